This design comes from an exercise in tuning for small area on the open sky130 flow, not from production work. In this exercise RTL edits were held to simulation tests only and were not proved equivalent to the original. The runs stand in the order in which they began. Some may have run side by side, so a run need not build on the results above it, and the first need not be the original design. Some runs may be left out. An edit can pass the tests and still lose a function that they never use.

`run.sh`:
```
#!/bin/bash
# synth_recipe.tcl (not shown) runs the flow's synth.tcl, then flattens the netlist and writes it again
# the make line also repeats each setting of config.mk as NAME=value (left out here)
make -C /OpenROAD-flow-scripts/flow DESIGN_CONFIG=/design/flow/config.mk WORK_HOME=/design/flow/orfs CLKGATE_MAP_FILE= SYNTH_SCRIPT=/design/flow/synth_recipe.tcl finish
```
`constraint.sdc`:
```
create_clock -name core_clock -period 500.0 [get_ports {clk_1k}]
set_input_delay 100.0000 -clock core_clock [delete_from_list [all_inputs] [get_ports {clk_1k}]]
set_output_delay 100.0000 -clock core_clock [all_outputs]
set_load 0.01 [all_outputs]
```
`config.mk`:
```
export PLATFORM = sky130hd
export DESIGN_NAME = DigitalClock
export DESIGN_NICKNAME = DigitalClock
export VERILOG_FILES = /design/flow/design.v
export SDC_FILE = /design/flow/constraint.sdc
export NUM_CORES = 4
export LEC_CHECK = 0
export ABC_AREA = 1
export CAP_MARGIN = 20
export CORE_MARGIN = 2
export CORE_UTILIZATION = 40
export SLEW_MARGIN = 20
```
`design.v`:
```
module oneshot_universal
#(
    parameter WIDTH = 1
)(
    input                   clk,
    input                   rst,
    input  [WIDTH-1:0]      btn,
    output reg [WIDTH-1:0]  btn_trig
);
    reg [WIDTH-1:0] btn_reg;
    always @(posedge clk) begin
        if (rst) begin
            btn_reg  <= {WIDTH{1'b0}};
            btn_trig <= {WIDTH{1'b0}};
        end
        else begin
            btn_reg  <= btn;
            btn_trig <= btn & ~btn_reg;
        end
    end
endmodule
module clock_divider_1k_to_1hz(
    input  clk,
    input  rst,
    output reg tick_1hz
);
    reg [9:0] cnt; 
    always @(posedge clk) begin
        if (rst) begin
            cnt      <= 10'd0;
            tick_1hz <= 1'b0;
        end
        else if (cnt == 10'd999) begin
            cnt      <= 10'd0;
            tick_1hz <= 1'b1;
        end
        else begin
            cnt      <= cnt + 10'd1;
            tick_1hz <= 1'b0;
        end
    end
endmodule
module time_counter_hms_bcd(
    input        clk,
    input        rst,
    input        clr_time,
    input        tick_1hz,
    input        inc_hour,
    input        inc_min,
    input        inc_sec,
    output reg [3:0] sec_ones,
    output reg [3:0] sec_tens,
    output reg [3:0] min_ones,
    output reg [3:0] min_tens,
    output reg [3:0] hour_ones,
    output reg [1:0] hour_tens
);
    wire sec_pulse  = tick_1hz | inc_sec;
    wire min_pulse  = inc_min;
    wire hour_pulse = inc_hour;
    always @(posedge clk) begin
        if (rst || clr_time) begin
            sec_ones  <= 4'd0;
            sec_tens  <= 4'd0;
            min_ones  <= 4'd0;
            min_tens  <= 4'd0;
            hour_ones <= 4'd0;
            hour_tens <= 2'd0;
        end
        else begin
            if (sec_pulse) begin
                if (sec_ones == 4'd9) begin
                    sec_ones <= 4'd0;
                    if (sec_tens == 4'd5) begin
                        sec_tens <= 4'd0;
                        if (min_ones == 4'd9) begin
                            min_ones <= 4'd0;
                            if (min_tens == 4'd5) begin
                                min_tens <= 4'd0;
                                if (hour_tens == 2'd2 && hour_ones == 4'd3) begin
                                    hour_tens <= 2'd0;
                                    hour_ones <= 4'd0;
                                end
                                else if (hour_ones == 4'd9) begin
                                    hour_ones <= 4'd0;
                                    hour_tens <= hour_tens + 2'd1;
                                end
                                else begin
                                    hour_ones <= hour_ones + 4'd1;
                                end
                            end
                            else begin
                                min_tens <= min_tens + 4'd1;
                            end
                        end
                        else begin
                            min_ones <= min_ones + 4'd1;
                        end
                    end
                    else begin
                        sec_tens <= sec_tens + 4'd1;
                    end
                end
                else begin
                    sec_ones <= sec_ones + 4'd1;
                end
            end
            if (min_pulse) begin
                if (min_ones == 4'd9) begin
                    min_ones <= 4'd0;
                    if (min_tens == 4'd5) begin
                        min_tens <= 4'd0;
                        if (hour_tens == 2'd2 && hour_ones == 4'd3) begin
                            hour_tens <= 2'd0;
                            hour_ones <= 4'd0;
                        end
                        else if (hour_ones == 4'd9) begin
                            hour_ones <= 4'd0;
                            hour_tens <= hour_tens + 2'd1;
                        end
                        else begin
                            hour_ones <= hour_ones + 4'd1;
                        end
                    end
                    else begin
                        min_tens <= min_tens + 4'd1;
                    end
                end
                else begin
                    min_ones <= min_ones + 4'd1;
                end
            end
            if (hour_pulse) begin
                if (hour_tens == 2'd2 && hour_ones == 4'd3) begin
                    hour_tens <= 2'd0;
                    hour_ones <= 4'd0;
                end
                else if (hour_ones == 4'd9) begin
                    hour_ones <= 4'd0;
                    hour_tens <= hour_tens + 2'd1;
                end
                else begin
                    hour_ones <= hour_ones + 4'd1;
                end
            end
        end
    end
endmodule
module AlarmController(
    input wire clk_1k,
    input wire rst,
    input wire tick_1hz,
    input wire alarm_sw,
    input wire btn_confirm,
    input wire btn_cancel,
    input wire btn_stop,
    input wire [2:0] alarm_btn_t,
    input wire [5:0] local_hour_val,
    input wire [5:0] cur_min_val,
    input wire [5:0] cur_sec_val,
    output reg alarm_enabled,
    output reg alarm_ringing,
    output reg [1:0] alarm_lcd_mode,
    output reg [5:0] alarm_hour_val,
    output reg [5:0] alarm_min_val,
    output reg [5:0] alarm_sec_val,
    output reg [3:0] alarm_h_tens,
    output reg [3:0] alarm_h_ones,
    output reg [3:0] alarm_m_tens,
    output reg [3:0] alarm_m_ones,
    output reg [3:0] alarm_s_tens,
    output reg [3:0] alarm_s_ones,
    output reg [7:0] alarm_leds
);
    reg [5:0] set_hour;
    reg [5:0] set_min;
    reg [5:0] set_sec;
    reg [5:0] mem_hour [0:7];
    reg [5:0] mem_min  [0:7];
    reg [5:0] mem_sec  [0:7];
    reg [3:0] alarm_count;
    reg [2:0] trigger_idx;
    reg [10:0] msg_timer;
    integer i;
    reg [2:0] next_alarm_idx;
    reg [16:0] min_diff;
    reg [16:0] diff;
    reg [16:0] cur_time_sec;
    reg [16:0] alarm_time_sec;
    always @(*) begin
        cur_time_sec = (local_hour_val * 3600) + (cur_min_val * 60) + cur_sec_val;
        min_diff = 17'd86401;
        next_alarm_idx = 3'd0;
        for (i = 0; i < 8; i = i + 1) begin
            if (i < alarm_count) begin
                alarm_time_sec = (mem_hour[i] * 3600) + (mem_min[i] * 60) + mem_sec[i];
                if (alarm_time_sec >= cur_time_sec) begin
                    diff = alarm_time_sec - cur_time_sec;
                end else begin
                    diff = (alarm_time_sec + 17'd86400) - cur_time_sec;
                end
                if (diff < min_diff) begin
                    min_diff = diff;
                    next_alarm_idx = i[2:0];
                end
            end
        end
    end
    always @(posedge clk_1k) begin
        if (rst) begin
            alarm_enabled <= 1'b0;
            alarm_ringing <= 1'b0;
            alarm_lcd_mode <= 2'b00;
            set_hour <= 0; set_min <= 0; set_sec <= 0;
            alarm_count <= 4'd0;
            trigger_idx <= 3'd0;
            msg_timer <= 11'd0;
        end else begin
        if (msg_timer > 0) msg_timer <= msg_timer - 1;
        if (alarm_ringing && btn_stop) begin
            alarm_ringing <= 1'b0;
            if (alarm_count > 0) begin
                if (trigger_idx != (alarm_count - 1)) begin
                    mem_hour[trigger_idx] <= mem_hour[alarm_count - 1];
                    mem_min[trigger_idx]  <= mem_min[alarm_count - 1];
                    mem_sec[trigger_idx]  <= mem_sec[alarm_count - 1];
                end
                alarm_count <= alarm_count - 1;
                if (alarm_count == 1) alarm_enabled <= 1'b0;
            end
            if (alarm_sw) alarm_lcd_mode <= 2'b01;
            else alarm_lcd_mode <= 2'b00;
            msg_timer <= 0;
        end
        else if (alarm_sw) begin
            if (alarm_btn_t[0]) begin
                if (set_hour >= 23) set_hour <= 0; else set_hour <= set_hour + 1;
            end
            if (alarm_btn_t[1]) begin
                if (set_min >= 59) set_min <= 0; else set_min <= set_min + 1;
            end
            if (alarm_btn_t[2]) begin
                if (set_sec >= 59) set_sec <= 0; else set_sec <= set_sec + 1;
            end
            if (btn_confirm) begin
                if (alarm_count < 4'd8) begin
                    mem_hour[alarm_count] <= set_hour;
                    mem_min[alarm_count]  <= set_min;
                    mem_sec[alarm_count]  <= set_sec;
                    alarm_count <= alarm_count + 1;
                    alarm_enabled <= 1'b1;
                end
                alarm_lcd_mode <= 2'b10;
                msg_timer <= 11'd2000;
            end
            else if (btn_cancel) begin
                alarm_count <= 4'd0;
                alarm_enabled <= 1'b0;
                alarm_ringing <= 1'b0;
                set_hour <= 0; set_min <= 0; set_sec <= 0;
                alarm_lcd_mode <= 2'b10;
                msg_timer <= 11'd2000;
            end
            else begin
                if (msg_timer == 0) begin
                    if (alarm_ringing) alarm_lcd_mode <= 2'b11;
                    else alarm_lcd_mode <= 2'b01;
                end
            end
        end
        else begin
            if (alarm_ringing) begin
                alarm_lcd_mode <= 2'b11;
            end
            else if (msg_timer == 0) begin
                alarm_lcd_mode <= 2'b00;
            end
        end
        if (alarm_enabled && !alarm_ringing) begin
            if (tick_1hz) begin
                for (i = 0; i < 8; i = i + 1) begin
                    if (i < alarm_count) begin
                        if ((local_hour_val == mem_hour[i]) && 
                            (cur_min_val == mem_min[i]) && 
                            (cur_sec_val == mem_sec[i])) begin
                            alarm_ringing <= 1'b1;
                            trigger_idx <= i[2:0];
                            alarm_lcd_mode <= 2'b11;
                        end
                    end
                end
            end
        end
        end
    end
    always @(*) begin
        case (alarm_count)
            4'd0: alarm_leds = 8'b0000_0000;
            4'd1: alarm_leds = 8'b0000_0001;
            4'd2: alarm_leds = 8'b0000_0011;
            4'd3: alarm_leds = 8'b0000_0111;
            4'd4: alarm_leds = 8'b0000_1111;
            4'd5: alarm_leds = 8'b0001_1111;
            4'd6: alarm_leds = 8'b0011_1111;
            4'd7: alarm_leds = 8'b0111_1111;
            4'd8: alarm_leds = 8'b1111_1111;
            default: alarm_leds = 8'b0000_0000;
        endcase
    end
    always @(*) begin
        if (alarm_sw) begin
            alarm_hour_val = set_hour;
            alarm_min_val  = set_min;
            alarm_sec_val  = set_sec;
        end 
        else if (alarm_count > 0) begin
            alarm_hour_val = mem_hour[next_alarm_idx];
            alarm_min_val  = mem_min[next_alarm_idx];
            alarm_sec_val  = mem_sec[next_alarm_idx];
        end 
        else begin
            alarm_hour_val = 6'd0;
            alarm_min_val  = 6'd0;
            alarm_sec_val  = 6'd0;
        end
        alarm_h_tens = alarm_hour_val / 10;
        alarm_h_ones = alarm_hour_val % 10;
        alarm_m_tens = alarm_min_val / 10;
        alarm_m_ones = alarm_min_val % 10;
        alarm_s_tens = alarm_sec_val / 10;
        alarm_s_ones = alarm_sec_val % 10;
    end
endmodule
module StopwatchController(
    input        clk_1k,
    input        rst,
    input        stopwatch_sw,
    input        btn_start,
    input        btn_lap,
    input        btn_clear,
    input        btn_view,
    output reg [3:0] cur_m_tens, cur_m_ones,
    output reg [3:0] cur_s_tens, cur_s_ones,
    output reg [3:0] cur_cs_tens, cur_cs_ones,
    output reg [3:0] lap_m_tens, lap_m_ones,
    output reg [3:0] lap_s_tens, lap_s_ones,
    output reg [3:0] lap_cs_tens, lap_cs_ones,
    output reg [3:0] int_m_tens, int_m_ones,
    output reg [3:0] int_s_tens, int_s_ones,
    output reg [3:0] int_cs_tens, int_cs_ones,
    output reg [3:0] best_m_tens, best_m_ones,
    output reg [3:0] best_s_tens, best_s_ones,
    output reg [3:0] best_cs_tens, best_cs_ones,
    output reg [3:0] avg_m_tens, avg_m_ones,
    output reg [3:0] avg_s_tens, avg_s_ones,
    output reg [3:0] avg_cs_tens, avg_cs_ones,
    output reg        lap_valid,
    output reg [1:0]  sw_lcd_mode,
    output reg        sw_update_toggle
);
    reg stopwatch_sw_d;
    wire sw_rise =  stopwatch_sw & ~stopwatch_sw_d;
    reg running;
    reg [3:0] cs_ones, cs_tens;
    reg [3:0] s_ones, s_tens;
    reg [3:0] m_ones, m_tens;
    reg [3:0] sub_10ms;
    reg [31:0] sw_ticks;
    reg [31:0] prev_lap_ticks;
    reg [31:0] interval_ticks;
    reg [31:0] lap_count;
    reg [31:0] sum_lap_ticks;
    reg [31:0] best_lap_ticks;
    reg [11:0] banner_cnt;
    task calc_bcd;
        input [31:0] ticks;
        output [3:0] mt, mo, st, so, cst, cso;
        reg [31:0] q;
        reg [12:0] t;
        reg [6:0] m, s, c;
        begin
            q = ticks / 6000;
            m = (q > 99) ? 7'd99 : q[6:0];
            t = ticks % 6000;
            s = t / 100;
            c = t % 100;
            mt = m / 10; mo = m % 10;
            st = s / 10; so = s % 10;
            cst = c / 10; cso = c % 10;
        end
    endtask
    always @(posedge clk_1k) begin
        if (rst) begin
            stopwatch_sw_d <= 0; running <= 0;
            cs_ones <= 0; cs_tens <= 0; s_ones <= 0; s_tens <= 0; m_ones <= 0; m_tens <= 0; sub_10ms <= 0;
            sw_ticks <= 0; prev_lap_ticks <= 0;
            lap_count <= 0; sum_lap_ticks <= 0;
            best_lap_ticks <= 32'hFFFF_FFFF;
            lap_valid <= 0; sw_lcd_mode <= 0; sw_update_toggle <= 0;
            banner_cnt <= 0;
            cur_m_tens<=0; cur_m_ones<=0; cur_s_tens<=0; cur_s_ones<=0; cur_cs_tens<=0; cur_cs_ones<=0;
            lap_m_tens<=0; lap_m_ones<=0; lap_s_tens<=0; lap_s_ones<=0; lap_cs_tens<=0; lap_cs_ones<=0;
            int_m_tens<=0; int_m_ones<=0; int_s_tens<=0; int_s_ones<=0; int_cs_tens<=0; int_cs_ones<=0;
            best_m_tens<=0; best_m_ones<=0; best_s_tens<=0; best_s_ones<=0; best_cs_tens<=0; best_cs_ones<=0;
            avg_m_tens<=0; avg_m_ones<=0; avg_s_tens<=0; avg_s_ones<=0; avg_cs_tens<=0; avg_cs_ones<=0;
        end
        else begin
        stopwatch_sw_d <= stopwatch_sw;
        if (sw_rise || (stopwatch_sw && btn_clear)) begin
            running <= 0;
            cs_ones <= 0; cs_tens <= 0; s_ones <= 0; s_tens <= 0; m_ones <= 0; m_tens <= 0; sub_10ms <= 0;
            sw_ticks <= 0;
            prev_lap_ticks <= 0;
            lap_count <= 0;
            sum_lap_ticks <= 0;
            best_lap_ticks <= 32'hFFFF_FFFF;
            lap_valid <= 0;
            cur_m_tens<=0; cur_m_ones<=0; cur_s_tens<=0; cur_s_ones<=0; cur_cs_tens<=0; cur_cs_ones<=0;
            lap_m_tens<=0; lap_m_ones<=0; lap_s_tens<=0; lap_s_ones<=0; lap_cs_tens<=0; lap_cs_ones<=0;
            int_m_tens<=0; int_m_ones<=0; int_s_tens<=0; int_s_ones<=0; int_cs_tens<=0; int_cs_ones<=0;
            best_m_tens<=0; best_m_ones<=0; best_s_tens<=0; best_s_ones<=0; best_cs_tens<=0; best_cs_ones<=0;
            avg_m_tens<=0; avg_m_ones<=0; avg_s_tens<=0; avg_s_ones<=0; avg_cs_tens<=0; avg_cs_ones<=0;
            if (sw_rise) begin
                sw_lcd_mode <= 2'b01;
                banner_cnt <= 0;
            end
            sw_update_toggle <= ~sw_update_toggle;
        end
        else if (!stopwatch_sw) begin
            running <= 0;
            sw_lcd_mode <= 2'b00;
        end
        else begin
            if (sw_lcd_mode == 2'b01) begin
                if (banner_cnt >= 3000) begin
                    sw_lcd_mode <= 2'b10;
                    sw_update_toggle <= ~sw_update_toggle;
                end else banner_cnt <= banner_cnt + 1;
            end
            if ((sw_lcd_mode != 2'b01) && btn_start) running <= ~running;
            if ((sw_lcd_mode != 2'b01) && btn_view) begin
                if (sw_lcd_mode == 2'b10) sw_lcd_mode <= 2'b11;
                else if (sw_lcd_mode == 2'b11) sw_lcd_mode <= 2'b10;
                sw_update_toggle <= ~sw_update_toggle;
            end
            if (running) begin
                if (sub_10ms == 9) begin
                    sub_10ms <= 0;
                    sw_ticks <= sw_ticks + 1;
                    if (cs_ones==9) begin cs_ones<=0;
                        if (cs_tens==9) begin cs_tens<=0;
                            if (s_ones==9) begin s_ones<=0;
                                if (s_tens==5) begin s_tens<=0;
                                    if (m_ones==9) begin m_ones<=0;
                                        if (m_tens==5) m_tens<=0; else m_tens<=m_tens+1;
                                    end else m_ones<=m_ones+1;
                                end else s_tens<=s_tens+1;
                            end else s_ones<=s_ones+1;
                        end else cs_tens<=cs_tens+1;
                    end else cs_ones<=cs_ones+1;
                end else sub_10ms <= sub_10ms + 1;
            end
            cur_m_tens <= m_tens; cur_m_ones <= m_ones;
            cur_s_tens <= s_tens; cur_s_ones <= s_ones;
            cur_cs_tens <= cs_tens; cur_cs_ones <= cs_ones;
            if ((sw_lcd_mode != 2'b01) && btn_lap) begin
                lap_m_tens <= m_tens; lap_m_ones <= m_ones;
                lap_s_tens <= s_tens; lap_s_ones <= s_ones;
                lap_cs_tens <= cs_tens; lap_cs_ones <= cs_ones;
                interval_ticks = sw_ticks - prev_lap_ticks;
                prev_lap_ticks <= sw_ticks;
                calc_bcd(interval_ticks, 
                         int_m_tens, int_m_ones, int_s_tens, int_s_ones, int_cs_tens, int_cs_ones);
                lap_valid <= 1;
                if (lap_count == 0 || sw_ticks < best_lap_ticks) begin
                    best_lap_ticks <= sw_ticks;
                    calc_bcd(sw_ticks, 
                             best_m_tens, best_m_ones, best_s_tens, best_s_ones, best_cs_tens, best_cs_ones);
                end
                sum_lap_ticks <= sum_lap_ticks + sw_ticks;
                lap_count <= lap_count + 1;
                calc_bcd((sum_lap_ticks + sw_ticks) / (lap_count + 1),
                         avg_m_tens, avg_m_ones, avg_s_tens, avg_s_ones, avg_cs_tens, avg_cs_ones);
                sw_update_toggle <= ~sw_update_toggle;
            end
        end
        end
    end
endmodule
module TimerController(
    input wire clk_1k,
    input wire rst,          
    input wire tick_1hz,        
    input wire timer_sw,        
    input wire btn_h_inc,       
    input wire btn_m_inc,       
    input wire btn_s_inc,       
    input wire btn_confirm,     
    input wire btn_start, 
    input wire btn_clear,
    input wire btn_add5,
    input wire btn_add10,
    input wire btn_add15,
    output reg [3:0] tm_h_tens,
    output reg [3:0] tm_h_ones,
    output reg [3:0] tm_m_tens,
    output reg [3:0] tm_m_ones,
    output reg [3:0] tm_s_tens,
    output reg [3:0] tm_s_ones,
    output reg [1:0] timer_state, 
    output wire led_1_blink,      
    output wire [2:0] rgb_pwm,    
    output wire piezo_out,
    output reg [3:0] sand_count
);
    reg [5:0] cnt_hour;
    reg [5:0] cnt_min;
    reg [5:0] cnt_sec;
    localparam S_IDLE_SET = 2'd0;
    localparam S_RUNNING  = 2'd1;
    localparam S_RINGING  = 2'd2;
    localparam S_CONFIRM  = 2'd3;
    reg [1:0] ring_cnt;
    reg [10:0] confirm_msg_cnt;
    reg [16:0] total_start_time;
    reg [16:0] current_remain;
    always @(posedge clk_1k) begin
        if (rst || btn_clear) begin
            timer_state <= S_IDLE_SET;
            cnt_hour <= 0; cnt_min <= 0; cnt_sec <= 0;
            ring_cnt <= 0; confirm_msg_cnt <= 0; total_start_time <= 0;
        end
        else begin
            case (timer_state)
                S_IDLE_SET: begin
                    ring_cnt <= 0;
                    if (timer_sw) begin
                        if (btn_h_inc) begin if (cnt_hour >= 23) cnt_hour <= 0; else cnt_hour <= cnt_hour + 1; end
                        if (btn_m_inc) begin if (cnt_min >= 59) cnt_min <= 0; else cnt_min <= cnt_min + 1; end
                        if (btn_s_inc) begin if (cnt_sec >= 59) cnt_sec <= 0; else cnt_sec <= cnt_sec + 1; end
                        if (btn_add5) begin
                            if (cnt_min + 5 >= 60) begin
                                cnt_min <= (cnt_min + 5) - 60;
                                if (cnt_hour < 23) cnt_hour <= cnt_hour + 1;
                            end else begin
                                cnt_min <= cnt_min + 5;
                            end
                        end
                        if (btn_add10) begin
                            if (cnt_min + 10 >= 60) begin
                                cnt_min <= (cnt_min + 10) - 60;
                                if (cnt_hour < 23) cnt_hour <= cnt_hour + 1;
                            end else begin
                                cnt_min <= cnt_min + 10;
                            end
                        end
                        if (btn_add15) begin
                            if (cnt_min + 15 >= 60) begin
                                cnt_min <= (cnt_min + 15) - 60;
                                if (cnt_hour < 23) cnt_hour <= cnt_hour + 1;
                            end else begin
                                cnt_min <= cnt_min + 15;
                            end
                        end
                        if (btn_confirm) begin
                            timer_state <= S_CONFIRM; confirm_msg_cnt <= 0;
                        end
                        if (btn_start) begin
                            if (cnt_hour != 0 || cnt_min != 0 || cnt_sec != 0) begin
                                timer_state <= S_RUNNING;
                                total_start_time <= (cnt_hour * 3600) + (cnt_min * 60) + cnt_sec;
                            end
                        end
                    end
                end
                S_CONFIRM: begin
                    if (confirm_msg_cnt >= 2000) timer_state <= S_IDLE_SET;
                    else confirm_msg_cnt <= confirm_msg_cnt + 1;
                end
                S_RUNNING: begin
                    if (tick_1hz) begin
                        if (cnt_sec > 0) cnt_sec <= cnt_sec - 1;
                        else begin 
                            if (cnt_min > 0) begin cnt_min <= cnt_min - 1; cnt_sec <= 59; end
                            else begin 
                                if (cnt_hour > 0) begin cnt_hour <= cnt_hour - 1; cnt_min <= 59; cnt_sec <= 59; end
                                else begin timer_state <= S_RINGING; ring_cnt <= 3; end
                            end
                        end
                    end
                end
                S_RINGING: begin
                    if (tick_1hz) begin
                        if (ring_cnt > 0) ring_cnt <= ring_cnt - 1;
                        else begin timer_state <= S_IDLE_SET; cnt_hour <= 0; cnt_min <= 0; cnt_sec <= 0; end
                    end
                end
            endcase
        end
    end
    always @(*) begin
        current_remain = (cnt_hour * 3600) + (cnt_min * 60) + cnt_sec;
        if (timer_state == S_RUNNING && total_start_time > 0) begin
            sand_count = (current_remain * 9 + (total_start_time/2)) / total_start_time;
            if (sand_count > 9) sand_count = 9;
            if (sand_count == 0 && current_remain > 0) sand_count = 1;
        end else if (timer_state == S_IDLE_SET || timer_state == S_CONFIRM) begin
            sand_count = 9;
        end else begin
            sand_count = 0;
        end
    end
    always @(*) begin
        tm_h_tens = cnt_hour / 10; tm_h_ones = cnt_hour % 10;
        tm_m_tens = cnt_min / 10; tm_m_ones = cnt_min % 10;
        tm_s_tens = cnt_sec / 10; tm_s_ones = cnt_sec % 10;
    end
    reg [9:0] blink_cnt;
    always @(posedge clk_1k) begin
        if (rst) blink_cnt <= 0;
        else if (timer_state == S_RUNNING) begin
            if (blink_cnt >= 999) blink_cnt <= 0; else blink_cnt <= blink_cnt + 1;
        end else blink_cnt <= 0;
    end
    assign led_1_blink = ((timer_state == S_RUNNING) && !timer_sw) ? (blink_cnt < 500) : 1'b0;
    reg piezo_reg;
    always @(posedge clk_1k) begin
        if (rst) piezo_reg <= 0; else if (timer_state == S_RINGING) piezo_reg <= ~piezo_reg; else piezo_reg <= 0;
    end
    assign piezo_out = (timer_state == S_RINGING) ? piezo_reg : 0;
    wire [11:0] total_sec = (cnt_hour * 3600) + (cnt_min * 60) + cnt_sec;
    reg r_on, g_on, b_on;
    always @(*) begin
        r_on = 0; g_on = 0; b_on = 0;
        if (timer_state == S_RUNNING && cnt_hour == 0) begin
            if (total_sec <= 15 && total_sec > 5) g_on = 1;
            else if (total_sec <= 5 && total_sec > 3) begin r_on = 1; g_on = 1; end
            else if (total_sec <= 3) r_on = 1;
        end
        else if (timer_state == S_RINGING) r_on = 1;
    end
    assign rgb_pwm[2] = r_on; assign rgb_pwm[1] = g_on; assign rgb_pwm[0] = b_on; 
endmodule
module seven_seg_driver_6digit(
    input        clk,
    input        rst,
    input  [3:0] d0,
    input  [3:0] d1,
    input  [3:0] d2,
    input  [3:0] d3,
    input  [3:0] d4,
    input  [3:0] d5,
    output [7:0] seg_data,
    output reg [7:0] seg_sel
);
    reg [2:0] scan_cnt;
    always @(posedge clk) begin
        if (rst)
            scan_cnt <= 3'd0;
        else if (scan_cnt == 3'd5)
            scan_cnt <= 3'd0;
        else
            scan_cnt <= scan_cnt + 3'd1;
    end
    reg [3:0] cur_digit;
    always @(*) begin
        case (scan_cnt)
            3'd0: cur_digit = d0;
            3'd1: cur_digit = d1;
            3'd2: cur_digit = d2;
            3'd3: cur_digit = d3;
            3'd4: cur_digit = d4;
            3'd5: cur_digit = d5;
            default: cur_digit = 4'd0;
        endcase
    end
    always @(*) begin
        seg_sel = 8'b1111_1111;
        case (scan_cnt)
            3'd0: seg_sel[0] = 1'b0;
            3'd1: seg_sel[1] = 1'b0;
            3'd2: seg_sel[2] = 1'b0;
            3'd3: seg_sel[3] = 1'b0;
            3'd4: seg_sel[4] = 1'b0;
            3'd5: seg_sel[5] = 1'b0;
            default: ;
        endcase
    end
    reg [7:0] seg_data_n;
    always @(*) begin
        case (cur_digit)
            4'd0: seg_data_n = 8'b1100_0000;
            4'd1: seg_data_n = 8'b1111_1001;
            4'd2: seg_data_n = 8'b1010_0100;
            4'd3: seg_data_n = 8'b1011_0000;
            4'd4: seg_data_n = 8'b1001_1001;
            4'd5: seg_data_n = 8'b1001_0010;
            4'd6: seg_data_n = 8'b1000_0010;
            4'd7: seg_data_n = 8'b1111_1000;
            4'd8: seg_data_n = 8'b1000_0000;
            4'd9: seg_data_n = 8'b1001_0000;
            default: seg_data_n = 8'b1111_1111;
        endcase
        case (scan_cnt)
            3'd0, 3'd2, 3'd4: seg_data_n[7] = 1'b0;
            default:           seg_data_n[7] = 1'b1;
        endcase
    end
    assign seg_data = ~seg_data_n;
endmodule
module LCD_WorldTime_Controller(
    input        clk,
    input        rst,
    input        is_pm,
    input  [2:0] world_mode,
    input        mode_12,
    input        alarm_enabled,
    input  [1:0] alarm_lcd_mode,
    input  [3:0] alarm_h_tens, alarm_h_ones,
    input  [3:0] alarm_m_tens, alarm_m_ones,
    input  [3:0] alarm_s_tens, alarm_s_ones,
    input  [1:0] sw_lcd_mode,
    input        sw_update_toggle,
    input        sw_lap_valid,
    input  [3:0] sw_lap_m_tens, sw_lap_m_ones, sw_lap_s_tens, sw_lap_s_ones, sw_lap_cs_tens, sw_lap_cs_ones,
    input  [3:0] sw_int_m_tens, sw_int_m_ones, sw_int_s_tens, sw_int_s_ones, sw_int_cs_tens, sw_int_cs_ones,
    input  [3:0] sw_best_m_tens, sw_best_m_ones, sw_best_s_tens, sw_best_s_ones, sw_best_cs_tens, sw_best_cs_ones,
    input  [3:0] sw_avg_m_tens, sw_avg_m_ones, sw_avg_s_tens, sw_avg_s_ones, sw_avg_cs_tens, sw_avg_cs_ones,
    input        timer_sw,
    input  [1:0] timer_state,
    input  [3:0] tm_h_tens, tm_h_ones,
    input  [3:0] tm_m_tens, tm_m_ones,
    input  [3:0] tm_s_tens, tm_s_ones,
    input  [3:0] timer_sand_count,
    output reg       lcd_rs,
    output reg       lcd_rw,
    output reg       lcd_e,
    output reg [7:0] lcd_data
);
    reg [7:0] city_rom [0:7];
    reg [3:0] city_len;
    integer j;
    always @(*) begin
        for (j=0; j<8; j=j+1) city_rom[j] = " ";
        case (world_mode)
            3'd0: begin city_rom[0]="S"; city_rom[1]="E"; city_rom[2]="O"; city_rom[3]="U"; city_rom[4]="L"; city_len=5; end
            3'd1: begin city_rom[0]="N"; city_rom[1]="Y"; city_rom[2]="C"; city_len=3; end
            3'd2: begin city_rom[0]="L"; city_rom[1]="O"; city_rom[2]="N"; city_rom[3]="D"; city_rom[4]="O"; city_rom[5]="N"; city_len=6; end
            3'd3: begin city_rom[0]="P"; city_rom[1]="A"; city_rom[2]="R"; city_rom[3]="I"; city_rom[4]="S"; city_len=5; end
            3'd4: begin city_rom[0]="R"; city_rom[1]="O"; city_rom[2]="M"; city_rom[3]="E"; city_len=4; end
            3'd5: begin city_rom[0]="T"; city_rom[1]="O"; city_rom[2]="K"; city_rom[3]="Y"; city_rom[4]="O"; city_len=5; end
            default: begin city_rom[0]="?"; city_len=1; end
        endcase
    end
    reg [7:0] row1_buf [0:15];
    reg [7:0] row2_buf [0:15];
    integer i, start;
    integer k; 
    reg        mode_banner;
    reg [11:0] mode_cnt;
    reg [2:0] prev_mode;
    reg       prev_pm;
    reg       prev_mode12;
    reg       prev_banner;
    reg       prev_alarm_enabled;
    reg [1:0] prev_alarm_lcd_mode;
    reg [3:0] prev_alarm_h_ones;
    reg [3:0] prev_alarm_m_ones;
    reg [3:0] prev_alarm_s_ones;
    reg [1:0] prev_sw_lcd_mode;
    reg       prev_sw_update_toggle;
    reg       prev_timer_sw;
    reg [1:0] prev_timer_state;
    reg [3:0] prev_tm_h_ones;
    reg [3:0] prev_tm_m_ones;
    reg [3:0] prev_tm_m_tens;
    reg [3:0] prev_tm_s_ones; 
    reg [3:0] prev_sand_count;
    always @(*) begin
        for (k=0; k<16; k=k+1) begin 
            row1_buf[k] = " "; 
            row2_buf[k] = " "; 
        end
        if (timer_state == 2'd2) begin
            row1_buf[3]="T"; row1_buf[4]="I"; row1_buf[5]="M"; row1_buf[6]="E"; row1_buf[7]="R";
            row1_buf[9]="E"; row1_buf[10]="N"; row1_buf[11]="D"; row1_buf[12]="!";
            row2_buf[4]="0"+tm_h_tens; row2_buf[5]="0"+tm_h_ones; row2_buf[6]=":";
            row2_buf[7]="0"+tm_m_tens; row2_buf[8]="0"+tm_m_ones; row2_buf[9]=":";
            row2_buf[10]="0"+tm_s_tens; row2_buf[11]="0"+tm_s_ones;
        end
        else if (timer_state == 2'd3) begin
            row1_buf[3]="T"; row1_buf[4]="I"; row1_buf[5]="M"; row1_buf[6]="E"; row1_buf[7]="R";
            row1_buf[9]="S"; row1_buf[10]="E"; row1_buf[11]="T"; row1_buf[12]="!";
            row2_buf[4]="0"+tm_h_tens; row2_buf[5]="0"+tm_h_ones; row2_buf[6]=":";
            row2_buf[7]="0"+tm_m_tens; row2_buf[8]="0"+tm_m_ones; row2_buf[9]=":";
            row2_buf[10]="0"+tm_s_tens; row2_buf[11]="0"+tm_s_ones;
        end
        else if (timer_sw) begin
            row1_buf[3]="T"; row1_buf[4]="I"; row1_buf[5]="M"; row1_buf[6]="E"; row1_buf[7]="R";
            row1_buf[9]="M"; row1_buf[10]="O"; row1_buf[11]="D"; row1_buf[12]="E";
            row2_buf[4]="0"+tm_h_tens; row2_buf[5]="0"+tm_h_ones; row2_buf[6]=":";
            row2_buf[7]="0"+tm_m_tens; row2_buf[8]="0"+tm_m_ones; row2_buf[9]=":";
            row2_buf[10]="0"+tm_s_tens; row2_buf[11]="0"+tm_s_ones;
        end
        else if (alarm_lcd_mode != 2'b00) begin
            row1_buf[5]="*"; row1_buf[6]="A"; row1_buf[7]="L"; row1_buf[8]="A"; row1_buf[9]="R"; row1_buf[10]="M";
            case (alarm_lcd_mode)
                2'b01: begin row2_buf[6]="M"; row2_buf[7]="O"; row2_buf[8]="D"; row2_buf[9]="E"; end
                2'b10: begin if (alarm_enabled) begin row2_buf[6]="S"; row2_buf[7]="E"; row2_buf[8]="T"; row2_buf[9]="!"; end
                             else begin row2_buf[5]="C"; row2_buf[6]="A"; row2_buf[7]="N"; row2_buf[8]="C"; row2_buf[9]="E"; row2_buf[10]="L"; end end
                2'b11: begin row2_buf[6]="E"; row2_buf[7]="N"; row2_buf[8]="D"; row2_buf[9]="!"; end
            endcase
        end
        else if (sw_lcd_mode != 2'b00) begin
            case (sw_lcd_mode)
                2'b01: begin
                    row1_buf[3]="S"; row1_buf[4]="T"; row1_buf[5]="O"; row1_buf[6]="P"; row1_buf[7]="W"; row1_buf[8]="A"; row1_buf[9]="T"; row1_buf[10]="C"; row1_buf[11]="H";
                    row2_buf[6]="M"; row2_buf[7]="O"; row2_buf[8]="D"; row2_buf[9]="E";
                end
                2'b10: begin
                    row1_buf[0]="L"; row1_buf[1]="A"; row1_buf[2]="P"; row1_buf[3]=":";
                    if (sw_lap_valid) begin
                        row1_buf[5]="0"+sw_lap_m_tens; row1_buf[6]="0"+sw_lap_m_ones; row1_buf[7]=".";
                        row1_buf[8]="0"+sw_lap_s_tens; row1_buf[9]="0"+sw_lap_s_ones; row1_buf[10]=".";
                        row1_buf[11]="0"+sw_lap_cs_tens; row1_buf[12]="0"+sw_lap_cs_ones;
                    end
                    row2_buf[0]="I"; row2_buf[1]="N"; row2_buf[2]="T"; row2_buf[3]=":";
                    if (sw_lap_valid) begin
                        row2_buf[5]="0"+sw_int_m_tens; row2_buf[6]="0"+sw_int_m_ones; row2_buf[7]=".";
                        row2_buf[8]="0"+sw_int_s_tens; row2_buf[9]="0"+sw_int_s_ones; row2_buf[10]=".";
                        row2_buf[11]="0"+sw_int_cs_tens; row2_buf[12]="0"+sw_int_cs_ones;
                    end
                end
                2'b11: begin
                    row1_buf[0]="B"; row1_buf[1]="E"; row1_buf[2]="S"; row1_buf[3]="T"; row1_buf[4]=":";
                    if (sw_lap_valid) begin
                        row1_buf[6]="0"+sw_best_m_tens; row1_buf[7]="0"+sw_best_m_ones; row1_buf[8]=".";
                        row1_buf[9]="0"+sw_best_s_tens; row1_buf[10]="0"+sw_best_s_ones; row1_buf[11]=".";
                        row1_buf[12]="0"+sw_best_cs_tens; row1_buf[13]="0"+sw_best_cs_ones;
                    end
                    row2_buf[0]="A"; row2_buf[1]="V"; row2_buf[2]="G"; row2_buf[3]=":";
                    if (sw_lap_valid) begin
                        row2_buf[5]="0"+sw_avg_m_tens; row2_buf[6]="0"+sw_avg_m_ones; row2_buf[7]=".";
                        row2_buf[8]="0"+sw_avg_s_tens; row2_buf[9]="0"+sw_avg_s_ones; row2_buf[10]=".";
                        row2_buf[11]="0"+sw_avg_cs_tens; row2_buf[12]="0"+sw_avg_cs_ones;
                    end
                end
            endcase
        end
        else begin
            if (mode_12) begin row1_buf[0]="1"; row1_buf[1]="2"; end else begin row1_buf[0]="2"; row1_buf[1]="4"; end
            if (alarm_enabled) begin
                row1_buf[8]="0"+alarm_h_tens; row1_buf[9]="0"+alarm_h_ones; row1_buf[10]=":";
                row1_buf[11]="0"+alarm_m_tens; row1_buf[12]="0"+alarm_m_ones; row1_buf[13]=":";
                row1_buf[14]="0"+alarm_s_tens; row1_buf[15]="0"+alarm_s_ones;
            end 
            else if (timer_state == 2'd1) begin 
                for (k = 0; k < 9; k = k + 1) begin
                    if (k < timer_sand_count) row1_buf[7 + k] = 8'h00;
                    else row1_buf[7 + k] = " ";
                end
            end 
            else if (mode_banner) begin
                row1_buf[3]="H"; row1_buf[4]="O"; row1_buf[5]="U"; row1_buf[6]="R";
                row1_buf[8]="M"; row1_buf[9]="O"; row1_buf[10]="D"; row1_buf[11]="E";
            end
            if (mode_12) begin row2_buf[0] = (is_pm ? "P" : "A"); row2_buf[1] = "M"; end
            for (k=0; k<8; k=k+1) if (k<city_len) row2_buf[16 - city_len + k] = city_rom[k];
        end
    end
    localparam S_POWERON_DELAY = 4'd0,
               S_FUNC_SET      = 4'd1,
               S_DISP_ON       = 4'd2,
               S_CLEAR         = 4'd3,
               S_ENTRY_MODE    = 4'd4,
               S_CGRAM_ADDR    = 4'd5,
               S_CGRAM_WRITE   = 4'd6,
               S_IDLE          = 4'd7,
               S_SETADDR_ROW1  = 4'd8,
               S_WRITE_ROW1    = 4'd9,
               S_SETADDR_ROW2  = 4'd10,
               S_WRITE_ROW2    = 4'd11;
    reg [3:0] state;
    reg [15:0] delay_cnt;
    reg [4:0]  idx;
    reg [7:0] bell_pattern;
    always @(*) begin
        case (idx[2:0])
            3'd0: bell_pattern = 8'b00100;
            3'd1: bell_pattern = 8'b01110;
            3'd2: bell_pattern = 8'b01110;
            3'd3: bell_pattern = 8'b01110;
            3'd4: bell_pattern = 8'b01110;
            3'd5: bell_pattern = 8'b11111;
            3'd6: bell_pattern = 8'b00100;
            default: bell_pattern = 8'b00000;
        endcase
    end
    wire [7:0] row1_char = idx[4] ? 8'h20 : row1_buf[idx[3:0]];
    wire [7:0] row2_char = idx[4] ? 8'h20 : row2_buf[idx[3:0]];
    always @(posedge clk) begin
        if (rst) begin
            state <= S_POWERON_DELAY;
            lcd_rs <= 0; lcd_rw <= 0; lcd_e <= 0; lcd_data <= 0;
            delay_cnt <= 0; idx <= 0;
            mode_banner <= 0; mode_cnt <= 0;
            prev_mode <= 3'd7; prev_pm <= 1; prev_mode12 <= 1; prev_banner <= 1;
            prev_alarm_enabled <= 1; prev_alarm_lcd_mode <= 3;
            prev_alarm_h_ones <= 15; prev_alarm_m_ones <= 15; prev_alarm_s_ones <= 15;
            prev_sw_lcd_mode <= 3; prev_sw_update_toggle <= 1;
            prev_timer_sw <= 1; prev_timer_state <= 3;
            prev_tm_h_ones <= 15; prev_tm_m_ones <= 15; prev_tm_m_tens <= 15;
            prev_tm_s_ones <= 15;
            prev_sand_count <= 15;
        end
        else case (state)
            S_POWERON_DELAY: begin
                if (delay_cnt >= 16'd500) begin delay_cnt <= 0; state <= S_FUNC_SET; end
                else delay_cnt <= delay_cnt + 1;
                lcd_e <= 0;
            end
            S_FUNC_SET: begin
                lcd_rs<=0; lcd_rw<=0; lcd_data<=8'h38; lcd_e<=1;
                if (delay_cnt == 5) begin lcd_e<=0; delay_cnt<=0; state<=S_DISP_ON; end
                else delay_cnt<=delay_cnt+1;
            end
            S_DISP_ON: begin
                lcd_rs<=0; lcd_rw<=0; lcd_data<=8'h0C; lcd_e<=1;
                if (delay_cnt == 5) begin lcd_e<=0; delay_cnt<=0; state<=S_CLEAR; end
                else delay_cnt<=delay_cnt+1;
            end
            S_CLEAR: begin
                lcd_rs<=0; lcd_rw<=0; lcd_data<=8'h01; lcd_e<=1;
                if (delay_cnt == 20) begin lcd_e<=0; delay_cnt<=0; state<=S_ENTRY_MODE; end
                else delay_cnt<=delay_cnt+1;
            end
            S_ENTRY_MODE: begin
                lcd_rs<=0; lcd_rw<=0; lcd_data<=8'h06; lcd_e<=1;
                if (delay_cnt == 5) begin lcd_e<=0; delay_cnt<=0; state<=S_CGRAM_ADDR; end 
                else delay_cnt<=delay_cnt+1;
            end
            S_CGRAM_ADDR: begin
                lcd_rs<=0; lcd_rw<=0; lcd_data<=8'h40; lcd_e<=1;
                if (delay_cnt == 5) begin 
                    lcd_e<=0; delay_cnt<=0; idx<=0; state<=S_CGRAM_WRITE; 
                end else delay_cnt<=delay_cnt+1;
            end
            S_CGRAM_WRITE: begin
                lcd_rs<=1; lcd_rw<=0; lcd_data<=bell_pattern; lcd_e<=1;
                if (delay_cnt == 5) begin
                    lcd_e<=0; delay_cnt<=0; idx<=idx+1;
                    if (idx == 7) state <= S_SETADDR_ROW1; 
                end else delay_cnt<=delay_cnt+1;
            end
            S_IDLE: begin
                lcd_e <= 0;
                if (mode_banner) begin
                    if (mode_cnt >= 12'd3000) mode_banner <= 0; else mode_cnt <= mode_cnt + 1;
                end
                if (prev_mode12 != mode_12) begin mode_banner <= 1; mode_cnt <= 0; end
                if ( (prev_mode != world_mode) || (prev_pm != is_pm) || (prev_mode12 != mode_12) ||
                     (prev_banner != mode_banner) || (prev_alarm_enabled != alarm_enabled) ||
                     (prev_alarm_lcd_mode != alarm_lcd_mode) || (prev_alarm_h_ones != alarm_h_ones) ||
                     (prev_alarm_m_ones != alarm_m_ones) || (prev_alarm_s_ones != alarm_s_ones) ||
                     (prev_sw_lcd_mode != sw_lcd_mode) || (prev_sw_update_toggle != sw_update_toggle) ||
                     (prev_timer_sw != timer_sw) || (prev_timer_state != timer_state) ||
                     (prev_tm_h_ones != tm_h_ones) || (prev_tm_m_tens != tm_m_tens) || (prev_tm_m_ones != tm_m_ones) ||
                     (prev_tm_s_ones != tm_s_ones) || (prev_sand_count != timer_sand_count) ) begin
                    state <= S_SETADDR_ROW1;
                end
            end
            S_SETADDR_ROW1: begin
                lcd_rs<=0; lcd_rw<=0; lcd_data<=8'h80; lcd_e<=1;
                if (delay_cnt == 3) begin lcd_e<=0; delay_cnt<=0; idx<=0; state<=S_WRITE_ROW1; end
                else delay_cnt<=delay_cnt+1;
            end
            S_WRITE_ROW1: begin
                lcd_rs<=1; lcd_rw<=0; lcd_data<=row1_char; lcd_e<=1;
                if (delay_cnt == 3) begin
                    lcd_e<=0; delay_cnt<=0; idx<=idx+1;
                    if (idx == 16) state <= S_SETADDR_ROW2;
                end else delay_cnt<=delay_cnt+1;
            end
            S_SETADDR_ROW2: begin
                lcd_rs<=0; lcd_rw<=0; lcd_data<=8'hC0; lcd_e<=1;
                if (delay_cnt == 3) begin lcd_e<=0; delay_cnt<=0; idx<=0; state<=S_WRITE_ROW2; end
                else delay_cnt<=delay_cnt+1;
            end
            S_WRITE_ROW2: begin
                lcd_rs<=1; lcd_rw<=0; lcd_data<=row2_char; lcd_e<=1;
                if (delay_cnt == 3) begin
                    lcd_e<=0; delay_cnt<=0; idx<=idx+1;
                    if (idx == 16) begin
                        prev_mode <= world_mode; prev_pm <= is_pm; prev_mode12 <= mode_12;
                        prev_banner <= mode_banner; prev_alarm_enabled <= alarm_enabled;
                        prev_alarm_lcd_mode <= alarm_lcd_mode; prev_alarm_h_ones <= alarm_h_ones;
                        prev_alarm_m_ones <= alarm_m_ones; prev_alarm_s_ones <= alarm_s_ones;
                        prev_sw_lcd_mode <= sw_lcd_mode; prev_sw_update_toggle <= sw_update_toggle;
                        prev_timer_sw <= timer_sw; prev_timer_state <= timer_state;
                        prev_tm_h_ones <= tm_h_ones; prev_tm_m_tens <= tm_m_tens; prev_tm_m_ones <= tm_m_ones;
                        prev_tm_s_ones <= tm_s_ones; prev_sand_count <= timer_sand_count;
                        state <= S_IDLE;
                    end
                end else delay_cnt<=delay_cnt+1;
            end
            default: state <= S_POWERON_DELAY;
        endcase
    end
endmodule
module DigitalClock(
    input        clk_1k,
    input        rst,
    input        clr_sw_n,
    input        alarm_sw,
    input        stopwatch_sw,
    input        timer_sw,
    input  [8:0] btn,          
    output [7:0] seg_data,
    output [7:0] seg_sel,
    output       lcd_rs,
    output       lcd_rw,
    output       lcd_e,
    output [7:0] lcd_data,
    output       piezo,
    output [7:0] led_1,        
    output [3:0] led_r,        
    output [3:0] led_g,        
    output [3:0] led_b         
);
    wire [8:0] btn_t;
    oneshot_universal #(.WIDTH(9)) u_btn_oneshot (
        .clk      (clk_1k),
        .rst      (rst),
        .btn      (btn),
        .btn_trig (btn_t)
    );
    wire clr_sw = ~clr_sw_n;
    wire clr_time;
    oneshot_universal #(.WIDTH(1)) u_clr_oneshot (
        .clk      (clk_1k),
        .rst      (rst),
        .btn      (clr_sw),
        .btn_trig (clr_time)
    );
    wire tick_1hz;
    clock_divider_1k_to_1hz u_div (
        .clk      (clk_1k),
        .rst      (rst),
        .tick_1hz (tick_1hz)
    );
    wire clock_adjust_enable = ~alarm_sw & ~stopwatch_sw & ~timer_sw;
    wire inc_hour_main = btn_t[0] & clock_adjust_enable;
    wire inc_min_main  = btn_t[1] & clock_adjust_enable;
    wire inc_sec_main  = btn_t[2] & clock_adjust_enable;
    wire [3:0] sec_ones, sec_tens;
    wire [3:0] min_ones, min_tens;
    wire [3:0] hour_ones;
    wire [1:0] hour_tens;
    time_counter_hms_bcd u_time (
        .clk       (clk_1k),
        .rst       (rst),
        .clr_time  (clr_time),
        .tick_1hz  (tick_1hz),
        .inc_hour  (inc_hour_main),
        .inc_min   (inc_min_main),
        .inc_sec   (inc_sec_main),
        .sec_ones  (sec_ones), .sec_tens  (sec_tens),
        .min_ones  (min_ones), .min_tens  (min_tens),
        .hour_ones (hour_ones), .hour_tens (hour_tens)
    );
    reg mode_12;
    always @(posedge clk_1k) begin
        if (rst) begin
            mode_12 <= 1'b0;
        end
        else if (btn_t[3] && clock_adjust_enable) begin
            mode_12 <= ~mode_12;
        end
    end
    reg [2:0] world_mode;
    always @(posedge clk_1k) begin
        if (rst) begin
            world_mode <= 3'd0;
        end
        else if (btn_t[4] && clock_adjust_enable) begin
            if (world_mode == 3'd5) world_mode <= 3'd0;
            else world_mode <= world_mode + 3'd1;
        end
    end
    reg [5:0] local_hour_val;
    reg [5:0] cur_min_val, cur_sec_val;
    always @(*) begin
        case (hour_tens)
            2'd0: local_hour_val = {2'b00, hour_ones};
            2'd1: local_hour_val = 6'd10 + hour_ones;
            2'd2: local_hour_val = 6'd20 + hour_ones;
            default: local_hour_val = 6'd0;
        endcase
        cur_min_val = {2'b00, min_tens} * 6'd10 + {2'b00, min_ones};
        cur_sec_val = {2'b00, sec_tens} * 6'd10 + {2'b00, sec_ones};
    end
    reg [5:0] world_hour_val, disp_hour_val;
    reg [1:0] disp_hour_tens;
    reg [3:0] disp_hour_ones;
    reg [5:0] temp_hour;
    reg       is_pm;
    always @(*) begin
        case (world_mode)
            3'd0: temp_hour = local_hour_val;
            3'd1: temp_hour = local_hour_val + 6'd10; 
            3'd2: temp_hour = local_hour_val + 6'd15; 
            3'd3: temp_hour = local_hour_val + 6'd16; 
            3'd4: temp_hour = local_hour_val + 6'd16; 
            3'd5: temp_hour = local_hour_val;
            default: temp_hour = local_hour_val;
        endcase
        if (temp_hour >= 6'd24) world_hour_val = temp_hour - 6'd24;
        else world_hour_val = temp_hour;
        is_pm = (world_hour_val >= 6'd12);
        if (!mode_12) disp_hour_val = world_hour_val;
        else begin
            if (world_hour_val == 6'd0) disp_hour_val = 6'd12;
            else if (world_hour_val <= 6'd12) disp_hour_val = world_hour_val;
            else disp_hour_val = world_hour_val - 6'd12;
        end
        if (disp_hour_val >= 6'd20) begin
            disp_hour_tens = 2'd2; disp_hour_ones = disp_hour_val - 6'd20;
        end else if (disp_hour_val >= 6'd10) begin
            disp_hour_tens = 2'd1; disp_hour_ones = disp_hour_val - 6'd10;
        end else begin
            disp_hour_tens = 2'd0; disp_hour_ones = disp_hour_val[3:0];
        end
    end
    wire alarm_ringing, alarm_enabled;
    wire [1:0] alarm_lcd_mode;
    wire [3:0] alarm_h_tens, alarm_h_ones, alarm_m_tens, alarm_m_ones, alarm_s_tens, alarm_s_ones;
    wire [5:0] ah_val, am_val, as_val; 
    wire [7:0] alarm_leds; 
    AlarmController u_alarm (
        .clk_1k         (clk_1k),
        .rst            (rst),
        .tick_1hz       (tick_1hz),
        .alarm_sw       (alarm_sw),
        .btn_confirm    (btn_t[3]),
        .btn_cancel     (btn_t[4]),
        .btn_stop       (btn_t[5]),
        .alarm_btn_t    (btn_t[2:0]),
        .local_hour_val (local_hour_val),
        .cur_min_val    (cur_min_val),
        .cur_sec_val    (cur_sec_val),
        .alarm_enabled  (alarm_enabled),
        .alarm_ringing  (alarm_ringing),
        .alarm_lcd_mode (alarm_lcd_mode),
        .alarm_hour_val (ah_val), .alarm_min_val (am_val), .alarm_sec_val (as_val),
        .alarm_h_tens   (alarm_h_tens), .alarm_h_ones   (alarm_h_ones),
        .alarm_m_tens   (alarm_m_tens), .alarm_m_ones   (alarm_m_ones),
        .alarm_s_tens   (alarm_s_tens), .alarm_s_ones   (alarm_s_ones),
        .alarm_leds     (alarm_leds) 
    );
    wire [3:0] sw_m_t, sw_m_o, sw_s_t, sw_s_o, sw_cs_t, sw_cs_o;
    wire [3:0] sw_lap_m_tens, sw_lap_m_ones, sw_lap_s_tens, sw_lap_s_ones, sw_lap_cs_tens, sw_lap_cs_ones;
    wire [3:0] sw_best_m_tens, sw_best_m_ones, sw_best_s_tens, sw_best_s_ones, sw_best_cs_tens, sw_best_cs_ones;
    wire [3:0] sw_avg_m_tens, sw_avg_m_ones, sw_avg_s_tens, sw_avg_s_ones, sw_avg_cs_tens, sw_avg_cs_ones;
    wire [3:0] sw_int_m_tens, sw_int_m_ones, sw_int_s_tens, sw_int_s_ones, sw_int_cs_tens, sw_int_cs_ones;
    wire sw_lap_valid, sw_update_toggle;
    wire [1:0] sw_lcd_mode;
    StopwatchController u_stopwatch (
        .clk_1k           (clk_1k),
        .rst              (rst),
        .stopwatch_sw     (stopwatch_sw),
        .btn_start        (btn_t[0]),
        .btn_lap          (btn_t[1]),
        .btn_clear        (btn_t[2]),
        .btn_view         (btn_t[3]),
        .cur_m_tens       (sw_m_t), .cur_m_ones (sw_m_o),
        .cur_s_tens       (sw_s_t), .cur_s_ones (sw_s_o),
        .cur_cs_tens      (sw_cs_t), .cur_cs_ones (sw_cs_o),
        .lap_m_tens       (sw_lap_m_tens), .lap_m_ones(sw_lap_m_ones),
        .lap_s_tens       (sw_lap_s_tens), .lap_s_ones(sw_lap_s_ones),
        .lap_cs_tens      (sw_lap_cs_tens), .lap_cs_ones(sw_lap_cs_ones),
        .int_m_tens(sw_int_m_tens), .int_m_ones(sw_int_m_ones),
        .int_s_tens(sw_int_s_tens), .int_s_ones(sw_int_s_ones),
        .int_cs_tens(sw_int_cs_tens), .int_cs_ones(sw_int_cs_ones),
        .best_m_tens      (sw_best_m_tens), .best_m_ones(sw_best_m_ones),
        .best_s_tens      (sw_best_s_tens), .best_s_ones(sw_best_s_ones),
        .best_cs_tens     (sw_best_cs_tens), .best_cs_ones(sw_best_cs_ones),
        .avg_m_tens       (sw_avg_m_tens), .avg_m_ones(sw_avg_m_ones),
        .avg_s_tens       (sw_avg_s_tens), .avg_s_ones(sw_avg_s_ones),
        .avg_cs_tens      (sw_avg_cs_tens), .avg_cs_ones(sw_avg_cs_ones),
        .lap_valid        (sw_lap_valid),
        .sw_lcd_mode      (sw_lcd_mode),
        .sw_update_toggle (sw_update_toggle)
    );
    wire [3:0] tm_h_tens, tm_h_ones;
    wire [3:0] tm_m_tens, tm_m_ones;
    wire [3:0] tm_s_tens, tm_s_ones;
    wire [1:0] timer_state;
    wire       timer_piezo;
    wire [2:0] timer_rgb_sig; 
    wire       timer_led_blink; 
    wire [3:0] timer_sand_count; 
    TimerController u_timer (
        .clk_1k      (clk_1k),
        .rst         (rst),
        .tick_1hz    (tick_1hz),
        .timer_sw    (timer_sw),
        .btn_h_inc   (btn_t[0]), 
        .btn_m_inc   (btn_t[1]), 
        .btn_s_inc   (btn_t[2]), 
        .btn_confirm (btn_t[3]), 
        .btn_start   (btn_t[4]), 
        .btn_clear   (btn_t[5]), 
        .btn_add5    (btn_t[6]), 
        .btn_add10   (btn_t[7]), 
        .btn_add15   (btn_t[8]), 
        .tm_h_tens   (tm_h_tens), .tm_h_ones(tm_h_ones),
        .tm_m_tens   (tm_m_tens), .tm_m_ones(tm_m_ones),
        .tm_s_tens   (tm_s_tens), .tm_s_ones(tm_s_ones),
        .timer_state (timer_state),
        .led_1_blink (timer_led_blink), 
        .rgb_pwm     (timer_rgb_sig),
        .piezo_out   (timer_piezo),
        .sand_count  (timer_sand_count) 
    );
    assign led_r = {4{timer_rgb_sig[2]}};
    assign led_g = {4{timer_rgb_sig[1]}};
    assign led_b = {4{timer_rgb_sig[0]}};
    wire timer_run_bg = (timer_state == 2'd1) && (!timer_sw);
    assign led_1[0]   = timer_run_bg ? timer_led_blink : alarm_leds[0];
    assign led_1[7:1] = alarm_leds[7:1];
    wire disp_timer = timer_sw;
    wire disp_sw    = stopwatch_sw && !disp_timer;
    wire disp_alarm = alarm_sw && !disp_sw && !disp_timer;
    wire [3:0] seg_d0, seg_d1, seg_d2, seg_d3, seg_d4, seg_d5;
    assign seg_d0 = disp_timer ? tm_s_ones :
                    disp_sw    ? sw_cs_o :
                    disp_alarm ? alarm_s_ones : sec_ones;
    assign seg_d1 = disp_timer ? tm_s_tens :
                    disp_sw    ? sw_cs_t :
                    disp_alarm ? alarm_s_tens : sec_tens;
    assign seg_d2 = disp_timer ? tm_m_ones :
                    disp_sw    ? sw_s_o :
                    disp_alarm ? alarm_m_ones : min_ones;
    assign seg_d3 = disp_timer ? tm_m_tens :
                    disp_sw    ? sw_s_t :
                    disp_alarm ? alarm_m_tens : min_tens;
    assign seg_d4 = disp_timer ? tm_h_ones :
                    disp_sw    ? sw_m_o :
                    disp_alarm ? alarm_h_ones : disp_hour_ones;
    assign seg_d5 = disp_timer ? tm_h_tens :
                    disp_sw    ? sw_m_t :
                    disp_alarm ? {2'b00, alarm_h_tens[1:0]} : {2'b00, disp_hour_tens};
    seven_seg_driver_6digit u_7seg (
        .clk      (clk_1k),
        .rst      (rst),
        .d0(seg_d0), .d1(seg_d1), .d2(seg_d2),
        .d3(seg_d3), .d4(seg_d4), .d5(seg_d5),
        .seg_data (seg_data),
        .seg_sel  (seg_sel)
    );
    LCD_WorldTime_Controller u_lcd (
        .clk             (clk_1k),
        .rst             (rst),
        .is_pm           (is_pm),
        .world_mode      (world_mode),
        .mode_12         (mode_12),
        .alarm_enabled   (alarm_enabled),
        .alarm_lcd_mode  (alarm_lcd_mode),
        .alarm_h_tens(alarm_h_tens), .alarm_h_ones(alarm_h_ones),
        .alarm_m_tens(alarm_m_tens), .alarm_m_ones(alarm_m_ones),
        .alarm_s_tens(alarm_s_tens), .alarm_s_ones(alarm_s_ones),
        .sw_lcd_mode       (sw_lcd_mode),
        .sw_update_toggle  (sw_update_toggle),
        .sw_lap_valid      (sw_lap_valid),
        .sw_lap_m_tens(sw_lap_m_tens), .sw_lap_m_ones(sw_lap_m_ones),
        .sw_lap_s_tens(sw_lap_s_tens), .sw_lap_s_ones(sw_lap_s_ones),
        .sw_lap_cs_tens(sw_lap_cs_tens), .sw_lap_cs_ones(sw_lap_cs_ones),
        .sw_int_m_tens(sw_int_m_tens), .sw_int_m_ones(sw_int_m_ones),
        .sw_int_s_tens(sw_int_s_tens), .sw_int_s_ones(sw_int_s_ones),
        .sw_int_cs_tens(sw_int_cs_tens), .sw_int_cs_ones(sw_int_cs_ones),
        .sw_best_m_tens(sw_best_m_tens), .sw_best_m_ones(sw_best_m_ones),
        .sw_best_s_tens(sw_best_s_tens), .sw_best_s_ones(sw_best_s_ones),
        .sw_best_cs_tens(sw_best_cs_tens), .sw_best_cs_ones(sw_best_cs_ones),
        .sw_avg_m_tens(sw_avg_m_tens), .sw_avg_m_ones(sw_avg_m_ones),
        .sw_avg_s_tens(sw_avg_s_tens), .sw_avg_s_ones(sw_avg_s_ones),
        .sw_avg_cs_tens(sw_avg_cs_tens), .sw_avg_cs_ones(sw_avg_cs_ones),
        .timer_sw        (timer_sw),
        .timer_state     (timer_state),
        .tm_h_tens(tm_h_tens), .tm_h_ones(tm_h_ones),
        .tm_m_tens(tm_m_tens), .tm_m_ones(tm_m_ones),
        .tm_s_tens(tm_s_tens), .tm_s_ones(tm_s_ones),
        .timer_sand_count(timer_sand_count), 
        .lcd_rs          (lcd_rs),
        .lcd_rw          (lcd_rw),
        .lcd_e           (lcd_e),
        .lcd_data        (lcd_data)
    );
    localparam MELODY_LEN = 5'd25;
    localparam HALF_SEC_CNT = 10'd500;
    localparam NOTE_REST = 2'd0;
    localparam NOTE_DO   = 2'd1;
    localparam NOTE_RE   = 2'd2;
    localparam NOTE_MI   = 2'd3;
    reg [1:0] cur_note;
    reg [4:0] note_idx;
    reg       play_phase;
    reg [9:0] half_cnt;
    reg [9:0] tone_cnt_melody;
    reg       piezo_melody;
    wire [9:0] tone_limit = (cur_note == NOTE_MI) ? 10'd1 :
                            (cur_note == NOTE_RE) ? 10'd2 :
                            (cur_note == NOTE_DO) ? 10'd3 : 10'd0;
    always @(posedge clk_1k) begin
        if (rst || !alarm_ringing) begin
            note_idx <= 0; play_phase <= 1; half_cnt <= 0; tone_cnt_melody <= 0;
            cur_note <= 0; piezo_melody <= 0;
        end else begin
            if (half_cnt >= HALF_SEC_CNT-1) begin
                half_cnt <= 0; play_phase <= ~play_phase;
                if (!play_phase) begin
                    if (note_idx == MELODY_LEN-1) note_idx <= 0;
                    else note_idx <= note_idx + 1;
                end
            end else half_cnt <= half_cnt + 1;
            if (play_phase) begin
                case (note_idx) 
                    5'd0,5'd4,5'd5,5'd6,5'd10,5'd11,5'd12,5'd13,5'd17,5'd18,5'd19,5'd22: cur_note <= NOTE_MI;
                    5'd1,5'd3,5'd7,5'd8,5'd9,5'd14,5'd16,5'd20,5'd21,5'd23: cur_note <= NOTE_RE;
                    5'd2,5'd15,5'd24: cur_note <= NOTE_DO;
                    default: cur_note <= NOTE_REST;
                endcase
            end else cur_note <= NOTE_REST;
            if (tone_limit == 0) begin
                piezo_melody <= 0; tone_cnt_melody <= 0;
            end else begin
                if (tone_cnt_melody >= tone_limit) begin
                    tone_cnt_melody <= 0; piezo_melody <= ~piezo_melody;
                end else tone_cnt_melody <= tone_cnt_melody + 1;
            end
        end
    end
    assign piezo = piezo_melody | timer_piezo;
endmodule
```
==> summary.md, run 1 <==
| Metric | Value |
|---|---|
| Status | complete, no violations |
| # setup viols final | 0 |
| Worst Hold Launch | u_btn_oneshot.btn_reg[2] |
| Final core occ | 42.8% |
| CP delay by family, top | compound AO/OA/AOI/OAI gates |
| Routed wire per std cell | 17.9 um |
| Total GRT Usage | 26.2% |
| Critical path's largest stage delay | 0.66 ns |
| Cell row count | 228 |
| CP Data Required Time | 400.00 ns |
| Count of buffer and inverter cells on the critical path | 6 |
| Nets | 27000 |
| Synth Cell Area | 155000 um^2 |
| ANT nets after route | 0 |
| Syn_area_per_cell | 6.29 um^2 |
| Vias in the first global route | between 100k and 150k |
| Max clock buf depth | 3 |
| Max_slew headroom | roughly 16% |
| Tmin final | 206.80 ns |
| Critical path class | in -> out |
| Die height | around 630 um |
| Layout cells sized above 1 | roughly 6.1% |
| Final HPWL from detailed placement | 433 mm |
| # hold bufs at CTS | 0 |
| Critical path launch point | alarm_sw |
| Vias/cell | 5.33 |
| Least-Margin Pin Slew | around 1.3 ns |
| Crit path capture type | primary output |
| Final slew viol count | 0 |
| Clock Tree Root | clkbuf_16 |
| Port Buffers | 55 |
| CP max FO | 23 |
| Synth async-reset ratio | 0% |
| Pin count of the biggest net entering global routing | 176 |
| 1st-pass router iterations | 7 |
| GP Congestion | 1.01 |
| First-pass GRT wire length | 822 mm |
| R2R Path Start | u_timer.cnt_min[0] |
| Initial Utilization | 40.2% |
| RSZ-0062 raised after global routing | no |
| Htree depth | 3 |
| CP dominant cell by count | o21ai_0 |
| FF+latch count, synth | about 760 |
| Arrival time worst endpoint | 106.80 ns |
| Yosys Warn Count | 13 |
| Final hold violations | 0 |
| GRT overflow | 0 |
| Max-cap viol count | 0 |
| Largest registers | u_alarm.mem_hour: 48 flops, u_alarm.mem_min: 48 flops, u_alarm.mem_sec: 48 flops |
| Worst Hold Class | reg -> reg |
| TNS Setup | 0 ns |
| Clk slew on worst S/H paths | 0.05 ns |
| CTS tree | built |
| Post-CTS Setup Bufs | 0 |
| Worst path slowest cell | nand4_1 |
| Clock skew | about 0.077 ns |
| Post-synthesis cell type count | 102 |
| Fraction of the cycle the final worst path needs | 41.4% |
| Synth-to-Final Area Change | 6.59% |
| Die area | 393000 um^2 |
| Post-synthesis cell count | roughly 25000 |
| Number of synthesized flops with an enable pin | 144 |
| Worst-Skew Late Latency | ~0.77 ns |
| Final wirelength | 534 mm |
| DR DRC count | 0 |
| Via count | 159000 |
| Max Fclk | 4.84 MHz |
| CTS sink cnt | 763 |
| Crit start category | input port |
| Die W | about 630 um |
| Core Footprint | slightly below 400000 um^2 |
| CTS buffer count | just over 90 |
| CP cell instances | clkdlybuf4s50_1, inv_1, o21ai_0, inv_1, ha_1, inv_1, ha_1, o21ai_0, nand2_1, nor3_1, or2_2, xor2_1, inv_1, o21ai_0, o2111ai_1, xor2_1, o21ai_0, o21bai_1, nand4_1, ha_1, nand2_1, nand2_1, o21ai_0, clkdlybuf4s50_1 |
| Most used DFF post-synth | dfxtp_1 |
| IO Pins | 63 |
| Initial antenna violation count | 12 |
| Seq/Total Area, Yosys | a little over a tenth |
| Resize count post-CTS | 0 |
| Iteration-0 DRC Markers | 11700 |
## placed cells by master, fill, tap and decap left out, types with 94 or more instances in the layout
master	instances
nand2_1	5109
inv_1	3748
ha_1	2172
a21oi_1	2084
nor2_1	2061
o21ai_0	1875
nand3_1	1175
xor2_1	904
dfxtp_1	617
xnor2_1	553
nand2_2	383
nor3_1	339
nand4_1	294
fa_1	280
o211ai_1	249
buf_4	237
or2_2	207
o21bai_1	161
edfxtp_1	144
a21o_1	140
a211oi_1	116
nor4_1	104
a31oi_1	101
inv_2	98
clkbuf_16	95
nor2_2	94
## path summary, 6_finish.rpt
kind              cells past startpoint                   endpoint  slack [ns]
hold / removal                        1  u_btn_oneshot.btn_trig[2]        0.38
setup reg to reg                    646             u_lcd.state[1]      389.48
setup / recovery                     24                seg_data[5]      293.20
hold reg to reg                       1  u_btn_oneshot.btn_trig[2]        0.38
## metrics by stage
stage               instances  cell area (um^2)  hold WS, ns  setup slack [ns]
global route            29800            165000        0.396            292.73
floorplan               24700            155000        0.367            295.99
global placement        29600            162000        0.370            293.21
CTS                     29800            165000        0.386            293.19
finish                  29800            165000        0.385            293.20
detailed placement      29600            162000        0.377            293.20
## synth_stat cells (361+ instances only)
cell type / n / area, um^2
xor2_1: 914 / 8010
nor2_1: 2073 / 7780
nand2_2: 382 / 2390
xnor2_1: 554 / 4850
ha_1: 2172 / 27200
inv_1: 3751 / 14100
nand2_1: 5111 / 19200
clkbuf_1: 361 / 1360
a21oi_1: 2085 / 10400
dfxtp_1: 619 / 12400
o21ai_0: 1889 / 9450
nand3_1: 1175 / 5880
## routing by layer
metal	routed length, um	GRT usage [%]
met3	28900	2.69
met5	50	0
met1	235000	33.6
met2	245000	44.5
met4	25400	10.7
## logic make-up after synthesis
logic type / after synthesis / synth area share, %
AND/OR/NAND/NOR: 10100 / 28.6
AO/OA/AOI/OAI: 5395 / 19.8
buffers and inverters: 4417 / 11.0
adder cells (fa/ha/maj): 2452 / 21.1
XOR/XNOR: 1473 / 8.34
flip-flops: 763 / 10.8
multiplexers: 46 / 0.298
other: 2 / 0.00484
## area by class of cell
| cell class | count | area [um^2] |
|---|---|---|
| Antenna cell | 6 | 15.0 |
| Clock buffer | 119 | 2600 |
| Clock inverter | 53 | 816 |
| Fill cell | 41200 | 221000 |
| Inverter | 3914 | 14700 |
| Multi-Input combinational cell | 19500 | 122000 |
| Sequential cell | 763 | 16700 |
| Tap cell | 5175 | 6470 |
| Timing Repair Buffer | 293 | 2350 |
## worst register-to-register path: cells and delay by family (launching register included)
| family | cells | cell delay, ns |
|---|---|---|
| simple gates | 211 | 27.42 |
| mux | 1 | 0.38 |
| buf+inv | 119 | 16.43 |
| xor+xnor | 3 | 0.71 |
| flops | 1 | 0.82 |
| compound gates | 274 | 52.17 |
| fa+ha+maj | 38 | 12.47 |
Power of run 1 is left out: the tool's default activity adds up to more than one toggle a clock period on the data nets, which glitch-free logic cannot reach.
==> run 2, diff against run 1 <==
--- a/design.v
+++ b/design.v
@@ -49,98 +49,51 @@
     input        inc_min,
     input        inc_sec,
-    output reg [3:0] sec_ones,
-    output reg [3:0] sec_tens,
-    output reg [3:0] min_ones,
-    output reg [3:0] min_tens,
+    output [3:0] sec_ones,
+    output [3:0] sec_tens,
+    output [3:0] min_ones,
+    output [3:0] min_tens,
     output reg [3:0] hour_ones,
     output reg [1:0] hour_tens
 );
-    wire sec_pulse  = tick_1hz | inc_sec;
-    wire min_pulse  = inc_min;
-    wire hour_pulse = inc_hour;
+    reg [3:0] s_o, m_o;
+    reg [2:0] s_t, m_t;
+    assign sec_ones = s_o;
+    assign sec_tens = {1'b0, s_t};
+    assign min_ones = m_o;
+    assign min_tens = {1'b0, m_t};
+    wire sec_pulse = tick_1hz | inc_sec;
+    wire sec_wrap  = sec_pulse & (s_o == 4'd9) & (s_t == 3'd5);
+    wire min_step  = sec_wrap | inc_min;
+    wire min_wrap  = min_step & (m_o == 4'd9) & (m_t == 3'd5);
+    wire hour_step = min_wrap | inc_hour;
     always @(posedge clk) begin
         if (rst || clr_time) begin
-            sec_ones  <= 4'd0;
-            sec_tens  <= 4'd0;
-            min_ones  <= 4'd0;
-            min_tens  <= 4'd0;
-            hour_ones <= 4'd0;
-            hour_tens <= 2'd0;
+            s_o <= 4'd0; s_t <= 3'd0;
+            m_o <= 4'd0; m_t <= 3'd0;
+            hour_ones <= 4'd0; hour_tens <= 2'd0;
         end
         else begin
             if (sec_pulse) begin
-                if (sec_ones == 4'd9) begin
-                    sec_ones <= 4'd0;
-                    if (sec_tens == 4'd5) begin
-                        sec_tens <= 4'd0;
-                        if (min_ones == 4'd9) begin
-                            min_ones <= 4'd0;
-                            if (min_tens == 4'd5) begin
-                                min_tens <= 4'd0;
-                                if (hour_tens == 2'd2 && hour_ones == 4'd3) begin
-                                    hour_tens <= 2'd0;
-                                    hour_ones <= 4'd0;
-                                end
-                                else if (hour_ones == 4'd9) begin
-                                    hour_ones <= 4'd0;
-                                    hour_tens <= hour_tens + 2'd1;
-                                end
-                                else begin
-                                    hour_ones <= hour_ones + 4'd1;
-                                end
-                            end
-                            else begin
-                                min_tens <= min_tens + 4'd1;
-                            end
-                        end
-                        else begin
-                            min_ones <= min_ones + 4'd1;
-                        end
-                    end
-                    else begin
-                        sec_tens <= sec_tens + 4'd1;
-                    end
-                end
-                else begin
-                    sec_ones <= sec_ones + 4'd1;
+                if (s_o == 4'd9) begin
+                    s_o <= 4'd0;
+                    s_t <= (s_t == 3'd5) ? 3'd0 : s_t + 3'd1;
                 end
+                else s_o <= s_o + 4'd1;
             end
-            if (min_pulse) begin
-                if (min_ones == 4'd9) begin
-                    min_ones <= 4'd0;
-                    if (min_tens == 4'd5) begin
-                        min_tens <= 4'd0;
-                        if (hour_tens == 2'd2 && hour_ones == 4'd3) begin
-                            hour_tens <= 2'd0;
-                            hour_ones <= 4'd0;
-                        end
-                        else if (hour_ones == 4'd9) begin
-                            hour_ones <= 4'd0;
-                            hour_tens <= hour_tens + 2'd1;
-                        end
-                        else begin
-                            hour_ones <= hour_ones + 4'd1;
-                        end
-                    end
-                    else begin
-                        min_tens <= min_tens + 4'd1;
-                    end
-                end
-                else begin
-                    min_ones <= min_ones + 4'd1;
+            if (min_step) begin
+                if (m_o == 4'd9) begin
+                    m_o <= 4'd0;
+                    m_t <= (m_t == 3'd5) ? 3'd0 : m_t + 3'd1;
                 end
+                else m_o <= m_o + 4'd1;
             end
-            if (hour_pulse) begin
+            if (hour_step) begin
                 if (hour_tens == 2'd2 && hour_ones == 4'd3) begin
-                    hour_tens <= 2'd0;
-                    hour_ones <= 4'd0;
+                    hour_tens <= 2'd0; hour_ones <= 4'd0;
                 end
                 else if (hour_ones == 4'd9) begin
-                    hour_ones <= 4'd0;
-                    hour_tens <= hour_tens + 2'd1;
-                end
-                else begin
-                    hour_ones <= hour_ones + 4'd1;
+                    hour_ones <= 4'd0; hour_tens <= hour_tens + 2'd1;
                 end
+                else hour_ones <= hour_ones + 4'd1;
             end
         end
@@ -156,58 +109,79 @@
     input wire btn_stop,
     input wire [2:0] alarm_btn_t,
-    input wire [5:0] local_hour_val,
-    input wire [5:0] cur_min_val,
-    input wire [5:0] cur_sec_val,
-    output reg alarm_enabled,
-    output reg alarm_ringing,
-    output reg [1:0] alarm_lcd_mode,
-    output reg [5:0] alarm_hour_val,
-    output reg [5:0] alarm_min_val,
-    output reg [5:0] alarm_sec_val,
-    output reg [3:0] alarm_h_tens,
-    output reg [3:0] alarm_h_ones,
-    output reg [3:0] alarm_m_tens,
-    output reg [3:0] alarm_m_ones,
-    output reg [3:0] alarm_s_tens,
-    output reg [3:0] alarm_s_ones,
+    input wire [4:0] cur_hour,
+    input wire [5:0] cur_min,
+    input wire [5:0] cur_sec,
+    output wire alarm_enabled,
+    output reg  alarm_ringing,
+    output reg  [1:0] alarm_lcd_mode,
+    output wire [3:0] alarm_h_tens,
+    output wire [3:0] alarm_h_ones,
+    output wire [3:0] alarm_m_tens,
+    output wire [3:0] alarm_m_ones,
+    output wire [3:0] alarm_s_tens,
+    output wire [3:0] alarm_s_ones,
     output reg [7:0] alarm_leds
 );
-    reg [5:0] set_hour;
+    reg [4:0] set_hour;
     reg [5:0] set_min;
     reg [5:0] set_sec;
-    reg [5:0] mem_hour [0:7];
-    reg [5:0] mem_min  [0:7];
-    reg [5:0] mem_sec  [0:7];
+    reg [16:0] mem [0:7];
     reg [3:0] alarm_count;
     reg [2:0] trigger_idx;
     reg [10:0] msg_timer;
+    assign alarm_enabled = (alarm_count != 4'd0);
+    wire [16:0] cur = {cur_hour, cur_min, cur_sec};
+    wire [7:0] valid;
+    wire [17:0] key [0:7];
+    genvar g;
+    generate
+        for (g = 0; g < 8; g = g + 1) begin : g_key
+            assign valid[g] = (alarm_count > g);
+            assign key[g] = {(mem[g] < cur), mem[g]};
+        end
+    endgenerate
+    wire [17:0] k1 [0:3];
+    wire [2:0]  i1 [0:3];
+    wire [3:0]  v1;
+    generate
+        for (g = 0; g < 4; g = g + 1) begin : g_l1
+            wire pick_b = valid[2*g+1] & (~valid[2*g] | (key[2*g+1] <= key[2*g]));
+            assign k1[g] = pick_b ? key[2*g+1] : key[2*g];
+            assign i1[g] = pick_b ? (2*g+1) : (2*g);
+            assign v1[g] = valid[2*g] | valid[2*g+1];
+        end
+    endgenerate
+    wire [17:0] k2 [0:1];
+    wire [2:0]  i2 [0:1];
+    wire [1:0]  v2;
+    generate
+        for (g = 0; g < 2; g = g + 1) begin : g_l2
+            wire pick_b = v1[2*g+1] & (~v1[2*g] | (k1[2*g+1] <= k1[2*g]));
+            assign k2[g] = pick_b ? k1[2*g+1] : k1[2*g];
+            assign i2[g] = pick_b ? i1[2*g+1] : i1[2*g];
+            assign v2[g] = v1[2*g] | v1[2*g+1];
+        end
+    endgenerate
+    wire pick3 = v2[1] & (~v2[0] | (k2[1] <= k2[0]));
+    wire [17:0] kmin = pick3 ? k2[1] : k2[0];
+    wire [2:0]  imin = pick3 ? i2[1] : i2[0];
+    wire match = (kmin == {1'b0, cur});
+    wire [3:0]  cnt_m1   = alarm_count - 4'd1;
+    wire [16:0] mem_last = mem[cnt_m1[2:0]];
+    wire do_stop    = alarm_ringing & btn_stop;
+    wire do_confirm = ~do_stop & alarm_sw & btn_confirm;
+    wire do_add     = do_confirm & (alarm_count < 4'd8);
+    wire do_cancel  = ~do_stop & alarm_sw & ~btn_confirm & btn_cancel;
+    wire do_remove  = do_stop & (alarm_count != 4'd0);
+    wire do_trig    = alarm_enabled & ~alarm_ringing & tick_1hz & match;
+    wire [2:0]  waddr = do_stop ? trigger_idx : alarm_count[2:0];
+    wire [16:0] wdata = do_stop ? mem_last : {set_hour, set_min, set_sec};
     integer i;
-    reg [2:0] next_alarm_idx;
-    reg [16:0] min_diff;
-    reg [16:0] diff;
-    reg [16:0] cur_time_sec;
-    reg [16:0] alarm_time_sec;
-    always @(*) begin
-        cur_time_sec = (local_hour_val * 3600) + (cur_min_val * 60) + cur_sec_val;
-        min_diff = 17'd86401;
-        next_alarm_idx = 3'd0;
-        for (i = 0; i < 8; i = i + 1) begin
-            if (i < alarm_count) begin
-                alarm_time_sec = (mem_hour[i] * 3600) + (mem_min[i] * 60) + mem_sec[i];
-                if (alarm_time_sec >= cur_time_sec) begin
-                    diff = alarm_time_sec - cur_time_sec;
-                end else begin
-                    diff = (alarm_time_sec + 17'd86400) - cur_time_sec;
-                end
-                if (diff < min_diff) begin
-                    min_diff = diff;
-                    next_alarm_idx = i[2:0];
-                end
-            end
-        end
+    always @(posedge clk_1k) begin
+        for (i = 0; i < 8; i = i + 1)
+            if ((do_remove | do_add) && waddr == i) mem[i] <= wdata;
     end
     always @(posedge clk_1k) begin
         if (rst) begin
-            alarm_enabled <= 1'b0;
             alarm_ringing <= 1'b0;
             alarm_lcd_mode <= 2'b00;
@@ -217,79 +191,40 @@
             msg_timer <= 11'd0;
         end else begin
-        if (msg_timer > 0) msg_timer <= msg_timer - 1;
-        if (alarm_ringing && btn_stop) begin
-            alarm_ringing <= 1'b0;
-            if (alarm_count > 0) begin
-                if (trigger_idx != (alarm_count - 1)) begin
-                    mem_hour[trigger_idx] <= mem_hour[alarm_count - 1];
-                    mem_min[trigger_idx]  <= mem_min[alarm_count - 1];
-                    mem_sec[trigger_idx]  <= mem_sec[alarm_count - 1];
-                end
-                alarm_count <= alarm_count - 1;
-                if (alarm_count == 1) alarm_enabled <= 1'b0;
-            end
-            if (alarm_sw) alarm_lcd_mode <= 2'b01;
-            else alarm_lcd_mode <= 2'b00;
-            msg_timer <= 0;
-        end
-        else if (alarm_sw) begin
-            if (alarm_btn_t[0]) begin
-                if (set_hour >= 23) set_hour <= 0; else set_hour <= set_hour + 1;
-            end
-            if (alarm_btn_t[1]) begin
-                if (set_min >= 59) set_min <= 0; else set_min <= set_min + 1;
-            end
-            if (alarm_btn_t[2]) begin
-                if (set_sec >= 59) set_sec <= 0; else set_sec <= set_sec + 1;
-            end
-            if (btn_confirm) begin
-                if (alarm_count < 4'd8) begin
-                    mem_hour[alarm_count] <= set_hour;
-                    mem_min[alarm_count]  <= set_min;
-                    mem_sec[alarm_count]  <= set_sec;
-                    alarm_count <= alarm_count + 1;
-                    alarm_enabled <= 1'b1;
-                end
-                alarm_lcd_mode <= 2'b10;
-                msg_timer <= 11'd2000;
-            end
-            else if (btn_cancel) begin
-                alarm_count <= 4'd0;
-                alarm_enabled <= 1'b0;
+            if (msg_timer != 0) msg_timer <= msg_timer - 11'd1;
+            if (do_stop) begin
                 alarm_ringing <= 1'b0;
-                set_hour <= 0; set_min <= 0; set_sec <= 0;
-                alarm_lcd_mode <= 2'b10;
-                msg_timer <= 11'd2000;
+                if (alarm_count != 0) alarm_count <= cnt_m1;
+                alarm_lcd_mode <= alarm_sw ? 2'b01 : 2'b00;
+                msg_timer <= 0;
+            end
+            else if (alarm_sw) begin
+                if (alarm_btn_t[0]) set_hour <= (set_hour >= 5'd23) ? 5'd0 : set_hour + 5'd1;
+                if (alarm_btn_t[1]) set_min  <= (set_min  >= 6'd59) ? 6'd0 : set_min + 6'd1;
+                if (alarm_btn_t[2]) set_sec  <= (set_sec  >= 6'd59) ? 6'd0 : set_sec + 6'd1;
+                if (btn_confirm) begin
+                    if (do_add) alarm_count <= alarm_count + 4'd1;
+                    alarm_lcd_mode <= 2'b10;
+                    msg_timer <= 11'd2000;
+                end
+                else if (btn_cancel) begin
+                    alarm_count <= 4'd0;
+                    alarm_ringing <= 1'b0;
+                    set_hour <= 0; set_min <= 0; set_sec <= 0;
+                    alarm_lcd_mode <= 2'b10;
+                    msg_timer <= 11'd2000;
+                end
+                else if (msg_timer == 0) begin
+                    alarm_lcd_mode <= alarm_ringing ? 2'b11 : 2'b01;
+                end
             end
             else begin
-                if (msg_timer == 0) begin
-                    if (alarm_ringing) alarm_lcd_mode <= 2'b11;
-                    else alarm_lcd_mode <= 2'b01;
-                end
+                if (alarm_ringing) alarm_lcd_mode <= 2'b11;
+                else if (msg_timer == 0) alarm_lcd_mode <= 2'b00;
             end
-        end
-        else begin
-            if (alarm_ringing) begin
+            if (do_trig) begin
+                alarm_ringing <= 1'b1;
+                trigger_idx <= imin;
                 alarm_lcd_mode <= 2'b11;
             end
-            else if (msg_timer == 0) begin
-                alarm_lcd_mode <= 2'b00;
-            end
-        end
-        if (alarm_enabled && !alarm_ringing) begin
-            if (tick_1hz) begin
-                for (i = 0; i < 8; i = i + 1) begin
-                    if (i < alarm_count) begin
-                        if ((local_hour_val == mem_hour[i]) && 
-                            (cur_min_val == mem_min[i]) && 
-                            (cur_sec_val == mem_sec[i])) begin
-                            alarm_ringing <= 1'b1;
-                            trigger_idx <= i[2:0];
-                            alarm_lcd_mode <= 2'b11;
-                        end
-                    end
-                end
-            end
-        end
         end
     end
@@ -308,27 +243,17 @@
         endcase
     end
-    always @(*) begin
-        if (alarm_sw) begin
-            alarm_hour_val = set_hour;
-            alarm_min_val  = set_min;
-            alarm_sec_val  = set_sec;
-        end 
-        else if (alarm_count > 0) begin
-            alarm_hour_val = mem_hour[next_alarm_idx];
-            alarm_min_val  = mem_min[next_alarm_idx];
-            alarm_sec_val  = mem_sec[next_alarm_idx];
-        end 
-        else begin
-            alarm_hour_val = 6'd0;
-            alarm_min_val  = 6'd0;
-            alarm_sec_val  = 6'd0;
-        end
-        alarm_h_tens = alarm_hour_val / 10;
-        alarm_h_ones = alarm_hour_val % 10;
-        alarm_m_tens = alarm_min_val / 10;
-        alarm_m_ones = alarm_min_val % 10;
-        alarm_s_tens = alarm_sec_val / 10;
-        alarm_s_ones = alarm_sec_val % 10;
-    end
+    wire [16:0] shown = alarm_sw ? {set_hour, set_min, set_sec} :
+                        alarm_enabled ? kmin[16:0] : 17'd0;
+    bin6_to_bcd u_h (.v({1'b0, shown[16:12]}), .tens(alarm_h_tens), .ones(alarm_h_ones));
+    bin6_to_bcd u_m (.v(shown[11:6]), .tens(alarm_m_tens), .ones(alarm_m_ones));
+    bin6_to_bcd u_s (.v(shown[5:0]),  .tens(alarm_s_tens), .ones(alarm_s_ones));
+endmodule
+module bin6_to_bcd(
+    input  [5:0] v,
+    output [3:0] tens,
+    output [3:0] ones
+);
+    assign tens = v / 10;
+    assign ones = v % 10;
 endmodule
 module StopwatchController(
@@ -340,19 +265,19 @@
     input        btn_clear,
     input        btn_view,
-    output reg [3:0] cur_m_tens, cur_m_ones,
-    output reg [3:0] cur_s_tens, cur_s_ones,
-    output reg [3:0] cur_cs_tens, cur_cs_ones,
-    output reg [3:0] lap_m_tens, lap_m_ones,
-    output reg [3:0] lap_s_tens, lap_s_ones,
-    output reg [3:0] lap_cs_tens, lap_cs_ones,
-    output reg [3:0] int_m_tens, int_m_ones,
-    output reg [3:0] int_s_tens, int_s_ones,
-    output reg [3:0] int_cs_tens, int_cs_ones,
-    output reg [3:0] best_m_tens, best_m_ones,
-    output reg [3:0] best_s_tens, best_s_ones,
-    output reg [3:0] best_cs_tens, best_cs_ones,
-    output reg [3:0] avg_m_tens, avg_m_ones,
-    output reg [3:0] avg_s_tens, avg_s_ones,
-    output reg [3:0] avg_cs_tens, avg_cs_ones,
+    output [3:0] cur_m_tens, cur_m_ones,
+    output [3:0] cur_s_tens, cur_s_ones,
+    output [3:0] cur_cs_tens, cur_cs_ones,
+    output [3:0] lap_m_tens, lap_m_ones,
+    output [3:0] lap_s_tens, lap_s_ones,
+    output [3:0] lap_cs_tens, lap_cs_ones,
+    output [3:0] int_m_tens, int_m_ones,
+    output [3:0] int_s_tens, int_s_ones,
+    output [3:0] int_cs_tens, int_cs_ones,
+    output [3:0] best_m_tens, best_m_ones,
+    output [3:0] best_s_tens, best_s_ones,
+    output [3:0] best_cs_tens, best_cs_ones,
+    output [3:0] avg_m_tens, avg_m_ones,
+    output [3:0] avg_s_tens, avg_s_ones,
+    output [3:0] avg_cs_tens, avg_cs_ones,
     output reg        lap_valid,
     output reg [1:0]  sw_lcd_mode,
@@ -360,159 +285,212 @@
 );
     reg stopwatch_sw_d;
-    wire sw_rise =  stopwatch_sw & ~stopwatch_sw_d;
+    wire sw_rise = stopwatch_sw & ~stopwatch_sw_d;
+    wire clear   = sw_rise | (stopwatch_sw & btn_clear);
+    wire active  = ~clear & stopwatch_sw;
     reg running;
-    reg [3:0] cs_ones, cs_tens;
-    reg [3:0] s_ones, s_tens;
-    reg [3:0] m_ones, m_tens;
     reg [3:0] sub_10ms;
-    reg [31:0] sw_ticks;
-    reg [31:0] prev_lap_ticks;
-    reg [31:0] interval_ticks;
-    reg [31:0] lap_count;
+    reg [11:0] banner_cnt;
+    wire not_banner = (sw_lcd_mode != 2'b01);
+    wire tick = active & running & (sub_10ms == 4'd9);
+    wire lap  = active & not_banner & btn_lap;
+    reg [21:0] cur;
+    reg pend;
+    wire [21:0] cur_inc;
+    bcd_mmsscc_inc u_inc (.v(cur), .o(cur_inc));
+    wire [21:0] cnt = pend ? cur_inc : cur;
+    assign {cur_m_tens, cur_m_ones, cur_s_tens, cur_s_ones, cur_cs_tens, cur_cs_ones} =
+        {1'b0, cur[21:19], cur[18:15], 1'b0, cur[14:12], cur[11:8], cur[7:4], cur[3:0]};
+    reg [21:0] lapr;
+    assign {lap_m_tens, lap_m_ones, lap_s_tens, lap_s_ones, lap_cs_tens, lap_cs_ones} =
+        {1'b0, lapr[21:19], lapr[18:15], 1'b0, lapr[14:12], lapr[11:8], lapr[7:4], lapr[3:0]};
+    reg [31:0] sw_ticks;      
+    reg [31:0] int_ticks;     
+    reg [31:0] lap_n;         
     reg [31:0] sum_lap_ticks;
     reg [31:0] best_lap_ticks;
-    reg [11:0] banner_cnt;
-    task calc_bcd;
-        input [31:0] ticks;
-        output [3:0] mt, mo, st, so, cst, cso;
-        reg [31:0] q;
-        reg [12:0] t;
-        reg [6:0] m, s, c;
-        begin
-            q = ticks / 6000;
-            m = (q > 99) ? 7'd99 : q[6:0];
-            t = ticks % 6000;
-            s = t / 100;
-            c = t % 100;
-            mt = m / 10; mo = m % 10;
-            st = s / 10; so = s % 10;
-            cst = c / 10; cso = c % 10;
-        end
-    endtask
+    wire sw_wrap  = &sw_ticks;
+    wire int_wrap = &int_ticks;
+    wire [23:0] best_live, int_live;
+    calc_bcd_track u_tb (.clk(clk_1k), .clr(rst | clear | (tick & sw_wrap)), .inc(tick), .set1(1'b0), .v(best_live));
+    calc_bcd_track u_ti (.clk(clk_1k), .clr(rst | clear | lap | (tick & int_wrap)), .inc(tick), .set1(lap & tick), .v(int_live));
+    reg [23:0] intr, bestr, avgr;
+    assign {int_m_tens, int_m_ones, int_s_tens, int_s_ones, int_cs_tens, int_cs_ones} = intr;
+    assign {best_m_tens, best_m_ones, best_s_tens, best_s_ones, best_cs_tens, best_cs_ones} = bestr;
+    assign {avg_m_tens, avg_m_ones, avg_s_tens, avg_s_ones, avg_cs_tens, avg_cs_ones} = avgr;
+    wire [31:0] sum_new = sum_lap_ticks + sw_ticks;
+    wire [31:0] avg_q = sum_new / lap_n;
+    wire [23:0] avg_bcd;
+    calc_bcd32 u_avg (.ticks(avg_q), .o(avg_bcd));
+    wire best_upd = (lap_n == 32'd1) || (sw_ticks < best_lap_ticks);
     always @(posedge clk_1k) begin
         if (rst) begin
             stopwatch_sw_d <= 0; running <= 0;
-            cs_ones <= 0; cs_tens <= 0; s_ones <= 0; s_tens <= 0; m_ones <= 0; m_tens <= 0; sub_10ms <= 0;
-            sw_ticks <= 0; prev_lap_ticks <= 0;
-            lap_count <= 0; sum_lap_ticks <= 0;
+            sub_10ms <= 0; cur <= 0; pend <= 0;
+            sw_ticks <= 0; int_ticks <= 0;
+            lap_n <= 32'd1; sum_lap_ticks <= 0;
             best_lap_ticks <= 32'hFFFF_FFFF;
             lap_valid <= 0; sw_lcd_mode <= 0; sw_update_toggle <= 0;
             banner_cnt <= 0;
-            cur_m_tens<=0; cur_m_ones<=0; cur_s_tens<=0; cur_s_ones<=0; cur_cs_tens<=0; cur_cs_ones<=0;
-            lap_m_tens<=0; lap_m_ones<=0; lap_s_tens<=0; lap_s_ones<=0; lap_cs_tens<=0; lap_cs_ones<=0;
-            int_m_tens<=0; int_m_ones<=0; int_s_tens<=0; int_s_ones<=0; int_cs_tens<=0; int_cs_ones<=0;
-            best_m_tens<=0; best_m_ones<=0; best_s_tens<=0; best_s_ones<=0; best_cs_tens<=0; best_cs_ones<=0;
-            avg_m_tens<=0; avg_m_ones<=0; avg_s_tens<=0; avg_s_ones<=0; avg_cs_tens<=0; avg_cs_ones<=0;
+            lapr <= 0; intr <= 0; bestr <= 0; avgr <= 0;
         end
         else begin
-        stopwatch_sw_d <= stopwatch_sw;
-        if (sw_rise || (stopwatch_sw && btn_clear)) begin
-            running <= 0;
-            cs_ones <= 0; cs_tens <= 0; s_ones <= 0; s_tens <= 0; m_ones <= 0; m_tens <= 0; sub_10ms <= 0;
-            sw_ticks <= 0;
-            prev_lap_ticks <= 0;
-            lap_count <= 0;
-            sum_lap_ticks <= 0;
-            best_lap_ticks <= 32'hFFFF_FFFF;
-            lap_valid <= 0;
-            cur_m_tens<=0; cur_m_ones<=0; cur_s_tens<=0; cur_s_ones<=0; cur_cs_tens<=0; cur_cs_ones<=0;
-            lap_m_tens<=0; lap_m_ones<=0; lap_s_tens<=0; lap_s_ones<=0; lap_cs_tens<=0; lap_cs_ones<=0;
-            int_m_tens<=0; int_m_ones<=0; int_s_tens<=0; int_s_ones<=0; int_cs_tens<=0; int_cs_ones<=0;
-            best_m_tens<=0; best_m_ones<=0; best_s_tens<=0; best_s_ones<=0; best_cs_tens<=0; best_cs_ones<=0;
-            avg_m_tens<=0; avg_m_ones<=0; avg_s_tens<=0; avg_s_ones<=0; avg_cs_tens<=0; avg_cs_ones<=0;
-            if (sw_rise) begin
-                sw_lcd_mode <= 2'b01;
-                banner_cnt <= 0;
-            end
-            sw_update_toggle <= ~sw_update_toggle;
-        end
-        else if (!stopwatch_sw) begin
-            running <= 0;
-            sw_lcd_mode <= 2'b00;
-        end
-        else begin
-            if (sw_lcd_mode == 2'b01) begin
-                if (banner_cnt >= 3000) begin
-                    sw_lcd_mode <= 2'b10;
-                    sw_update_toggle <= ~sw_update_toggle;
-                end else banner_cnt <= banner_cnt + 1;
-            end
-            if ((sw_lcd_mode != 2'b01) && btn_start) running <= ~running;
-            if ((sw_lcd_mode != 2'b01) && btn_view) begin
-                if (sw_lcd_mode == 2'b10) sw_lcd_mode <= 2'b11;
-                else if (sw_lcd_mode == 2'b11) sw_lcd_mode <= 2'b10;
+            stopwatch_sw_d <= stopwatch_sw;
+            if (clear) begin
+                running <= 0;
+                sub_10ms <= 0; cur <= 0; pend <= 0;
+                sw_ticks <= 0; int_ticks <= 0;
+                lap_n <= 32'd1; sum_lap_ticks <= 0;
+                best_lap_ticks <= 32'hFFFF_FFFF;
+                lap_valid <= 0;
+                lapr <= 0; intr <= 0; bestr <= 0; avgr <= 0;
+                if (sw_rise) begin
+                    sw_lcd_mode <= 2'b01;
+                    banner_cnt <= 0;
+                end
                 sw_update_toggle <= ~sw_update_toggle;
             end
-            if (running) begin
-                if (sub_10ms == 9) begin
-                    sub_10ms <= 0;
-                    sw_ticks <= sw_ticks + 1;
-                    if (cs_ones==9) begin cs_ones<=0;
-                        if (cs_tens==9) begin cs_tens<=0;
-                            if (s_ones==9) begin s_ones<=0;
-                                if (s_tens==5) begin s_tens<=0;
-                                    if (m_ones==9) begin m_ones<=0;
-                                        if (m_tens==5) m_tens<=0; else m_tens<=m_tens+1;
-                                    end else m_ones<=m_ones+1;
-                                end else s_tens<=s_tens+1;
-                            end else s_ones<=s_ones+1;
-                        end else cs_tens<=cs_tens+1;
-                    end else cs_ones<=cs_ones+1;
-                end else sub_10ms <= sub_10ms + 1;
-            end
-            cur_m_tens <= m_tens; cur_m_ones <= m_ones;
-            cur_s_tens <= s_tens; cur_s_ones <= s_ones;
-            cur_cs_tens <= cs_tens; cur_cs_ones <= cs_ones;
-            if ((sw_lcd_mode != 2'b01) && btn_lap) begin
-                lap_m_tens <= m_tens; lap_m_ones <= m_ones;
-                lap_s_tens <= s_tens; lap_s_ones <= s_ones;
-                lap_cs_tens <= cs_tens; lap_cs_ones <= cs_ones;
-                interval_ticks = sw_ticks - prev_lap_ticks;
-                prev_lap_ticks <= sw_ticks;
-                calc_bcd(interval_ticks, 
-                         int_m_tens, int_m_ones, int_s_tens, int_s_ones, int_cs_tens, int_cs_ones);
-                lap_valid <= 1;
-                if (lap_count == 0 || sw_ticks < best_lap_ticks) begin
-                    best_lap_ticks <= sw_ticks;
-                    calc_bcd(sw_ticks, 
-                             best_m_tens, best_m_ones, best_s_tens, best_s_ones, best_cs_tens, best_cs_ones);
-                end
-                sum_lap_ticks <= sum_lap_ticks + sw_ticks;
-                lap_count <= lap_count + 1;
-                calc_bcd((sum_lap_ticks + sw_ticks) / (lap_count + 1),
-                         avg_m_tens, avg_m_ones, avg_s_tens, avg_s_ones, avg_cs_tens, avg_cs_ones);
-                sw_update_toggle <= ~sw_update_toggle;
+            else if (!stopwatch_sw) begin
+                running <= 0;
+                sw_lcd_mode <= 2'b00;
+            end
+            else begin
+                if (sw_lcd_mode == 2'b01) begin
+                    if (banner_cnt >= 12'd3000) begin
+                        sw_lcd_mode <= 2'b10;
+                        sw_update_toggle <= ~sw_update_toggle;
+                    end else banner_cnt <= banner_cnt + 12'd1;
+                end
+                if (not_banner && btn_start) running <= ~running;
+                if (not_banner && btn_view) begin
+                    if (sw_lcd_mode == 2'b10) sw_lcd_mode <= 2'b11;
+                    else if (sw_lcd_mode == 2'b11) sw_lcd_mode <= 2'b10;
+                    sw_update_toggle <= ~sw_update_toggle;
+                end
+                if (running) begin
+                    if (sub_10ms == 4'd9) begin
+                        sub_10ms <= 0;
+                        sw_ticks <= sw_ticks + 32'd1;
+                        int_ticks <= int_ticks + 32'd1;
+                    end else sub_10ms <= sub_10ms + 4'd1;
+                end
+                cur <= cnt;
+                pend <= tick;
+                if (lap) begin
+                    lapr <= cnt;
+                    int_ticks <= {31'd0, tick};
+                    intr <= int_live;
+                    lap_valid <= 1;
+                    if (best_upd) begin
+                        best_lap_ticks <= sw_ticks;
+                        bestr <= best_live;
+                    end
+                    sum_lap_ticks <= sum_new;
+                    lap_n <= lap_n + 32'd1;
+                    avgr <= avg_bcd;
+                    sw_update_toggle <= ~sw_update_toggle;
+                end
             end
         end
+    end
+endmodule
+module bcd_mmsscc_inc(
+    input  [21:0] v,
+    output [21:0] o
+);
+    wire [2:0] mt = v[21:19];
+    wire [3:0] mo = v[18:15];
+    wire [2:0] st = v[14:12];
+    wire [3:0] so = v[11:8];
+    wire [3:0] ct = v[7:4];
+    wire [3:0] co = v[3:0];
+    wire c0 = (co == 4'd9);
+    wire c1 = c0 & (ct == 4'd9);
+    wire c2 = c1 & (so == 4'd9);
+    wire c3 = c2 & (st == 3'd5);
+    wire c4 = c3 & (mo == 4'd9);
+    assign o[3:0]   = c0 ? 4'd0 : co + 4'd1;
+    assign o[7:4]   = c0 ? (c1 ? 4'd0 : ct + 4'd1) : ct;
+    assign o[11:8]  = c1 ? (c2 ? 4'd0 : so + 4'd1) : so;
+    assign o[14:12] = c2 ? (c3 ? 3'd0 : st + 3'd1) : st;
+    assign o[18:15] = c3 ? (c4 ? 4'd0 : mo + 4'd1) : mo;
+    assign o[21:19] = c4 ? ((mt == 3'd5) ? 3'd0 : mt + 3'd1) : mt;
+endmodule
+module calc_bcd_track(
+    input clk,
+    input clr,
+    input inc,
+    input set1,
+    output [23:0] v
+);
+    reg [3:0] mt, mo, so, ct, co;
+    reg [2:0] st;
+    assign v = {mt, mo, 1'b0, st, so, ct, co};
+    wire c0 = (co == 4'd9);
+    wire c1 = c0 & (ct == 4'd9);
+    wire c2 = c1 & (so == 4'd9);
+    wire c3 = c2 & (st == 3'd5);
+    wire sat = (mt == 4'd9) & (mo == 4'd9);
+    always @(posedge clk) begin
+        if (clr) begin
+            mt <= 0; mo <= 0; st <= 0; so <= 0; ct <= 0; co <= {3'd0, set1};
+        end else if (inc) begin
+            co <= c0 ? 4'd0 : co + 4'd1;
+            if (c0) ct <= c1 ? 4'd0 : ct + 4'd1;
+            if (c1) so <= c2 ? 4'd0 : so + 4'd1;
+            if (c2) st <= c3 ? 3'd0 : st + 3'd1;
+            if (c3 & ~sat) begin
+                if (mo == 4'd9) begin mo <= 0; mt <= mt + 4'd1; end
+                else mo <= mo + 4'd1;
+            end
         end
     end
 endmodule
+module calc_bcd32(
+    input  [31:0] ticks,
+    output [23:0] o
+);
+    reg [31:0] q;
+    reg [12:0] t;
+    reg [6:0] m, s, c;
+    reg [3:0] mt, mo, st, so, cst, cso;
+    always @(*) begin
+        q = ticks / 6000;
+        m = (q > 99) ? 7'd99 : q[6:0];
+        t = ticks % 6000;
+        s = t / 100;
+        c = t % 100;
+        mt = m / 10; mo = m % 10;
+        st = s / 10; so = s % 10;
+        cst = c / 10; cso = c % 10;
+    end
+    assign o = {mt, mo, st, so, cst, cso};
+endmodule
 module TimerController(
     input wire clk_1k,
-    input wire rst,          
-    input wire tick_1hz,        
-    input wire timer_sw,        
-    input wire btn_h_inc,       
-    input wire btn_m_inc,       
-    input wire btn_s_inc,       
-    input wire btn_confirm,     
-    input wire btn_start, 
+    input wire rst,
+    input wire tick_1hz,
+    input wire timer_sw,
+    input wire btn_h_inc,
+    input wire btn_m_inc,
+    input wire btn_s_inc,
+    input wire btn_confirm,
+    input wire btn_start,
     input wire btn_clear,
     input wire btn_add5,
     input wire btn_add10,
     input wire btn_add15,
-    output reg [3:0] tm_h_tens,
-    output reg [3:0] tm_h_ones,
-    output reg [3:0] tm_m_tens,
-    output reg [3:0] tm_m_ones,
-    output reg [3:0] tm_s_tens,
-    output reg [3:0] tm_s_ones,
-    output reg [1:0] timer_state, 
-    output wire led_1_blink,      
-    output wire [2:0] rgb_pwm,    
+    output wire [3:0] tm_h_tens,
+    output wire [3:0] tm_h_ones,
+    output wire [3:0] tm_m_tens,
+    output wire [3:0] tm_m_ones,
+    output wire [3:0] tm_s_tens,
+    output wire [3:0] tm_s_ones,
+    output reg [1:0] timer_state,
+    output wire led_1_blink,
+    output wire [2:0] rgb_pwm,
     output wire piezo_out,
     output reg [3:0] sand_count
 );
-    reg [5:0] cnt_hour;
+    reg [4:0] cnt_hour;
     reg [5:0] cnt_min;
     reg [5:0] cnt_sec;
@@ -524,5 +502,9 @@
     reg [10:0] confirm_msg_cnt;
     reg [16:0] total_start_time;
-    reg [16:0] current_remain;
+    wire [16:0] current_remain = (cnt_hour * 17'd3600) + (cnt_min * 17'd60) + cnt_sec;
+    wire any_set = (cnt_hour != 0) | (cnt_min != 0) | (cnt_sec != 0);
+    wire [6:0] m5  = cnt_min + 7'd5;
+    wire [6:0] m10 = cnt_min + 7'd10;
+    wire [6:0] m15 = cnt_min + 7'd15;
     always @(posedge clk_1k) begin
         if (rst || btn_clear) begin
@@ -536,61 +518,43 @@
                     ring_cnt <= 0;
                     if (timer_sw) begin
-                        if (btn_h_inc) begin if (cnt_hour >= 23) cnt_hour <= 0; else cnt_hour <= cnt_hour + 1; end
-                        if (btn_m_inc) begin if (cnt_min >= 59) cnt_min <= 0; else cnt_min <= cnt_min + 1; end
-                        if (btn_s_inc) begin if (cnt_sec >= 59) cnt_sec <= 0; else cnt_sec <= cnt_sec + 1; end
+                        if (btn_h_inc) cnt_hour <= (cnt_hour >= 5'd23) ? 5'd0 : cnt_hour + 5'd1;
+                        if (btn_m_inc) cnt_min <= (cnt_min >= 6'd59) ? 6'd0 : cnt_min + 6'd1;
+                        if (btn_s_inc) cnt_sec <= (cnt_sec >= 6'd59) ? 6'd0 : cnt_sec + 6'd1;
                         if (btn_add5) begin
-                            if (cnt_min + 5 >= 60) begin
-                                cnt_min <= (cnt_min + 5) - 60;
-                                if (cnt_hour < 23) cnt_hour <= cnt_hour + 1;
-                            end else begin
-                                cnt_min <= cnt_min + 5;
-                            end
+                            if (m5 >= 7'd60) begin cnt_min <= m5 - 7'd60; if (cnt_hour < 5'd23) cnt_hour <= cnt_hour + 5'd1; end
+                            else cnt_min <= m5[5:0];
                         end
                         if (btn_add10) begin
-                            if (cnt_min + 10 >= 60) begin
-                                cnt_min <= (cnt_min + 10) - 60;
-                                if (cnt_hour < 23) cnt_hour <= cnt_hour + 1;
-                            end else begin
-                                cnt_min <= cnt_min + 10;
-                            end
+                            if (m10 >= 7'd60) begin cnt_min <= m10 - 7'd60; if (cnt_hour < 5'd23) cnt_hour <= cnt_hour + 5'd1; end
+                            else cnt_min <= m10[5:0];
                         end
                         if (btn_add15) begin
-                            if (cnt_min + 15 >= 60) begin
-                                cnt_min <= (cnt_min + 15) - 60;
-                                if (cnt_hour < 23) cnt_hour <= cnt_hour + 1;
-                            end else begin
-                                cnt_min <= cnt_min + 15;
-                            end
+                            if (m15 >= 7'd60) begin cnt_min <= m15 - 7'd60; if (cnt_hour < 5'd23) cnt_hour <= cnt_hour + 5'd1; end
+                            else cnt_min <= m15[5:0];
                         end
                         if (btn_confirm) begin
                             timer_state <= S_CONFIRM; confirm_msg_cnt <= 0;
                         end
-                        if (btn_start) begin
-                            if (cnt_hour != 0 || cnt_min != 0 || cnt_sec != 0) begin
-                                timer_state <= S_RUNNING;
-                                total_start_time <= (cnt_hour * 3600) + (cnt_min * 60) + cnt_sec;
-                            end
+                        if (btn_start && any_set) begin
+                            timer_state <= S_RUNNING;
+                            total_start_time <= current_remain;
                         end
                     end
                 end
                 S_CONFIRM: begin
-                    if (confirm_msg_cnt >= 2000) timer_state <= S_IDLE_SET;
-                    else confirm_msg_cnt <= confirm_msg_cnt + 1;
+                    if (confirm_msg_cnt >= 11'd2000) timer_state <= S_IDLE_SET;
+                    else confirm_msg_cnt <= confirm_msg_cnt + 11'd1;
                 end
                 S_RUNNING: begin
                     if (tick_1hz) begin
-                        if (cnt_sec > 0) cnt_sec <= cnt_sec - 1;
-                        else begin 
-                            if (cnt_min > 0) begin cnt_min <= cnt_min - 1; cnt_sec <= 59; end
-                            else begin 
-                                if (cnt_hour > 0) begin cnt_hour <= cnt_hour - 1; cnt_min <= 59; cnt_sec <= 59; end
-                                else begin timer_state <= S_RINGING; ring_cnt <= 3; end
-                            end
-                        end
+                        if (cnt_sec != 0) cnt_sec <= cnt_sec - 6'd1;
+                        else if (cnt_min != 0) begin cnt_min <= cnt_min - 6'd1; cnt_sec <= 6'd59; end
+                        else if (cnt_hour != 0) begin cnt_hour <= cnt_hour - 5'd1; cnt_min <= 6'd59; cnt_sec <= 6'd59; end
+                        else begin timer_state <= S_RINGING; ring_cnt <= 2'd3; end
                     end
                 end
                 S_RINGING: begin
                     if (tick_1hz) begin
-                        if (ring_cnt > 0) ring_cnt <= ring_cnt - 1;
+                        if (ring_cnt != 0) ring_cnt <= ring_cnt - 2'd1;
                         else begin timer_state <= S_IDLE_SET; cnt_hour <= 0; cnt_min <= 0; cnt_sec <= 0; end
                     end
@@ -599,10 +563,11 @@
         end
     end
+    wire [19:0] sand_num = current_remain * 20'd9 + {4'd0, total_start_time[16:1]};
+    wire [19:0] sand_q = sand_num / {3'd0, total_start_time};
     always @(*) begin
-        current_remain = (cnt_hour * 3600) + (cnt_min * 60) + cnt_sec;
-        if (timer_state == S_RUNNING && total_start_time > 0) begin
-            sand_count = (current_remain * 9 + (total_start_time/2)) / total_start_time;
+        if (timer_state == S_RUNNING && total_start_time != 0) begin
+            sand_count = sand_q[3:0];
             if (sand_count > 9) sand_count = 9;
-            if (sand_count == 0 && current_remain > 0) sand_count = 1;
+            if (sand_count == 0 && current_remain != 0) sand_count = 1;
         end else if (timer_state == S_IDLE_SET || timer_state == S_CONFIRM) begin
             sand_count = 9;
@@ -611,34 +576,35 @@
         end
     end
-    always @(*) begin
-        tm_h_tens = cnt_hour / 10; tm_h_ones = cnt_hour % 10;
-        tm_m_tens = cnt_min / 10; tm_m_ones = cnt_min % 10;
-        tm_s_tens = cnt_sec / 10; tm_s_ones = cnt_sec % 10;
-    end
+    bin6_to_bcd u_th (.v({1'b0, cnt_hour}), .tens(tm_h_tens), .ones(tm_h_ones));
+    bin6_to_bcd u_tm (.v(cnt_min), .tens(tm_m_tens), .ones(tm_m_ones));
+    bin6_to_bcd u_ts (.v(cnt_sec), .tens(tm_s_tens), .ones(tm_s_ones));
     reg [9:0] blink_cnt;
     always @(posedge clk_1k) begin
         if (rst) blink_cnt <= 0;
         else if (timer_state == S_RUNNING) begin
-            if (blink_cnt >= 999) blink_cnt <= 0; else blink_cnt <= blink_cnt + 1;
+            if (blink_cnt >= 10'd999) blink_cnt <= 0; else blink_cnt <= blink_cnt + 10'd1;
         end else blink_cnt <= 0;
     end
-    assign led_1_blink = ((timer_state == S_RUNNING) && !timer_sw) ? (blink_cnt < 500) : 1'b0;
+    assign led_1_blink = ((timer_state == S_RUNNING) && !timer_sw) ? (blink_cnt < 10'd500) : 1'b0;
     reg piezo_reg;
     always @(posedge clk_1k) begin
-        if (rst) piezo_reg <= 0; else if (timer_state == S_RINGING) piezo_reg <= ~piezo_reg; else piezo_reg <= 0;
-    end
-    assign piezo_out = (timer_state == S_RINGING) ? piezo_reg : 0;
-    wire [11:0] total_sec = (cnt_hour * 3600) + (cnt_min * 60) + cnt_sec;
-    reg r_on, g_on, b_on;
+        if (rst) piezo_reg <= 0;
+        else if (timer_state == S_RINGING) piezo_reg <= ~piezo_reg;
+        else piezo_reg <= 0;
+    end
+    assign piezo_out = (timer_state == S_RINGING) ? piezo_reg : 1'b0;
+    wire hour0 = (cnt_hour == 0);
+    wire [11:0] total_sec = current_remain[11:0];
+    reg r_on, g_on;
     always @(*) begin
-        r_on = 0; g_on = 0; b_on = 0;
-        if (timer_state == S_RUNNING && cnt_hour == 0) begin
-            if (total_sec <= 15 && total_sec > 5) g_on = 1;
-            else if (total_sec <= 5 && total_sec > 3) begin r_on = 1; g_on = 1; end
-            else if (total_sec <= 3) r_on = 1;
+        r_on = 0; g_on = 0;
+        if (timer_state == S_RUNNING && hour0) begin
+            if (total_sec <= 12'd15 && total_sec > 12'd5) g_on = 1;
+            else if (total_sec <= 12'd5 && total_sec > 12'd3) begin r_on = 1; g_on = 1; end
+            else if (total_sec <= 12'd3) r_on = 1;
         end
         else if (timer_state == S_RINGING) r_on = 1;
     end
-    assign rgb_pwm[2] = r_on; assign rgb_pwm[1] = g_on; assign rgb_pwm[0] = b_on; 
+    assign rgb_pwm = {r_on, g_on, 1'b0};
 endmodule
 module seven_seg_driver_6digit(
@@ -882,5 +848,5 @@
                S_WRITE_ROW2    = 4'd11;
     reg [3:0] state;
-    reg [15:0] delay_cnt;
+    reg [8:0] delay_cnt;
     reg [4:0]  idx;
     reg [7:0] bell_pattern;
@@ -916,5 +882,5 @@
         else case (state)
             S_POWERON_DELAY: begin
-                if (delay_cnt >= 16'd500) begin delay_cnt <= 0; state <= S_FUNC_SET; end
+                if (delay_cnt >= 9'd500) begin delay_cnt <= 0; state <= S_FUNC_SET; end
                 else delay_cnt <= delay_cnt + 1;
                 lcd_e <= 0;
@@ -1088,16 +1054,9 @@
         end
     end
-    reg [5:0] local_hour_val;
-    reg [5:0] cur_min_val, cur_sec_val;
-    always @(*) begin
-        case (hour_tens)
-            2'd0: local_hour_val = {2'b00, hour_ones};
-            2'd1: local_hour_val = 6'd10 + hour_ones;
-            2'd2: local_hour_val = 6'd20 + hour_ones;
-            default: local_hour_val = 6'd0;
-        endcase
-        cur_min_val = {2'b00, min_tens} * 6'd10 + {2'b00, min_ones};
-        cur_sec_val = {2'b00, sec_tens} * 6'd10 + {2'b00, sec_ones};
-    end
+    wire [4:0] local_hour_val = (hour_tens == 2'd0) ? {1'b0, hour_ones} :
+                                (hour_tens == 2'd1) ? 5'd10 + hour_ones :
+                                (hour_tens == 2'd2) ? 5'd20 + hour_ones : 5'd0;
+    wire [5:0] cur_min_val = min_tens[2:0] * 6'd10 + min_ones;
+    wire [5:0] cur_sec_val = sec_tens[2:0] * 6'd10 + sec_ones;
     reg [5:0] world_hour_val, disp_hour_val;
     reg [1:0] disp_hour_tens;
@@ -1107,11 +1066,9 @@
     always @(*) begin
         case (world_mode)
-            3'd0: temp_hour = local_hour_val;
-            3'd1: temp_hour = local_hour_val + 6'd10; 
-            3'd2: temp_hour = local_hour_val + 6'd15; 
-            3'd3: temp_hour = local_hour_val + 6'd16; 
-            3'd4: temp_hour = local_hour_val + 6'd16; 
-            3'd5: temp_hour = local_hour_val;
-            default: temp_hour = local_hour_val;
+            3'd1: temp_hour = local_hour_val + 6'd10;
+            3'd2: temp_hour = local_hour_val + 6'd15;
+            3'd3: temp_hour = local_hour_val + 6'd16;
+            3'd4: temp_hour = local_hour_val + 6'd16;
+            default: temp_hour = {1'b0, local_hour_val};
         endcase
         if (temp_hour >= 6'd24) world_hour_val = temp_hour - 6'd24;
@@ -1135,5 +1092,4 @@
     wire [1:0] alarm_lcd_mode;
     wire [3:0] alarm_h_tens, alarm_h_ones, alarm_m_tens, alarm_m_ones, alarm_s_tens, alarm_s_ones;
-    wire [5:0] ah_val, am_val, as_val; 
     wire [7:0] alarm_leds; 
     AlarmController u_alarm (
@@ -1146,11 +1102,10 @@
         .btn_stop       (btn_t[5]),
         .alarm_btn_t    (btn_t[2:0]),
-        .local_hour_val (local_hour_val),
-        .cur_min_val    (cur_min_val),
-        .cur_sec_val    (cur_sec_val),
+        .cur_hour       (local_hour_val),
+        .cur_min        (cur_min_val),
+        .cur_sec        (cur_sec_val),
         .alarm_enabled  (alarm_enabled),
         .alarm_ringing  (alarm_ringing),
         .alarm_lcd_mode (alarm_lcd_mode),
-        .alarm_hour_val (ah_val), .alarm_min_val (am_val), .alarm_sec_val (as_val),
         .alarm_h_tens   (alarm_h_tens), .alarm_h_ones   (alarm_h_ones),
         .alarm_m_tens   (alarm_m_tens), .alarm_m_ones   (alarm_m_ones),
@@ -1297,5 +1252,5 @@
     );
     localparam MELODY_LEN = 5'd25;
-    localparam HALF_SEC_CNT = 10'd500;
+    localparam HALF_SEC_CNT = 9'd500;
     localparam NOTE_REST = 2'd0;
     localparam NOTE_DO   = 2'd1;
@@ -1305,10 +1260,10 @@
     reg [4:0] note_idx;
     reg       play_phase;
-    reg [9:0] half_cnt;
-    reg [9:0] tone_cnt_melody;
+    reg [8:0] half_cnt;
+    reg [1:0] tone_cnt_melody;
     reg       piezo_melody;
-    wire [9:0] tone_limit = (cur_note == NOTE_MI) ? 10'd1 :
-                            (cur_note == NOTE_RE) ? 10'd2 :
-                            (cur_note == NOTE_DO) ? 10'd3 : 10'd0;
+    wire [1:0] tone_limit = (cur_note == NOTE_MI) ? 2'd1 :
+                            (cur_note == NOTE_RE) ? 2'd2 :
+                            (cur_note == NOTE_DO) ? 2'd3 : 2'd0;
     always @(posedge clk_1k) begin
         if (rst || !alarm_ringing) begin
==> run 2 against run 1 <==
Critical path depth fell by 1. Core utilization rose by 0.32 points. Highest routed layer unchanged. Global-route usage rose by 0.26 points. Synthesized cell count fell by 35%. Area after synthesis fell by 34%. Still clean. Fmax rose by 0.32%.
==> summary.md, run 2 <==
| Metric | Value |
|---|---|
| Status | complete, no violations (unchanged) |
| Synth async-reset ratio | 0% (unchanged) |
| ANT nets after route | 0 (unchanged) |
| Worst path slowest cell | nor4_2 (was nand4_1) |
| Max FFs per register | around 140 |
| # setup viols final | 0 (unchanged) |
| R2R Path Start | u_stopwatch.sw_ticks[16] (was u_timer.cnt_min[0]) |
| Synth top area share | 16.3% (was 17.5%) |
| Pre-CTS WS | 293.84 ns (was 293.20 ns) |
| Hold Crit Depth | 1 (unchanged) |
| Worst R2R End | u_stopwatch.avgr[1] (was u_lcd.state[1]) |
| R2R setup slack | 401.03 ns (was 389.48 ns) |
| Crit start category | input port (unchanged) |
| Arrival time worst endpoint | 106.15 ns (was 106.80 ns) |
| GRT overflow | 0 (unchanged) |
| Worst-Skew Late Latency | 0.78 ns (was 0.77 ns) |
| Via count | 105000 (was 159000) |
| CTS tree | built (unchanged) |
| Crit path capture type | primary output (unchanged) |
| Layout cells sized above 1 | 6.12% (was 6.13%) |
| TNS Setup | 0 ns (unchanged) |
| GP Congestion | 1.05 (was 1.01) |
| Total GRT Usage | 26.4% (was 26.2%) |
| Max Fclk | 4.85 MHz (was 4.84 MHz) |
| Critical path's largest stage delay | 0.78 ns (was 0.66 ns) |
| CTS buffer count | 93 (was 92) |
| Register with the most flip-flops | u_alarm.mem |
| Hold EP | u_clr_oneshot.btn_trig (was u_btn_oneshot.btn_trig[2]) |
| Cell row count | 185 (was 228) |
| Clock Tree Root | clkbuf_16 (unchanged) |
| Worst Hold Class | reg -> reg (unchanged) |
| Htree depth | 3 (unchanged) |
| Clk slew on worst S/H paths | 0.05 ns (about the same) |
| Initial antenna violation count | 4 (was 12) |
| Clock skew | 0.0863 ns (was 0.0765 ns) |
| Yosys Warn Count | 16 (was 13) |
| Final worst slack | 293.85 ns (was 293.20 ns) |
| Port Buffers | 55 (unchanged) |
| Post-synthesis cell type count | 110 (was 102) |
| Least-Margin Pin Slew | 1.17 ns (was 1.26 ns) |
| Ranking of synthesized cells by area | ha_1, dfxtp_1, nand2_1 (was ha_1, nand2_1, inv_1) |
| Vias in the first global route | 97900 (was 146000) |
| Fillers | 27000 (was 41200) |
| Core Footprint | 254000 um^2 (was 386000 um^2) |
| 1st-pass router iterations | 10 (was 7) |
| Routed wire per std cell | 18.3 um (was 17.9 um) |
| CP Data Required Time | 400.00 ns (about the same) |
| Initial Utilization | 40.2% (about the same) |
| Critical path class | in -> out (unchanged) |
| DR DRC count | 0 (unchanged) |
| Resize count post-CTS | 0 (unchanged) |
| Commonest cells after routing, fill and taps aside | nand2_1, inv_1, nor2_1, a21oi_1, o21ai_0 (was nand2_1, inv_1, ha_1, a21oi_1, nor2_1) |
| Max clock buf depth | 3 (unchanged) |
| IO Pins | 63 (unchanged) |
| Post-synthesis cell count | 15900 (was 24700) |
| Die area | 259000 um^2 (was 393000 um^2) |
| Number of synthesized flops with an enable pin | 137 (was 144) |
| Nets | 17300 (was 27000) |
| Syn_area_per_cell | 6.40 um^2 (was 6.29 um^2) |
| Final hold violations | 0 (unchanged) |
| Die W | 509 um (was 627 um) |
| Most used DFF post-synth | dfxtp_1 (unchanged) |
| CP max FO | 22 (was 23) |
| Final slew viol count | 0 (unchanged) |
| Fraction of the cycle the final worst path needs | 41.2% (was 41.4%) |
| FF-to-FF path depth | 604 (was 646) |
| Max-cap viol count | 0 (unchanged) |
| Tmin final | 206.15 ns (was 206.80 ns) |
| Most frequent cell after synthesis | nand2_1 (unchanged) |
| RSZ-0062 raised after global routing | no (unchanged) |
| Synth Cell Area | 102000 um^2 (was 155000 um^2) |
| Iteration-0 DRC Markers | 8310 (was 11700) |
| Cell count after placement | 19200 (was 29600) |
| Worst Hold Launch | u_clr_oneshot.btn_reg (was u_btn_oneshot.btn_reg[2]) |
| Post-CTS Setup Bufs | 0 (unchanged) |
| Seq/Total Area, Yosys | 16.1% (was 10.8%) |
| First-pass GRT wire length | 550 mm (was 822 mm) |
| Synth cell count leaders | nand2_1, inv_1, nor2_1 (was nand2_1, inv_1, ha_1) |
| Most common cell after layout, fill and taps aside | nand2_1 (unchanged) |
| Final HPWL from detailed placement | 282 mm (was 433 mm) |
| Synth-to-Final Area Change | 7.43% (was 6.59%) |
| Pin count of the biggest net entering global routing | 87 (was 176) |
| Die height | 509 um (was 627 um) |
| Largest area contributor in the netlist | ha_1 (unchanged) |
| CP cell instances | clkdlybuf4s50_1, buf_4, inv_1, o21ai_0, inv_1, ha_1, inv_1, ha_1, o21ai_0, nand3_1, nand2_1, xor2_1, inv_1, o21ai_0, nand4_1, inv_1, nor2_1, xor2_1, a221oi_1, nor4_2, o21ai_0, o21ai_0, clkdlybuf4s50_1 (was clkdlybuf4s50_1, inv_1, o21ai_0, inv_1, ha_1, inv_1, ha_1, o21ai_0, nand2_1, nor3_1, or2_2, xor2_1, inv_1, o21ai_0, o2111ai_1, xor2_1, o21ai_0, o21bai_1, nand4_1, ha_1, nand2_1, nand2_1, o21ai_0, clkdlybuf4s50_1) |
| Max_slew headroom | 22.0% (was 15.8%) |
| Final wirelength | 353 mm (was 534 mm) |
| FF+latch count, synth | 751 (was 763) |
| CTS sink cnt | 751 (was 763) |
| Vias/cell | 5.46 (was 5.33) |
| # hold bufs at CTS | 0 (unchanged) |
| Fin cells | 19300 (was 29800) |
## run 2: changes by cell type after synthesis, sizes merged, moves of 275 or more
| cell | previous run | this run |
|---|---|---|
| a21oi | 2112 | 1486 |
| ha | 2172 | 1330 |
| inv | 3855 | 2377 |
| nand2 | 5568 | 3236 |
| nand3 | 1246 | 662 |
| nor2 | 2189 | 1582 |
| o21ai | 1981 | 1427 |
| xnor2 | 554 | 279 |
| xor2 | 919 | 438 |
## run 2: cell type report
type / count / area [um^2] / area share (%)
flip-flops and latches: 751 / 16400 / 15.0
diodes: 1 / 2.50 / 0.00228
clock inverters: 43 / 569 / 0.519
clock buffers: 127 / 2620 / 2.39
repair buffers: 221 / 1790 / 1.64
inverters: 2425 / 9170 / 8.36
multi-input cells: 12400 / 74800 / 68.3
well taps: 3366 / 4210 / 3.84
## run 2: kinds of logic (layout without fill, tap and decap cells)
group / after synthesis / in the layout / share of synthesized area [%]
simple gates: 6321 / 6321 / 27.5
buf+inv: 2790 / 2816 / 10.7
mux: 22 / 22 / 0.216
fa+ha+maj: 1361 / 1361 / 16.9
compound gates: 3967 / 3967 / 22.3
flops: 751 / 751 / 16.1
xor+xnor: 717 / 717 / 6.20
other cells: 2 / 8 / 0.00736
## run 2: per-stage QoR
stage	util [%]	hold WS (ns)	instance area [um^2]
floorplan	-	0.367	102000
global placement	41.9	0.380	106000
detailed placement	41.9	0.371	106000
CTS	43.2	0.378	110000
global route	43.2	0.394	110000
finish	43.2	0.377	110000
## run 2: worst max-delay path by stage
stage	from	endpoint	slack [ns]	depth (start not counted)
floorplan	alarm_sw	seg_data[4]	296.22	22
global placement	alarm_sw	seg_data[4]	293.92	23
detailed placement	alarm_sw	seg_data[4]	293.84	23
CTS	alarm_sw	seg_data[4]	293.81	23
global route	alarm_sw	seg_data[4]	293.19	23
finish	alarm_sw	seg_data[4]	293.85	23
## run 2: critical path, delay by kind of cell
family	cells	cell delay (ns)
AOI/OAI and AO/OA	6	1.63
xor gates and xnor gates	2	0.62
adders and majority gates	2	0.41
buffers and inverters	8	2.02
and+or+nand+nor	5	1.44
## run 2: metal layers
layer	global-route usage, %	wire length, um	up-vias
met3	2.85	19300	666
met4	10.5	15300	4
li1	-	-	53800
met1	33.8	157000	48200
met5	0	27	-
met2	45.0	162000	2788
Power of run 2 is left out for the same reason.
==> run 3, diff against run 2 <==
--- a/design.v
+++ b/design.v
@@ -229,17 +229,8 @@
         end
     end
+    integer li;
     always @(*) begin
-        case (alarm_count)
-            4'd0: alarm_leds = 8'b0000_0000;
-            4'd1: alarm_leds = 8'b0000_0001;
-            4'd2: alarm_leds = 8'b0000_0011;
-            4'd3: alarm_leds = 8'b0000_0111;
-            4'd4: alarm_leds = 8'b0000_1111;
-            4'd5: alarm_leds = 8'b0001_1111;
-            4'd6: alarm_leds = 8'b0011_1111;
-            4'd7: alarm_leds = 8'b0111_1111;
-            4'd8: alarm_leds = 8'b1111_1111;
-            default: alarm_leds = 8'b0000_0000;
-        endcase
+        for (li = 0; li < 8; li = li + 1)
+            alarm_leds[li] = (alarm_count > li) && (alarm_count <= 4'd8);
     end
     wire [16:0] shown = alarm_sw ? {set_hour, set_min, set_sec} :
@@ -280,4 +271,9 @@
     output [3:0] avg_s_tens, avg_s_ones,
     output [3:0] avg_cs_tens, avg_cs_ones,
+    input        tmr_job,
+    input [19:0] tmr_a,
+    input [16:0] tmr_b,
+    output [3:0] tmr_q,
+    output [16:0] tmr_r,
     output reg        lap_valid,
     output reg [1:0]  sw_lcd_mode,
@@ -318,8 +314,23 @@
     assign {best_m_tens, best_m_ones, best_s_tens, best_s_ones, best_cs_tens, best_cs_ones} = bestr;
     assign {avg_m_tens, avg_m_ones, avg_s_tens, avg_s_ones, avg_cs_tens, avg_cs_ones} = avgr;
-    wire [31:0] sum_new = sum_lap_ticks + sw_ticks;
-    wire [31:0] avg_q = sum_new / lap_n;
+    reg        stage_ok;
+    reg [23:0] avg_stage;
+    wire lap_now  = lap & ~stage_ok;
+    wire mode_tmr = tmr_job;
+    wire mode_la  = ~tmr_job & ~lap_now;
+    wire zero_nxt = rst | clear;
+    wire [31:0] sum_new = sum_lap_ticks + sw_ticks + {31'd0, mode_la & tick & ~lap};
+    wire [31:0] div_a = mode_tmr ? {12'd0, tmr_a} : (mode_la & zero_nxt) ? 32'd0 : sum_new;
+    wire [31:0] div_b = mode_tmr ? {15'd0, tmr_b} : (mode_la & zero_nxt) ? 32'd1 : lap_n;
+    wire [31:0] div_q, div_r;
+    udiv #(.W(32), .DW(32)) u_div (.a(div_a), .d(div_b), .q(div_q), .r(div_r));
+    assign tmr_q = div_q[3:0];
+    assign tmr_r = div_r[16:0];
     wire [23:0] avg_bcd;
-    calc_bcd32 u_avg (.ticks(avg_q), .o(avg_bcd));
+    calc_bcd32 u_avg (.ticks(div_q), .o(avg_bcd));
+    always @(posedge clk_1k) begin
+        stage_ok <= mode_la;
+        if (mode_la) avg_stage <= avg_bcd;
+    end
     wire best_upd = (lap_n == 32'd1) || (sw_ticks < best_lap_ticks);
     always @(posedge clk_1k) begin
@@ -387,5 +398,5 @@
                     sum_lap_ticks <= sum_new;
                     lap_n <= lap_n + 32'd1;
-                    avgr <= avg_bcd;
+                    avgr <= stage_ok ? avg_stage : avg_bcd;
                     sw_update_toggle <= ~sw_update_toggle;
                 end
@@ -466,4 +477,47 @@
     assign o = {mt, mo, st, so, cst, cso};
 endmodule
+module udiv #(parameter W = 32, parameter DW = 32) (
+    input  [W-1:0]  a,
+    input  [DW-1:0] d,
+    output [W-1:0]  q,
+    output [DW-1:0] r
+);
+    wire [DW:0] rem [0:W];
+    assign rem[W] = {(DW+1){1'b0}};
+    genvar k;
+    generate
+        for (k = W - 1; k >= 0; k = k - 1) begin : row
+            localparam integer N  = (W - k < DW + 1) ? (W - k) : (DW + 1);
+            wire [N-1:0] p;
+            if (N > 1) begin : g_p
+                assign p = {rem[k+1][N-2:0], a[k]};
+            end else begin : g_p1
+                assign p = a[k];
+            end
+            wire hi_zero;
+            if (W - k >= DW) begin : g_hz
+                assign hi_zero = 1'b1;
+            end else begin : g_hz2
+                assign hi_zero = ~|d[DW-1:W-k];
+            end
+            wire [N-1:0] dd;
+            if (N <= DW) begin : g_dd
+                assign dd = d[N-1:0];
+            end else begin : g_dd2
+                assign dd = {1'b0, d};
+            end
+            wire [N:0] diff = {1'b0, p} - {1'b0, dd};
+            wire ge = hi_zero & ~diff[N];
+            assign q[k] = ge;
+            wire [N-1:0] nr = ge ? diff[N-1:0] : p;
+            if (N < DW + 1) begin : g_r
+                assign rem[k] = {{(DW+1-N){1'b0}}, nr};
+            end else begin : g_r2
+                assign rem[k] = nr;
+            end
+        end
+    endgenerate
+    assign r = rem[0][DW-1:0];
+endmodule
 module TimerController(
     input wire clk_1k,
@@ -480,4 +534,9 @@
     input wire btn_add10,
     input wire btn_add15,
+    output wire        div_job,
+    output wire [19:0] div_a,
+    output wire [16:0] div_b,
+    input  wire [3:0]  div_q,
+    input  wire [16:0] div_r,
     output wire [3:0] tm_h_tens,
     output wire [3:0] tm_h_ones,
@@ -500,16 +559,61 @@
     localparam S_CONFIRM  = 2'd3;
     reg [1:0] ring_cnt;
-    reg [10:0] confirm_msg_cnt;
+    reg [10:0] cnt2;               
     reg [16:0] total_start_time;
-    wire [16:0] current_remain = (cnt_hour * 17'd3600) + (cnt_min * 17'd60) + cnt_sec;
+    reg [16:0] sand_x;             
+    reg [3:0]  sand_q;             
     wire any_set = (cnt_hour != 0) | (cnt_min != 0) | (cnt_sec != 0);
+    wire [16:0] remain = (cnt_hour * 17'd3600) + (cnt_min * 17'd60) + cnt_sec;
     wire [6:0] m5  = cnt_min + 7'd5;
     wire [6:0] m10 = cnt_min + 7'd10;
     wire [6:0] m15 = cnt_min + 7'd15;
+    reg [4:0] set_h;
+    reg [5:0] set_m, set_s;
+    always @(*) begin
+        set_h = cnt_hour; set_m = cnt_min; set_s = cnt_sec;
+        if (btn_h_inc) set_h = (cnt_hour >= 5'd23) ? 5'd0 : cnt_hour + 5'd1;
+        if (btn_m_inc) set_m = (cnt_min >= 6'd59) ? 6'd0 : cnt_min + 6'd1;
+        if (btn_s_inc) set_s = (cnt_sec >= 6'd59) ? 6'd0 : cnt_sec + 6'd1;
+        if (btn_add5) begin
+            if (m5 >= 7'd60) begin set_m = m5 - 7'd60; if (cnt_hour < 5'd23) set_h = cnt_hour + 5'd1; end
+            else set_m = m5[5:0];
+        end
+        if (btn_add10) begin
+            if (m10 >= 7'd60) begin set_m = m10 - 7'd60; if (cnt_hour < 5'd23) set_h = cnt_hour + 5'd1; end
+            else set_m = m10[5:0];
+        end
+        if (btn_add15) begin
+            if (m15 >= 7'd60) begin set_m = m15 - 7'd60; if (cnt_hour < 5'd23) set_h = cnt_hour + 5'd1; end
+            else set_m = m15[5:0];
+        end
+    end
+    wire [16:0] remain_set = (set_h * 17'd3600) + (set_m * 17'd60) + set_s;
+    wire in_idle = (timer_state == S_IDLE_SET);
+    wire start = in_idle & timer_sw & btn_start & any_set;
+    assign div_job = ~rst & ~btn_clear & start;
+    assign div_a = remain_set * 20'd9 + {4'd0, remain[16:1]};
+    assign div_b = remain;
+    wire running = (timer_state == S_RUNNING);
+    wire count_down = running & tick_1hz & any_set;
+    reg [16:0] nx;
+    reg [3:0]  nj;
+    integer jj;
+    always @(*) begin
+        if (sand_x >= 17'd9) begin
+            nx = sand_x - 17'd9; nj = 4'd0;
+        end else if (total_start_time >= 17'd9) begin
+            nx = sand_x + total_start_time - 17'd9; nj = 4'd1;
+        end else begin
+            nj = 4'd9;
+            for (jj = 9; jj >= 1; jj = jj - 1)
+                if ({4'd0, sand_x[3:0]} + jj * total_start_time[3:0] >= 9) nj = jj;
+            nx = {13'd0, sand_x[3:0]} + nj * total_start_time[3:0] - 17'd9;
+        end
+    end
     always @(posedge clk_1k) begin
         if (rst || btn_clear) begin
             timer_state <= S_IDLE_SET;
             cnt_hour <= 0; cnt_min <= 0; cnt_sec <= 0;
-            ring_cnt <= 0; confirm_msg_cnt <= 0; total_start_time <= 0;
+            ring_cnt <= 0; cnt2 <= 0; total_start_time <= 0;
         end
         else begin
@@ -517,34 +621,22 @@
                 S_IDLE_SET: begin
                     ring_cnt <= 0;
+                    cnt2 <= 0;
                     if (timer_sw) begin
-                        if (btn_h_inc) cnt_hour <= (cnt_hour >= 5'd23) ? 5'd0 : cnt_hour + 5'd1;
-                        if (btn_m_inc) cnt_min <= (cnt_min >= 6'd59) ? 6'd0 : cnt_min + 6'd1;
-                        if (btn_s_inc) cnt_sec <= (cnt_sec >= 6'd59) ? 6'd0 : cnt_sec + 6'd1;
-                        if (btn_add5) begin
-                            if (m5 >= 7'd60) begin cnt_min <= m5 - 7'd60; if (cnt_hour < 5'd23) cnt_hour <= cnt_hour + 5'd1; end
-                            else cnt_min <= m5[5:0];
-                        end
-                        if (btn_add10) begin
-                            if (m10 >= 7'd60) begin cnt_min <= m10 - 7'd60; if (cnt_hour < 5'd23) cnt_hour <= cnt_hour + 5'd1; end
-                            else cnt_min <= m10[5:0];
-                        end
-                        if (btn_add15) begin
-                            if (m15 >= 7'd60) begin cnt_min <= m15 - 7'd60; if (cnt_hour < 5'd23) cnt_hour <= cnt_hour + 5'd1; end
-                            else cnt_min <= m15[5:0];
-                        end
-                        if (btn_confirm) begin
-                            timer_state <= S_CONFIRM; confirm_msg_cnt <= 0;
-                        end
-                        if (btn_start && any_set) begin
+                        cnt_hour <= set_h; cnt_min <= set_m; cnt_sec <= set_s;
+                        if (btn_confirm) timer_state <= S_CONFIRM;
+                        if (start) begin
                             timer_state <= S_RUNNING;
-                            total_start_time <= current_remain;
+                            total_start_time <= remain;
+                            sand_x <= div_r;
+                            sand_q <= div_q;
                         end
                     end
                 end
                 S_CONFIRM: begin
-                    if (confirm_msg_cnt >= 11'd2000) timer_state <= S_IDLE_SET;
-                    else confirm_msg_cnt <= confirm_msg_cnt + 11'd1;
+                    if (cnt2 >= 11'd2000) begin timer_state <= S_IDLE_SET; cnt2 <= 0; end
+                    else cnt2 <= cnt2 + 11'd1;
                 end
                 S_RUNNING: begin
+                    cnt2 <= (cnt2 >= 11'd999) ? 11'd0 : cnt2 + 11'd1;
                     if (tick_1hz) begin
                         if (cnt_sec != 0) cnt_sec <= cnt_sec - 6'd1;
@@ -553,6 +645,11 @@
                         else begin timer_state <= S_RINGING; ring_cnt <= 2'd3; end
                     end
+                    if (count_down) begin
+                        sand_x <= nx;
+                        sand_q <= sand_q - nj;
+                    end
                 end
                 S_RINGING: begin
+                    cnt2 <= 0;
                     if (tick_1hz) begin
                         if (ring_cnt != 0) ring_cnt <= ring_cnt - 2'd1;
@@ -563,11 +660,8 @@
         end
     end
-    wire [19:0] sand_num = current_remain * 20'd9 + {4'd0, total_start_time[16:1]};
-    wire [19:0] sand_q = sand_num / {3'd0, total_start_time};
     always @(*) begin
-        if (timer_state == S_RUNNING && total_start_time != 0) begin
-            sand_count = sand_q[3:0];
-            if (sand_count > 9) sand_count = 9;
-            if (sand_count == 0 && current_remain != 0) sand_count = 1;
+        if (running && total_start_time != 0) begin
+            sand_count = (sand_q > 4'd9) ? 4'd9 : sand_q;
+            if (sand_count == 0 && any_set) sand_count = 1;
         end else if (timer_state == S_IDLE_SET || timer_state == S_CONFIRM) begin
             sand_count = 9;
@@ -579,12 +673,5 @@
     bin6_to_bcd u_tm (.v(cnt_min), .tens(tm_m_tens), .ones(tm_m_ones));
     bin6_to_bcd u_ts (.v(cnt_sec), .tens(tm_s_tens), .ones(tm_s_ones));
-    reg [9:0] blink_cnt;
-    always @(posedge clk_1k) begin
-        if (rst) blink_cnt <= 0;
-        else if (timer_state == S_RUNNING) begin
-            if (blink_cnt >= 10'd999) blink_cnt <= 0; else blink_cnt <= blink_cnt + 10'd1;
-        end else blink_cnt <= 0;
-    end
-    assign led_1_blink = ((timer_state == S_RUNNING) && !timer_sw) ? (blink_cnt < 10'd500) : 1'b0;
+    assign led_1_blink = (running && !timer_sw) ? (cnt2 < 11'd500) : 1'b0;
     reg piezo_reg;
     always @(posedge clk_1k) begin
@@ -595,9 +682,9 @@
     assign piezo_out = (timer_state == S_RINGING) ? piezo_reg : 1'b0;
     wire hour0 = (cnt_hour == 0);
-    wire [11:0] total_sec = current_remain[11:0];
+    wire [11:0] total_sec = remain[11:0];
     reg r_on, g_on;
     always @(*) begin
         r_on = 0; g_on = 0;
-        if (timer_state == S_RUNNING && hour0) begin
+        if (running && hour0) begin
             if (total_sec <= 12'd15 && total_sec > 12'd5) g_on = 1;
             else if (total_sec <= 12'd5 && total_sec > 12'd3) begin r_on = 1; g_on = 1; end
@@ -1120,5 +1207,11 @@
     wire sw_lap_valid, sw_update_toggle;
     wire [1:0] sw_lcd_mode;
+    wire        tmr_job;
+    wire [19:0] tmr_a;
+    wire [16:0] tmr_b;
+    wire [3:0]  tmr_q;
+    wire [16:0] tmr_r;
     StopwatchController u_stopwatch (
+        .tmr_job (tmr_job), .tmr_a (tmr_a), .tmr_b (tmr_b), .tmr_q (tmr_q), .tmr_r (tmr_r),
         .clk_1k           (clk_1k),
         .rst              (rst),
@@ -1156,4 +1249,5 @@
     wire [3:0] timer_sand_count; 
     TimerController u_timer (
+        .div_job (tmr_job), .div_a (tmr_a), .div_b (tmr_b), .div_q (tmr_q), .div_r (tmr_r),
         .clk_1k      (clk_1k),
         .rst         (rst),
==> flow/run.sh (new file) <==
#!/bin/bash
# Standard ORFS synthesis, then the combinational logic between the (unchanged) registers is
# re-mapped by ABC for area, then the standard ORFS layout continues from that netlist.
set -euo pipefail
W=$(pwd)
YOSYS=${FLOW_HOME}/../tools/install/yosys/bin/yosys
[ -x "$YOSYS" ] || YOSYS=yosys
R=$W/orfs/results/${FLOW_PLATFORM}/DigitalClock/base
LIB=${FLOW_HOME}/platforms/${FLOW_PLATFORM}/lib/sky130_fd_sc_hd__tt_025C_1v80.lib

bash standard.sh synth > $W/synth_std.log 2>&1
cp $R/1_2_yosys.v $W/std_synth.v

DU=$(sed -n '/export DONT_USE_CELLS/,/^$/p' ${FLOW_HOME}/platforms/${FLOW_PLATFORM}/config.mk \
     | grep -o "sky130_fd_sc_hd__[a-z0-9_]*" | sed 's/^/-dont_use /' | tr '\n' ' ')
sed -e "s#@LIB@#$LIB#g" -e "s#@IN@#$W/std_synth.v#" -e "s#@OUT@#$W/resyn.v#" \
    -e "s#@ABC@#$W/flow/area.abc#" -e "s#@DU@#$DU#" -e "s#@TOP@#${FLOW_TOP}#" \
    $W/flow/resyn.ys > $W/resyn_run.ys
$YOSYS -l $W/resyn.log -s $W/resyn_run.ys > /dev/null 2>&1

cp $W/resyn.v $R/1_2_yosys.v
rm -f $R/1_synth.odb $R/1_synth.sdc
bash standard.sh > $W/layout.log 2>&1
==> flow/area.abc (new file) <==
strash
&get -n
&deepsyn -T 120
&put
dch -f
amap
topo
==> flow/resyn.ys (new file) <==
read_liberty -ignore_miss_func @LIB@
blackbox sky130_fd_sc_hd__*df* sky130_fd_sc_hd__*dl* sky130_fd_sc_hd__*sdf*
read_verilog @IN@
hierarchy -top @TOP@
flatten
opt -purge
stat
abc -script @ABC@ -liberty @LIB@ @DU@ -D 500
opt_clean -purge
hilomap -singleton -hicell sky130_fd_sc_hd__conb_1 HI -locell sky130_fd_sc_hd__conb_1 LO
insbuf -buf sky130_fd_sc_hd__buf_4 A X
stat -liberty @LIB@
write_verilog -noattr -noexpr -nohex -nodec @OUT@
==> standard.sh (new file) <==
#!/bin/bash
# synth_recipe.tcl (not shown) runs the flow's synth.tcl, then flattens the netlist and writes it again
# the make line also repeats each setting of config.mk as NAME=value (left out here)
make -C /OpenROAD-flow-scripts/flow DESIGN_CONFIG=/design/flow/config.mk WORK_HOME=/design/flow/orfs CLKGATE_MAP_FILE= SYNTH_SCRIPT=/design/flow/synth_recipe.tcl "${@:-finish}"
--- a/config.mk
+++ b/config.mk
@@ -9,4 +9,7 @@
 export CAP_MARGIN = 20
 export CORE_MARGIN = 2
-export CORE_UTILIZATION = 40
+export CORE_UTILIZATION = 60
+export CTS_CLUSTER_DIAMETER = 60
+export CTS_CLUSTER_SIZE = 30
+export GPL_TIMING_DRIVEN = 0
 export SLEW_MARGIN = 20
removed: run.sh
==> run 3 against run 2 <==
Cell area decreased by 36%. Worst hold slack improved by 0.0093 ns. Clock-buffer cell count down 53. Critical path depth rose by 826. Area after synthesis down 37%. Die area shrank 58%. Final cell count is 39% lower. Global-route usage increased by 19 points. Largest cell class unchanged.
==> summary.md, run 3 <==
| Metric | Value |
|---|---|
| Critical path class | in -> reg (was in -> out) |
| Final HPWL from detailed placement | 197 mm (was 282 mm) |
| Most common cell after layout, fill and taps aside | nor2_1 (was nand2_1) |
| Max FFs per register | 136 (unchanged) |
| Final slew viol count | 0 (unchanged) |
| Resize count post-CTS | 0 (unchanged) |
| CTS buffer count | 70 (was 93) |
| Worst Setup EP | u_timer.sand_x[14] (was seg_data[4]) |
| Final wirelength | 259 mm (was 353 mm) |
| Synth-to-Final Area Change | 10.6% (was 7.43%) |
| Max-cap viol count | 0 (unchanged) |
| Vias in the first global route | 70400 (was 97900) |
| Fillers | 9314 (was 27000) |
| Post-route cell area | 70700 um^2 (was 110000 um^2) |
| Least-Margin Pin Slew | 1.40 ns (was 1.17 ns) |
| Clk slew on worst S/H paths | 0.07 ns (was 0.05 ns) |
| Iteration-0 DRC Markers | 10700 (was 8310) |
| CTS tree | built (unchanged) |
| Worst Hold Class | reg -> reg (unchanged) |
| FF-to-FF path depth | 1107 (was 604) |
| Final worst slack | 175.68 ns (was 293.85 ns) |
| Port Buffers | 55 (unchanged) |
| Layout cells sized above 1 | 3.05% (was 6.12%) |
| DR DRC count | 0 (unchanged) |
| GRT overflow | 0 (unchanged) |
| Vias/cell | 6.80 (was 5.46) |
| Commonest cells after routing, fill and taps aside | nor2_1, o21ai_0, nand2_1, clkinv_1, a21oi_1 (was nand2_1, inv_1, nor2_1, a21oi_1, o21ai_0) |
| Worst Hold Launch | u_clr_oneshot.btn_reg (unchanged) |
| # setup viols final | 0 (unchanged) |
| Max Fclk | 3.08 MHz (was 4.85 MHz) |
| ANT nets after route | 0 (unchanged) |
| Die area | 109000 um^2 (was 259000 um^2) |
| First-pass GRT wire length | 389 mm (was 550 mm) |
| Total GRT Usage | 45.2% (was 26.4%) |
| IO Pins | 63 (unchanged) |
| Crit start category | input port (unchanged) |
| Fraction of the cycle the final worst path needs | 64.9% (was 41.2%) |
| Clock skew | 0.0357 ns (was 0.0863 ns) |
| Die height | 330 um (was 509 um) |
| Pin count of the biggest net entering global routing | 99 (was 87) |
| Via count | 80100 (was 105000) |
| Critical path launch point | stopwatch_sw (was alarm_sw) |
| CP Data Required Time | 500.49 ns (was 400.00 ns) |
| Status | complete, no violations (unchanged) |
| Crit path capture type | register (was primary output) |
| Register with the most flip-flops | u_alarm.mem (unchanged) |
| Post-synthesis cell count | 10100 (was 15900) |
| Synth Cell Area | 63900 um^2 (was 102000 um^2) |
| Post-CTS Setup Bufs | 0 (unchanged) |
| Hold EP | u_clr_oneshot.btn_trig (unchanged) |
| Nets | 10300 (was 17300) |
| Final hold violations | 0 (unchanged) |
| CTS sink cnt | 779 (was 751) |
| Core Footprint | 105000 um^2 (was 254000 um^2) |
| CP delay by family, top | compound AO/OA/AOI/OAI gates (was buffers and inverters) |
| Initial Utilization | 60.6% (was 40.2%) |
| Max_slew headroom | 6.28% (was 22.0%) |
| Critical path depth in cells | 849 (was 23) |
| Max clock buf depth | 3 (unchanged) |
| Area after DPL | 68000 um^2 (was 106000 um^2) |
| Yosys Warn Count | 17 (was 16) |
| GP Congestion | 1.04 (was 1.05) |
| Initial antenna violation count | 10 (was 4) |
| Clock Tree Root | clkbuf_16 (unchanged) |
| # hold bufs at CTS | 0 (unchanged) |
| R2R setup slack | 275.26 ns (was 401.03 ns) |
| Syn_area_per_cell | 6.31 um^2 (was 6.40 um^2) |
| Pre-CTS WS | 185.16 ns (was 293.84 ns) |
| Worst-Skew Late Latency | 0.68 ns (was 0.78 ns) |
| Cell row count | 119 (was 185) |
| RSZ-0062 raised after global routing | no (unchanged) |
| CP dominant cell by count | nor2_1 |
| Routed wire per std cell | 22.0 um (was 18.3 um) |
| Htree depth | 3 (unchanged) |
| CP max FO | 31 (was 22) |
| Tmin final | 324.32 ns (was 206.15 ns) |
| 1st-pass router iterations | 10 (unchanged) |
| R2R Path Start | u_stopwatch.sw_lcd_mode[0] (was u_stopwatch.sw_ticks[16]) |
| Hold Crit Depth | 1 (unchanged) |
| Worst R2R End | u_timer.sand_x[14] (was u_stopwatch.avgr[1]) |
| Critical path's largest stage delay | 0.92 ns (was 0.78 ns) |
| Worst path slowest cell | clkinv_1 (was nor4_2) |
| Arrival time worst endpoint | 324.81 ns (was 106.15 ns) |
| TNS Setup | 0 ns (unchanged) |
| Count of buffer and inverter cells on the critical path | 29 (was 8) |
| Die W | 330 um (was 509 um) |
run 3: per-layer routing:
| metal | share of wire, % | GRT usage [%] |
|---|---|---|
| met1 | 38 | 57.2 |
| met3 | 15 | 16.5 |
| met5 | 0.049 | 0 |
| met2 | 41 | 67.3 |
| met4 | 5.9 | 23.0 |
run 3: final cells by class:
type                       count  area (um^2)  area share (%)
antenna                       13         32.5          0.0460
tap                         1391         1740            2.46
sequential                   779        17400            24.6
clock inverter                56          772            1.09
timing repair buffer         120         1740            2.46
inverter                    1097         4130            5.85
buffer                        23          176           0.250
multi-input combinational   8235        42900            60.6
clock buffer                  74         1820            2.57
run 3: through the flow:
step	hold slack, ns	std cells	util, %
6_report	0.387	11800	67.1
5_1_grt	0.396	11800	67.0
4_1_cts	0.388	11800	66.9
3_5_place_dp	0.376	11600	64.5
3_3_place_gp	0.375	11600	62.8
2_1_floorplan	0.367	10100	-
Power of run 3 is not shown: the default activity estimate is doubtful for this run.
==> run 4, diff against run 3 <==
--- a/flow/run.sh
+++ b/flow/run.sh
@@ -17,7 +17,18 @@
     -e "s#@ABC@#$W/flow/area.abc#" -e "s#@DU@#$DU#" -e "s#@TOP@#${FLOW_TOP}#" \
     $W/flow/resyn.ys > $W/resyn_run.ys
+# keep the divider's logic (the input cone of the registers it feeds) as the standard
+# synthesis made it; re-map the rest
+sed -e "s#@LIB@#$LIB#g" -e "s#@IN@#$W/std_synth.v#" -e "s#@JSON@#$W/std_synth.json#" \
+    -e "s#@TOP@#${FLOW_TOP}#" $W/flow/resyn1.ys > $W/resyn1_run.ys
+$YOSYS -l $W/resyn1.log -s $W/resyn1_run.ys > /dev/null 2>&1
+python3 $W/flow/cone.py $W/std_synth.json $W/cone.txt '*avgr*' '*avg_stage*' '*sand_x*' '*sand_q*' > $W/cone.log 2>&1
+sed -i "s#@CONE@#$W/cone.txt#" $W/resyn_run.ys
 $YOSYS -l $W/resyn.log -s $W/resyn_run.ys > /dev/null 2>&1
 
 cp $W/resyn.v $R/1_2_yosys.v
+# clock tree options (ORFS's cts.tcl takes CTS_ARGS in place of its own)
+if [ -f $W/flow/cts_args.txt ]; then
+  export CTS_ARGS="$(cat $W/flow/cts_args.txt)"
+fi
 rm -f $R/1_synth.odb $R/1_synth.sdc
 bash standard.sh > $W/layout.log 2>&1
==> flow/cone.py (new file) <==
#!/usr/bin/env python3
"""Lists the combinational cells in the input cone of the registers whose names match the
given patterns (the cone stops at registers and ports). Usage: cone.py netlist.json out.txt pat..."""
import json, sys, fnmatch
net = json.load(open(sys.argv[1]))
out = sys.argv[2]
pats = sys.argv[3:]
top = [m for m, d in net['modules'].items() if d.get('attributes', {}).get('top')]
mod = net['modules'][top[0]]
cells = mod['cells']
def is_seq(t):
    return any(k in t for k in ('__df', '__edf', '__sdf', '__dl'))
driver = {}
for name, c in cells.items():
    dirs = c.get('port_directions', {})
    for p, bits in c['connections'].items():
        if dirs.get(p) == 'output':
            for b in bits:
                if isinstance(b, int):
                    driver[b] = name
todo = []
for name, c in cells.items():
    if is_seq(c['type']) and any(fnmatch.fnmatchcase(name, p) for p in pats):
        dirs = c.get('port_directions', {})
        for p, bits in c['connections'].items():
            if dirs.get(p) == 'input' and p != 'CLK':
                todo += [b for b in bits if isinstance(b, int)]
cone = set()
seen = set()
while todo:
    b = todo.pop()
    if b in seen:
        continue
    seen.add(b)
    d = driver.get(b)
    if d is None or d in cone or is_seq(cells[d]['type']):
        continue
    cone.add(d)
    c = cells[d]
    dirs = c.get('port_directions', {})
    for p, bits in c['connections'].items():
        if dirs.get(p) == 'input':
            todo += [x for x in bits if isinstance(x, int)]
with open(out, 'w') as f:
    for n in sorted(cone):
        f.write(top[0] + '/' + n + '\n')
print(len(cone), 'cells kept of', len(cells))
--- a/flow/resyn.ys
+++ b/flow/resyn.ys
@@ -3,9 +3,13 @@
 read_verilog @IN@
 hierarchy -top @TOP@
+select -read @CONE@
+setattr -set keep_hierarchy 1
+select -clear
 flatten
 opt -purge
 stat
-abc -script @ABC@ -liberty @LIB@ @DU@ -D 500
+abc -script @ABC@ -liberty @LIB@ @DU@ -D 500 @TOP@
 opt_clean -purge
+blackbox sky130_fd_sc_hd__*
 hilomap -singleton -hicell sky130_fd_sc_hd__conb_1 HI -locell sky130_fd_sc_hd__conb_1 LO
 insbuf -buf sky130_fd_sc_hd__buf_4 A X
==> flow/resyn1.ys (new file) <==
read_liberty -ignore_miss_func @LIB@
blackbox sky130_fd_sc_hd__*df* sky130_fd_sc_hd__*dl* sky130_fd_sc_hd__*sdf*
read_verilog @IN@
hierarchy -top @TOP@
write_json @JSON@
==> run 4 against run 3 <==
Still clean on timing, DRC and antenna. Critical path type unchanged. Routed wire length is 28% higher. First-iteration DRC count is 4.8% lower. Clock-buffer cell count is 1 higher. Non-clock buffer count is 154 higher. Final cell count is 25% higher. Register-to-register slack better by 110 ns. Synthesized cell count is 24% higher. Die area is 36% higher.
==> summary.md, run 4 <==
| Metric | Value |
|---|---|
| Status | complete, no violations (unchanged) |
| CTS sink cnt | 779 (unchanged) |
| Critical path's largest stage delay | 0.79 ns (was 0.92 ns) |
| Final HPWL from detailed placement | 269 mm (was 197 mm) |
| CP delay by family, top | simple AND/OR/NAND/NOR gates (was compound AO/OA/AOI/OAI gates) |
| R2R Path Start | u_timer.timer_state[1] (was u_stopwatch.sw_lcd_mode[0]) |
| Nets | 13700 (was 10300) |
| Initial antenna violation count | 12 (was 10) |
| Cell row count | 139 (was 119) |
| CP dominant cell by count | nand2_1 (was nor2_1) |
| CTS buffer count | 74 (was 70) |
| Final slew viol count | 0 (unchanged) |
| Critical path launch point | timer_sw (was stopwatch_sw) |
| Core Footprint | 144000 um^2 (was 105000 um^2) |
| Pin count of the biggest net entering global routing | 61 (was 99) |
| Clock skew | 0.0839 ns (was 0.0357 ns) |
| Critical path depth in cells | 664 (was 849) |
| Commonest cells after routing, fill and taps aside | nand2_1, nor2_1, a21oi_1, inv_1, ha_1 (was nor2_1, o21ai_0, nand2_1, clkinv_1, a21oi_1) |
| Count of buffer and inverter cells on the critical path | 108 (was 29) |
| Fillers | 12600 (was 9314) |
| Iteration-0 DRC Markers | 10200 (was 10700) |
| Vias in the first global route | 88500 (was 70400) |
| # setup viols final | 0 (unchanged) |
| Worst Hold Class | reg -> reg (unchanged) |
| Final wirelength | 332 mm (was 259 mm) |
| Crit path capture type | register (unchanged) |
| Vias/cell | 6.38 (was 6.80) |
| Syn_area_per_cell | 6.91 um^2 (was 6.31 um^2) |
| Worst R2R End | u_stopwatch.avgr[3] (was u_timer.sand_x[14]) |
| Hold Crit Depth | 1 (unchanged) |
| Yosys Warn Count | 17 (unchanged) |
| Via count | 94300 (was 80100) |
| Worst-Skew Late Latency | 0.76 ns (was 0.68 ns) |
| Port Buffers | 53 (was 55) |
| ANT nets after route | 0 (unchanged) |
| Least-Margin Pin Slew | 1.28 ns (was 1.40 ns) |
| CP Data Required Time | 500.59 ns (was 500.49 ns) |
| Worst Setup EP | u_stopwatch.avgr[3] (was u_timer.sand_x[14]) |
| Die W | 385 um (was 330 um) |
| DR DRC count | 0 (unchanged) |
| Post-CTS Setup Bufs | 0 (unchanged) |
| Total GRT Usage | 43.3% (was 45.2%) |
| Die area | 148000 um^2 (was 109000 um^2) |
| Max FFs per register | 136 (unchanged) |
| Layout cells sized above 1 | 8.29% (was 3.05%) |
| Register with the most flip-flops | u_alarm.mem (unchanged) |
| Routed wire per std cell | 22.5 um (was 22.0 um) |
| Hold EP | u_btn_oneshot.btn_trig[3] (was u_clr_oneshot.btn_trig) |
| Critical path class | in -> reg (unchanged) |
| FF-to-FF path depth | 666 (was 1107) |
| Max_slew headroom | 14.1% (was 6.28%) |
| Tmin final | 211.88 ns (was 324.32 ns) |
| GRT overflow | 0 (unchanged) |
| CTS tree | built (unchanged) |
| Max clock buf depth | 3 (unchanged) |
| R2R setup slack | 386.15 ns (was 275.26 ns) |
| Htree depth | 3 (unchanged) |
| First-pass GRT wire length | 501 mm (was 389 mm) |
| GP Congestion | 1.07 (was 1.04) |
| Arrival time worst endpoint | 212.47 ns (was 324.81 ns) |
| Area of the multi-input gates | 62300 um^2 (was 42900 um^2) |
| Synth Cell Area | 87100 um^2 (was 63900 um^2) |
| FF/Latch Area | 17400 um^2 (unchanged) |
| Worst path slowest cell | buf_1 (was clkinv_1) |
| Post-synthesis cell count | 12600 (was 10100) |
| Initial Utilization | 60.6% (about the same) |
| Max Fclk | 4.72 MHz (was 3.08 MHz) |
| Resize count post-CTS | 0 (unchanged) |
| Synth-to-Final Area Change | 7.99% (was 10.6%) |
| RSZ-0062 raised after global routing | no (unchanged) |
| CP max FO | 14 (was 31) |
| TNS Setup | 0 ns (unchanged) |
| Clock Tree Root | clkbuf_16 (unchanged) |
| Fraction of the cycle the final worst path needs | 42.4% (was 64.9%) |
| Max-cap viol count | 0 (unchanged) |
| Crit start category | input port (unchanged) |
| Most common cell after layout, fill and taps aside | nand2_1 (was nor2_1) |
| Final hold violations | 0 (unchanged) |
| # hold bufs at CTS | 0 (unchanged) |
| Clk slew on worst S/H paths | 0.09 ns (was 0.07 ns) |
| IO Pins | 63 (unchanged) |
| Worst Hold Launch | u_btn_oneshot.btn_reg[3] (was u_clr_oneshot.btn_reg) |
| 1st-pass router iterations | 8 (was 10) |
| Die height | 385 um (was 330 um) |
[run 4: cell type report]
type | count | area share, %
Clock buffer | 75 | 1.98
Antenna cell | 8 | 0.0213
Multi-Input combinational cell | 9918 | 66.2
Buffer | 182 | 1.24
Tap cell | 1903 | 2.53
Sequential cell | 779 | 18.5
Timing Repair Buffer | 115 | 1.45
Clock inverter | 63 | 1.06
Inverter | 1733 | 7.05
[run 4: metal layers]
layer	vias to the layer above	global-route usage [%]	share of wire, %
met3	1132	10.0	10
met1	44100	53.2	39
li1	44200	-	-
met4	10	29.6	7.8
met2	4800	67.1	43
met5	-	0	0.025
[run 4: per-stage QoR]
stage	utilization [%]	setup WS [ns]	hold slack (ns)	instance area (um^2)	instances
global route	65.4	279.19	0.391	94100	14800
global placement	62.6	292.24	0.372	90100	14600
detailed placement	63.4	291.75	0.375	91100	14600
CTS	65.4	292.14	0.384	94000	14800
finish	65.4	288.12	0.383	94100	14800
floorplan	-	296.40	0.367	87200	12600
Power of run 4 is not shown: the default activity estimate is doubtful for this run.
==> run 5, diff against run 4 <==
--- a/design.v
+++ b/design.v
@@ -310,10 +310,13 @@
     calc_bcd_track u_tb (.clk(clk_1k), .clr(rst | clear | (tick & sw_wrap)), .inc(tick), .set1(1'b0), .v(best_live));
     calc_bcd_track u_ti (.clk(clk_1k), .clr(rst | clear | lap | (tick & int_wrap)), .inc(tick), .set1(lap & tick), .v(int_live));
-    reg [23:0] intr, bestr, avgr;
+    reg [23:0] intr, bestr;
+    reg [31:0] avgr;    
     assign {int_m_tens, int_m_ones, int_s_tens, int_s_ones, int_cs_tens, int_cs_ones} = intr;
     assign {best_m_tens, best_m_ones, best_s_tens, best_s_ones, best_cs_tens, best_cs_ones} = bestr;
-    assign {avg_m_tens, avg_m_ones, avg_s_tens, avg_s_ones, avg_cs_tens, avg_cs_ones} = avgr;
+    wire [23:0] avg_bcd;
+    calc_bcd32 u_avg (.ticks(avgr), .o(avg_bcd));
+    assign {avg_m_tens, avg_m_ones, avg_s_tens, avg_s_ones, avg_cs_tens, avg_cs_ones} = avg_bcd;
     reg        stage_ok;
-    reg [23:0] avg_stage;
+    reg [31:0] avg_stage;
     wire lap_now  = lap & ~stage_ok;
     wire mode_tmr = tmr_job;
@@ -327,9 +330,7 @@
     assign tmr_q = div_q[3:0];
     assign tmr_r = div_r[16:0];
-    wire [23:0] avg_bcd;
-    calc_bcd32 u_avg (.ticks(div_q), .o(avg_bcd));
     always @(posedge clk_1k) begin
         stage_ok <= mode_la;
-        if (mode_la) avg_stage <= avg_bcd;
+        if (mode_la) avg_stage <= div_q;
     end
     wire best_upd = (lap_n == 32'd1) || (sw_ticks < best_lap_ticks);
@@ -398,5 +399,5 @@
                     sum_lap_ticks <= sum_new;
                     lap_n <= lap_n + 32'd1;
-                    avgr <= stage_ok ? avg_stage : avg_bcd;
+                    avgr <= stage_ok ? avg_stage : div_q;
                     sw_update_toggle <= ~sw_update_toggle;
                 end
==> run 5 against run 4 <==
Still clean on timing, DRC and antenna. Clock-buffer cell count fell by 6. Global-route usage fell by 0.65 points. Die area fell by 7.6%. Setup slack improved by 3.9 ns.
==> summary.md, run 5 <==
| Metric | Value |
|---|---|
| FF-to-FF path depth | 612 (was 666) |
| Post-CTS Setup Bufs | 0 (unchanged) |
| Critical path class | in -> reg (unchanged) |
| Resize count post-CTS | 0 (unchanged) |
| Final HPWL from detailed placement | 239 mm (was 269 mm) |
| Worst Hold Launch | u_clr_oneshot.btn_reg (was u_btn_oneshot.btn_reg[3]) |
| Die area | 137000 um^2 (was 148000 um^2) |
| RSZ-0062 raised after global routing | no (unchanged) |
| Cell row count | 134 (was 139) |
| IO Pins | 63 (unchanged) |
| Final slew viol count | 0 (unchanged) |
| Commonest cells after routing, fill and taps aside | nand2_1, nor2_1, o21ai_0, a21oi_1, clkinv_1 (was nand2_1, nor2_1, a21oi_1, inv_1, ha_1) |
| Synth Cell Area | 80400 um^2 (was 87100 um^2) |
| CP max FO | 15 (was 14) |
| Initial antenna violation count | 9 (was 12) |
| Routed wire per std cell | 22.1 um (was 22.5 um) |
| Via count | 88200 (was 94300) |
| Clock Tree Root | clkbuf_16 (unchanged) |
| Yosys Warn Count | 17 (unchanged) |
| Hold Crit Depth | 1 (unchanged) |
| Core Footprint | 133000 um^2 (was 144000 um^2) |
| Worst path slowest cell | nor2_1 (was buf_1) |
| Post-synthesis cell count | 11700 (was 12600) |
| TNS Setup | 0 ns (unchanged) |
| CP Data Required Time | 500.43 ns (was 500.59 ns) |
| R2R Path Start | u_timer.cnt_hour[0] (was u_timer.timer_state[1]) |
| Syn_area_per_cell | 6.87 um^2 (was 6.91 um^2) |
| Critical path's largest stage delay | 0.84 ns (was 0.79 ns) |
| Most common cell after layout, fill and taps aside | nand2_1 (unchanged) |
| Die W | 370 um (was 385 um) |
| CP delay by family, top | compound AO/OA/AOI/OAI gates (was simple AND/OR/NAND/NOR gates) |
| Worst R2R End | u_timer.sand_x[13] (was u_stopwatch.avgr[3]) |
| ANT nets after route | 0 (unchanged) |
| GRT overflow | 0 (unchanged) |
| Initial Utilization | 60.3% (was 60.6%) |
| CP dominant cell by count | a21oi_1 (was nand2_1) |
| Register with the most flip-flops | u_alarm.mem (unchanged) |
| Nets | 12800 (was 13700) |
| Critical path depth in cells | 610 (was 664) |
| Arrival time worst endpoint | 208.40 ns (was 212.47 ns) |
| Final wirelength | 302 mm (was 332 mm) |
| R2R setup slack | 390.75 ns (was 386.15 ns) |
| Max Fclk | 4.81 MHz (was 4.72 MHz) |
| Die height | 370 um (was 385 um) |
| Synth-to-Final Area Change | 7.84% (was 7.99%) |
| Critical path launch point | timer_sw (unchanged) |
| # setup viols final | 0 (unchanged) |
| Worst Setup EP | u_timer.sand_x[13] (was u_stopwatch.avgr[3]) |
| CTS tree | built (unchanged) |
| Count of buffer and inverter cells on the critical path | 70 (was 108) |
| Total GRT Usage | 42.6% (was 43.3%) |
| Max clock buf depth | 3 (unchanged) |
| Vias/cell | 6.44 (was 6.38) |
| CTS sink cnt | 795 (was 779) |
| Max FFs per register | 136 (unchanged) |
| Status | complete, no violations (unchanged) |
| Final core occ | 65.1% (was 65.4%) |
| Final hold violations | 0 (unchanged) |
| Vias in the first global route | 83400 (was 88500) |
| Layout cells sized above 1 | 2.52% (was 8.29%) |
| Clock skew | 0.0547 ns (was 0.0839 ns) |
| Clk slew on worst S/H paths | 0.09 ns (about the same) |
| Crit path capture type | register (unchanged) |
| GP Congestion | 1.07 (about the same) |
| # hold bufs at CTS | 0 (unchanged) |
| CTS buffer count | 66 (was 74) |
| Fraction of the cycle the final worst path needs | 41.6% (was 42.4%) |
| Max-cap viol count | 0 (unchanged) |
| Max_slew headroom | 6.85% (was 14.1%) |
| Tmin final | 207.96 ns (was 211.88 ns) |
| Worst-Skew Late Latency | 0.72 ns (was 0.76 ns) |
| Port Buffers | 53 (unchanged) |
| DR DRC count | 0 (unchanged) |
| Iteration-0 DRC Markers | 9580 (was 10200) |
| Worst Hold Class | reg -> reg (unchanged) |
| Hold EP | u_clr_oneshot.btn_trig (was u_btn_oneshot.btn_trig[3]) |
| Pin count of the biggest net entering global routing | 55 (was 61) |
| Htree depth | 3 (unchanged) |
| First-pass GRT wire length | 460 mm (was 501 mm) |
| 1st-pass router iterations | 9 (was 8) |
| Crit start category | input port (unchanged) |
| Least-Margin Pin Slew | 1.38 ns (was 1.28 ns) |
-- run 5: metrics by stage --
stage               std cells  cell area, um^2  hold slack (ns)  worst slack [ns]
floorplan               11700            80400            0.367            296.56
global route            13700            86700            0.404            281.61
CTS                     13700            86700            0.390            293.16
detailed placement      13600            84000            0.374            293.10
finish                  13700            86700            0.388            292.04
global placement        13500            83200            0.372            292.83
-- run 5: layer usage --
metal	global-route usage [%]	routed length, um
met4	29.9	24400
met1	50.5	114000
met3	7.81	28500
met2	69.6	135000
met5	0	61
-- run 5: worst max path at each step --
stage,from,cells past startpoint,end
2_1_floorplan,alarm_sw,20,seg_data[3]
3_3_place_gp,alarm_sw,22,seg_data[3]
3_5_place_dp,alarm_sw,20,seg_data[3]
4_1_cts,alarm_sw,20,seg_data[3]
-- run 5: cell type report --
type,count,area [um^2]
clock buffers,69,1700
diodes,5,12.5
well taps,1768,2210
repair buffers,89,1120
clock inverters,53,962
inverters,1671,6300
multi-input cells,9052,55700
flip-flops and latches,795,17800
plain buffers,190,905
fillers,11900,46600
Power of run 5 is not shown: the default activity estimate is doubtful for this run.
==> run 6, diff against run 5 <==
==> flow/cts_args.txt (new file) <==
-sink_clustering_enable -repair_clock_nets -sink_clustering_size 30 -sink_clustering_max_diameter 60 -dont_use_dummy_load
==> run 6 against run 5 <==
Setup slack got worse by 0.55 ns. Sequential cell count unchanged. Still clean. Critical path depth increased by 2.
==> summary.md, run 6 <==
| Metric | Value |
|---|---|
| Status | complete, no violations (unchanged) |
| Yosys Warn Count | 17 (unchanged) |
| Final HPWL from detailed placement | 240 mm (was 239 mm) |
| Worst path slowest cell | clkinv_1 (was nor2_1) |
| Vias in the first global route | 81700 (was 83400) |
| IO Pins | 63 (unchanged) |
| Critical path launch point | timer_sw (unchanged) |
| Crit path capture type | register (unchanged) |
| CP Data Required Time | 500.38 ns (was 500.43 ns) |
| Max-cap viol count | 0 (unchanged) |
| Die height | 370 um (about the same) |
| CP delay by family, top | compound AO/OA/AOI/OAI gates (unchanged) |
| Core Footprint | 133000 um^2 (unchanged) |
| Synth-to-Final Area Change | 6.98% (was 7.84%) |
| Nets | 12800 (about the same) |
| ANT nets after route | 0 (unchanged) |
| FF-to-FF path depth | 614 (was 612) |
| Resize count post-CTS | 0 (unchanged) |
| Syn_area_per_cell | 6.87 um^2 (about the same) |
| Crit start category | input port (unchanged) |
| Synth Cell Area | 80500 um^2 (was 80400 um^2) |
| Least-Margin Pin Slew | 1.22 ns (was 1.38 ns) |
| Grt peak-use layer | met2 (unchanged) |
| Die area | 137000 um^2 (about the same) |
| Tmin final | 208.51 ns (was 207.96 ns) |
| GR Util met1 | 54.9% (was 50.5%) |
| Port Buffers | 53 (unchanged) |
| Htree depth | 3 (unchanged) |
| # hold bufs at CTS | 0 (unchanged) |
| GRT overflow | 0 (unchanged) |
| Die W | 370 um (about the same) |
| Critical path class | in -> reg (unchanged) |
| Max_slew headroom | 18.1% (was 6.85%) |
| Pin count of the biggest net entering global routing | 55 (unchanged) |
| Count of buffer and inverter cells on the critical path | 67 (was 70) |
| Vias/cell | 6.42 (was 6.44) |
| Fraction of the cycle the final worst path needs | 41.7% (was 41.6%) |
| First-pass GRT wire length | 458 mm (was 460 mm) |
| Met3 usage | 10.4% (was 7.81%) |
| Clock Tree Root | clkbuf_16 (unchanged) |
| Critical path depth in cells | 612 (was 610) |
| Post-synthesis cell count | 11700 (about the same) |
| Arrival time worst endpoint | 208.89 ns (was 208.40 ns) |
| Final wirelength | 302 mm (about the same) |
| Final hold violations | 0 (unchanged) |
| Max clock buf depth | 3 (unchanged) |
| Max FFs per register | 136 (unchanged) |
| Worst Setup EP | u_timer.sand_x[3] (was u_timer.sand_x[13]) |
| CTS tree | built (unchanged) |
| GP Congestion | 1.03 (was 1.07) |
| Met2 global-route usage | 64.4% (was 69.6%) |
| Clock skew | 0.0978 ns (was 0.0547 ns) |
| CP dominant cell by count | a21oi_1 (unchanged) |
| CP max FO | 17 (was 15) |
| Cell row count | 134 (unchanged) |
| 1st-pass router iterations | 10 (was 9) |
| Layout cells sized above 1 | 2.15% (was 2.52%) |
| Max Fclk | 4.80 MHz (was 4.81 MHz) |
| Post-CTS Setup Bufs | 0 (unchanged) |
| RSZ-0062 raised after global routing | no (unchanged) |
| Commonest cells after routing, fill and taps aside | nand2_1, nor2_1, o21ai_0, a21oi_1, clkinv_1 (unchanged) |
| Via count | 87700 (was 88200) |
| Critical path's largest stage delay | 0.90 ns (was 0.84 ns) |
| R2R Path Start | u_timer.cnt_min[0] (was u_timer.cnt_hour[0]) |
| Most common cell after layout, fill and taps aside | nand2_1 (unchanged) |
| DR DRC count | 0 (unchanged) |
| Worst-Skew Late Latency | 0.72 ns (about the same) |
| Clk slew on worst S/H paths | 0.07 ns (was 0.09 ns) |
| CTS buffer count | 75 (was 66) |
| # setup viols final | 0 (unchanged) |
| Initial Utilization | 60.4% (was 60.3%) |
| Final slew viol count | 0 (unchanged) |
| Worst Hold Class | reg -> reg (unchanged) |
| Routed wire per std cell | 22.1 um (about the same) |
| R2R setup slack | 390.30 ns (was 390.75 ns) |
| Worst Hold Launch | u_btn_oneshot.btn_reg[5] (was u_clr_oneshot.btn_reg) |
| TNS Setup | 0 ns (unchanged) |
| Total GRT Usage | 42.3% (was 42.6%) |
| Hold EP | u_btn_oneshot.btn_trig[5] (was u_clr_oneshot.btn_trig) |
| CTS sink cnt | 795 (unchanged) |
| Iteration-0 DRC Markers | 10400 (was 9580) |
| Register with the most flip-flops | u_alarm.mem (unchanged) |
| Worst R2R End | u_timer.sand_x[3] (was u_timer.sand_x[13]) |
| Initial antenna violation count | 22 (was 9) |
| Hold Crit Depth | 1 (unchanged) |
| Hold Slack | 0.373 ns (was 0.388 ns) |
==> run 6: layout make-up <==
cell class	instances	area, um^2
multi-input combinational	9085	55900
fill	12000	47200
sequential	795	17800
inverter	1646	6200
tap	1768	2210
clock buffer	75	1880
timing repair buffer	93	1200
buffer	188	892
antenna	7	17.5
==> run 6: metal layers <==
layer  up-vias  share of wire [%]
met5         -              0.034
met1     40700                 40
li1      41300                  -
met2      4716                 42
met4        16                6.1
met3       919                 12
==> run 6: worst max path at each step <==
stage,to,cells past startpoint,from
4_1_cts,seg_data[3],20,alarm_sw
3_5_place_dp,seg_data[3],20,alarm_sw
3_3_place_gp,seg_data[3],17,stopwatch_sw
2_1_floorplan,seg_data[0],19,alarm_sw
==> run 6: through the flow <==
| step | cell area [um^2] | std cells | worst slack [ns] | util (%) |
|---|---|---|---|---|
| 3_5_place_dp | 84100 | 13600 | 293.87 | 63.1 |
| 5_1_grt | 86100 | 13700 | 281.71 | 64.6 |
| 2_1_floorplan | 80500 | 11700 | 296.53 | - |
| 4_1_cts | 86000 | 13600 | 293.83 | 64.5 |
| 6_report | 86100 | 13700 | 291.49 | 64.6 |
| 3_3_place_gp | 83200 | 13500 | 292.04 | 62.4 |
Power of run 6 is not shown: the default activity estimate is doubtful for this run.
==> run 7, diff against run 6 <==
--- a/config.mk
+++ b/config.mk
@@ -9,5 +9,5 @@
 export CAP_MARGIN = 20
 export CORE_MARGIN = 2
-export CORE_UTILIZATION = 60
+export CORE_UTILIZATION = 70
 export CTS_CLUSTER_DIAMETER = 60
 export CTS_CLUSTER_SIZE = 30
==> run 7 against run 6 <==
Largest cell class unchanged. Final cell count shrank 1.8%. Clock skew grew 0.078 ns. Global-route usage grew 8.3 points. Area after synthesis is the same. Critical path depth shrank 9. Fmax fell by 0.78%. Clock-buffer cell count up 2. Still clean. Setup slack lost 1.6 ns.
==> summary.md, run 7 <==
| Metric | Value |
|---|---|
| Status | complete, no violations (unchanged) |
| Tmin final | 210.16 ns (was 208.51 ns) |
| First-pass GRT wire length | 469 mm (was 458 mm) |
| Core Footprint | 114000 um^2 (was 133000 um^2) |
| Final hold violations | 0 (unchanged) |
| CTS sink cnt | 795 (unchanged) |
| Final slew viol count | 0 (unchanged) |
| CP Data Required Time | 500.40 ns (was 500.38 ns) |
| Fraction of the cycle the final worst path needs | 42.0% (was 41.7%) |
| Port Buffers | 53 (unchanged) |
| # hold bufs at CTS | 0 (unchanged) |
| Worst-Skew Late Latency | 0.78 ns (was 0.72 ns) |
| Worst R2R End | u_timer.sand_x[13] (was u_timer.sand_x[3]) |
| Cell count after placement | 13300 (was 13600) |
| Least-Margin Pin Slew | 1.35 ns (was 1.22 ns) |
| Max clock buf depth | 3 (unchanged) |
| # setup viols final | 0 (unchanged) |
| Nets | 12800 (about the same) |
| Worst path slowest cell | clkinv_1 (unchanged) |
| Worst Setup EP | u_timer.sand_x[13] (was u_timer.sand_x[3]) |
| Syn_area_per_cell | 6.87 um^2 (unchanged) |
| Count of buffer and inverter cells on the critical path | 68 (was 67) |
| Worst Hold Class | reg -> reg (unchanged) |
| Hold Slack | 0.348 ns (was 0.373 ns) |
| Crit path capture type | register (unchanged) |
| Clock Tree Root | clkbuf_16 (unchanged) |
| Area after DPL | 83700 um^2 (was 84100 um^2) |
| GP Congestion | 1.18 (was 1.03) |
| Fin cells | 13400 (was 13700) |
| R2R Path Start | u_timer.cnt_min[0] (unchanged) |
| Synth-to-Final Area Change | 6.57% (was 6.98%) |
| RSZ-0062 raised after global routing | no (unchanged) |
| Total GRT Usage | 50.6% (was 42.3%) |
| TNS Setup | 0 ns (unchanged) |
| Die W | 343 um (was 370 um) |
| Post-synthesis cell count | 11700 (unchanged) |
| Critical path class | in -> reg (unchanged) |
| Post-CTS Setup Bufs | 0 (unchanged) |
| Register with the most flip-flops | u_alarm.mem (unchanged) |
| Die area | 118000 um^2 (was 137000 um^2) |
| Critical path's largest stage delay | 0.92 ns (was 0.90 ns) |
| Resize count post-CTS | 0 (unchanged) |
| CP delay by family, top | compound AO/OA/AOI/OAI gates (unchanged) |
| Worst Hold Launch | u_btn_oneshot.btn_reg[3] (was u_btn_oneshot.btn_reg[5]) |
| 1st-pass router iterations | 16 (was 10) |
| Max_slew headroom | 10.0% (was 18.1%) |
| Fillers | 8553 (was 12000) |
| Max FFs per register | 136 (unchanged) |
| Final wirelength | 310 mm (was 302 mm) |
| CP max FO | 17 (unchanged) |
| Die height | 343 um (was 370 um) |
| Layout cells sized above 1 | 2.19% (was 2.15%) |
| CTS buffer count | 77 (was 75) |
| Hold EP | u_btn_oneshot.btn_trig[3] (was u_btn_oneshot.btn_trig[5]) |
| Vias in the first global route | 85900 (was 81700) |
| DR DRC count | 0 (unchanged) |
| Pin count of the biggest net entering global routing | 49 (was 55) |
| CTS tree | built (unchanged) |
| Yosys Warn Count | 17 (unchanged) |
| FF-to-FF path depth | 605 (was 614) |
| Arrival time worst endpoint | 210.56 ns (was 208.89 ns) |
| IO Pins | 63 (unchanged) |
| Commonest cells after routing, fill and taps aside | nand2_1, nor2_1, o21ai_0, a21oi_1, clkinv_1 (unchanged) |
| Max-cap viol count | 0 (unchanged) |
| R2R setup slack | 388.34 ns (was 390.30 ns) |
| Initial Utilization | 70.5% (was 60.4%) |
| Synth Cell Area | 80500 um^2 (unchanged) |
| Max Fclk | 4.76 MHz (was 4.80 MHz) |
| CP dominant cell by count | a21oi_1 (unchanged) |
| Hold Crit Depth | 1 (unchanged) |
| Vias/cell | 6.81 (was 6.42) |
| Critical path depth in cells | 603 (was 612) |
| Post-route cell area | 85700 um^2 (was 86100 um^2) |
| Critical path launch point | timer_sw (unchanged) |
| Routed wire per std cell | 23.1 um (was 22.1 um) |
| Via count | 91400 (was 87700) |
| Htree depth | 3 (unchanged) |
| Clock skew | 0.176 ns (was 0.0978 ns) |
| Cell row count | 124 (was 134) |
| Final HPWL from detailed placement | 242 mm (was 240 mm) |
| Iteration-0 DRC Markers | 12700 (was 10400) |
| Clk slew on worst S/H paths | 0.06 ns (was 0.07 ns) |
| Crit start category | input port (unchanged) |
| GRT overflow | 0 (unchanged) |
| Most common cell after layout, fill and taps aside | nand2_1 (unchanged) |
| ANT nets after route | 0 (unchanged) |
| Initial antenna violation count | 26 (was 22) |
-- run 7: metal layers --
layer / wire length (um) / vias up / track usage (%) / part of all wire (%)
met2: 128000 / 6667 / 75.6 / 41
met5: 97 / - / 0 / 0.031
met1: 110000 / 41600 / 59.4 / 35
li1: - / 41300 / - / -
met4: 29300 / 14 / 41.0 / 9.4
met3: 43300 / 1807 / 16.4 / 14
-- run 7: through the flow --
stage	worst slack [ns]	utilization [%]
final	289.84	75.1
after global routing	281.62	75.1
after CTS	294.00	75.0
after detailed placement	294.09	73.3
after global placement	291.97	72.6
after floorplan	296.53	-
-- run 7: worst max path at each step --
stage,from,endpoint,cells past startpoint
CTS,alarm_sw,seg_data[3],20
detailed placement,alarm_sw,seg_data[3],20
global placement,timer_sw,seg_data[3],17
floorplan,alarm_sw,seg_data[0],19
-- run 7: final cells by class --
| cell class | instances | area (um^2) | area share, % |
|---|---|---|---|
| multi-input combinational | 9085 | 55800 | 65.1 |
| sequential | 795 | 17800 | 20.8 |
| inverter | 1646 | 6200 | 7.23 |
| clock buffer | 77 | 1930 | 2.25 |
| tap | 1512 | 1890 | 2.21 |
| timing repair buffer | 93 | 1120 | 1.30 |
| buffer | 188 | 891 | 1.04 |
| antenna | 22 | 55.1 | 0.0642 |
Power of run 7 is not shown: the default activity estimate is doubtful for this run.

[static timing again, ports no longer ideal]
In the flow no input, the clock included, has a driving cell. The finished layouts below were timed again as built, in two steps.
Step 1 sets driving cells, clkbuf_16 on the clock port and buf_2 on the other inputs (assumed; they add their load-dependent delay and slew).
Step 2 also shifts input and output timing later by t, the mid clock arrival at the registers, as if the neighbouring blocks saw the same clock.
a / b / c = ideal / step 1 / step 2; a / b = the first two.
run | shift t [ns] | setup WS [ns] | worst hold slack (ns) | worst setup path after step 2 | worst slew at a driven data input, ns
run 1 | 0.831 | 293.197 / 292.961 / 292.961 | 0.385 / 0.385 / 0.385 | input to output | 0.23
run 2 | 0.835 | 293.850 / 293.805 / 293.805 | 0.377 / 0.377 / 0.377 | input to output | 0.05
run 3 | 0.740 | 175.681 / 175.579 / 174.839 | 0.387 / 0.387 / 0.387 | input to register | 0.17
run 4 | 0.789 | 288.121 / 288.174 / 287.385 | 0.383 / 0.383 / 0.383 | input to register | 0.09
run 5 | 0.784 | 292.037 / 292.102 / 291.317 | 0.388 / 0.388 / 0.388 | input to register | 0.14
run 6 | 0.760 | 291.491 / 291.418 / 290.658 | 0.373 / 0.373 / 0.373 | input to register | 0.28
run 7 | 0.777 | 289.843 / 289.828 / 289.050 | 0.348 / 0.348 / 0.348 | input to register | 0.18
After both steps setup and hold are still met in every run listed. For run 3, which loses most, drivers alone change the setup slack by -0.102 ns; drivers and shift together by -0.842 ns.
